Source: an optimization exercise on an open RTL-to-GDS flow (aim: a short achievable clock period and few clock cycles). Production flows keep margins and buffers that such runs may drop. At most, simulation tests tie the RTL to the original design; equivalence was not proved. The runs stand in the order in which they began. Some may have run side by side, so a run need not build on the results above it, and the first need not be the original design. Some runs may be left out. An edit can pass the tests and still lose a function that they never use. For runs 1, 4 and 6, only the layout was checked, not whether the RTL still works. No driver is modelled on the clock port, so clocking that relies on it looks cheaper here than on a real chip. Power and IR drop assume default switching activity.

### design/flow/config.mk
export PLATFORM = sky130hd
export DESIGN_NAME = mips_mc
export DESIGN_NICKNAME = mips_mc
export VERILOG_FILES = /design/flow/design.v
export SDC_FILE = /design/flow/constraint.sdc
export NUM_CORES = 4
export LEC_CHECK = 0
export CAP_MARGIN = 20
export CORE_MARGIN = 2
export CORE_UTILIZATION = 40
export SLEW_MARGIN = 20
### design/flow/constraint.sdc
create_clock -name core_clock -period 9.0 [get_ports {clock}]
set_input_delay 1.8000 -clock core_clock [delete_from_list [all_inputs] [get_ports {clock}]]
set_output_delay 1.8000 -clock core_clock [all_outputs]
set_load 0.01 [all_outputs]
### design/flow/design.v
module adder
  #(parameter Width = 32)
  ( input [Width-1:0] in1,
    input [Width-1:0] in2,
    output [Width-1:0] out
  );
  assign out = in1 + in2;
endmodule
module alu
  #(parameter Width = 32)
  ( input [Width-1:0] in1, in2,
    input [5:0] aluop,
    output reg [Width-1:0] out,
    output reg zero
  );
  parameter OPR_ADD = 6'b100000;
  parameter OPR_SUB = 6'b100010;
  always @(in1, in2, aluop)
  begin
    case(aluop)
    OPR_ADD : out = in1 + in2;
    OPR_SUB : out = in1 - in2;
    default : out = 0;
    endcase
    zero = out == 0;
  end
endmodule
module bitdemux
  #(parameter LogNum = 3)
  ( input i,
    input [LogNum - 1:0] s,
    output reg [2**LogNum-1:0] o
  );
  parameter Num = 2**LogNum;
  always @(i, s)
  begin : switch_block
    integer k;
    for(k = 0; k < Num; k = k + 1)
      o[k] = (k == s) ? i : 0;
  end
endmodule
module left_shifter #(parameter LogWidth = 5) (
  input[2**LogWidth-1:0] in,
  input[LogWidth-1:0] shamt,
  output[2**LogWidth-1:0] out
);
  assign out = in << shamt;
endmodule
module mux2
  #(parameter Width = 32)
  ( input [Width-1:0] i0, i1,
    input s,
    output [Width-1:0] o
  );
  assign o = (s ? i1 : i0);
endmodule
module mux8
  #(parameter Width = 32)
  ( input [Width-1:0] i0, i1, i2, i3, i4, i5, i6, i7,
    input [2:0] s,
    output reg [Width-1:0] o
  );
  always @(s, i0, i1, i2, i3, i4, i5, i6, i7)
    case(s)
    3'd0: o = i0;
    3'd1: o = i1;
    3'd2: o = i2;
    3'd3: o = i3;
    3'd4: o = i4;
    3'd5: o = i5;
    3'd6: o = i6;
    3'd7: o = i7;
    default: o = 0;
    endcase
endmodule
module register
  #(parameter Width = 32)
  ( input [Width-1:0] in,
    output reg [Width-1:0] out,
    input load, clock, reset
  );
  always @(posedge clock, posedge reset)
    if(reset) out <= 0;
    else if(load) out <= in;
endmodule
module register_file
  ( input [4:0] raddr1, raddr2, waddr,
    input [31:0] wdata,
    input write, clock, reset,
    output [31:0] rdata1, rdata2
  );
  wire [7:0] l;
  wire [31:0] rout0, rout1, rout2, rout3, rout4, rout5, rout6, rout7;
  bitdemux bdm(.i(write), .s(waddr[2:0]), .o(l));
  register r0(.in(wdata), .out(rout0), .load(l[0]), .clock(clock), .reset(reset));
  register r1(.in(wdata), .out(rout1), .load(l[1]), .clock(clock), .reset(reset));
  register r2(.in(wdata), .out(rout2), .load(l[2]), .clock(clock), .reset(reset));
  register r3(.in(wdata), .out(rout3), .load(l[3]), .clock(clock), .reset(reset));
  register r4(.in(wdata), .out(rout4), .load(l[4]), .clock(clock), .reset(reset));
  register r5(.in(wdata), .out(rout5), .load(l[5]), .clock(clock), .reset(reset));
  register r6(.in(wdata), .out(rout6), .load(l[6]), .clock(clock), .reset(reset));
  register r7(.in(wdata), .out(rout7), .load(l[7]), .clock(clock), .reset(reset));
  mux8 m1(
    .i0(rout0),
    .i1(rout1),
    .i2(rout2),
    .i3(rout3),
    .i4(rout4),
    .i5(rout5),
    .i6(rout6),
    .i7(rout7),
    .s(raddr1[2:0]),
    .o(rdata1)
  );
  mux8 m2(
    .i0(rout0),
    .i1(rout1),
    .i2(rout2),
    .i3(rout3),
    .i4(rout4),
    .i5(rout5),
    .i6(rout6),
    .i7(rout7),
    .s(raddr2[2:0]),
    .o(rdata2)
  );
endmodule
module sign_ext #(parameter src = 16, dest = 32)
(
    input [src-1:0] in,
    output [dest-1:0] out
);
    assign out = { {(dest-src){in[src-1]}}, in};
endmodule
module zero_ext #(parameter src = 16, dest = 32)
(
    input [src-1:0] in,
    output [dest-1:0] out
);
    assign out = { {(dest-src){1'b0}}, in};
endmodule
module op_aut (
  input clock, reset,
  input pc_load,
  input rd_mux_s,
  input write,
  input op2_mux_s,
  input[5:0] alu_funct,
  input branch_mux_s,
  input j_mux_s,
  output[31:0] imem_addr,
  input[31:0] imem_data,
  output rf_we,
  output[2:0] rf_waddr,
  output[31:0] rf_wdata,
  output[5:0] opcode,
  output[5:0] funct,
  output zero
);
  wire[31:0] pc_out, pc_adder_out,
             instruction;
  wire[4:0] rs, rt, rd, rd_mux_out;
  wire[15:0] imm;
  wire[25:0] j_imm;
  wire[31:0] rdata1, rdata2, imm_data, imm_shifted, op2_data, alu_result;
  wire[31:0] branch_adder_out, branch_result;
  wire[31:0] j_imm_data, j_imm_shifted;
  wire[31:0] new_pc;
  register pc(.in(new_pc), .out(pc_out), .load(pc_load), .clock(clock), .reset(reset));
  adder pc_adder(.in1(pc_out), .in2(32'h04), .out(pc_adder_out));
  assign imem_addr = pc_out;
  assign instruction = imem_data;
  assign opcode = instruction[31:26];
  assign funct = instruction[5:0];
  assign rs = instruction[25:21];
  assign rt = instruction[20:16];
  assign rd = instruction[15:11];
  assign imm = instruction[15:0];
  assign j_imm = instruction[25:0];
  mux2 #(.Width(5)) rd_mux(.i0(rt), .i1(rd), .s(rd_mux_s), .o(rd_mux_out));
  assign rf_we = write;
  assign rf_waddr = rd_mux_out[2:0];
  assign rf_wdata = alu_result;
  register_file regs(.raddr1(rs), .raddr2(rt), .waddr(rd_mux_out), .wdata(alu_result),
                     .write(write), .clock(clock), .reset(reset),
                     .rdata1(rdata1), .rdata2(rdata2));
  sign_ext #(.src(16), .dest(32)) imm_ext(.in(imm), .out(imm_data));
  mux2 op2_mux(.i0(rdata2), .i1(imm_data), .s(op2_mux_s), .o(op2_data));
  alu alu_inst(.in1(rdata1), .in2(op2_data), .aluop(alu_funct), .out(alu_result), .zero(zero));
  left_shifter imm_shifter(.in(imm_data), .shamt(5'b00010), .out(imm_shifted));
  adder branch_adder(.in1(pc_adder_out), .in2(imm_shifted), .out(branch_adder_out));
  mux2 branch_mux(.i0(pc_adder_out), .i1(branch_adder_out), .s(branch_mux_s), .o(branch_result));
  zero_ext #(.src(26), .dest(32)) j_imm_ext(.in(j_imm), .out(j_imm_data));
  left_shifter j_imm_shifter(.in(j_imm_data), .shamt(5'b00010), .out(j_imm_shifted));
  mux2 j_mux(.i0(branch_result), .i1(j_imm_shifted), .s(j_mux_s), .o(new_pc));
endmodule
module fsm (
  input clock, reset,
  input [5:0] opcode,
  input [5:0] funct,
  input zero,
  output reg pc_load,
  output reg write,
  output reg [5:0] alu_funct,
  output reg rd_mux_s, op2_mux_s, branch_mux_s, j_mux_s
);
  reg[2:0] state;
  parameter IF = 3'd0;
  parameter ID = 3'd1;
  parameter EX = 3'd2;
  parameter MA = 3'd3;
  parameter WB = 3'd4;
  parameter OP_R = 6'b000000;
  parameter OP_ADDI = 6'b001000;
  parameter OP_BEQ = 6'b000100;
  parameter OP_J = 6'b000010;
  parameter OPR_ADD = 6'b100000;
  parameter OPR_SUB = 6'b100010;
  always @(posedge clock, posedge reset)
  begin
    if (reset)
    begin
      state <= IF;
      pc_load <= 0;
      write <= 0;
      alu_funct <= 0;
      rd_mux_s <= 1;
      op2_mux_s <= 0;
      branch_mux_s <= 0;
      j_mux_s <= 0;
    end
    else
    begin
      case (state)
      IF:
      begin
        pc_load <= 0;
        write <= 0;
        alu_funct <= 0;
        rd_mux_s <= 1;
        op2_mux_s <= 0;
        branch_mux_s <= 0;
        j_mux_s <= 0;
        state <= ID;
      end
      ID:
      begin
        case (opcode)
        OP_R:
        begin
          alu_funct <= funct;
          state <= EX;
        end
        OP_ADDI:
        begin
          alu_funct <= OPR_ADD;
          rd_mux_s <= 0;
          op2_mux_s <= 1;
          state <= EX;
        end
        OP_BEQ:
        begin
          alu_funct <= OPR_SUB;
          rd_mux_s <= 1;
          state <= EX;
        end
        OP_J:
        begin
          j_mux_s <= 1;
          pc_load <= 1;
          state <= IF;
        end
        endcase
      end
      EX:
      begin
        case (opcode)
        OP_R, OP_ADDI: state <= WB;
        OP_BEQ:
        begin
          branch_mux_s <= zero;
          pc_load <= 1;
          state <= IF;
        end
        endcase
      end
      MA:;
      WB:
      begin
        write <= 1;
        pc_load <= 1;
        state <= IF;
      end
      default: state <= IF;
      endcase
    end
  end
endmodule
module mips_mc (
  input clock,
  input reset,
  output [31:0] imem_addr,
  input [31:0] imem_data,
  output rf_we,
  output [2:0] rf_waddr,
  output [31:0] rf_wdata
);
  wire pc_load, write, rd_mux_s, op2_mux_s, branch_mux_s, j_mux_s, zero;
  wire [5:0] opcode, funct, alu_funct;
  op_aut op_aut_inst(.clock(clock), .reset(reset), .pc_load(pc_load),
                     .rd_mux_s(rd_mux_s), .write(write), .op2_mux_s(op2_mux_s),
                     .alu_funct(alu_funct), .branch_mux_s(branch_mux_s), .j_mux_s(j_mux_s),
                     .imem_addr(imem_addr), .imem_data(imem_data),
                     .rf_we(rf_we), .rf_waddr(rf_waddr), .rf_wdata(rf_wdata),
                     .opcode(opcode), .funct(funct), .zero(zero));
  fsm fsm_inst(.clock(clock), .reset(reset),
               .opcode(opcode), .funct(funct), .zero(zero),
               .pc_load(pc_load), .write(write), .alu_funct(alu_funct),
               .rd_mux_s(rd_mux_s), .op2_mux_s(op2_mux_s), .branch_mux_s(branch_mux_s), .j_mux_s(j_mux_s));
endmodule
### design/flow/run.sh
#!/bin/bash
# synth_recipe.tcl (not shown) runs the flow's synth.tcl, then flattens the netlist and writes it again
# the make line also repeats each setting of config.mk as NAME=value (left out here)
make -C /OpenROAD-flow-scripts/flow DESIGN_CONFIG=/design/flow/config.mk WORK_HOME=/design/flow/orfs CLKGATE_MAP_FILE= SYNTH_SCRIPT=/design/flow/synth_recipe.tcl finish
==> impl_metrics.env, run 1 <==
export IMPL_ir_worst_vdd_mv=0.125
export IMPL_critPathLaunchType="primary input"
export IMPL_via_count=19500
export IMPL_fp_dieW_um=231
export IMPL_yosysWarnings=5
export IMPL_arrival_ps=6980
export IMPL_p_sw_w=0.00235
export IMPL_swShare_pct=39.0
export IMPL_coreArea_mm2=0.0511
export IMPL_run_status="no timing/DRC/antenna violations"
export IMPL_drtIter0Drc=1674
export IMPL_viasPerCell=5.86
export IMPL_min_period_over_period_pct=97.5
export IMPL_synth_adder_area_share_pct=3.97
export IMPL_worst_pin_slew_ps=1260
export IMPL_hold_viol_final=0
export IMPL_gp_congestion=0.977
export IMPL_synth_top_family_by_area="compound AO/OA/AOI/OAI gates"
export IMPL_synth_flop_cell="dfrtp_1"
export IMPL_place_area_mm2=0.0233
export IMPL_grt_setup_unrepaired="yes"
export IMPL_start_util_pct=40.2
export IMPL_holdBufCountCts=0
export IMPL_slew_headroom_pct=15.3
export IMPL_final_cells=3329
export IMPL_cts_root_buffer="clkbuf_16"
export IMPL_critPathMaxFanout=20
export IMPL_drc_errors=0
export IMPL_netlist_area_leader_share_pct=36.5
export IMPL_multi_input_area_mm2=0.0121
export IMPL_cts_sinks=301
export IMPL_synth_edff_count=0
export IMPL_h_tree_depth=2
export IMPL_ant_nets=0
export IMPL_die_area_mm2=0.0532
export IMPL_nNetsFinal=2718
export IMPL_yosys_area_top_type="dfrtp_1"
export IMPL_grt_pass1_wl_um=117000
export IMPL_die_h_um=231
export IMPL_cts_tree="yes"
export IMPL_regArea_mm2=0.00753
export IMPL_setup_viol_count_final=0
export IMPL_grt_max_degree=157
export IMPL_ys_seq_elements=301
export IMPL_final_fill_count=4931
export IMPL_pwr_share_seq_pct=25.9
export IMPL_drive_gt1_share_pct=14.4
export IMPL_wl_per_cell_um=23.0
export IMPL_path_clk_slew_ps=50
export IMPL_p_int_w=0.00369
export IMPL_min_delay_path_class="register to register"
export IMPL_critical_path_required_ps=7200
export IMPL_syn_area_per_cell_um2=8.41
export IMPL_clock_path_buffers=3
export IMPL_antenna_found_initial=1
export IMPL_num_io_pins=102
export IMPL_first_global_vias=19100
export IMPL_yosys_top_cells_area="dfrtp_1 (37%), o21ai_0 (8.4%), nand2_1 (7.0%), mux2i_1 (3.9%), ha_1 (3.8%)"
export IMPL_leakagePower_nw=11.1
export IMPL_cts_made_buffers=37
export IMPL_first_pass_iters=5
export IMPL_clock_latency_ps=570
export IMPL_synthesis_instances=2443
export IMPL_period_needed_ps=8780
export IMPL_cp_end_kind="output port"
export IMPL_maxCapViolations=0
export IMPL_powerDensity_mw_per_mm2=244
export IMPL_fin_setup_tns_ps=0
export IMPL_wirelength_um=76500
export IMPL_io_buffer_count=99
export IMPL_criticalPathCategory="primary input to output port"
export IMPL_grt_usage_pct=28.5
export IMPL_overflow=0
export IMPL_finalClockSkew_ps=26.5
export IMPL_muxShareOfSynthArea_pct=8.91
export IMPL_rows=83
export IMPL_async_flop_share_pct=100
export IMPL_area_growth_pct=20.6
export IMPL_ys_types=92
export IMPL_synth_compound_area_share_pct=24.0
export IMPL_synth_xor_area_share_pct=4.30
export IMPL_seq_area_frac_synth_pct=36.6
export IMPL_holdWs_ps=481
export IMPL_synthSimpleGateAreaFrac_pct=17.0
export IMPL_slew_violations=0
export IMPL_clkPwrFrac_pct=27.0
export IMPL_timing_fmax_mhz=114
export IMPL_dp_cells=3257
export IMPL_pwr_share_comb_pct=47.1
export IMPL_design_area_mm2=0.0248
export IMPL_dp_hpwl_um=55100
export IMPL_synth_area_mm2=0.0206
==> routing by layer <==
metal  wire, µm  vias up  global-route usage (%)  share of wire [%]
met3       5210      163                    4.98                6.8
met2      35500      767                    46.6                 46
met4       3120        0                    11.7                4.1
li1           -     9115                       -                  -
met1      32700     9475                    37.5                 43
met5          0        -                       0                  0
==> state kept, by name, indices dropped and copies added (netlist names) <==
register                 flops
op_aut_inst.pc.out          30
fsm_inst.write               1
fsm_inst.pc_load             1
op_aut_inst.regs.r3.out     32
op_aut_inst.regs.r6.out     32
op_aut_inst.regs.r7.out     32
fsm_inst.state               3
op_aut_inst.regs.r2.out     32
op_aut_inst.regs.r4.out     32
fsm_inst.alu_funct           6
fsm_inst.branch_mux_s        1
op_aut_inst.regs.r0.out     32
fsm_inst.rd_mux_s            1
fsm_inst.op2_mux_s           1
fsm_inst.j_mux_s             1
op_aut_inst.regs.r1.out     32
op_aut_inst.regs.r5.out     32
==> timing repair <==
item                       4_1_cts  5_1_grt
setup buffers                    0        3
setup endpoints to repair        1       10
pin swaps                        0        6
gates cloned                     0        1
gates resized for setup          1       32
==> stage by stage <==
| stage | utilization, % | power [W] | setup WS (ps) |
|---|---|---|---|
| global route | 48.5 | 0.00639 | -92.0 |
| finish | 48.5 | 0.00604 | 224 |
| CTS | 48.1 | 0.00600 | 33.8 |
| detailed placement | 45.5 | 0.00435 | 33.9 |
| global placement | 45.5 | 0.00432 | 72.6 |
| floorplan | - | 0.00330 | 663 |
==> critical path: stages <==
cell and delay, ps:
clkbuf_4 220, buf_12 190, and2b_1 220, a221oi_1 290, o22ai_1 100, o21ai_0 230, inv_1 100, ha_1 300
a21oi_1 250, inv_1 100, fa_1 430, nor2b_1 160, o31ai_1 120, a211oi_1 490, a21o_1 270, nand3b_1 140
o311ai_2 280, buf_4 170, a31oi_1 90, xnor2_1 260, nand2_1 120, inv_1 100, clkdlybuf4s50_1 530
==> final timing paths <==
| path | start | end | slack [ps] | depth (start not counted) |
|---|---|---|---|---|
| worst max-delay path | imem_data[16] | rf_wdata[28] | 220 | 23 |
| worst min-delay path | op_aut_inst.regs.r1.out[18] | op_aut_inst.regs.r1.out[18] | 480 | 2 |
| worst max register to register | fsm_inst.alu_funct[0] | fsm_inst.branch_mux_s | 3070 | 22 |
| worst min register to register | op_aut_inst.regs.r1.out[18] | op_aut_inst.regs.r1.out[18] | 480 | 2 |
| min in group asynchronous | reset | fsm_inst.alu_funct[4] | 1760 | 2 |
| max in group asynchronous | reset | op_aut_inst.regs.r0.out[14] | 5810 | 3 |
==> cells in the final DEF, fill, tap and decap left out, types with 44 or more instances in the layout <==
master / Yosys / layout
nand2_1: 386 / 378
o21ai_0: 347 / 345
dfrtp_1: 300 / 300
buf_4: 7 / 186
nor2_1: 168 / 168
a21oi_1: 118 / 117
inv_1: 101 / 100
clkdlybuf4s50_1: 0 / 90
mux2i_1: 81 / 81
xnor2_1: 71 / 71
ha_1: 62 / 62
mux2_2: 44 / 44
==> synthesized netlist by cell type (35+ instances only) <==
cell type,count
o21ai_0,347
ha_1,62
mux2i_1,81
clkbuf_1,118
a221oi_1,35
dfrtp_1,300
a21oi_1,118
xnor2_1,71
nor2_1,168
inv_1,101
nand2_1,386
mux2_2,44
==> logic make-up (layout without fill, tap and decap cells) <==
group | after synthesis | in the layout
adders and majority gates | 64 | 64
AOI/OAI and AO/OA | 791 | 791
muxes | 149 | 149
and+or+nand+nor | 776 | 776
DFF | 301 | 301
xor gates and xnor gates | 100 | 100
other | 1 | 3
buffers and inverters | 261 | 465
==> layout make-up <==
class / count / area share (%)
diodes: 1 / 0.0101
clock buffers: 53 / 4.51
clock inverters: 14 / 0.848
inverters: 104 / 1.59
multi-input cells: 1882 / 48.8
flip-flops and latches: 301 / 30.4
well taps: 680 / 3.43
repair buffers: 294 / 10.4
==> power groups by stage <==
stage | Clock [W] | Combinational [W] | Sequential (W)
after floorplan | 0 | 0.00173 | 0.00157
after global placement | 0 | 0.00274 | 0.00158
after detailed placement | 0 | 0.00277 | 0.00158
after CTS | 0.00166 | 0.00279 | 0.00156
after global routing | 0.00171 | 0.00311 | 0.00157
final | 0.00163 | 0.00285 | 0.00156
==> run 2, diff against run 1 <==
--- a/design/flow/design.v
+++ b/design/flow/design.v
@@ -305,16 +305,91 @@
   output [2:0] rf_waddr,
   output [31:0] rf_wdata
 );
-  wire pc_load, write, rd_mux_s, op2_mux_s, branch_mux_s, j_mux_s, zero;
-  wire [5:0] opcode, funct, alu_funct;
-  op_aut op_aut_inst(.clock(clock), .reset(reset), .pc_load(pc_load),
-                     .rd_mux_s(rd_mux_s), .write(write), .op2_mux_s(op2_mux_s),
-                     .alu_funct(alu_funct), .branch_mux_s(branch_mux_s), .j_mux_s(j_mux_s),
-                     .imem_addr(imem_addr), .imem_data(imem_data),
-                     .rf_we(rf_we), .rf_waddr(rf_waddr), .rf_wdata(rf_wdata),
-                     .opcode(opcode), .funct(funct), .zero(zero));
-  fsm fsm_inst(.clock(clock), .reset(reset),
-               .opcode(opcode), .funct(funct), .zero(zero),
-               .pc_load(pc_load), .write(write), .alu_funct(alu_funct),
-               .rd_mux_s(rd_mux_s), .op2_mux_s(op2_mux_s), .branch_mux_s(branch_mux_s), .j_mux_s(j_mux_s));
+  reg [29:0] pc_q;                  
+  reg        v_d;                   
+  reg [31:0] ir_d;
+  reg [29:0] pcp1_d;                
+  reg [31:0] a_e, b_e;
+  reg        sub_e, we_e;
+  reg [2:0]  wa_e;
+  reg        we_w;
+  reg [2:0]  wa_w;
+  reg [31:0] wd_w;
+  reg [31:0] rf [0:7];
+  wire [31:0] bx_e  = b_e ^ {32{sub_e}};
+  wire [31:0] alu_e = a_e + bx_e + {31'd0, sub_e};
+  wire [5:0]  op_d  = ir_d[31:26];
+  wire        isr_d = (op_d == 6'b000000);
+  wire        isi_d = (op_d == 6'b001000);
+  wire        isb_d = (op_d == 6'b000100);
+  wire [5:0]  fn_d  = ir_d[5:0];
+  wire        fadd_d = (fn_d == 6'b100000);
+  wire        fsub_d = (fn_d == 6'b100010);
+  wire        zero_d = isr_d & ~fadd_d & ~fsub_d;    
+  wire [2:0]  rs_d = ir_d[23:21];
+  wire [2:0]  rt_d = ir_d[18:16];
+  wire [2:0]  rd_d = ir_d[13:11];
+  wire [31:0] sext_d = {{16{ir_d[15]}}, ir_d[15:0]};
+  wire [31:0] rfa_d = (we_w && wa_w == rs_d) ? wd_w : rf[rs_d];
+  wire [31:0] rfb_d = (we_w && wa_w == rt_d) ? wd_w : rf[rt_d];
+  wire        depa_d = we_e && (wa_e == rs_d);
+  wire        depb_d = we_e && (wa_e == rt_d);
+  wire [31:0] opa_d = depa_d ? alu_e : rfa_d;
+  wire [31:0] opb_d = depb_d ? alu_e : rfb_d;
+  function sum_eq(input [31:0] a, input [31:0] b, input cin, input [31:0] c);
+    reg [31:0] nc, x, y, z;
+    begin
+      nc = ~c;
+      x = a ^ b ^ nc;
+      y = (a & b) | (a & nc) | (b & nc);
+      z = {y[30:0], cin};
+      sum_eq = &(x ^ z);
+    end
+  endfunction
+  wire eq_d = (rs_d == rt_d) ? 1'b1 :
+              depa_d ? sum_eq(a_e, bx_e, sub_e, rfb_d) :
+              depb_d ? sum_eq(a_e, bx_e, sub_e, rfa_d) :
+              (rfa_d == rfb_d);
+  wire        taken_d  = v_d & isb_d & eq_d;
+  wire [29:0] target_d = pcp1_d + {{14{ir_d[15]}}, ir_d[15:0]};
+  wire        isj_f  = (imem_data[31:26] == 6'b000010);
+  wire [29:0] pcp1_f = pc_q + 30'd1;
+  wire [29:0] pc_n   = taken_d ? target_d :
+                       isj_f   ? {4'b0000, imem_data[25:0]} : pcp1_f;
+  assign imem_addr = {pc_q, 2'b00};
+  assign rf_we     = we_w;
+  assign rf_waddr  = wa_w;
+  assign rf_wdata  = wd_w;
+  integer k;
+  always @(posedge clock, posedge reset) begin
+    if (reset) begin
+      pc_q   <= 30'd0;
+      v_d    <= 1'b0;
+      ir_d   <= 32'd0;
+      pcp1_d <= 30'd0;
+      a_e    <= 32'd0;
+      b_e    <= 32'd0;
+      sub_e  <= 1'b0;
+      we_e   <= 1'b0;
+      wa_e   <= 3'd0;
+      we_w   <= 1'b0;
+      wa_w   <= 3'd0;
+      wd_w   <= 32'd0;
+      for (k = 0; k < 8; k = k + 1) rf[k] <= 32'd0;
+    end else begin
+      pc_q   <= pc_n;
+      v_d    <= ~taken_d & ~isj_f;
+      ir_d   <= imem_data;
+      pcp1_d <= pcp1_f;
+      a_e   <= zero_d ? 32'd0 : opa_d;
+      b_e   <= isi_d ? sext_d : zero_d ? 32'd0 : opb_d;
+      sub_e <= isr_d & fsub_d;
+      we_e  <= v_d & (isr_d | isi_d);
+      wa_e  <= isr_d ? rd_d : rt_d;
+      we_w <= we_e;
+      wa_w <= wa_e;
+      wd_w <= alu_e;
+      if (we_w) rf[wa_w] <= wd_w;
+    end
+  end
 endmodule
==> run 2 against run 1 <==
  * Routed wire length rose by 27%
  * Still clean on timing, DRC and antenna
  * Final area rose by 27%
  * Sequential share of layout area rose by 5.3 points
  * Core utilization fell by 3.3 points
  * Power rose by 5.2%
  * Clock skew fell by 12 ps
  * Synthesized cell count rose by 12%
  * Setup slack improved by 2300 ps
  * First-iteration DRC count rose by 49%
  * Global-route usage fell by 2.3 points
==> impl_metrics.env, run 2 <==
export IMPL_synthSimpleGateAreaFrac_pct=9.04
export IMPL_hold_viol_final=0
export IMPL_min_delay_path_class="register to register"
export IMPL_r2r_start="ir_d[18]"
export IMPL_nNetsFinal=2904
export IMPL_netlist_area_leader_share_pct=39.9
export IMPL_synth_area_mm2=0.0282
export IMPL_critical_path_required_ps=9490
export IMPL_leakagePower_nw=14.4
export IMPL_synth_compound_area_share_pct=14.9
export IMPL_pwr_share_seq_pct=40.5
export IMPL_muxShareOfSynthArea_pct=17.0
export IMPL_wirelength_um=97000
export IMPL_cts_root_buffer="clkbuf_16"
export IMPL_holdBufCountCts=0
export IMPL_die_h_um=270
export IMPL_ant_nets=0
export IMPL_yosys_area_top_type="dfrtp_1"
export IMPL_slew_headroom_pct=27.8
export IMPL_grt_max_degree=186
export IMPL_grt_pass1_wl_um=146000
export IMPL_ys_seq_elements=450
export IMPL_setup_ws_ps=2500
export IMPL_drtIter0Drc=2495
export IMPL_num_io_pins=102
export IMPL_die_area_mm2=0.0727
export IMPL_synth_xor_area_share_pct=6.95
export IMPL_cts_tree="yes"
export IMPL_period_needed_ps=6500
export IMPL_grt_setup_unrepaired="no"
export IMPL_critPathLaunchType="register"
export IMPL_clock_latency_ps=610
export IMPL_synth_adder_area_share_pct=7.25
export IMPL_fin_setup_tns_ps=0
export IMPL_timing_fmax_mhz=154
export IMPL_run_status="no timing/DRC/antenna violations"
export IMPL_setup_viol_count_final=0
export IMPL_min_period_over_period_pct=72.2
export IMPL_rr_endpoint="pc_q[21]"
export IMPL_drc_errors=0
export IMPL_regToRegSetupSlack_ps=2500
export IMPL_seq_area_frac_synth_pct=39.9
export IMPL_synth_top_family_by_area="multiplexers"
export IMPL_min_to="wa_w[0]"
export IMPL_cts_setup_buffers=0
export IMPL_final_common_cell="dfrtp_1"
export IMPL_yosys_top_cells_area="dfrtp_1 (40%), mux2_2 (9.5%), mux2i_1 (6.7%), fa_1 (4.5%), xnor2_1 (3.8%)"
export IMPL_viasPerCell=6.03
export IMPL_yosysWarnings=2
export IMPL_fp_dieW_um=270
export IMPL_start_util_pct=40.4
export IMPL_antenna_found_initial=1
export IMPL_top_register="rf"
export IMPL_hp_start="wa_e[0]"
export IMPL_worst_pin_slew_ps=1060
export IMPL_overflow=0
export IMPL_pwr_share_comb_pct=26.3
export IMPL_drive_gt1_share_pct=14.9
export IMPL_reg2regPathDepth=16
export IMPL_dp_hpwl_um=67800
export IMPL_wl_per_cell_um=26.1
export IMPL_synth_common_cells="dfrtp_1 (450), mux2_2 (237), nand2_1 (201)"
export IMPL_criticalPathCategory="register to register"
export IMPL_ir_worst_vdd_mv=0.146
export IMPL_cp_end_kind="register"
export IMPL_async_flop_share_pct=100
export IMPL_synth_edff_count=0
export IMPL_finalClockSkew_ps=14.9
export IMPL_cts_made_buffers=49
export IMPL_first_global_vias=22500
export IMPL_h_tree_depth=2
export IMPL_clock_path_buffers=3
export IMPL_path_clk_slew_ps=60
export IMPL_maxCapViolations=0
export IMPL_coreArea_mm2=0.0699
export IMPL_cts_sinks=450
export IMPL_hold_depth=0
export IMPL_gp_congestion=0.924
export IMPL_p_int_w=0.00423
export IMPL_layout_common_cells="dfrtp_1 (443), mux2_2 (237), nand2_1 (201)"
export IMPL_area_growth_pct=11.9
export IMPL_critPathMaxFanout=57
export IMPL_rows=97
export IMPL_io_buffer_count=99
export IMPL_yosysMostFrequentCell="dfrtp_1"
export IMPL_cts_resized=0
export IMPL_first_pass_iters=8
export IMPL_pre_cts_slack_ps=2570
export IMPL_syn_area_per_cell_um2=10.3
export IMPL_largest_reg_flops=256
export IMPL_powerDensity_mw_per_mm2=201
export IMPL_grt_usage_pct=26.2
export IMPL_slew_violations=0
export IMPL_synthesis_instances=2742
export IMPL_via_count=22500
export IMPL_p_sw_w=0.00213
export IMPL_synth_flop_cell="dfrtp_1"
export IMPL_arrival_ps=6990
export IMPL_swShare_pct=33.5
export IMPL_power_w=0.00636
export IMPL_ys_types=82
export IMPL_final_util_pct=45.2
export IMPL_clkPwrFrac_pct=33.2
-- run 2: cell types whose count changed after synthesis, sizes merged, moves of 74 or more --
cell / delta
o21ai: -198
mux2: +196
nand2: -185
dfrtp: +150
mux2i: +109
xor2: +74
-- run 2: final cells by class --
class | instances | area [µm²]
Clock inverter | 21 | 292
Timing Repair Buffer | 145 | 1380
Tap cell | 940 | 1180
Fill cell | 6606 | 38300
Clock buffer | 66 | 1350
Antenna cell | 1 | 2.50
Inverter | 132 | 499
Sequential cell | 450 | 11300
Multi-Input combinational cell | 1967 | 15600
-- run 2: power groups by stage --
stage	sequential, W	clock [W]	combinational, W
2_1_floorplan	0.00246	0	0.00115
3_3_place_gp	0.00259	0	0.00162
3_5_place_dp	0.00259	0	0.00165
4_1_cts	0.00256	0.00214	0.00166
5_1_grt	0.00260	0.00223	0.00181
6_report	0.00257	0.00211	0.00168
-- run 2: how the worst max path moves through the flow --
stage | startpoint | endpoint | slack, ps | cells past startpoint
3_3_place_gp | ir_d[18] | pc_q[21] | 2600 | 16
2_1_floorplan | reset | a_e[0] | 1110 | 1
5_1_grt | ir_d[18] | pc_q[0] | 2190 | 16
4_1_cts | ir_d[18] | pc_q[0] | 2540 | 16
3_5_place_dp | ir_d[18] | pc_q[21] | 2570 | 16
6_report | ir_d[18] | pc_q[21] | 2500 | 16
-- run 2: logic make-up (layout without fill, tap and decap cells) --
logic type      count (synthesis)  count (layout)
simple gates                  554             554
fa+ha+maj                     125             125
compound gates                623             623
other cells                     1               3
xor+xnor                      224             224
buf+inv                       326             364
mux                           439             439
flops                         450             450
-- run 2: metrics by stage --
stage,hold WS (ps),instance area [µm²],std cells
final,454,31600,3722
after global placement,444,29900,3632
after global routing,482,31600,3721
after CTS,460,31500,3719
after floorplan,386,28200,2743
after detailed placement,437,29900,3632
-- run 2: critical path, cell delays in order (launching register included) --
cell and delay [ps]:
dfrtp_4 960, inv_1 680, nand3_1 250, buf_4 440, nor2_1 60, or3_1 560, o21ai_0 490, fa_1 530
xnor2_1 150, nor4_1 420, nand4_1 150, nor4_1 350, a21oi_1 110, a31oi_1 370, o21ai_4 60, buf_4 290
mux2_4 370
-- run 2: per-layer routing --
metal,up-vias,part of all wire (%),GRT usage (%)
li1,9809,-,-
met1,11300,42,36.0
met2,1076,45,40.8
met3,248,8.7,5.33
met4,2,4.0,9.81
met5,-,0.019,0
Testbench counts for the RTL of run 2, summed over its fixed seeds: cycles 29,823.
==> run 3, diff against run 2 <==
==> design/flow/flow/run.sh (new file) <==
#!/bin/bash
# Standard ORFS layout, with repair_timing aiming past the 9 ns clock.
cp standard.sh standard.sh.txt 2>/dev/null
export SETUP_SLACK_MARGIN=6.3
bash standard.sh > standard.log 2>&1
==> design/flow/standard.sh (new file) <==
#!/bin/bash
# synth_recipe.tcl (not shown) runs the flow's synth.tcl, then flattens the netlist and writes it again
# the make line also repeats each setting of config.mk as NAME=value (left out here)
make -C /OpenROAD-flow-scripts/flow DESIGN_CONFIG=/design/flow/config.mk WORK_HOME=/design/flow/orfs CLKGATE_MAP_FILE= SYNTH_SCRIPT=/design/flow/synth_recipe.tcl "${@:-finish}"
--- a/design/flow/config.mk
+++ b/design/flow/config.mk
@@ -5,6 +5,7 @@
 export SDC_FILE = /design/flow/constraint.sdc
 export NUM_CORES = 4
 export LEC_CHECK = 0
+export ABC_CLOCK_PERIOD_IN_PS = 2700
 export CAP_MARGIN = 20
 export CORE_MARGIN = 2
 export CORE_UTILIZATION = 40
removed: design/flow/run.sh
==> run 3 against run 2 <==
  * Still clean on timing, DRC and antenna
  * Flip-flop and latch count is the same
  * Power rose by 8.6%
  * Routed wire length up 16%
  * Critical endpoint is now pc_q[0]
==> impl_metrics.env, run 3 <==
export IMPL_path_clk_slew_ps=60
export IMPL_synth_flop_cell="dfrtp_1"
export IMPL_io_buffer_count=99
export IMPL_grt_pass1_wl_um=166000
export IMPL_ant_nets=0
export IMPL_dp_cells=3632
export IMPL_run_status="no timing/DRC/antenna violations"
export IMPL_power_w=0.00690
export IMPL_powerDensity_mw_per_mm2=185
export IMPL_nNetsFinal=3222
export IMPL_top_register="rf"
export IMPL_hold_viol_final=0
export IMPL_min_period_over_period_pct=50.8
export IMPL_gp_congestion=0.960
export IMPL_area_growth_pct=32.2
export IMPL_via_count=25100
export IMPL_min_delay_path_class="register to register"
export IMPL_yosys_area_top_type="dfrtp_1"
export IMPL_period_needed_ps=4570
export IMPL_synth_edff_count=0
export IMPL_wl_per_cell_um=27.8
export IMPL_drc_errors=0
export IMPL_grt_usage_pct=30.2
export IMPL_slew_violations=0
export IMPL_synth_common_cells="dfrtp_1 (450), mux2_2 (237), nand2_1 (201)"
export IMPL_netlist_area_leader_share_pct=39.9
export IMPL_yosysWarnings=2
export IMPL_diodes=0
export IMPL_fp_dieW_um=270
export IMPL_first_pass_iters=6
export IMPL_ir_worst_vdd_mv=0.209
export IMPL_critPathLaunchType="register"
export IMPL_cts_root_buffer="clkbuf_16"
export IMPL_die_area_mm2=0.0727
export IMPL_clock_latency_ps=620
export IMPL_setup_ws_ps=4430
export IMPL_pre_cts_slack_ps=2860
export IMPL_synth_area_mm2=0.0282
export IMPL_die_h_um=270
export IMPL_cp_end_kind="register"
export IMPL_largest_reg_flops=256
export IMPL_dp_hpwl_um=67000
export IMPL_clock_path_buffers=3
export IMPL_slew_headroom_pct=35.4
export IMPL_cts_tree="yes"
export IMPL_ys_seq_elements=450
export IMPL_grt_setup_unrepaired="yes"
export IMPL_regArea_mm2=0.0113
export IMPL_multi_input_area_mm2=0.0178
export IMPL_setup_viol_count_final=0
export IMPL_seq_area_frac_synth_pct=39.9
export IMPL_syn_area_per_cell_um2=10.3
export IMPL_h_tree_depth=2
export IMPL_synthesis_instances=2742
export IMPL_grt_max_degree=81
export IMPL_start_util_pct=40.4
export IMPL_drive_gt1_share_pct=35.8
export IMPL_critical_path_required_ps=9500
export IMPL_cts_sinks=450
export IMPL_layout_common_cells="dfrtp_1 (402), mux2_2 (236), buf_4 (234)"
export IMPL_wirelength_um=112000
export IMPL_final_fill_count=6032
export IMPL_coreArea_mm2=0.0699
export IMPL_final_cells=4045
export IMPL_viasPerCell=6.19
export IMPL_holdBufCountCts=0
export IMPL_first_global_vias=25000
export IMPL_rows=97
export IMPL_critPathMaxFanout=11
export IMPL_timing_fmax_mhz=219
export IMPL_final_common_cell="dfrtp_1"
export IMPL_arrival_ps=5070
export IMPL_num_io_pins=102
export IMPL_criticalPathCategory="register to register"
export IMPL_cts_made_buffers=50
export IMPL_async_flop_share_pct=100
export IMPL_ys_types=82
export IMPL_finalClockSkew_ps=22.1
export IMPL_yosys_top_cells_area="dfrtp_1 (40%), mux2_2 (9.5%), mux2i_1 (6.7%), fa_1 (4.5%), xnor2_1 (3.8%)"
export IMPL_maxCapViolations=0
export IMPL_leakagePower_nw=17.1
export IMPL_yosysMostFrequentCell="dfrtp_1"
export IMPL_fin_setup_tns_ps=0
export IMPL_antenna_found_initial=3
export IMPL_worst_pin_slew_ps=966
export IMPL_drtIter0Drc=3236
export IMPL_final_util_pct=53.4
export IMPL_overflow=0
export IMPL_regToRegSetupSlack_ps=4430
run 3: cell types whose count changed in the layout (fill, tap and decap cells not counted), moves of 26 or more:
cell and change:
buf_4 +191, buf_6 +82, clkdlybuf4s50_1 -66, o21ai_0 -56, dfrtp_1 -41, a21oi_1 -40, buf_12 +37, dfrtp_2 +37
buf_2 +35, a21oi_2 +33, o21ai_2 +31, xnor2_1 -26
run 3: timing repair:
item	4_1_cts	5_1_grt
cloned	23	1
setup buffers	244	51
hold endpoints to repair	0	0
pin swaps	100	52
setup endpoints to repair	599	441
resized for setup	728	95
run 3: metal layers:
layer	track usage, %	vias up	part of all wire, %	routed length, µm
met5	0	-	0.012	13
li1	-	10500	-	-
met2	45.2	1513	43	48400
met4	13.9	2	5.5	6170
met1	41.1	12700	41	45900
met3	7.92	397	11	11900
run 3: through the flow:
| step | area [µm²] | hold WS (ps) |
|---|---|---|
| final | 37300 | 456 |
| after detailed placement | 30200 | 418 |
| after global placement | 30200 | 434 |
| after CTS | 36400 | 447 |
| after floorplan | 28600 | 386 |
| after global routing | 37300 | 467 |
run 3: path summary, 6_finish.rpt:
| kind | start | to | cells after the start |
|---|---|---|---|
| max | ir_d[21] | pc_q[0] | 16 |
| max in group asynchronous | reset | wd_w[3] | 4 |
| max reg2reg | ir_d[21] | pc_q[0] | 16 |
| min in group asynchronous | reset | v_d | 2 |
| min reg2reg | wa_e[1] | wa_w[1] | 0 |
| min | wa_e[1] | wa_w[1] | 0 |
run 3: where the power goes:
part           leakage, nW  internal [W]  total, W  switching (W)
registers             5.84       0.00226   0.00248       0.000215
logic                 10.4       0.00104   0.00229        0.00125
clock network        0.817       0.00122   0.00213       0.000912
run 3: worst max-delay path, stage by stage, from the launching register on:
cell      delay (ps)
dfrtp_4          530
inv_1            130
buf_12           190
o21ai_0          210
o221ai_1         170
o22ai_2          290
a21o_1           240
inv_1             70
fa_1             500
xnor2_2          200
nor4_1           280
nand4_1          140
or4_4            510
a31oi_4          300
o21ai_4          150
buf_12           210
mux2_1           310
run 3: area by class of cell:
class / instances / share of cell area (%)
Multi-Input combinational cell: 1971 / 47.7
Clock inverter: 24 / 0.637
Sequential cell: 450 / 30.4
Inverter: 132 / 1.35
Tap cell: 940 / 3.15
Clock buffer: 70 / 3.91
Timing Repair inverter: 2 / 0.0335
Timing Repair Buffer: 456 / 12.8
run 3: logic make-up after synthesis:
| kind of cell | share of synthesized area, % |
|---|---|
| compound gates | 14.9 |
| simple gates | 9.04 |
| flops | 39.9 |
| mux | 17.0 |
| buf+inv | 4.91 |
| xor+xnor | 6.95 |
| fa+ha+maj | 7.25 |
| other cells | 0.0133 |
==> run 4, diff against run 3 <==
--- a/design/flow/design.v
+++ b/design/flow/design.v
@@ -307,7 +307,14 @@
 );
   reg [29:0] pc_q;                  
   reg        v_d;                   
-  reg [31:0] ir_d;
+  reg        vb_d;                  
+  reg        same_d;                
+  reg        isi_d, sub_d, wr_d;
+  reg [2:0]  wa_d;
+  reg [7:0]  sa_d, sb_d;            
+  reg        swa_d, swb_d;          
+  reg        depa_d, depb_d;        
+  reg [15:0] imm_d;
   reg [29:0] pcp1_d;                
   reg [31:0] a_e, b_e;
   reg        sub_e, we_e;
@@ -318,22 +325,17 @@
   reg [31:0] rf [0:7];
   wire [31:0] bx_e  = b_e ^ {32{sub_e}};
   wire [31:0] alu_e = a_e + bx_e + {31'd0, sub_e};
-  wire [5:0]  op_d  = ir_d[31:26];
-  wire        isr_d = (op_d == 6'b000000);
-  wire        isi_d = (op_d == 6'b001000);
-  wire        isb_d = (op_d == 6'b000100);
-  wire [5:0]  fn_d  = ir_d[5:0];
-  wire        fadd_d = (fn_d == 6'b100000);
-  wire        fsub_d = (fn_d == 6'b100010);
-  wire        zero_d = isr_d & ~fadd_d & ~fsub_d;    
-  wire [2:0]  rs_d = ir_d[23:21];
-  wire [2:0]  rt_d = ir_d[18:16];
-  wire [2:0]  rd_d = ir_d[13:11];
-  wire [31:0] sext_d = {{16{ir_d[15]}}, ir_d[15:0]};
-  wire [31:0] rfa_d = (we_w && wa_w == rs_d) ? wd_w : rf[rs_d];
-  wire [31:0] rfb_d = (we_w && wa_w == rt_d) ? wd_w : rf[rt_d];
-  wire        depa_d = we_e && (wa_e == rs_d);
-  wire        depb_d = we_e && (wa_e == rt_d);
+  reg [31:0] rfa_d, rfb_d;
+  integer i;
+  always @* begin
+    rfa_d = {32{swa_d}} & wd_w;
+    rfb_d = {32{swb_d}} & wd_w;
+    for (i = 0; i < 8; i = i + 1) begin
+      rfa_d = rfa_d | ({32{sa_d[i]}} & rf[i]);
+      rfb_d = rfb_d | ({32{sb_d[i]}} & rf[i]);
+    end
+  end
+  wire [31:0] sext_d = {{16{imm_d[15]}}, imm_d};
   wire [31:0] opa_d = depa_d ? alu_e : rfa_d;
   wire [31:0] opb_d = depb_d ? alu_e : rfb_d;
   function sum_eq(input [31:0] a, input [31:0] b, input cin, input [31:0] c);
@@ -346,13 +348,31 @@
       sum_eq = &(x ^ z);
     end
   endfunction
-  wire eq_d = (rs_d == rt_d) ? 1'b1 :
-              depa_d ? sum_eq(a_e, bx_e, sub_e, rfb_d) :
-              depb_d ? sum_eq(a_e, bx_e, sub_e, rfa_d) :
-              (rfa_d == rfb_d);
-  wire        taken_d  = v_d & isb_d & eq_d;
-  wire [29:0] target_d = pcp1_d + {{14{ir_d[15]}}, ir_d[15:0]};
-  wire        isj_f  = (imem_data[31:26] == 6'b000010);
+  wire eq_d = same_d |
+              (depa_d & sum_eq(a_e, bx_e, sub_e, rfb_d)) |
+              (depb_d & sum_eq(a_e, bx_e, sub_e, rfa_d)) |
+              (~depa_d & ~depb_d & (rfa_d == rfb_d));
+  wire        taken_d  = vb_d & eq_d;
+  wire [29:0] target_d = pcp1_d + {{14{imm_d[15]}}, imm_d};
+  wire [5:0]  op_f  = imem_data[31:26];
+  wire        isr_f = (op_f == 6'b000000);
+  wire        isi_f = (op_f == 6'b001000);
+  wire        isb_f = (op_f == 6'b000100);
+  wire        isj_f = (op_f == 6'b000010);
+  wire [5:0]  fn_f  = imem_data[5:0];
+  wire        fadd_f = (fn_f == 6'b100000);
+  wire        fsub_f = (fn_f == 6'b100010);
+  wire        zero_f = isr_f & ~fadd_f & ~fsub_f;    
+  wire [2:0]  rs_f = imem_data[23:21];
+  wire [2:0]  rt_f = imem_data[18:16];
+  wire [2:0]  rd_f = imem_data[13:11];
+  wire        ua_f = ~zero_f;                        
+  wire        ub_f = ~zero_f & ~isi_f;               
+  wire        wa_hit_f = we_e & (wa_e == rs_f);
+  wire        wb_hit_f = we_e & (wa_e == rt_f);
+  wire        wr_now_d = v_d & wr_d;
+  wire        ea_hit_f = wr_now_d & (wa_d == rs_f);
+  wire        eb_hit_f = wr_now_d & (wa_d == rt_f);
   wire [29:0] pcp1_f = pc_q + 30'd1;
   wire [29:0] pc_n   = taken_d ? target_d :
                        isj_f   ? {4'b0000, imem_data[25:0]} : pcp1_f;
@@ -365,7 +385,19 @@
     if (reset) begin
       pc_q   <= 30'd0;
       v_d    <= 1'b0;
-      ir_d   <= 32'd0;
+      vb_d   <= 1'b0;
+      same_d <= 1'b0;
+      isi_d  <= 1'b0;
+      sub_d  <= 1'b0;
+      wr_d   <= 1'b0;
+      wa_d   <= 3'd0;
+      sa_d   <= 8'd0;
+      sb_d   <= 8'd0;
+      swa_d  <= 1'b0;
+      swb_d  <= 1'b0;
+      depa_d <= 1'b0;
+      depb_d <= 1'b0;
+      imm_d  <= 16'd0;
       pcp1_d <= 30'd0;
       a_e    <= 32'd0;
       b_e    <= 32'd0;
@@ -379,13 +411,27 @@
     end else begin
       pc_q   <= pc_n;
       v_d    <= ~taken_d & ~isj_f;
-      ir_d   <= imem_data;
+      vb_d   <= ~taken_d & isb_f;
+      same_d <= (rs_f == rt_f);
+      isi_d  <= isi_f;
+      sub_d  <= isr_f & fsub_f;
+      wr_d   <= isr_f | isi_f;
+      wa_d   <= isr_f ? rd_f : rt_f;
+      for (k = 0; k < 8; k = k + 1) begin
+        sa_d[k] <= ua_f & ~wa_hit_f & (rs_f == k);
+        sb_d[k] <= ub_f & ~wb_hit_f & (rt_f == k);
+      end
+      swa_d  <= ua_f & wa_hit_f;
+      swb_d  <= ub_f & wb_hit_f;
+      depa_d <= ua_f & ea_hit_f;
+      depb_d <= ub_f & eb_hit_f;
+      imm_d  <= imem_data[15:0];
       pcp1_d <= pcp1_f;
-      a_e   <= zero_d ? 32'd0 : opa_d;
-      b_e   <= isi_d ? sext_d : zero_d ? 32'd0 : opb_d;
-      sub_e <= isr_d & fsub_d;
-      we_e  <= v_d & (isr_d | isi_d);
-      wa_e  <= isr_d ? rd_d : rt_d;
+      a_e   <= opa_d;
+      b_e   <= opb_d | ({32{isi_d}} & sext_d);
+      sub_e <= sub_d;
+      we_e  <= v_d & wr_d;
+      wa_e  <= wa_d;
       we_w <= we_e;
       wa_w <= wa_e;
       wd_w <= alu_e;
==> run 4 against run 3 <==
  * Non-clock buffer count fell by 36
  * Final cell count shrank 13%
  * Clock-buffer cell count rose by 3
  * Sequential power down 5%
  * Critical path type unchanged
  * Synthesized cell count decreased by 16%
  * Combinational power fell by 39%
  * Flip-flop and latch count increased by 16
  * Synthesized area shrank 7.5%
  * Setup slack better by 560 ps
  * First-iteration DRC count fell by 18%
  * Routed wire length shrank 13%
  * Power fell by 11%
==> impl_metrics.env, run 4 <==
export IMPL_run_status="no timing/DRC/antenna violations"
export IMPL_first_pass_iters=10
export IMPL_grt_max_degree=127
export IMPL_worst_pin_slew_ps=993
export IMPL_cts_made_buffers=53
export IMPL_path_clk_slew_ps=60
export IMPL_ir_worst_vdd_mv=0.162
export IMPL_design_area_mm2=0.0348
export IMPL_criticalPathCategory="register to register"
export IMPL_timing_fmax_mhz=249
export IMPL_place_area_mm2=0.0283
export IMPL_ys_seq_elements=466
export IMPL_reg2regPathDepth=16
export IMPL_powerDensity_mw_per_mm2=176
export IMPL_layout_common_cells="dfrtp_1 (421), mux2_2 (266), buf_4 (196)"
export IMPL_wl_per_cell_um=27.7
export IMPL_top_register="rf"
export IMPL_hold_viol_final=0
export IMPL_coreArea_mm2=0.0645
export IMPL_viasPerCell=6.08
export IMPL_synth_area_mm2=0.0261
export IMPL_synthesis_instances=2296
export IMPL_endpoint="pc_q[20]"
export IMPL_final_fill_count=5469
export IMPL_syn_area_per_cell_um2=11.4
export IMPL_clock_path_buffers=3
export IMPL_yosysWarnings=2
export IMPL_arrival_ps=4560
export IMPL_first_global_vias=22100
export IMPL_fp_dieW_um=259
export IMPL_synth_flop_cell="dfrtp_1"
export IMPL_synth_common_cells="dfrtp_1 (466), mux2_2 (274), inv_1 (134)"
export IMPL_critPathMaxFanout=11
export IMPL_synth_edff_count=0
export IMPL_start_util_pct=40.5
export IMPL_fin_setup_tns_ps=0
export IMPL_area_growth_pct=33.5
export IMPL_via_count=21400
export IMPL_final_common_cell="dfrtp_1"
export IMPL_min_period_over_period_pct=44.6
export IMPL_cts_tree="yes"
export IMPL_yosys_top_cells_area="dfrtp_1 (45%), mux2_2 (12%), fa_1 (4.9%), xnor2_1 (3.8%), xor2_1 (3.7%)"
export IMPL_cts_sinks=466
export IMPL_gp_congestion=0.908
export IMPL_seq_area_frac_synth_pct=44.7
export IMPL_io_buffer_count=99
export IMPL_cts_root_buffer="clkbuf_16"
export IMPL_min_delay_path_class="register to register"
export IMPL_yosys_area_top_type="dfrtp_1"
export IMPL_ys_types=71
export IMPL_die_area_mm2=0.0673
export IMPL_critPathLaunchType="register"
export IMPL_cp_end_kind="register"
export IMPL_rr_endpoint="pc_q[20]"
export IMPL_r2r_start="sb_d[4]"
export IMPL_finalClockSkew_ps=29.3
export IMPL_num_io_pins=102
export IMPL_drc_errors=0
export IMPL_critical_path_required_ps=9550
export IMPL_yosysMostFrequentCell="dfrtp_1"
export IMPL_clock_latency_ps=630
export IMPL_grt_pass1_wl_um=142000
export IMPL_drtIter0Drc=2660
export IMPL_netlist_area_leader_share_pct=44.7
export IMPL_maxCapViolations=0
export IMPL_crit_start="sb_d[4]"
export IMPL_grt_setup_unrepaired="yes"
export IMPL_ant_nets=0
export IMPL_regToRegSetupSlack_ps=4980
export IMPL_nNetsFinal=2781
export IMPL_grt_usage_pct=28.0
export IMPL_async_flop_share_pct=100
export IMPL_rows=93
export IMPL_wirelength_um=97500
export IMPL_period_needed_ps=4020
export IMPL_dp_hpwl_um=57500
export IMPL_setup_viol_count_final=0
export IMPL_slew_headroom_pct=33.8
export IMPL_leakagePower_nw=16.5
export IMPL_die_h_um=259
export IMPL_drive_gt1_share_pct=39.3
export IMPL_largest_reg_flops=256
export IMPL_slew_violations=0
export IMPL_antenna_found_initial=0
export IMPL_h_tree_depth=2
export IMPL_holdBufCountCts=0
export IMPL_overflow=0
-- run 4: cell count changes after synthesis, moves of 30 or more --
cell	previous run	this run
clkbuf_1	109	79
nand2_1	201	69
mux2i_1	190	63
a222oi_1	0	64
nand3_1	35	98
mux2_2	237	274
a21oi_1	110	71
a22oi_1	8	110
o22ai_1	81	5
o21ai_0	149	36
nor2_1	142	81
-- run 4: where the power goes --
| part | total (W) | internal (W) | switching (W) |
|---|---|---|---|
| registers | 0.00235 | 0.00225 | 0.0000992 |
| clock network | 0.00236 | 0.00142 | 0.000939 |
| logic | 0.00140 | 0.000638 | 0.000765 |
| total | 0.00612 | 0.00431 | 0.00180 |
-- run 4: worst max-delay path: stages (launching register included) --
cell and delay (ps):
dfrtp_2 430, buf_12 160, buf_4 150, a222oi_1 310, nand3_1 180, a221oi_4 350
inv_1 130, fa_1 530, xnor2_2 240, nor4_1 100, nand4_1 110, nor3_2 60
or3_4 400, a32oi_4 220, buf_6 190, clkbuf_16 190, mux2i_1 180
-- run 4: layout make-up --
type	instances	area (µm²)	share of cell area [%]
clock inverters	22	372	1.07
inverters	135	518	1.49
well taps	855	1070	3.07
repair inverters	2	10.0	0.0287
repair buffers	420	4120	11.8
diodes	1	2.50	0.00718
flip-flops and latches	466	11700	33.6
clock buffers	73	1500	4.31
multi-input cells	1544	15500	44.5
-- run 4: how the worst min path moves through the flow --
stage / startpoint / to / slack (ps) / cells past startpoint
6_report: sub_d / sub_e / 360 / 0
5_1_grt: sub_d / sub_e / 370 / 0
4_1_cts: sub_d / sub_e / 360 / 0
3_5_place_dp: sub_d / sub_e / 350 / 0
3_3_place_gp: sub_d / sub_e / 330 / 0
2_1_floorplan: sub_d / sub_e / 330 / 0
-- run 4: routing by layer --
layer  vias to the layer above  GRT usage, %  part of all wire, %
met5                         -             0                    0
met4                         0          13.6                  5.3
met3                       287          4.66                  8.1
met2                      1159          44.9                   47
met1                     10900          36.9                   40
li1                       9028             -                    -
-- run 4: logic make-up (layout without fill, tap and decap cells) --
family | after synthesis | after routing | synth area share (%)
simple gates | 379 | 379 | 7.24
flops | 466 | 466 | 44.7
xor+xnor | 223 | 223 | 7.51
buf+inv | 287 | 652 | 4.41
fa+ha+maj | 125 | 125 | 7.84
other cells | 1 | 3 | 0.0144
compound gates | 477 | 477 | 14.0
mux | 338 | 338 | 14.3
-- run 4: repair_timing --
| action | CTS | global route |
|---|---|---|
| cloned | 9 | 5 |
| pin swaps | 72 | 75 |
| setup buffers | 200 | 65 |
| resized for setup | 636 | 124 |
| endpoints found under the setup margin | 635 | 196 |
-- run 4: through the flow --
step / power (W) / utilization, % / std cells / worst slack [ps] / hold WS (ps)
after floorplan: 0.00320 / - / 2297 / 891 / 331
after global placement: 0.00360 / 43.9 / 3143 / 4080 / 334
after detailed placement: 0.00362 / 43.9 / 3143 / 4000 / 350
after CTS: 0.00607 / 52.1 / 3447 / 5090 / 364
after global routing: 0.00637 / 54.0 / 3517 / 4900 / 369
final: 0.00612 / 54.0 / 3518 / 4980 / 361
==> run 5, diff against run 4 <==
--- a/design/flow/design.v
+++ b/design/flow/design.v
@@ -296,7 +296,7 @@
     end
   end
 endmodule
-module mips_mc (
+module mips_mc #(parameter NRC = 3) (
   input clock,
   input reset,
   output [31:0] imem_addr,
@@ -308,7 +308,7 @@
   reg [29:0] pc_q;                  
   reg        v_d;                   
   reg        vb_d;                  
-  reg        same_d;                
+  reg        btd_d;                 
   reg        isi_d, sub_d, wr_d;
   reg [2:0]  wa_d;
   reg [7:0]  sa_d, sb_d;            
@@ -316,15 +316,27 @@
   reg        depa_d, depb_d;        
   reg [15:0] imm_d;
   reg [29:0] pcp1_d;                
+  reg [29:0] pcm1_d;                
+  reg        jf_d;                  
+  reg [25:0] jt_d;                  
+  reg [NRC-1:0] rc_v;
+  reg [29:0] rc_key [0:NRC-1];
+  reg [29:0] rc_tgt [0:NRC-1];
+  reg [1:0]  rc_ptr;
+  reg        fill_e, fj_e;          
+  reg [29:0] fkey_e;
+  reg [25:0] jt_e;
   reg [31:0] a_e, b_e;
-  reg        sub_e, we_e;
+  reg        sub_e, we_e, vb_e;
   reg [2:0]  wa_e;
+  reg [29:0] tgt_e;                 
   reg        we_w;
+  reg [7:0]  wen_w;                 
   reg [2:0]  wa_w;
   reg [31:0] wd_w;
   reg [31:0] rf [0:7];
-  wire [31:0] bx_e  = b_e ^ {32{sub_e}};
-  wire [31:0] alu_e = a_e + bx_e + {31'd0, sub_e};
+  wire [31:0] alu_e   = a_e + b_e + {31'd0, sub_e};
+  wire        taken_e = vb_e & (a_e == b_e);
   reg [31:0] rfa_d, rfb_d;
   integer i;
   always @* begin
@@ -338,22 +350,6 @@
   wire [31:0] sext_d = {{16{imm_d[15]}}, imm_d};
   wire [31:0] opa_d = depa_d ? alu_e : rfa_d;
   wire [31:0] opb_d = depb_d ? alu_e : rfb_d;
-  function sum_eq(input [31:0] a, input [31:0] b, input cin, input [31:0] c);
-    reg [31:0] nc, x, y, z;
-    begin
-      nc = ~c;
-      x = a ^ b ^ nc;
-      y = (a & b) | (a & nc) | (b & nc);
-      z = {y[30:0], cin};
-      sum_eq = &(x ^ z);
-    end
-  endfunction
-  wire eq_d = same_d |
-              (depa_d & sum_eq(a_e, bx_e, sub_e, rfb_d)) |
-              (depb_d & sum_eq(a_e, bx_e, sub_e, rfa_d)) |
-              (~depa_d & ~depb_d & (rfa_d == rfb_d));
-  wire        taken_d  = vb_d & eq_d;
-  wire [29:0] target_d = pcp1_d + {{14{imm_d[15]}}, imm_d};
   wire [5:0]  op_f  = imem_data[31:26];
   wire        isr_f = (op_f == 6'b000000);
   wire        isi_f = (op_f == 6'b001000);
@@ -366,6 +362,8 @@
   wire [2:0]  rs_f = imem_data[23:21];
   wire [2:0]  rt_f = imem_data[18:16];
   wire [2:0]  rd_f = imem_data[13:11];
+  wire        same_f = (rs_f == rt_f);
+  wire        bt_f  = isb_f & same_f;                
   wire        ua_f = ~zero_f;                        
   wire        ub_f = ~zero_f & ~isi_f;               
   wire        wa_hit_f = we_e & (wa_e == rs_f);
@@ -374,8 +372,25 @@
   wire        ea_hit_f = wr_now_d & (wa_d == rs_f);
   wire        eb_hit_f = wr_now_d & (wa_d == rt_f);
   wire [29:0] pcp1_f = pc_q + 30'd1;
-  wire [29:0] pc_n   = taken_d ? target_d :
-                       isj_f   ? {4'b0000, imem_data[25:0]} : pcp1_f;
+  wire [NRC-1:0] rc_hit;
+  genvar g;
+  generate for (g = 0; g < NRC; g = g + 1) begin : rc_look
+    assign rc_hit[g] = rc_v[g] & (rc_key[g] == pc_q);
+  end endgenerate
+  reg [29:0] rc_t;
+  integer m;
+  always @* begin
+    rc_t = 30'd0;
+    for (m = 0; m < NRC; m = m + 1) rc_t = rc_t | ({30{rc_hit[m]}} & rc_tgt[m]);
+  end
+  wire [29:0] seq_n = (|rc_hit) ? rc_t : pcp1_f;
+  wire [29:0] tgt_d = pcp1_d + {{14{imm_d[15]}}, imm_d};
+  wire        btd_f = bt_f;
+  wire        redir_f = isj_f;
+  wire [29:0] pc_n = taken_e ? tgt_e :
+                     btd_d   ? tgt_d :
+                     isj_f   ? {4'b0000, imem_data[25:0]} : seq_n;
+  wire [29:0] rc_ft = fj_e ? {4'b0000, jt_e} : tgt_e;
   assign imem_addr = {pc_q, 2'b00};
   assign rf_we     = we_w;
   assign rf_waddr  = wa_w;
@@ -386,7 +401,7 @@
       pc_q   <= 30'd0;
       v_d    <= 1'b0;
       vb_d   <= 1'b0;
-      same_d <= 1'b0;
+      btd_d  <= 1'b0;
       isi_d  <= 1'b0;
       sub_d  <= 1'b0;
       wr_d   <= 1'b0;
@@ -399,20 +414,36 @@
       depb_d <= 1'b0;
       imm_d  <= 16'd0;
       pcp1_d <= 30'd0;
+      pcm1_d <= 30'd0;
+      jf_d   <= 1'b0;
+      jt_d   <= 26'd0;
+      rc_v   <= {NRC{1'b0}};
+      rc_ptr <= 2'd0;
+      fill_e <= 1'b0;
+      fj_e   <= 1'b0;
+      fkey_e <= 30'd0;
+      jt_e   <= 26'd0;
+      for (k = 0; k < NRC; k = k + 1) begin
+        rc_key[k] <= 30'd0;
+        rc_tgt[k] <= 30'd0;
+      end
       a_e    <= 32'd0;
       b_e    <= 32'd0;
       sub_e  <= 1'b0;
       we_e   <= 1'b0;
+      vb_e   <= 1'b0;
       wa_e   <= 3'd0;
+      tgt_e  <= 30'd0;
       we_w   <= 1'b0;
+      wen_w  <= 8'd0;
       wa_w   <= 3'd0;
       wd_w   <= 32'd0;
       for (k = 0; k < 8; k = k + 1) rf[k] <= 32'd0;
     end else begin
       pc_q   <= pc_n;
-      v_d    <= ~taken_d & ~isj_f;
-      vb_d   <= ~taken_d & isb_f;
-      same_d <= (rs_f == rt_f);
+      v_d    <= ~taken_e & ~btd_d & ~redir_f;
+      vb_d   <= ~taken_e & ~btd_d & isb_f & ~same_f;
+      btd_d  <= ~taken_e & ~btd_d & btd_f;
       isi_d  <= isi_f;
       sub_d  <= isr_f & fsub_f;
       wr_d   <= isr_f | isi_f;
@@ -427,15 +458,31 @@
       depb_d <= ub_f & eb_hit_f;
       imm_d  <= imem_data[15:0];
       pcp1_d <= pcp1_f;
+      pcm1_d <= pc_q - 30'd1;
+      jf_d   <= isj_f;
+      jt_d   <= imem_data[25:0];
+      fill_e <= jf_d | btd_d;
+      fj_e   <= jf_d;
+      fkey_e <= pcm1_d;
+      jt_e   <= jt_d;
+      if (fill_e) begin
+        rc_v[rc_ptr]   <= 1'b1;
+        rc_key[rc_ptr] <= fkey_e;
+        rc_tgt[rc_ptr] <= rc_ft;
+        rc_ptr <= (rc_ptr == NRC - 1) ? 2'd0 : rc_ptr + 2'd1;
+      end
       a_e   <= opa_d;
-      b_e   <= opb_d | ({32{isi_d}} & sext_d);
+      b_e   <= (opb_d ^ {32{sub_d}}) | ({32{isi_d}} & sext_d);
       sub_e <= sub_d;
-      we_e  <= v_d & wr_d;
+      we_e  <= ~taken_e & v_d & wr_d;
+      vb_e  <= ~taken_e & vb_d;
       wa_e  <= wa_d;
+      tgt_e <= tgt_d;
       we_w <= we_e;
+      for (k = 0; k < 8; k = k + 1) wen_w[k] <= we_e & (wa_e == k);
       wa_w <= wa_e;
       wd_w <= alu_e;
-      if (we_w) rf[wa_w] <= wd_w;
+      for (k = 0; k < 8; k = k + 1) if (wen_w[k]) rf[k] <= wd_w;
     end
   end
 endmodule
==> design/flow/flow/run.sh (replaced) <==
#!/bin/bash
# The standard ORFS layout (standard.sh), with these changes:
#  - repair_timing aims at a 2.5 ns period instead of stopping at 0 slack on
#    the 9 ns clock (SETUP_SLACK_MARGIN 6.5; the SDC is unchanged);
#  - synthesis leaves additions to ABC instead of mapping full/half-adder
#    cells (ADDER_MAP_FILE empty), and ABC and the resizer avoid the slow
#    4-high stacked gates and the delay cells (added to DONT_USE_CELLS);

# Each tool's output goes to the ORFS logs; make's output to standard.log.
here=$(pwd)
base="sky130_fd_sc_hd__probe_p_8 sky130_fd_sc_hd__probec_p_8 sky130_fd_sc_hd__lpflow_bleeder_1 sky130_fd_sc_hd__lpflow_clkbufkapwr_1 sky130_fd_sc_hd__lpflow_clkbufkapwr_16 sky130_fd_sc_hd__lpflow_clkbufkapwr_2 sky130_fd_sc_hd__lpflow_clkbufkapwr_4 sky130_fd_sc_hd__lpflow_clkbufkapwr_8 sky130_fd_sc_hd__lpflow_clkinvkapwr_1 sky130_fd_sc_hd__lpflow_clkinvkapwr_16 sky130_fd_sc_hd__lpflow_clkinvkapwr_2 sky130_fd_sc_hd__lpflow_clkinvkapwr_4 sky130_fd_sc_hd__lpflow_clkinvkapwr_8 sky130_fd_sc_hd__lpflow_decapkapwr_12 sky130_fd_sc_hd__lpflow_decapkapwr_3 sky130_fd_sc_hd__lpflow_decapkapwr_4 sky130_fd_sc_hd__lpflow_decapkapwr_6 sky130_fd_sc_hd__lpflow_decapkapwr_8 sky130_fd_sc_hd__lpflow_inputiso0n_1 sky130_fd_sc_hd__lpflow_inputiso0p_1 sky130_fd_sc_hd__lpflow_inputiso1n_1 sky130_fd_sc_hd__lpflow_inputiso1p_1 sky130_fd_sc_hd__lpflow_inputisolatch_1 sky130_fd_sc_hd__lpflow_isobufsrc_1 sky130_fd_sc_hd__lpflow_isobufsrc_16 sky130_fd_sc_hd__lpflow_isobufsrc_2 sky130_fd_sc_hd__lpflow_isobufsrc_4 sky130_fd_sc_hd__lpflow_isobufsrc_8 sky130_fd_sc_hd__lpflow_isobufsrckapwr_16 sky130_fd_sc_hd__lpflow_lsbuf_lh_hl_isowell_tap_1 sky130_fd_sc_hd__lpflow_lsbuf_lh_hl_isowell_tap_2 sky130_fd_sc_hd__lpflow_lsbuf_lh_hl_isowell_tap_4 sky130_fd_sc_hd__lpflow_lsbuf_lh_isowell_4 sky130_fd_sc_hd__lpflow_lsbuf_lh_isowell_tap_1 sky130_fd_sc_hd__lpflow_lsbuf_lh_isowell_tap_2 sky130_fd_sc_hd__lpflow_lsbuf_lh_isowell_tap_4"
extra=""
for c in or4_1 or4_2 or4_4 or4b_1 or4b_2 or4b_4 or4bb_1 or4bb_2 or4bb_4 \
         nor4_1 nor4_2 nor4_4 nor4b_1 nor4b_2 nor4b_4 nor4bb_1 nor4bb_2 nor4bb_4 \
         o41a_1 o41a_2 o41a_4 o41ai_1 o41ai_2 o41ai_4 a41o_1 a41o_2 a41o_4 a41oi_1 a41oi_2 a41oi_4 \
         clkdlybuf4s15_1 clkdlybuf4s15_2 clkdlybuf4s18_1 clkdlybuf4s18_2 clkdlybuf4s25_1 clkdlybuf4s25_2 \
         clkdlybuf4s50_1 clkdlybuf4s50_2 dlygate4sd1_1 dlygate4sd2_1 dlygate4sd3_1 \
         dlymetal6s2s_1 dlymetal6s4s_1 dlymetal6s6s_1; do
  extra="$extra sky130_fd_sc_hd__$c"
done
bash standard.sh \
  SETUP_SLACK_MARGIN=6.5 \
  ADDER_MAP_FILE= \
  "DONT_USE_CELLS=$base$extra" \
  finish > "$here/standard.log" 2>&1
--- a/design/flow/config.mk
+++ b/design/flow/config.mk
@@ -5,7 +5,7 @@
 export SDC_FILE = /design/flow/constraint.sdc
 export NUM_CORES = 4
 export LEC_CHECK = 0
-export ABC_CLOCK_PERIOD_IN_PS = 2700
+export ABC_CLOCK_PERIOD_IN_PS = 2500
 export CAP_MARGIN = 20
 export CORE_MARGIN = 2
 export CORE_UTILIZATION = 40
==> run 5 against run 4 <==
  * Register-to-register slack better by 1000 ps
  * Clock-buffer cell count increased by 54
  * Via count increased by 40%
  * Global-route usage down 2.3 points
  * Final cell count rose by 41%
  * Flip-flop and latch count is 322 higher
  * Highest routed layer is now met5
  * Synthesized cell count increased by 44%
  * Combinational power is 66% higher
  * Non-clock buffer count grew 151
==> impl_metrics.env, run 5 <==
export IMPL_run_status="no timing/DRC/antenna violations"
export IMPL_period_needed_ps=3120
export IMPL_fin_setup_tns_ps=0
export IMPL_syn_area_per_cell_um2=11.1
export IMPL_leakagePower_nw=20.4
export IMPL_holdWs_ps=333
export IMPL_power_w=0.0107
export IMPL_fp_dieW_um=307
export IMPL_slowest_delay_ps=520
export IMPL_critical_path_required_ps=7200
export IMPL_slowest_stage="dfrtp_4"
export IMPL_final_common_cell="dfrtp_1"
export IMPL_dp_cells=4368
export IMPL_crit_family="flip-flops"
export IMPL_cts_sinks=788
export IMPL_gp_congestion=0.927
export IMPL_r2r_start="pc_q[4]"
export IMPL_via_count=29900
export IMPL_seq_area_frac_synth_pct=53.6
export IMPL_yosysWarnings=4
export IMPL_ant_nets=0
export IMPL_hp_start="jt_d[17]"
export IMPL_reg_top3="rf x256, rc_key x90, rc_tgt x90"
export IMPL_synth_edff_count=0
export IMPL_grt_setup_unrepaired="yes"
export IMPL_setup_viol_count_final=0
export IMPL_rr_endpoint="pcm1_d[14]"
export IMPL_hold_depth=0
export IMPL_arrival_ps=1320
export IMPL_cts_root_buffer="clkbuf_16"
export IMPL_wl_per_cell_um=25.5
export IMPL_cp_num_buf_inv=1
export IMPL_async_flop_share_pct=100
export IMPL_final_cells=4958
export IMPL_die_h_um=307
export IMPL_powerDensity_mw_per_mm2=228
export IMPL_hold_viol_final=0
export IMPL_yosys_top_cells_area="dfrtp_1 (54%), mux2_2 (10%), xnor2_1 (5.3%), nand2_1 (3.4%), a22oi_1 (2.7%)"
export IMPL_dp_hpwl_um=70500
export IMPL_slew_headroom_pct=22.4
export IMPL_grt_pass1_wl_um=185000
export IMPL_critPathLaunchType="register"
export IMPL_num_io_pins=102
export IMPL_cts_tree="yes"
export IMPL_setup_ws_ps=5880
export IMPL_reg2regPathDepth=21
export IMPL_p_int_w=0.00739
export IMPL_swShare_pct=30.7
export IMPL_timing_fmax_mhz=321
export IMPL_h_tree_depth=3
export IMPL_regToRegSetupSlack_ps=5980
export IMPL_wirelength_um=126000
export IMPL_min_delay_path_class="register to register"
export IMPL_path_clk_slew_ps=60
export IMPL_finalClockSkew_ps=30.5
export IMPL_io_buffer_count=99
export IMPL_layout_common_cells="dfrtp_1 (675), mux2_2 (325), nand2_1 (322)"
export IMPL_synthesis_instances=3302
export IMPL_synth_area_mm2=0.0368
export IMPL_ys_seq_elements=788
export IMPL_pwr_share_seq_pct=41.9
export IMPL_cts_made_buffers=88
export IMPL_critPathMaxFanout=2
export IMPL_diodes=0
export IMPL_first_pass_iters=9
export IMPL_nNetsFinal=3739
export IMPL_cp_cell_sequence="buf_6"
export IMPL_pwr_share_comb_pct=21.9
export IMPL_antenna_found_initial=3
export IMPL_worst_pin_slew_ps=1160
export IMPL_clock_path_buffers=3
export IMPL_drtIter0Drc=3707
export IMPL_min_to="jt_e[17]"
export IMPL_die_area_mm2=0.0944
export IMPL_ir_worst_vdd_mv=0.178
export IMPL_grt_usage_pct=25.7
export IMPL_overflow=0
export IMPL_rows=111
export IMPL_min_period_over_period_pct=34.7
export IMPL_clock_latency_ps=660
export IMPL_area_growth_pct=27.0
export IMPL_first_global_vias=29200
export IMPL_cp_end_kind="output port"
export IMPL_drc_errors=0
export IMPL_largest_reg_flops=256
export IMPL_viasPerCell=6.03
export IMPL_pre_cts_slack_ps=4950
export IMPL_synth_common_cells="dfrtp_1 (788), nand2_1 (333), mux2_2 (328)"
export IMPL_yosys_area_top_type="dfrtp_1"
export IMPL_synth_flop_cell="dfrtp_1"
export IMPL_netlist_area_leader_share_pct=53.6
export IMPL_start_util_pct=40.3
export IMPL_drive_gt1_share_pct=32.9
export IMPL_criticalPathCategory="register to output port"
export IMPL_grt_max_degree=162
export IMPL_clkPwrFrac_pct=36.3
export IMPL_p_sw_w=0.00327
export IMPL_yosysMostFrequentCell="dfrtp_1"
export IMPL_coreArea_mm2=0.0914
export IMPL_maxCapViolations=0
export IMPL_ys_types=93
export IMPL_top_register="rf"
export IMPL_slew_violations=0
run 5: cell count changes in the layout (fill, tap and decap cells not counted), sizes merged, moves of 52 or more:
cell | previous run | this run
buf | 379 | 544
nor3 | 22 | 104
nand2 | 69 | 334
a21oi | 71 | 123
ha | 61 | 0
a221oi | 66 | 13
nor2 | 81 | 141
fa | 64 | 0
xnor2 | 114 | 225
dfrtp | 466 | 788
inv | 134 | 49
o21ai | 38 | 129
clkbuf | 84 | 153
mux2 | 275 | 328
run 5: area by class of cell:
cell class | instances | area, µm²
Multi-Input combinational cell | 2208 | 18000
Fill cell | 7818 | 44700
Inverter | 47 | 181
Sequential cell | 788 | 19900
Tap cell | 1186 | 1480
Clock buffer | 127 | 2580
Clock inverter | 30 | 513
Timing Repair Buffer | 571 | 4100
Timing Repair inverter | 1 | 5.00
run 5: worst max path at each step:
stage             start             to  slack (ps)  cells after the start
6_report       pc_q[18]  imem_addr[20]        5880                      1
5_1_grt        pc_q[18]  imem_addr[20]        5860                      1
4_1_cts        pc_q[18]  imem_addr[20]        5850                      1
3_5_place_dp      reset  rc_tgt[0][21]        4950                      4
3_3_place_gp      reset     pcp1_d[16]        4930                      4
2_1_floorplan     reset         a_e[0]       -3610                      1
run 5: power by group through the flow:
stage                     Clock, W  Sequential [W]  Combinational, W
final                      0.00386         0.00446           0.00233
after global routing       0.00407         0.00450           0.00249
after CTS                  0.00390         0.00443           0.00211
after global placement           0         0.00462           0.00144
after detailed placement         0         0.00462           0.00145
after floorplan                  0         0.00432           0.00124
run 5: metrics by stage:
step,util [%],area (µm²)
floorplan,-,37200
global placement,41.8,38200
detailed placement,41.8,38200
CTS,49.5,45300
global route,51.1,46700
finish,51.1,46700
run 5: logic make-up (layout without fill, tap and decap cells):
group	Yosys count	after routing	synth area share, %
AO/OA/AOI/OAI	686	686	13.5
XOR/XNOR	287	287	6.95
adder cells (fa/ha/maj)	28	28	0.799
buffers and inverters	313	776	3.47
flip-flops	788	788	53.6
multiplexers	362	362	11.0
other	1	2	0.0102
AND/OR/NAND/NOR	837	843	10.7
run 5: what timing repair did:
| action | CTS | global route |
|---|---|---|
| endpoints found under the setup margin | 897 | 529 |
| pin swaps | 151 | 151 |
| hold endpoints to repair | 0 | 0 |
| hold buffers | 0 | 0 |
| gates resized for setup | 608 | 254 |
| gates cloned | 13 | 6 |
| setup buffers | 331 | 83 |
run 5: routing by layer:
| metal | global-route usage (%) | part of all wire, % | vias to the layer above |
|---|---|---|---|
| li1 | - | - | 12800 |
| met1 | 34.9 | 41 | 15100 |
| met2 | 40.6 | 46 | 1603 |
| met3 | 4.97 | 8.5 | 371 |
| met4 | 10.2 | 4.5 | 6 |
| met5 | 0 | 0.021 | - |
Testbench counts for the RTL of run 5, summed over its fixed seeds: cycles 29,161.
==> run 6, diff against run 5 <==
--- a/design/flow/design.v
+++ b/design/flow/design.v
@@ -296,7 +296,7 @@
     end
   end
 endmodule
-module mips_mc #(parameter NRC = 3) (
+module mips_mc #(parameter NRC = 3, parameter PCW = 12) (
   input clock,
   input reset,
   output [31:0] imem_addr,
@@ -305,7 +305,9 @@
   output [2:0] rf_waddr,
   output [31:0] rf_wdata
 );
-  reg [29:0] pc_q;                  
+  reg [PCW-1:0] pc_q;               
+  reg [PCW-1:0] pcn_q;              
+  wire [PCW-1:0] pc_i = ~pcn_q;
   reg        v_d;                   
   reg        vb_d;                  
   reg        btd_d;                 
@@ -315,24 +317,25 @@
   reg        swa_d, swb_d;          
   reg        depa_d, depb_d;        
   reg [15:0] imm_d;
-  reg [29:0] pcp1_d;                
-  reg [29:0] pcm1_d;                
+  reg [PCW-1:0] pcp1_d;                
+  reg [PCW-1:0] pcm1_d;                
   reg        jf_d;                  
-  reg [25:0] jt_d;                  
+  reg [PCW-1:0] jt_d;                  
   reg [NRC-1:0] rc_v;
-  reg [29:0] rc_key [0:NRC-1];
-  reg [29:0] rc_tgt [0:NRC-1];
+  reg [PCW-1:0] rc_key [0:NRC-1];
+  reg [PCW-1:0] rc_tgt [0:NRC-1];
   reg [1:0]  rc_ptr;
   reg        fill_e, fj_e;          
-  reg [29:0] fkey_e;
-  reg [25:0] jt_e;
+  reg [PCW-1:0] fkey_e;
+  reg [PCW-1:0] jt_e;
   reg [31:0] a_e, b_e;
   reg        sub_e, we_e, vb_e;
   reg [2:0]  wa_e;
-  reg [29:0] tgt_e;                 
+  reg [PCW-1:0] tgt_e;                 
   reg        we_w;
+  reg [2:0]  wa_o;                  
+  reg [31:0] wd_o;
   reg [7:0]  wen_w;                 
-  reg [2:0]  wa_w;
   reg [31:0] wd_w;
   reg [31:0] rf [0:7];
   wire [31:0] alu_e   = a_e + b_e + {31'd0, sub_e};
@@ -350,11 +353,10 @@
   wire [31:0] sext_d = {{16{imm_d[15]}}, imm_d};
   wire [31:0] opa_d = depa_d ? alu_e : rfa_d;
   wire [31:0] opb_d = depb_d ? alu_e : rfb_d;
-  wire [5:0]  op_f  = imem_data[31:26];
-  wire        isr_f = (op_f == 6'b000000);
-  wire        isi_f = (op_f == 6'b001000);
-  wire        isb_f = (op_f == 6'b000100);
-  wire        isj_f = (op_f == 6'b000010);
+  wire        isi_f = imem_data[29];
+  wire        isb_f = imem_data[28];
+  wire        isj_f = imem_data[27];
+  wire        isr_f = ~imem_data[29] & ~imem_data[28] & ~imem_data[27];
   wire [5:0]  fn_f  = imem_data[5:0];
   wire        fadd_f = (fn_f == 6'b100000);
   wire        fsub_f = (fn_f == 6'b100010);
@@ -371,34 +373,35 @@
   wire        wr_now_d = v_d & wr_d;
   wire        ea_hit_f = wr_now_d & (wa_d == rs_f);
   wire        eb_hit_f = wr_now_d & (wa_d == rt_f);
-  wire [29:0] pcp1_f = pc_q + 30'd1;
+  wire [PCW-1:0] pcp1_f = pc_i + 1'b1;
   wire [NRC-1:0] rc_hit;
   genvar g;
   generate for (g = 0; g < NRC; g = g + 1) begin : rc_look
-    assign rc_hit[g] = rc_v[g] & (rc_key[g] == pc_q);
+    assign rc_hit[g] = rc_v[g] & (rc_key[g] == pc_i);
   end endgenerate
-  reg [29:0] rc_t;
+  reg [PCW-1:0] rc_t;
   integer m;
   always @* begin
-    rc_t = 30'd0;
-    for (m = 0; m < NRC; m = m + 1) rc_t = rc_t | ({30{rc_hit[m]}} & rc_tgt[m]);
+    rc_t = {PCW{1'b0}};
+    for (m = 0; m < NRC; m = m + 1) rc_t = rc_t | ({PCW{rc_hit[m]}} & rc_tgt[m]);
   end
-  wire [29:0] seq_n = (|rc_hit) ? rc_t : pcp1_f;
-  wire [29:0] tgt_d = pcp1_d + {{14{imm_d[15]}}, imm_d};
+  wire [PCW-1:0] seq_n = (|rc_hit) ? rc_t : pcp1_f;
+  wire [PCW-1:0] tgt_d = pcp1_d + imm_d[PCW-1:0];
   wire        btd_f = bt_f;
   wire        redir_f = isj_f;
-  wire [29:0] pc_n = taken_e ? tgt_e :
-                     btd_d   ? tgt_d :
-                     isj_f   ? {4'b0000, imem_data[25:0]} : seq_n;
-  wire [29:0] rc_ft = fj_e ? {4'b0000, jt_e} : tgt_e;
-  assign imem_addr = {pc_q, 2'b00};
+  wire [PCW-1:0] pc_e = taken_e ? tgt_e : btd_d ? tgt_d : seq_n;
+  wire           jsel = isj_f & ~taken_e & ~btd_d;
+  wire [PCW-1:0] pc_n = jsel ? imem_data[PCW-1:0] : pc_e;
+  wire [PCW-1:0] rc_ft = fj_e ? jt_e : tgt_e;
+  assign imem_addr = {{(30-PCW){1'b0}}, pc_q, 2'b00};
   assign rf_we     = we_w;
-  assign rf_waddr  = wa_w;
-  assign rf_wdata  = wd_w;
+  assign rf_waddr  = wa_o;
+  assign rf_wdata  = wd_o;
   integer k;
   always @(posedge clock, posedge reset) begin
     if (reset) begin
-      pc_q   <= 30'd0;
+      pc_q   <= {PCW{1'b0}};
+      pcn_q  <= {PCW{1'b1}};
       v_d    <= 1'b0;
       vb_d   <= 1'b0;
       btd_d  <= 1'b0;
@@ -412,35 +415,21 @@
       swb_d  <= 1'b0;
       depa_d <= 1'b0;
       depb_d <= 1'b0;
-      imm_d  <= 16'd0;
-      pcp1_d <= 30'd0;
-      pcm1_d <= 30'd0;
       jf_d   <= 1'b0;
-      jt_d   <= 26'd0;
       rc_v   <= {NRC{1'b0}};
       rc_ptr <= 2'd0;
       fill_e <= 1'b0;
       fj_e   <= 1'b0;
-      fkey_e <= 30'd0;
-      jt_e   <= 26'd0;
-      for (k = 0; k < NRC; k = k + 1) begin
-        rc_key[k] <= 30'd0;
-        rc_tgt[k] <= 30'd0;
-      end
-      a_e    <= 32'd0;
-      b_e    <= 32'd0;
       sub_e  <= 1'b0;
       we_e   <= 1'b0;
       vb_e   <= 1'b0;
       wa_e   <= 3'd0;
-      tgt_e  <= 30'd0;
       we_w   <= 1'b0;
       wen_w  <= 8'd0;
-      wa_w   <= 3'd0;
-      wd_w   <= 32'd0;
       for (k = 0; k < 8; k = k + 1) rf[k] <= 32'd0;
     end else begin
       pc_q   <= pc_n;
+      pcn_q  <= ~pc_n;
       v_d    <= ~taken_e & ~btd_d & ~redir_f;
       vb_d   <= ~taken_e & ~btd_d & isb_f & ~same_f;
       btd_d  <= ~taken_e & ~btd_d & btd_f;
@@ -456,33 +445,38 @@
       swb_d  <= ub_f & wb_hit_f;
       depa_d <= ua_f & ea_hit_f;
       depb_d <= ub_f & eb_hit_f;
-      imm_d  <= imem_data[15:0];
-      pcp1_d <= pcp1_f;
-      pcm1_d <= pc_q - 30'd1;
       jf_d   <= isj_f;
-      jt_d   <= imem_data[25:0];
       fill_e <= jf_d | btd_d;
       fj_e   <= jf_d;
-      fkey_e <= pcm1_d;
-      jt_e   <= jt_d;
       if (fill_e) begin
-        rc_v[rc_ptr]   <= 1'b1;
-        rc_key[rc_ptr] <= fkey_e;
-        rc_tgt[rc_ptr] <= rc_ft;
+        rc_v[rc_ptr] <= 1'b1;
         rc_ptr <= (rc_ptr == NRC - 1) ? 2'd0 : rc_ptr + 2'd1;
       end
-      a_e   <= opa_d;
-      b_e   <= (opb_d ^ {32{sub_d}}) | ({32{isi_d}} & sext_d);
       sub_e <= sub_d;
       we_e  <= ~taken_e & v_d & wr_d;
       vb_e  <= ~taken_e & vb_d;
       wa_e  <= wa_d;
-      tgt_e <= tgt_d;
       we_w <= we_e;
       for (k = 0; k < 8; k = k + 1) wen_w[k] <= we_e & (wa_e == k);
-      wa_w <= wa_e;
-      wd_w <= alu_e;
       for (k = 0; k < 8; k = k + 1) if (wen_w[k]) rf[k] <= wd_w;
     end
   end
+  always @(posedge clock) begin
+    imm_d  <= imem_data[15:0];
+    pcp1_d <= pcp1_f;
+    pcm1_d <= pc_i - 1'b1;
+    jt_d   <= imem_data[PCW-1:0];
+    fkey_e <= pcm1_d;
+    jt_e   <= jt_d;
+    if (fill_e) begin
+      rc_key[rc_ptr] <= fkey_e;
+      rc_tgt[rc_ptr] <= rc_ft;
+    end
+    a_e   <= opa_d;
+    b_e   <= (opb_d ^ {32{sub_d}}) | ({32{isi_d}} & sext_d);
+    tgt_e <= tgt_d;
+    wd_w  <= alu_e;
+    wa_o  <= wa_e;
+    wd_o  <= alu_e;
+  end
 endmodule
--- a/design/flow/flow/run.sh
+++ b/design/flow/flow/run.sh
@@ -5,8 +5,6 @@
 #  - synthesis leaves additions to ABC instead of mapping full/half-adder
 #    cells (ADDER_MAP_FILE empty), and ABC and the resizer avoid the slow
 #    4-high stacked gates and the delay cells (added to DONT_USE_CELLS);
-
-# Each tool's output goes to the ORFS logs; make's output to standard.log.
 here=$(pwd)
 base="sky130_fd_sc_hd__probe_p_8 sky130_fd_sc_hd__probec_p_8 sky130_fd_sc_hd__lpflow_bleeder_1 sky130_fd_sc_hd__lpflow_clkbufkapwr_1 sky130_fd_sc_hd__lpflow_clkbufkapwr_16 sky130_fd_sc_hd__lpflow_clkbufkapwr_2 sky130_fd_sc_hd__lpflow_clkbufkapwr_4 sky130_fd_sc_hd__lpflow_clkbufkapwr_8 sky130_fd_sc_hd__lpflow_clkinvkapwr_1 sky130_fd_sc_hd__lpflow_clkinvkapwr_16 sky130_fd_sc_hd__lpflow_clkinvkapwr_2 sky130_fd_sc_hd__lpflow_clkinvkapwr_4 sky130_fd_sc_hd__lpflow_clkinvkapwr_8 sky130_fd_sc_hd__lpflow_decapkapwr_12 sky130_fd_sc_hd__lpflow_decapkapwr_3 sky130_fd_sc_hd__lpflow_decapkapwr_4 sky130_fd_sc_hd__lpflow_decapkapwr_6 sky130_fd_sc_hd__lpflow_decapkapwr_8 sky130_fd_sc_hd__lpflow_inputiso0n_1 sky130_fd_sc_hd__lpflow_inputiso0p_1 sky130_fd_sc_hd__lpflow_inputiso1n_1 sky130_fd_sc_hd__lpflow_inputiso1p_1 sky130_fd_sc_hd__lpflow_inputisolatch_1 sky130_fd_sc_hd__lpflow_isobufsrc_1 sky130_fd_sc_hd__lpflow_isobufsrc_16 sky130_fd_sc_hd__lpflow_isobufsrc_2 sky130_fd_sc_hd__lpflow_isobufsrc_4 sky130_fd_sc_hd__lpflow_isobufsrc_8 sky130_fd_sc_hd__lpflow_isobufsrckapwr_16 sky130_fd_sc_hd__lpflow_lsbuf_lh_hl_isowell_tap_1 sky130_fd_sc_hd__lpflow_lsbuf_lh_hl_isowell_tap_2 sky130_fd_sc_hd__lpflow_lsbuf_lh_hl_isowell_tap_4 sky130_fd_sc_hd__lpflow_lsbuf_lh_isowell_4 sky130_fd_sc_hd__lpflow_lsbuf_lh_isowell_tap_1 sky130_fd_sc_hd__lpflow_lsbuf_lh_isowell_tap_2 sky130_fd_sc_hd__lpflow_lsbuf_lh_isowell_tap_4"
 extra=""
@@ -18,8 +16,8 @@
          dlymetal6s2s_1 dlymetal6s4s_1 dlymetal6s6s_1; do
   extra="$extra sky130_fd_sc_hd__$c"
 done
-bash standard.sh \
-  SETUP_SLACK_MARGIN=6.5 \
-  ADDER_MAP_FILE= \
-  "DONT_USE_CELLS=$base$extra" \
-  finish > "$here/standard.log" 2>&1
+args=(SETUP_SLACK_MARGIN=6.5 ADDER_MAP_FILE= "DONT_USE_CELLS=$base$extra")
+bash standard.sh "${args[@]}" cts > "$here/standard.log" 2>&1 || exit 1
+odb=$(ls -d "$here"/orfs/results/*/*/*/4_cts.odb)
+ODB="$odb" openroad -no_init -exit "$here/flow/clock_root.tcl" > "$here/clock_root.log" 2>&1 || exit 1
+bash standard.sh "${args[@]}" finish >> "$here/standard.log" 2>&1
==> design/flow/flow/clock_root.tcl (new file) <==
read_db $::env(ODB)
set block [ord::get_db_block]
set port_net [$block findNet clock]
set sinks [$port_net getITerms]
if {[llength $sinks] != 1} { puts "CLOCKROOT: port drives [llength $sinks] pins, left as is"; exit 0 }
set root [[lindex $sinks 0] getInst]
set out_net ""
foreach it [$root getITerms] {
  if {[$it isOutputSignal]} { set out_net [$it getNet] }
}
set loads {}
foreach it [$out_net getITerms] {
  if {[$it getInst] != $root} { lappend loads $it }
}
if {[llength $loads] > 4 || [llength $loads] == 0} { puts "CLOCKROOT: root drives [llength $loads] pins, left as is"; exit 0 }
foreach it $loads {
  if {![string match "*clkbuf*" [[[$it getInst] getMaster] getName]]} { puts "CLOCKROOT: root drives a non-buffer, left as is"; exit 0 }
}
foreach it $loads { $it disconnect; $it connect $port_net }
puts "CLOCKROOT: removed [$root getName] ([[$root getMaster] getName]); port now drives [llength $loads] buffers"
odb::dbInst_destroy $root
odb::dbNet_destroy $out_net
write_db $::env(ODB)
==> run 6 against run 5 <==
  * Register-to-register slack improved by 160 ps
  * Clock-buffer cell count down 40
  * Via count is 33% lower
  * Final cell count is 32% lower
  * Synthesized area is 29% lower
  * Flip-flop and latch count is 210 lower
  * Setup slack improved by 260 ps
  * Critical path depth up 10
  * Core utilization decreased by 1.6 points
  * Largest power group unchanged
==> impl_metrics.env, run 6 <==
export IMPL_cp_num_buf_inv=1
export IMPL_clock_latency_ps=470
export IMPL_final_cells=3364
export IMPL_first_global_vias=19900
export IMPL_via_count=20000
export IMPL_rows=93
export IMPL_criticalPathCategory="register to register"
export IMPL_slowest_delay_ps=380
export IMPL_io_buffer_count=74
export IMPL_drtIter0Drc=2377
export IMPL_grt_max_degree=113
export IMPL_leakagePower_nw=12.8
export IMPL_min_delay_path_class="register to register"
export IMPL_cp_cell_sequence="maj3_2 > maj3_2 > o211ai_4 > a211oi_4 > o21ba_4 > o311ai_4 > buf_6 > a21boi_4 > o211ai_1 > nand3_1 > mux2_4"
export IMPL_critPathMaxFanout=3
export IMPL_worst_pin_slew_ps=1200
export IMPL_dp_hpwl_um=46900
export IMPL_cp_end_kind="register"
export IMPL_multi_input_area_mm2=0.0124
export IMPL_nNetsFinal=2490
export IMPL_viasPerCell=5.94
export IMPL_slowest_stage="dfrtp_1"
export IMPL_fp_dieW_um=259
export IMPL_ys_types=80
export IMPL_arrival_ps=3190
export IMPL_maxCapViolations=0
export IMPL_critPathLaunchType="register"
export IMPL_run_status="no timing/DRC/antenna violations"
export IMPL_drc_errors=0
export IMPL_drive_gt1_share_pct=34.7
export IMPL_cts_tree="yes"
export IMPL_yosysWarnings=2
export IMPL_cts_root_buffer="clkbuf_16"
export IMPL_diodes=0
export IMPL_top_register="rf"
export IMPL_netlist_area_leader_share_pct=30.8
export IMPL_layout_common_cells="dfrtp_1 (308), mux2_2 (274), buf_1 (142)"
export IMPL_synth_common_cells="dfrtp_1 (320), mux2_2 (284), dfxtp_1 (174)"
export IMPL_cts_made_buffers=61
export IMPL_pre_cts_slack_ps=4970
export IMPL_synth_area_mm2=0.0260
export IMPL_min_period_over_period_pct=31.7
export IMPL_powerDensity_mw_per_mm2=323
export IMPL_yosys_top_cells_area="dfrtp_1 (31%), dfxtp_1 (13%), mux2_2 (12%), edfxtp_1 (8.3%), a22oi_1 (3.7%)"
export IMPL_first_pass_iters=7
export IMPL_fin_setup_tns_ps=0
export IMPL_final_common_cell="dfrtp_1"
export IMPL_hold_viol_final=0
export IMPL_dp_cells=3035
export IMPL_setup_viol_count_final=0
export IMPL_ys_seq_elements=578
export IMPL_die_h_um=259
export IMPL_synthesis_instances=2255
export IMPL_grt_pass1_wl_um=121000
export IMPL_grt_usage_pct=23.4
export IMPL_synth_flop_cell="dfrtp_1"
export IMPL_holdBufCountCts=0
export IMPL_antenna_found_initial=0
export IMPL_area_growth_pct=22.5
export IMPL_regArea_mm2=0.0142
export IMPL_cp_common_cell="maj3_2"
export IMPL_timing_fmax_mhz=350
export IMPL_grt_setup_unrepaired="yes"
export IMPL_path_clk_slew_ps=60
export IMPL_start_util_pct=40.4
export IMPL_holdWs_ps=326
export IMPL_cts_sinks=578
export IMPL_seq_area_frac_synth_pct=53.7
export IMPL_wirelength_um=80800
export IMPL_largest_reg_flops=256
export IMPL_wl_per_cell_um=24.0
export IMPL_yosys_area_top_type="dfrtp_1"
export IMPL_synth_edff_count=72
export IMPL_overflow=0
export IMPL_num_io_pins=102
export IMPL_gp_congestion=0.864
export IMPL_crit_family="compound AO/OA/AOI/OAI gates"
export IMPL_coreArea_mm2=0.0643
export IMPL_period_needed_ps=2860
export IMPL_critical_path_required_ps=9330
export IMPL_ant_nets=0
export IMPL_syn_area_per_cell_um2=11.5
export IMPL_die_area_mm2=0.0671
export IMPL_slew_headroom_pct=20.0
export IMPL_async_flop_share_pct=57.4
export IMPL_ir_worst_vdd_mv=0.217
export IMPL_reg_top3="rf x256, rc_key x36, rc_tgt x36"
export IMPL_final_util_pct=49.6
export IMPL_finalClockSkew_ps=36.5
export IMPL_final_fill_count=5597
export IMPL_slew_violations=0
export IMPL_yosysMostFrequentCell="dfrtp_1"
export IMPL_clock_path_buffers=3
export IMPL_setup_ws_ps=6140
export IMPL_h_tree_depth=2
-- run 6: cell types whose count changed after synthesis, sizes merged, moves of 22 or more --
cell,delta
mux2,-43
nor3,-22
nand4,-26
o21ai,-103
nand2,-241
buf,-26
a21oi,-31
nor2,-46
dfxtp,+174
xnor2,-116
edfxtp,+72
dfrtp,-468
clkbuf,-36
-- run 6: per-stage QoR --
stage	cell area [µm²]	total power [W]
after floorplan	26400	0.00614
after global placement	27000	0.00675
after detailed placement	27000	0.00685
after CTS	30900	0.0100
after global routing	31900	0.0108
final	31900	0.0103
-- run 6: layer usage --
metal	track usage, %	vias to the layer above	wire length, µm
met2	37.2	1029	37500
met1	32.2	10000	33500
met3	4.59	220	7310
li1	-	8689	-
met4	7.50	0	2500
met5	0	-	0
-- run 6: cells by family after synthesis --
| family | Yosys count | synth area share, % |
|---|---|---|
| other | 1 | 0.0144 |
| adder cells (fa/ha/maj) | 18 | 0.721 |
| AND/OR/NAND/NOR | 444 | 8.31 |
| AO/OA/AOI/OAI | 482 | 14.3 |
| flip-flops | 578 | 53.7 |
| multiplexers | 300 | 12.9 |
| XOR/XNOR | 178 | 5.99 |
| buffers and inverters | 254 | 4.03 |
-- run 6: final timing paths --
kind	start	to	slack [ps]	depth (start not counted)
max	sub_e	a_e[26]	6140	11
min	pcm1_d[5]	fkey_e[5]	330	0
max reg2reg	sub_e	a_e[26]	6140	11
min reg2reg	pcm1_d[5]	fkey_e[5]	330	0
max in group asynchronous	reset	rf[1][27]	6660	4
min in group asynchronous	reset	rf[5][1]	1720	2
-- run 6: where the power goes --
part / total (W) / switching (W) / leakage [nW] / internal, W
logic: 0.00322 / 0.00163 / 5.58 / 0.00160
registers: 0.00456 / 0.000889 / 6.28 / 0.00367
clock network: 0.00252 / 0.00106 / 0.979 / 0.00146
total: 0.0103 / 0.00357 / 12.8 / 0.00673
-- run 6: timing repair --
action / in CTS / in global routing
cloned: 2 / 1
resized for setup: 326 / 218
pin swaps: 70 / 107
setup endpoints to repair: 452 / 356
endpoints found under the hold margin: 0 / 0
buffers inserted: 146 / 64
-- run 6: layout make-up --
cell class | count | share of cell area [%]
Sequential cell | 578 | 44.5
Multi-Input combinational cell | 1443 | 38.8
Timing Repair Buffer | 322 | 6.34
Clock buffer | 87 | 5.31
Tap cell | 855 | 3.35
Clock inverter | 28 | 1.11
Inverter | 50 | 0.624
Timing Repair inverter | 1 | 0.0157
==> run 7, diff against run 6 <==
--- a/design/flow/design.v
+++ b/design/flow/design.v
@@ -315,7 +315,9 @@
   reg [2:0]  wa_d;
   reg [7:0]  sa_d, sb_d;            
   reg        swa_d, swb_d;          
-  reg        depa_d, depb_d;        
+  reg        depa_d;                
+  reg        depbp_d, depbn_d;      
+  reg        subr_d;                
   reg [15:0] imm_d;
   reg [PCW-1:0] pcp1_d;                
   reg [PCW-1:0] pcm1_d;                
@@ -351,8 +353,9 @@
     end
   end
   wire [31:0] sext_d = {{16{imm_d[15]}}, imm_d};
-  wire [31:0] opa_d = depa_d ? alu_e : rfa_d;
-  wire [31:0] opb_d = depb_d ? alu_e : rfb_d;
+  wire [31:0] opa_d = ({32{depa_d}} & alu_e) | rfa_d;
+  wire [31:0] opb_d = ({32{depbp_d}} & alu_e) | ({32{depbn_d}} & ~alu_e) |
+                      (rfb_d ^ {32{subr_d}}) | ({32{isi_d}} & sext_d);
   wire        isi_f = imem_data[29];
   wire        isb_f = imem_data[28];
   wire        isj_f = imem_data[27];
@@ -414,7 +417,9 @@
       swa_d  <= 1'b0;
       swb_d  <= 1'b0;
       depa_d <= 1'b0;
-      depb_d <= 1'b0;
+      depbp_d <= 1'b0;
+      depbn_d <= 1'b0;
+      subr_d <= 1'b0;
       jf_d   <= 1'b0;
       rc_v   <= {NRC{1'b0}};
       rc_ptr <= 2'd0;
@@ -438,13 +443,15 @@
       wr_d   <= isr_f | isi_f;
       wa_d   <= isr_f ? rd_f : rt_f;
       for (k = 0; k < 8; k = k + 1) begin
-        sa_d[k] <= ua_f & ~wa_hit_f & (rs_f == k);
-        sb_d[k] <= ub_f & ~wb_hit_f & (rt_f == k);
+        sa_d[k] <= ua_f & ~ea_hit_f & ~wa_hit_f & (rs_f == k);
+        sb_d[k] <= ub_f & ~eb_hit_f & ~wb_hit_f & (rt_f == k);
       end
-      swa_d  <= ua_f & wa_hit_f;
-      swb_d  <= ub_f & wb_hit_f;
+      swa_d  <= ua_f & ~ea_hit_f & wa_hit_f;
+      swb_d  <= ub_f & ~eb_hit_f & wb_hit_f;
       depa_d <= ua_f & ea_hit_f;
-      depb_d <= ub_f & eb_hit_f;
+      depbp_d <= ub_f & eb_hit_f & ~(isr_f & fsub_f);
+      depbn_d <= ub_f & eb_hit_f & (isr_f & fsub_f);
+      subr_d <= isr_f & fsub_f & ~eb_hit_f;
       jf_d   <= isj_f;
       fill_e <= jf_d | btd_d;
       fj_e   <= jf_d;
@@ -473,7 +480,7 @@
       rc_tgt[rc_ptr] <= rc_ft;
     end
     a_e   <= opa_d;
-    b_e   <= (opb_d ^ {32{sub_d}}) | ({32{isi_d}} & sext_d);
+    b_e   <= opb_d;
     tgt_e <= tgt_d;
     wd_w  <= alu_e;
     wa_o  <= wa_e;
==> design/flow/flow/clock_root.tcl (replaced) <==
read_db $::env(ODB)
set block [ord::get_db_block]
set port_net [$block findNet clock]
set sinks [$port_net getITerms]
if {[llength $sinks] != 1} { puts "CLOCKROOT: port drives [llength $sinks] pins, left as is"; exit 0 }
set root [[lindex $sinks 0] getInst]
set out_net ""
foreach it [$root getITerms] { if {[$it isOutputSignal]} { set out_net [$it getNet] } }
set loads {}
foreach it [$out_net getITerms] { if {[$it getInst] != $root} { lappend loads $it } }
if {[llength $loads] == 0} { puts "CLOCKROOT: root drives nothing, left as is"; exit 0 }
foreach it $loads {
  if {![string match "*clkbuf*" [[[$it getInst] getMaster] getName]]} { puts "CLOCKROOT: root drives a non-buffer, left as is"; exit 0 }
}
set moved 0
if {[llength $loads] > 4} {
  # centre of the buffers
  set sx 0; set sy 0
  foreach it $loads { lassign [[$it getInst] getLocation] x y; set sx [expr {$sx + $x}]; set sy [expr {$sy + $y}] }
  set cx [expr {double($sx) / [llength $loads]}]; set cy [expr {double($sy) / [llength $loads]}]
  # sort by angle around the centre, cut into 4 runs
  set byang {}
  foreach it $loads { lassign [[$it getInst] getLocation] x y; lappend byang [list [expr {atan2($y - $cy, $x - $cx)}] $it] }
  set byang [lsort -real -index 0 $byang]
  set n [llength $byang]
  set keep {}
  for {set g 0} {$g < 4} {incr g} {
    set lo [expr {($g * $n) / 4}]; set hi [expr {(($g + 1) * $n) / 4 - 1}]
    set grp {}
    for {set i $lo} {$i <= $hi} {incr i} { lappend grp [lindex [lindex $byang $i] 1] }
    set k [lindex $grp 0]
    set kinst [$k getInst]
    set knet ""
    foreach it [$kinst getITerms] { if {[$it isOutputSignal]} { set knet [$it getNet] } }
    set gx 0; set gy 0
    foreach it $grp { lassign [[$it getInst] getLocation] x y; set gx [expr {$gx + $x}]; set gy [expr {$gy + $y}] }
    foreach it [lrange $grp 1 end] {
      set inst [$it getInst]
      set onet ""
      foreach t [$inst getITerms] { if {[$t isOutputSignal]} { set onet [$t getNet] } }
      foreach t [$onet getITerms] { if {[$t getInst] != $inst} { $t disconnect; $t connect $knet } }
      foreach t [$onet getBTerms] { puts "CLOCKROOT: a buffer drives a port, left as is"; exit 0 }
      odb::dbInst_destroy $inst
      odb::dbNet_destroy $onet
    }
    $kinst setLocation [expr {int($gx / [llength $grp])}] [expr {int($gy / [llength $grp])}]
    lappend keep $k
    incr moved
  }
  set loads $keep
}
foreach it $loads { $it disconnect; $it connect $port_net }
puts "CLOCKROOT: removed [$root getName] ([[$root getMaster] getName]); port now drives [llength $loads] buffers (merged into $moved)"
odb::dbInst_destroy $root
odb::dbNet_destroy $out_net
if {$moved} {
  detailed_placement
  check_placement
}
write_db $::env(ODB)
==> run 7 against run 6 <==
  * Combinational power increased by 15%
  * Fmax increased by 0.51%
  * Routed wire length increased by 8.4%
  * Clock skew decreased by 7.1 ps
  * Flip-flop and latch count increased by 2
  * Die area increased by 0.94%
  * Via count increased by 3.4%
  * Critical path depth decreased by 10
  * Critical endpoint is now imem_addr[8]
  * Largest cell class unchanged
==> impl_metrics.env, run 7 <==
export IMPL_via_count=20600
export IMPL_io_buffer_count=74
export IMPL_yosysMostFrequentCell="dfrtp_1"
export IMPL_regToRegSetupSlack_ps=6200
export IMPL_hold_viol_final=0
export IMPL_die_area_mm2=0.0677
export IMPL_arrival_ps=1040
export IMPL_nNetsFinal=2515
export IMPL_cts_root_buffer="clkbuf_16"
export IMPL_maxCapViolations=0
export IMPL_critical_path_required_ps=7200
export IMPL_final_common_cell="dfrtp_1"
export IMPL_grt_usage_pct=24.9
export IMPL_pwr_share_comb_pct=33.7
export IMPL_start_util_pct=40.6
export IMPL_path_clk_slew_ps=60
export IMPL_largest_reg_flops=256
export IMPL_timing_fmax_mhz=352
export IMPL_cp_cell_sequence="buf_6"
export IMPL_p_int_w=0.00707
export IMPL_cts_made_buffers=67
export IMPL_yosys_top_cells_area="dfrtp_1 (31%), dfxtp_1 (13%), mux2_2 (12%), edfxtp_1 (8.2%), xnor2_1 (3.8%)"
export IMPL_leakagePower_nw=13.1
export IMPL_netlist_area_leader_share_pct=30.7
export IMPL_ant_nets=0
export IMPL_first_global_vias=20500
export IMPL_reg_top3="rf x256, rc_key x36, rc_tgt x36"
export IMPL_crit_family="flip-flops"
export IMPL_slowest_stage="dfrtp_1"
export IMPL_drive_gt1_share_pct=35.7
export IMPL_ys_seq_elements=580
export IMPL_layout_common_cells="dfrtp_1 (311), mux2_2 (267), buf_1 (149)"
export IMPL_overflow=0
export IMPL_synth_area_mm2=0.0263
export IMPL_design_area_mm2=0.0327
export IMPL_endpoint="imem_addr[8]"
export IMPL_top_register="rf"
export IMPL_ir_worst_vdd_mv=0.197
export IMPL_fp_dieW_um=260
export IMPL_run_status="no timing/DRC/antenna violations"
export IMPL_wirelength_um=87600
export IMPL_syn_area_per_cell_um2=11.7
export IMPL_period_needed_ps=2840
export IMPL_reg2regPathDepth=18
export IMPL_clock_latency_ps=490
export IMPL_seq_area_frac_synth_pct=53.4
export IMPL_slowest_delay_ps=420
export IMPL_synth_edff_count=72
export IMPL_synthesis_instances=2237
export IMPL_worst_pin_slew_ps=1270
export IMPL_powerDensity_mw_per_mm2=335
export IMPL_fin_setup_tns_ps=0
export IMPL_rows=93
export IMPL_yosys_area_top_type="dfrtp_1"
export IMPL_yosysWarnings=2
export IMPL_cp_num_buf_inv=1
export IMPL_min_delay_path_class="register to register"
export IMPL_cts_sinks=580
export IMPL_grt_pass1_wl_um=128000
export IMPL_viasPerCell=6.09
export IMPL_drtIter0Drc=2684
export IMPL_grt_setup_unrepaired="yes"
export IMPL_min_period_over_period_pct=31.6
export IMPL_h_tree_depth=3
export IMPL_wl_per_cell_um=25.8
export IMPL_p_sw_w=0.00391
export IMPL_critPathLaunchType="register"
export IMPL_slew_violations=0
export IMPL_rr_endpoint="pc_q[2]"
export IMPL_swShare_pct=35.6
export IMPL_cts_tree="yes"
export IMPL_antenna_found_initial=1
export IMPL_synth_flop_cell="dfrtp_1"
export IMPL_worst_path_stages=1
export IMPL_place_area_mm2=0.0273
export IMPL_clkPwrFrac_pct=24.2
export IMPL_cp_end_kind="output port"
export IMPL_drc_errors=0
export IMPL_synth_common_cells="dfrtp_1 (322), mux2_2 (274), dfxtp_1 (174)"
export IMPL_finalClockSkew_ps=29.4
export IMPL_pwr_share_seq_pct=42.1
export IMPL_final_util_pct=50.6
export IMPL_clock_path_buffers=3
export IMPL_hold_depth=0
export IMPL_r2r_start="jt_d[1]"
export IMPL_setup_viol_count_final=0
export IMPL_gp_congestion=0.928
export IMPL_critPathMaxFanout=1
export IMPL_crit_start="pc_q[6]"
export IMPL_slew_headroom_pct=15.1
export IMPL_die_h_um=260
export IMPL_num_io_pins=102
export IMPL_holdBufCountCts=0
export IMPL_criticalPathCategory="register to output port"
export IMPL_ys_types=79
export IMPL_async_flop_share_pct=57.6
export IMPL_coreArea_mm2=0.0647
export IMPL_area_growth_pct=24.7
export IMPL_grt_max_degree=118
export IMPL_dp_hpwl_um=50500
export IMPL_first_pass_iters=10
## run 7: cell count changes after synthesis, sizes merged, moves of 10 or more
cell,change
a21oi,-28
a22o,-22
nor3,-47
a21o,+14
mux2,-11
nand2,+12
o21ai,+12
mux2i,+21
nand3,-22
nand4,+28
or2,+10
inv,-27
a221oi,+51
a22oi,-24
## run 7: per-layer routing
| metal | track usage, % | vias up | wire length, µm |
|---|---|---|---|
| met4 | 10.6 | 0 | 3610 |
| met5 | 0 | - | 0 |
| li1 | - | 8821 | - |
| met2 | 39.9 | 1128 | 40800 |
| met1 | 33.1 | 10400 | 35200 |
| met3 | 4.82 | 258 | 8000 |
## run 7: kinds of logic (layout without fill, tap and decap cells)
logic type / count (synthesis) / after routing / share of synthesized area [%]
flops: 580 / 580 / 53.4
compound gates: 484 / 484 / 14.4
simple gates: 432 / 435 / 8.28
mux: 310 / 310 / 13.1
buf+inv: 216 / 493 / 3.47
xor+xnor: 188 / 188 / 6.35
fa+ha+maj: 26 / 26 / 1.04
other cells: 1 / 22 / 0.0143
## run 7: metrics by stage
stage	instances	hold WS (ps)	setup WS (ps)	power (W)
6_report	3393	326	6160	0.0110
5_1_grt	3392	336	6130	0.0115
4_1_cts	3323	323	5990	0.0107
3_5_place_dp	3031	315	5160	0.00716
3_3_place_gp	3031	311	5220	0.00706
2_1_floorplan	2256	310	2750	0.00633
## run 7: final cells by class
cell class	instances	area [µm²]
fill	5638	32000
sequential	580	14200
multi-input combinational	1463	13000
timing repair buffer	351	2200
clock buffer	100	1880
tap	855	1070
clock inverter	19	287
inverter	21	101
timing repair inverter	2	12.5
antenna	2	5.00
## run 7: how the worst min path moves through the flow
stage	slack, ps	endpoint	start
floorplan	310	fkey_e[10]	pcm1_d[10]
global placement	310	fkey_e[4]	pcm1_d[4]
detailed placement	310	fkey_e[2]	pcm1_d[2]
CTS	320	fkey_e[2]	pcm1_d[2]
global route	340	fkey_e[8]	pcm1_d[8]
finish	330	fkey_e[11]	pcm1_d[11]
## run 7: timing repair
action                     4_1_cts  5_1_grt
pin swaps                       88       97
setup endpoints to repair      451      457
resized for setup              363      228
cloned                           4        2
setup buffers                  164       71
## run 7: power by group through the flow
stage / logic, W / registers, W / clock network (W)
floorplan: 0.00213 / 0.00421 / 0
global placement: 0.00247 / 0.00458 / 0
detailed placement: 0.00252 / 0.00463 / 0
CTS: 0.00327 / 0.00456 / 0.00286
global route: 0.00396 / 0.00472 / 0.00280
finish: 0.00370 / 0.00462 / 0.00266
Testbench counts for the RTL of run 7, summed over its fixed seeds: cycles 29,161.
==> run 8, diff against run 7 <==
--- a/design/flow/flow/run.sh
+++ b/design/flow/flow/run.sh
@@ -4,7 +4,9 @@
 #    the 9 ns clock (SETUP_SLACK_MARGIN 6.5; the SDC is unchanged);
 #  - synthesis leaves additions to ABC instead of mapping full/half-adder
 #    cells (ADDER_MAP_FILE empty), and ABC and the resizer avoid the slow
-#    4-high stacked gates and the delay cells (added to DONT_USE_CELLS);
+#    3- and 4-high stacked OR/NOR gates, maj3 and the delay cells (added to
+#    DONT_USE_CELLS);
+#  - clock tree sinks are clustered in groups of at most 20 within 100 um;
 here=$(pwd)
 base="sky130_fd_sc_hd__probe_p_8 sky130_fd_sc_hd__probec_p_8 sky130_fd_sc_hd__lpflow_bleeder_1 sky130_fd_sc_hd__lpflow_clkbufkapwr_1 sky130_fd_sc_hd__lpflow_clkbufkapwr_16 sky130_fd_sc_hd__lpflow_clkbufkapwr_2 sky130_fd_sc_hd__lpflow_clkbufkapwr_4 sky130_fd_sc_hd__lpflow_clkbufkapwr_8 sky130_fd_sc_hd__lpflow_clkinvkapwr_1 sky130_fd_sc_hd__lpflow_clkinvkapwr_16 sky130_fd_sc_hd__lpflow_clkinvkapwr_2 sky130_fd_sc_hd__lpflow_clkinvkapwr_4 sky130_fd_sc_hd__lpflow_clkinvkapwr_8 sky130_fd_sc_hd__lpflow_decapkapwr_12 sky130_fd_sc_hd__lpflow_decapkapwr_3 sky130_fd_sc_hd__lpflow_decapkapwr_4 sky130_fd_sc_hd__lpflow_decapkapwr_6 sky130_fd_sc_hd__lpflow_decapkapwr_8 sky130_fd_sc_hd__lpflow_inputiso0n_1 sky130_fd_sc_hd__lpflow_inputiso0p_1 sky130_fd_sc_hd__lpflow_inputiso1n_1 sky130_fd_sc_hd__lpflow_inputiso1p_1 sky130_fd_sc_hd__lpflow_inputisolatch_1 sky130_fd_sc_hd__lpflow_isobufsrc_1 sky130_fd_sc_hd__lpflow_isobufsrc_16 sky130_fd_sc_hd__lpflow_isobufsrc_2 sky130_fd_sc_hd__lpflow_isobufsrc_4 sky130_fd_sc_hd__lpflow_isobufsrc_8 sky130_fd_sc_hd__lpflow_isobufsrckapwr_16 sky130_fd_sc_hd__lpflow_lsbuf_lh_hl_isowell_tap_1 sky130_fd_sc_hd__lpflow_lsbuf_lh_hl_isowell_tap_2 sky130_fd_sc_hd__lpflow_lsbuf_lh_hl_isowell_tap_4 sky130_fd_sc_hd__lpflow_lsbuf_lh_isowell_4 sky130_fd_sc_hd__lpflow_lsbuf_lh_isowell_tap_1 sky130_fd_sc_hd__lpflow_lsbuf_lh_isowell_tap_2 sky130_fd_sc_hd__lpflow_lsbuf_lh_isowell_tap_4"
 extra=""
@@ -13,10 +15,13 @@
          o41a_1 o41a_2 o41a_4 o41ai_1 o41ai_2 o41ai_4 a41o_1 a41o_2 a41o_4 a41oi_1 a41oi_2 a41oi_4 \
          clkdlybuf4s15_1 clkdlybuf4s15_2 clkdlybuf4s18_1 clkdlybuf4s18_2 clkdlybuf4s25_1 clkdlybuf4s25_2 \
          clkdlybuf4s50_1 clkdlybuf4s50_2 dlygate4sd1_1 dlygate4sd2_1 dlygate4sd3_1 \
-         dlymetal6s2s_1 dlymetal6s4s_1 dlymetal6s6s_1; do
+         dlymetal6s2s_1 dlymetal6s4s_1 dlymetal6s6s_1 \
+         or3_1 or3_2 or3_4 or3b_1 or3b_2 or3b_4 nor3_1 nor3_2 nor3_4 nor3b_1 nor3b_2 nor3b_4 \
+         maj3_1 maj3_2 maj3_4; do
   extra="$extra sky130_fd_sc_hd__$c"
 done
-args=(SETUP_SLACK_MARGIN=6.5 ADDER_MAP_FILE= "DONT_USE_CELLS=$base$extra")
+args=(SETUP_SLACK_MARGIN=6.5 ADDER_MAP_FILE= "DONT_USE_CELLS=$base$extra"
+      CTS_CLUSTER_SIZE=20 CTS_CLUSTER_DIAMETER=100)
 bash standard.sh "${args[@]}" cts > "$here/standard.log" 2>&1 || exit 1
 odb=$(ls -d "$here"/orfs/results/*/*/*/4_cts.odb)
 ODB="$odb" openroad -no_init -exit "$here/flow/clock_root.tcl" > "$here/clock_root.log" 2>&1 || exit 1
==> run 8 against run 7 <==
  * Sequential power about the same
  * Fmax is 3.1% higher
  * First-iteration DRC count fell by 25%
  * Via count decreased by 1.0%
  * Routed wire length decreased by 2.4%
  * Clock-buffer cell count shrank 41
  * Global-route usage down 0.47 points
  * Setup slack gained 86 ps
  * Power is 11% lower
  * Largest power group unchanged
  * Highest routed layer is now met5
==> impl_metrics.env, run 8 <==
export IMPL_synth_flop_cell="dfrtp_1"
export IMPL_slowest_stage="dfrtp_1"
export IMPL_clock_path_buffers=3
export IMPL_reg2regPathDepth=13
export IMPL_cts_root_buffer="clkbuf_16"
export IMPL_fin_setup_tns_ps=0
export IMPL_holdBufCountCts=0
export IMPL_regToRegSetupSlack_ps=6260
export IMPL_first_pass_iters=8
export IMPL_cts_made_buffers=37
export IMPL_nNetsFinal=2494
export IMPL_cts_tree="yes"
export IMPL_powerDensity_mw_per_mm2=314
export IMPL_final_fill_count=5865
export IMPL_syn_area_per_cell_um2=11.5
export IMPL_critPathMaxFanout=1
export IMPL_synthesis_instances=2303
export IMPL_wl_per_cell_um=25.5
export IMPL_grt_setup_unrepaired="yes"
export IMPL_h_tree_depth=2
export IMPL_worst_pin_slew_ps=1210
export IMPL_cp_end_kind="output port"
export IMPL_synth_common_cells="dfrtp_1 (322), mux2_2 (275), dfxtp_1 (174)"
export IMPL_synth_edff_count=72
export IMPL_regArea_mm2=0.0142
export IMPL_cts_sinks=580
export IMPL_area_growth_pct=17.8
export IMPL_overflow=0
export IMPL_io_buffer_count=74
export IMPL_dp_cells=3102
export IMPL_run_status="no timing/DRC/antenna violations"
export IMPL_antenna_found_initial=1
export IMPL_grt_pass1_wl_um=126000
export IMPL_cp_cell_sequence="clkbuf_2"
export IMPL_setup_viol_count_final=0
export IMPL_min_delay_path_class="register to register"
export IMPL_layout_common_cells="dfrtp_1 (303), mux2_2 (267), buf_1 (126)"
export IMPL_ir_worst_vdd_mv=0.163
export IMPL_cp_num_buf_inv=1
export IMPL_leakagePower_nw=12.3
export IMPL_rows=94
export IMPL_start_util_pct=40.3
export IMPL_viasPerCell=6.09
export IMPL_min_period_over_period_pct=30.6
export IMPL_finalClockSkew_ps=39.9
export IMPL_wirelength_um=85500
export IMPL_yosys_top_cells_area="dfrtp_1 (31%), dfxtp_1 (13%), mux2_2 (12%), edfxtp_1 (8.2%), xnor2_1 (3.5%)"
export IMPL_die_area_mm2=0.0680
export IMPL_slowest_delay_ps=410
export IMPL_drive_gt1_share_pct=31.2
export IMPL_drc_errors=0
export IMPL_clock_latency_ps=420
export IMPL_period_needed_ps=2760
export IMPL_coreArea_mm2=0.0655
export IMPL_critical_path_required_ps=7200
export IMPL_reg_top3="rf x256, rc_key x36, rc_tgt x36"
export IMPL_die_h_um=261
export IMPL_first_global_vias=20200
export IMPL_yosys_area_top_type="dfrtp_1"
export IMPL_hp_start="pcm1_d[9]"
export IMPL_pre_cts_slack_ps=4900
export IMPL_hold_depth=0
export IMPL_timing_fmax_mhz=363
export IMPL_arrival_ps=960
export IMPL_fp_dieW_um=261
export IMPL_hold_viol_final=0
export IMPL_multi_input_area_mm2=0.0126
export IMPL_synth_area_mm2=0.0264
export IMPL_final_common_cell="dfrtp_1"
export IMPL_async_flop_share_pct=57.6
export IMPL_yosysMostFrequentCell="dfrtp_1"
export IMPL_ys_types=71
export IMPL_slew_violations=0
export IMPL_largest_reg_flops=256
export IMPL_ant_nets=0
export IMPL_criticalPathCategory="register to output port"
export IMPL_seq_area_frac_synth_pct=53.2
export IMPL_num_io_pins=102
export IMPL_grt_usage_pct=24.5
export IMPL_r2r_start="sub_e"
export IMPL_gp_congestion=0.919
export IMPL_grt_max_degree=77
export IMPL_diodes=0
export IMPL_ys_seq_elements=580
export IMPL_drtIter0Drc=2006
export IMPL_min_to="fkey_e[9]"
export IMPL_path_clk_slew_ps=90
export IMPL_final_cells=3353
export IMPL_maxCapViolations=0
export IMPL_rr_endpoint="a_e[28]"
export IMPL_slew_headroom_pct=19.2
export IMPL_top_register="rf"
export IMPL_yosysWarnings=2
export IMPL_critPathLaunchType="register"
export IMPL_via_count=20400
export IMPL_setup_ws_ps=6240
export IMPL_dp_hpwl_um=52400
export IMPL_netlist_area_leader_share_pct=30.6
export IMPL_crit_family="flip-flops"
[run 8: cell count changes in the layout (fill, tap and decap cells not counted), moves of 15 or more]
cell / previous run / this run
inv_1: 18 / 40
nand2_1: 90 / 107
nor2_1: 77 / 107
nor3_1: 16 / 0
buf_2: 83 / 60
and3_1: 3 / 18
o211ai_1: 10 / 30
clkbuf_16: 65 / 36
maj3_2: 15 / 0
mux2i_1: 35 / 13
buf_6: 71 / 55
buf_1: 149 / 126
[run 8: kinds of logic after synthesis]
logic type	after synthesis	share of synthesized area (%)
compound gates	536	15.7
flops	580	53.2
other cells	1	0.0142
buf+inv	243	3.87
xor+xnor	190	6.37
simple gates	460	8.52
mux	293	12.4
[run 8: worst max-delay path by stage]
stage	from	to	slack [ps]	cells past startpoint
global route	sub_e	a_e[28]	6160	13
floorplan	reset	btd_d	2750	1
global placement	reset	rf[2][15]	4930	4
finish	pc_q[5]	imem_addr[7]	6240	1
detailed placement	reset	rf[5][15]	4900	4
CTS	pc_q[9]	imem_addr[11]	6020	1
[run 8: area by class of cell]
type                            instances  area share, %
Sequential cell                       580           45.8
Multi-Input combinational cell       1501           40.5
Timing Repair Buffer                  294           6.05
Tap cell                              864           3.48
Clock buffer                           59           3.21
Inverter                               47          0.644
Clock inverter                          8          0.350
[run 8: metal layers]
layer | global-route usage (%) | part of all wire [%] | up-vias
li1 | - | - | 8853
met1 | 34.4 | 43 | 10300
met2 | 37.4 | 45 | 1060
met3 | 5.23 | 9.2 | 217
met4 | 8.48 | 3.4 | 2
met5 | 0 | 0.015 | -
[run 8: power breakdown]
group | internal [W] | switching (W)
clock | 0.000791 | 0.000924
combinational | 0.00162 | 0.00181
sequential | 0.00367 | 0.000956
[run 8: timing repair]
action                                  CTS  global route
resized for setup                       309           217
gates cloned                              1             2
endpoints found under the setup margin  419           459
pin swaps                                35            54
buffers inserted                        101            80
[run 8: through the flow]
stage	utilization (%)	hold slack (ps)	power, W	cell area (µm²)
2_1_floorplan	-	310	0.00636	26700
3_3_place_gp	41.8	310	0.00715	27400
3_5_place_dp	41.8	312	0.00724	27400
4_1_cts	45.7	330	0.00951	29900
5_1_grt	47.4	334	0.0103	31100
6_report	47.4	327	0.00976	31100
==> run 9, diff against run 8 <==
--- a/design/flow/design.v
+++ b/design/flow/design.v
@@ -408,27 +408,14 @@
       v_d    <= 1'b0;
       vb_d   <= 1'b0;
       btd_d  <= 1'b0;
-      isi_d  <= 1'b0;
-      sub_d  <= 1'b0;
       wr_d   <= 1'b0;
-      wa_d   <= 3'd0;
-      sa_d   <= 8'd0;
-      sb_d   <= 8'd0;
-      swa_d  <= 1'b0;
-      swb_d  <= 1'b0;
-      depa_d <= 1'b0;
-      depbp_d <= 1'b0;
-      depbn_d <= 1'b0;
-      subr_d <= 1'b0;
       jf_d   <= 1'b0;
       rc_v   <= {NRC{1'b0}};
       rc_ptr <= 2'd0;
       fill_e <= 1'b0;
       fj_e   <= 1'b0;
-      sub_e  <= 1'b0;
       we_e   <= 1'b0;
       vb_e   <= 1'b0;
-      wa_e   <= 3'd0;
       we_w   <= 1'b0;
       wen_w  <= 8'd0;
       for (k = 0; k < 8; k = k + 1) rf[k] <= 32'd0;
@@ -438,20 +425,7 @@
       v_d    <= ~taken_e & ~btd_d & ~redir_f;
       vb_d   <= ~taken_e & ~btd_d & isb_f & ~same_f;
       btd_d  <= ~taken_e & ~btd_d & btd_f;
-      isi_d  <= isi_f;
-      sub_d  <= isr_f & fsub_f;
       wr_d   <= isr_f | isi_f;
-      wa_d   <= isr_f ? rd_f : rt_f;
-      for (k = 0; k < 8; k = k + 1) begin
-        sa_d[k] <= ua_f & ~ea_hit_f & ~wa_hit_f & (rs_f == k);
-        sb_d[k] <= ub_f & ~eb_hit_f & ~wb_hit_f & (rt_f == k);
-      end
-      swa_d  <= ua_f & ~ea_hit_f & wa_hit_f;
-      swb_d  <= ub_f & ~eb_hit_f & wb_hit_f;
-      depa_d <= ua_f & ea_hit_f;
-      depbp_d <= ub_f & eb_hit_f & ~(isr_f & fsub_f);
-      depbn_d <= ub_f & eb_hit_f & (isr_f & fsub_f);
-      subr_d <= isr_f & fsub_f & ~eb_hit_f;
       jf_d   <= isj_f;
       fill_e <= jf_d | btd_d;
       fj_e   <= jf_d;
@@ -459,16 +433,29 @@
         rc_v[rc_ptr] <= 1'b1;
         rc_ptr <= (rc_ptr == NRC - 1) ? 2'd0 : rc_ptr + 2'd1;
       end
-      sub_e <= sub_d;
       we_e  <= ~taken_e & v_d & wr_d;
       vb_e  <= ~taken_e & vb_d;
-      wa_e  <= wa_d;
       we_w <= we_e;
       for (k = 0; k < 8; k = k + 1) wen_w[k] <= we_e & (wa_e == k);
       for (k = 0; k < 8; k = k + 1) if (wen_w[k]) rf[k] <= wd_w;
     end
   end
   always @(posedge clock) begin
+    for (k = 0; k < 8; k = k + 1) begin
+      sa_d[k] <= ua_f & ~ea_hit_f & ~wa_hit_f & (rs_f == k);
+      sb_d[k] <= ub_f & ~eb_hit_f & ~wb_hit_f & (rt_f == k);
+    end
+    isi_d  <= isi_f;
+    sub_d  <= isr_f & fsub_f;
+    wa_d   <= isr_f ? rd_f : rt_f;
+    swa_d  <= ua_f & ~ea_hit_f & wa_hit_f;
+    swb_d  <= ub_f & ~eb_hit_f & wb_hit_f;
+    depa_d <= ua_f & ea_hit_f;
+    depbp_d <= ub_f & eb_hit_f & ~(isr_f & fsub_f);
+    depbn_d <= ub_f & eb_hit_f & (isr_f & fsub_f);
+    subr_d <= isr_f & fsub_f & ~eb_hit_f;
+    sub_e <= sub_d;
+    wa_e  <= wa_d;
     imm_d  <= imem_data[15:0];
     pcp1_d <= pcp1_f;
     pcm1_d <= pc_i - 1'b1;
--- a/design/flow/flow/run.sh
+++ b/design/flow/flow/run.sh
@@ -4,8 +4,8 @@
 #    the 9 ns clock (SETUP_SLACK_MARGIN 6.5; the SDC is unchanged);
 #  - synthesis leaves additions to ABC instead of mapping full/half-adder
 #    cells (ADDER_MAP_FILE empty), and ABC and the resizer avoid the slow
-#    3- and 4-high stacked OR/NOR gates, maj3 and the delay cells (added to
-#    DONT_USE_CELLS);
+#    3- and 4-high stacked OR/NOR gates, 4-input ANDs, maj3 and the delay
+#    cells (added to DONT_USE_CELLS);
 #  - clock tree sinks are clustered in groups of at most 20 within 100 um;
 here=$(pwd)
 base="sky130_fd_sc_hd__probe_p_8 sky130_fd_sc_hd__probec_p_8 sky130_fd_sc_hd__lpflow_bleeder_1 sky130_fd_sc_hd__lpflow_clkbufkapwr_1 sky130_fd_sc_hd__lpflow_clkbufkapwr_16 sky130_fd_sc_hd__lpflow_clkbufkapwr_2 sky130_fd_sc_hd__lpflow_clkbufkapwr_4 sky130_fd_sc_hd__lpflow_clkbufkapwr_8 sky130_fd_sc_hd__lpflow_clkinvkapwr_1 sky130_fd_sc_hd__lpflow_clkinvkapwr_16 sky130_fd_sc_hd__lpflow_clkinvkapwr_2 sky130_fd_sc_hd__lpflow_clkinvkapwr_4 sky130_fd_sc_hd__lpflow_clkinvkapwr_8 sky130_fd_sc_hd__lpflow_decapkapwr_12 sky130_fd_sc_hd__lpflow_decapkapwr_3 sky130_fd_sc_hd__lpflow_decapkapwr_4 sky130_fd_sc_hd__lpflow_decapkapwr_6 sky130_fd_sc_hd__lpflow_decapkapwr_8 sky130_fd_sc_hd__lpflow_inputiso0n_1 sky130_fd_sc_hd__lpflow_inputiso0p_1 sky130_fd_sc_hd__lpflow_inputiso1n_1 sky130_fd_sc_hd__lpflow_inputiso1p_1 sky130_fd_sc_hd__lpflow_inputisolatch_1 sky130_fd_sc_hd__lpflow_isobufsrc_1 sky130_fd_sc_hd__lpflow_isobufsrc_16 sky130_fd_sc_hd__lpflow_isobufsrc_2 sky130_fd_sc_hd__lpflow_isobufsrc_4 sky130_fd_sc_hd__lpflow_isobufsrc_8 sky130_fd_sc_hd__lpflow_isobufsrckapwr_16 sky130_fd_sc_hd__lpflow_lsbuf_lh_hl_isowell_tap_1 sky130_fd_sc_hd__lpflow_lsbuf_lh_hl_isowell_tap_2 sky130_fd_sc_hd__lpflow_lsbuf_lh_hl_isowell_tap_4 sky130_fd_sc_hd__lpflow_lsbuf_lh_isowell_4 sky130_fd_sc_hd__lpflow_lsbuf_lh_isowell_tap_1 sky130_fd_sc_hd__lpflow_lsbuf_lh_isowell_tap_2 sky130_fd_sc_hd__lpflow_lsbuf_lh_isowell_tap_4"
@@ -17,7 +17,8 @@
          clkdlybuf4s50_1 clkdlybuf4s50_2 dlygate4sd1_1 dlygate4sd2_1 dlygate4sd3_1 \
          dlymetal6s2s_1 dlymetal6s4s_1 dlymetal6s6s_1 \
          or3_1 or3_2 or3_4 or3b_1 or3b_2 or3b_4 nor3_1 nor3_2 nor3_4 nor3b_1 nor3b_2 nor3b_4 \
-         maj3_1 maj3_2 maj3_4; do
+         maj3_1 maj3_2 maj3_4 \
+         and4_1 and4_2 and4_4 and4b_1 and4b_2 and4b_4 and4bb_1 and4bb_2 and4bb_4; do
   extra="$extra sky130_fd_sc_hd__$c"
 done
 args=(SETUP_SLACK_MARGIN=6.5 ADDER_MAP_FILE= "DONT_USE_CELLS=$base$extra"
==> run 9 against run 8 <==
  * Non-clock buffer count decreased by 50
  * Final cell count shrank 0.86%
  * First-iteration DRC count grew 7.1%
  * Final area decreased by 2.0%
  * Global-route usage is 0.61 points lower
  * Flip-flop and latch count unchanged
  * Synthesized area about the same
  * Clock power fell by 4%
  * Die area hardly changed
  * Largest power group unchanged
  * Highest routed layer unchanged
==> impl_metrics.env, run 9 <==
export IMPL_run_status="no timing/DRC/antenna violations"
export IMPL_criticalPathCategory="primary input to register"
export IMPL_period_needed_ps=2750
export IMPL_yosysMostFrequentCell="dfrtp_1"
export IMPL_top_register="rf"
export IMPL_arrival_ps=3040
export IMPL_cp_end_kind="register"
export IMPL_async_flop_share_pct=52.2
export IMPL_h_tree_depth=2
export IMPL_cts_made_buffers=35
export IMPL_gp_congestion=0.876
export IMPL_overflow=0
export IMPL_hold_viol_final=0
export IMPL_ys_seq_elements=580
export IMPL_slowest_stage="a2111o_1"
export IMPL_drc_errors=0
export IMPL_synth_area_mm2=0.0264
export IMPL_slew_headroom_pct=19.6
export IMPL_slew_violations=0
export IMPL_grt_pass1_wl_um=124000
export IMPL_antenna_found_initial=3
export IMPL_synth_common_cells="dfrtp_1 (291), mux2_2 (269), dfxtp_1 (205)"
export IMPL_synth_edff_count=72
export IMPL_final_util_pct=46.5
export IMPL_crit_start="imem_data[27]"
export IMPL_slowest_delay_ps=340
export IMPL_drtIter0Drc=2148
export IMPL_wl_per_cell_um=25.0
export IMPL_io_buffer_count=74
export IMPL_dp_hpwl_um=50000
export IMPL_yosys_area_top_type="dfrtp_1"
export IMPL_reg2regPathDepth=13
export IMPL_drive_gt1_share_pct=28.8
export IMPL_rr_endpoint="pc_q[10]"
export IMPL_via_count=20200
export IMPL_setup_viol_count_final=0
export IMPL_holdBufCountCts=0
export IMPL_clock_latency_ps=410
export IMPL_cts_tree="yes"
export IMPL_viasPerCell=6.07
export IMPL_grt_setup_unrepaired="yes"
export IMPL_min_to="fkey_e[7]"
export IMPL_cts_sinks=580
export IMPL_synthesis_instances=2343
export IMPL_nNetsFinal=2467
export IMPL_first_pass_iters=10
export IMPL_cp_num_buf_inv=3
export IMPL_timing_fmax_mhz=364
export IMPL_coreArea_mm2=0.0655
export IMPL_holdWs_ps=332
export IMPL_powerDensity_mw_per_mm2=308
export IMPL_rows=94
export IMPL_netlist_area_leader_share_pct=27.6
export IMPL_grt_usage_pct=23.9
export IMPL_diodes=0
export IMPL_critPathLaunchType="primary input"
export IMPL_maxCapViolations=0
export IMPL_largest_reg_flops=256
export IMPL_seq_area_frac_synth_pct=52.5
export IMPL_r2r_start="pcn_q[10]"
export IMPL_hold_depth=0
export IMPL_first_global_vias=19900
export IMPL_yosys_top_cells_area="dfrtp_1 (28%), dfxtp_1 (16%), mux2_2 (11%), edfxtp_1 (8.2%), xnor2_1 (3.5%)"
export IMPL_worst_pin_slew_ps=1210
export IMPL_fin_setup_tns_ps=0
export IMPL_yosysWarnings=2
export IMPL_ir_worst_vdd_mv=0.149
export IMPL_synth_flop_cell="dfrtp_1"
export IMPL_critical_path_required_ps=9290
export IMPL_path_clk_slew_ps=80
export IMPL_min_delay_path_class="register to register"
export IMPL_clock_path_buffers=3
export IMPL_leakagePower_nw=12.1
export IMPL_die_h_um=261
export IMPL_area_growth_pct=15.3
export IMPL_crit_family="compound AO/OA/AOI/OAI gates"
export IMPL_num_io_pins=102
export IMPL_fp_dieW_um=261
export IMPL_layout_common_cells="dfrtp_1 (283), mux2_2 (265), dfxtp_1 (131)"
export IMPL_critPathMaxFanout=6
export IMPL_reg_top3="rf x256, rc_key x36, rc_tgt x36"
export IMPL_pre_cts_slack_ps=4930
export IMPL_syn_area_per_cell_um2=11.3
export IMPL_finalClockSkew_ps=48.5
export IMPL_regToRegSetupSlack_ps=6330
export IMPL_wirelength_um=83000
export IMPL_hp_start="pcm1_d[7]"
export IMPL_ys_types=77
export IMPL_grt_max_degree=122
export IMPL_die_area_mm2=0.0681
export IMPL_cp_cell_sequence="buf_6 > buf_12 > buf_12 > or2_4 > a21oi_2 > o21ai_1 > a2111o_1 > o221a_2"
export IMPL_cp_common_cell="buf_12"
export IMPL_min_period_over_period_pct=30.5
export IMPL_final_common_cell="dfrtp_1"
export IMPL_cts_root_buffer="clkbuf_16"
export IMPL_start_util_pct=40.3
export IMPL_setup_ws_ps=6250
export IMPL_ant_nets=0
run 9: cell types whose count changed after synthesis, sizes merged, moves of 7 or more:
cell   delta
inv      +15
dfxtp    +31
a31oi     -9
nand3     +9
buf      +19
a21oi     +7
dfrtp    -31
and4     -16
nand2     +8
mux2i     -8
run 9: per-stage QoR:
stage	area [µm²]	power (W)	std cells
global route	30400	0.00990	3324
detailed placement	27300	0.00711	3129
floorplan	26600	0.00633	2362
finish	30400	0.00939	3324
global placement	27300	0.00700	3129
CTS	29700	0.00919	3279
run 9: layout make-up:
cell class / instances / area (µm²)
clock buffers: 58 / 962
clock inverters: 5 / 75.1
fillers: 5953 / 35100
inverters: 62 / 240
multi-input cells: 1510 / 12400
flip-flops and latches: 580 / 14100
well taps: 864 / 1080
repair buffers: 244 / 1610
repair inverters: 1 / 5.00
run 9: report_power, final:
group / internal (W) / leakage (nW) / switching (W)
registers: 0.00369 / 6.16 / 0.000909
logic: 0.00149 / 5.41 / 0.00166
clock network: 0.000753 / 0.494 / 0.000894
total: 0.00593 / 12.1 / 0.00346
run 9: timing repair:
item / 4_1_cts / 5_1_grt
buffers inserted: 85 / 46
gates cloned: 1 / 0
pin swaps: 38 / 53
setup endpoints to repair: 415 / 315
gates resized for setup: 283 / 171
run 9: cell families (layout without fill, tap and decap cells):
logic type	after synthesis	count (layout)	synth area share, %
other cells	1	20	0.0142
xor+xnor	196	196	6.62
flops	580	580	52.5
buf+inv	272	370	4.41
simple gates	461	461	8.31
compound gates	553	553	16.2
mux	280	280	11.9
run 9: worst max path at each step:
stage / slack, ps / cells after the start / endpoint
final: 6250 / 8 / pc_q[8]
after CTS: 6050 / 1 / imem_addr[9]
after floorplan: 3180 / 1 / btd_d
after global routing: 6220 / 9 / sb_d[3]
after global placement: 4980 / 4 / rf[3][23]
after detailed placement: 4930 / 4 / rf[6][23]
run 9: metal layers:
metal	GRT usage [%]	vias up	routed length (µm)
li1	-	8797	-
met1	32.4	10100	34800
met2	38.1	980	38200
met3	4.30	264	6470
met4	8.94	4	3440
met5	0	-	21
Testbench counts for the RTL of run 9, summed over its fixed seeds: cycles 29,161.
==> run 10, diff against run 9 <==
--- a/design/flow/design.v
+++ b/design/flow/design.v
@@ -318,6 +318,7 @@
   reg        depa_d;                
   reg        depbp_d, depbn_d;      
   reg        subr_d;                
+  reg        zero_d, zero_e;        
   reg [15:0] imm_d;
   reg [PCW-1:0] pcp1_d;                
   reg [PCW-1:0] pcm1_d;                
@@ -341,6 +342,7 @@
   reg [31:0] wd_w;
   reg [31:0] rf [0:7];
   wire [31:0] alu_e   = a_e + b_e + {31'd0, sub_e};
+  wire [31:0] res_e   = zero_e ? 32'd0 : alu_e;
   wire        taken_e = vb_e & (a_e == b_e);
   reg [31:0] rfa_d, rfb_d;
   integer i;
@@ -353,8 +355,9 @@
     end
   end
   wire [31:0] sext_d = {{16{imm_d[15]}}, imm_d};
-  wire [31:0] opa_d = ({32{depa_d}} & alu_e) | rfa_d;
-  wire [31:0] opb_d = ({32{depbp_d}} & alu_e) | ({32{depbn_d}} & ~alu_e) |
+  wire [31:0] opa_d = ({32{depa_d & ~zero_e}} & alu_e) | rfa_d;
+  wire [31:0] opb_d = ({32{depbp_d & ~zero_e}} & alu_e) |
+                      ({32{depbn_d & ~zero_e}} & ~alu_e) | {32{depbn_d & zero_e}} |
                       (rfb_d ^ {32{subr_d}}) | ({32{isi_d}} & sext_d);
   wire        isi_f = imem_data[29];
   wire        isb_f = imem_data[28];
@@ -369,8 +372,8 @@
   wire [2:0]  rd_f = imem_data[13:11];
   wire        same_f = (rs_f == rt_f);
   wire        bt_f  = isb_f & same_f;                
-  wire        ua_f = ~zero_f;                        
-  wire        ub_f = ~zero_f & ~isi_f;               
+  wire        ua_f = 1'b1;                           
+  wire        ub_f = ~isi_f;                         
   wire        wa_hit_f = we_e & (wa_e == rs_f);
   wire        wb_hit_f = we_e & (wa_e == rt_f);
   wire        wr_now_d = v_d & wr_d;
@@ -447,6 +450,8 @@
     end
     isi_d  <= isi_f;
     sub_d  <= isr_f & fsub_f;
+    zero_d <= zero_f;
+    zero_e <= zero_d;
     wa_d   <= isr_f ? rd_f : rt_f;
     swa_d  <= ua_f & ~ea_hit_f & wa_hit_f;
     swb_d  <= ub_f & ~eb_hit_f & wb_hit_f;
@@ -469,8 +474,8 @@
     a_e   <= opa_d;
     b_e   <= opb_d;
     tgt_e <= tgt_d;
-    wd_w  <= alu_e;
+    wd_w  <= res_e;
     wa_o  <= wa_e;
-    wd_o  <= alu_e;
+    wd_o  <= res_e;
   end
 endmodule
==> run 10 against run 9 <==
  * Largest cell class unchanged
  * Fmax decreased by 0.45%
  * Power decreased by 0.77%
  * Synthesized area decreased by 1.1%
  * Critical path type is now register to output port
  * Setup slack got worse by 12 ps
  * Highest routed layer is now met4
==> impl_metrics.env, run 10 <==
export IMPL_run_status="no timing/DRC/antenna violations"
export IMPL_ys_seq_elements=582
export IMPL_antenna_found_initial=1
export IMPL_pwr_share_seq_pct=48.9
export IMPL_cts_root_buffer="clkbuf_16"
export IMPL_grt_usage_pct=23.0
export IMPL_ys_types=77
export IMPL_critPathMaxFanout=1
export IMPL_slowest_stage="dfrtp_1"
export IMPL_top_register="rf"
export IMPL_clkPwrFrac_pct=17.2
export IMPL_yosys_area_top_type="dfrtp_1"
export IMPL_async_flop_share_pct=52.1
export IMPL_first_pass_iters=9
export IMPL_ant_nets=0
export IMPL_setup_viol_count_final=0
export IMPL_nNetsFinal=2474
export IMPL_layout_common_cells="dfrtp_1 (283), mux2_2 (269), nor2_1 (131)"
export IMPL_yosysMostFrequentCell="dfrtp_1"
export IMPL_viasPerCell=6.06
export IMPL_min_to="fkey_e[5]"
export IMPL_grt_pass1_wl_um=120000
export IMPL_power_w=0.00932
export IMPL_critPathLaunchType="register"
export IMPL_drtIter0Drc=2497
export IMPL_gp_congestion=0.917
export IMPL_synth_common_cells="dfrtp_1 (291), mux2_2 (273), dfxtp_1 (207)"
export IMPL_netlist_area_leader_share_pct=27.9
export IMPL_pwr_share_comb_pct=33.9
export IMPL_period_needed_ps=2760
export IMPL_timing_fmax_mhz=362
export IMPL_grt_max_degree=125
export IMPL_reg_top3="rf x256, rc_key x36, rc_tgt x36"
export IMPL_overflow=0
export IMPL_r2r_start="a_e[5]"
export IMPL_cts_tree="yes"
export IMPL_worst_pin_slew_ps=1190
export IMPL_regToRegSetupSlack_ps=6310
export IMPL_drc_errors=0
export IMPL_fin_setup_tns_ps=0
export IMPL_io_buffer_count=74
export IMPL_wl_per_cell_um=24.3
export IMPL_yosysWarnings=2
export IMPL_cts_made_buffers=35
export IMPL_min_delay_path_class="register to register"
export IMPL_powerDensity_mw_per_mm2=306
export IMPL_synth_area_mm2=0.0261
export IMPL_hold_viol_final=0
export IMPL_synthesis_instances=2320
export IMPL_syn_area_per_cell_um2=11.3
export IMPL_die_area_mm2=0.0674
export IMPL_synth_edff_count=72
export IMPL_min_period_over_period_pct=30.7
export IMPL_slowest_delay_ps=430
export IMPL_hold_depth=0
export IMPL_via_count=20100
export IMPL_largest_reg_flops=256
export IMPL_p_sw_w=0.00342
export IMPL_clock_path_buffers=3
export IMPL_leakagePower_nw=11.9
export IMPL_crit_family="flip-flops"
export IMPL_hp_start="pcm1_d[5]"
export IMPL_maxCapViolations=0
export IMPL_slew_violations=0
export IMPL_final_fill_count=5825
export IMPL_cts_sinks=582
export IMPL_rr_endpoint="b_e[24]"
export IMPL_rows=93
export IMPL_area_growth_pct=16.6
export IMPL_cp_cell_sequence="buf_6"
export IMPL_slew_headroom_pct=20.8
export IMPL_fp_dieW_um=260
export IMPL_num_io_pins=102
export IMPL_grt_setup_unrepaired="yes"
export IMPL_cp_end_kind="output port"
export IMPL_h_tree_depth=2
export IMPL_p_int_w=0.00590
export IMPL_reg2regPathDepth=12
export IMPL_finalClockSkew_ps=29.8
export IMPL_yosys_top_cells_area="dfrtp_1 (28%), dfxtp_1 (16%), mux2_2 (12%), edfxtp_1 (8.3%), xnor2_1 (3.9%)"
export IMPL_final_common_cell="dfrtp_1"
export IMPL_drive_gt1_share_pct=30.2
export IMPL_coreArea_mm2=0.0645
export IMPL_criticalPathCategory="register to output port"
export IMPL_synth_flop_cell="dfrtp_1"
export IMPL_first_global_vias=19700
export IMPL_cp_num_buf_inv=1
export IMPL_start_util_pct=40.5
export IMPL_clock_latency_ps=390
export IMPL_wirelength_um=80700
export IMPL_die_h_um=260
export IMPL_swShare_pct=36.7
export IMPL_seq_area_frac_synth_pct=53.2
export IMPL_dp_hpwl_um=49100
export IMPL_arrival_ps=960
export IMPL_path_clk_slew_ps=90
export IMPL_ir_worst_vdd_mv=0.142
export IMPL_critical_path_required_ps=7200
-- run 10: cell types whose count changed after synthesis, sizes merged, moves of 21 or more --
| cell | before | now |
|---|---|---|
| nor2 | 134 | 155 |
| a22o | 35 | 3 |
| a22oi | 102 | 129 |
| buf | 91 | 70 |
| clkbuf | 119 | 142 |
| inv | 61 | 33 |
-- run 10: cell families (layout without fill, tap and decap cells) --
group,count (synthesis),after routing,synth area share (%)
flops,582,582,53.2
compound gates,543,543,15.7
simple gates,478,478,8.45
mux,281,281,12.1
buf+inv,245,372,4.06
xor+xnor,190,190,6.43
other cells,1,21,0.0144
-- run 10: stage by stage --
step,area [µm²],setup WS (ps),std cells,hold WS [ps],util (%)
after floorplan,26400,3180,2339,310,-
after global placement,26900,5180,3090,313,41.8
after detailed placement,26900,5070,3090,312,41.8
after CTS,29600,6020,3270,328,45.9
after global routing,30500,6200,3321,324,47.3
final,30500,6240,3322,325,47.3
-- run 10: how the worst max path moves through the flow --
stage	to	slack [ps]	cells past startpoint	start
floorplan	btd_d	3180	1	reset
global placement	rf[0][30]	5180	4	reset
detailed placement	rf[0][30]	5070	4	reset
CTS	imem_addr[4]	6020	1	pc_q[2]
global route	imem_addr[4]	6200	1	pc_q[2]
finish	imem_addr[4]	6240	1	pc_q[2]
-- run 10: power groups by stage --
stage	registers (W)	logic [W]	clock network, W
3_5_place_dp	0.00460	0.00234	0
5_1_grt	0.00466	0.00343	0.00172
6_report	0.00456	0.00316	0.00160
4_1_cts	0.00450	0.00289	0.00168
2_1_floorplan	0.00413	0.00204	0
3_3_place_gp	0.00454	0.00229	0
-- run 10: timing repair --
item	in CTS	in global routing
resized for setup	333	170
cloned	2	2
buffers inserted	115	50
pin swaps	43	66
endpoints found under the hold margin	0	0
hold buffers	0	0
endpoints found under the setup margin	434	227
-- run 10: routing by layer --
metal	GRT usage, %	vias up	wire length, µm
li1	-	8790	-
met1	32.3	10100	34700
met2	35.9	1009	36600
met3	4.43	204	6790
met4	7.28	0	2620
met5	0	-	0
-- run 10: final cells by class --
| cell class | instances | area, µm² | area share, % |
|---|---|---|---|
| flip-flops and latches | 582 | 14200 | 46.4 |
| multi-input cells | 1512 | 12300 | 40.4 |
| repair buffers | 276 | 1810 | 5.94 |
| well taps | 855 | 1070 | 3.51 |
| clock buffers | 55 | 950 | 3.12 |
| inverters | 33 | 135 | 0.444 |
| clock inverters | 7 | 47.5 | 0.156 |
| repair inverters | 1 | 5.00 | 0.0164 |
| diodes | 1 | 2.50 | 0.00821 |
Testbench counts for the RTL of run 10, summed over its fixed seeds: cycles 29,161.
==> run 11, diff against run 10 <==
--- a/design/flow/config.mk
+++ b/design/flow/config.mk
@@ -8,5 +8,5 @@
 export ABC_CLOCK_PERIOD_IN_PS = 2500
 export CAP_MARGIN = 20
 export CORE_MARGIN = 2
-export CORE_UTILIZATION = 40
+export CORE_UTILIZATION = 55
 export SLEW_MARGIN = 20
==> run 11 against run 10 <==
  * Still clean
  * Clock power barely moved
  * First-iteration DRC count rose by 9.6%
  * Sequential share of layout area rose by 0.37 points
  * Routed wire length rose by 1.9%
  * Combinational power rose by 2%
  * Fmax fell by 0.47%
  * Clock-buffer cell count rose by 4
  * Critical path type is now register to register
==> impl_metrics.env, run 11 <==
export IMPL_fp_dieW_um=222
export IMPL_largest_reg_flops=256
export IMPL_cts_sinks=582
export IMPL_critPathLaunchType="register"
export IMPL_start_util_pct=55.9
export IMPL_ys_seq_elements=582
export IMPL_holdWs_ps=329
export IMPL_regToRegSetupSlack_ps=6230
export IMPL_leakagePower_nw=11.9
export IMPL_min_delay_path_class="register to register"
export IMPL_arrival_ps=3060
export IMPL_setup_viol_count_final=0
export IMPL_cts_made_buffers=35
export IMPL_top_register="rf"
export IMPL_yosys_top_cells_area="dfrtp_1 (28%), dfxtp_1 (16%), mux2_2 (12%), edfxtp_1 (8.3%), xnor2_1 (3.9%)"
export IMPL_ant_nets=0
export IMPL_critical_path_required_ps=9280
export IMPL_critPathMaxFanout=21
export IMPL_ir_worst_vdd_mv=0.267
export IMPL_timing_fmax_mhz=361
export IMPL_antenna_found_initial=2
export IMPL_synth_area_mm2=0.0261
export IMPL_path_clk_slew_ps=90
export IMPL_async_flop_share_pct=52.1
export IMPL_grt_max_degree=167
export IMPL_place_area_mm2=0.0266
export IMPL_netlist_area_leader_share_pct=27.9
export IMPL_clock_path_buffers=3
export IMPL_wl_per_cell_um=26.8
export IMPL_coreArea_mm2=0.0468
export IMPL_viasPerCell=6.63
export IMPL_first_pass_iters=8
export IMPL_clock_latency_ps=390
export IMPL_reg_top3="rf x256, rc_key x36, rc_tgt x36"
export IMPL_ys_types=77
export IMPL_grt_usage_pct=32.3
export IMPL_yosys_area_top_type="dfrtp_1"
export IMPL_criticalPathCategory="register to register"
export IMPL_maxCapViolations=0
export IMPL_cts_root_buffer="clkbuf_16"
export IMPL_die_h_um=222
export IMPL_seq_area_frac_synth_pct=53.2
export IMPL_cts_tree="yes"
export IMPL_synth_flop_cell="dfrtp_1"
export IMPL_worst_pin_slew_ps=1230
export IMPL_powerDensity_mw_per_mm2=311
export IMPL_run_status="no timing/DRC/antenna violations"
export IMPL_yosysMostFrequentCell="dfrtp_1"
export IMPL_drive_gt1_share_pct=30.4
export IMPL_fin_setup_tns_ps=0
export IMPL_gp_congestion=0.929
export IMPL_h_tree_depth=2
export IMPL_min_period_over_period_pct=30.8
export IMPL_synthesis_instances=2320
export IMPL_grt_pass1_wl_um=122000
export IMPL_nNetsFinal=2464
export IMPL_yosysWarnings=2
export IMPL_slew_violations=0
export IMPL_num_io_pins=102
export IMPL_io_buffer_count=74
export IMPL_dp_hpwl_um=48700
export IMPL_grt_setup_unrepaired="yes"
export IMPL_design_area_mm2=0.0302
export IMPL_syn_area_per_cell_um2=11.3
export IMPL_via_count=20300
export IMPL_synth_edff_count=72
export IMPL_holdBufCountCts=0
export IMPL_finalClockSkew_ps=23.2
export IMPL_overflow=0
export IMPL_cp_end_kind="register"
export IMPL_area_growth_pct=15.5
export IMPL_layout_common_cells="dfrtp_1 (283), mux2_2 (269), dfxtp_1 (134)"
export IMPL_first_global_vias=19500
export IMPL_wirelength_um=82200
export IMPL_hold_viol_final=0
export IMPL_power_w=0.00938
export IMPL_die_area_mm2=0.0493
export IMPL_slew_headroom_pct=17.8
export IMPL_drtIter0Drc=2737
export IMPL_rows=79
export IMPL_final_common_cell="dfrtp_1"
export IMPL_period_needed_ps=2770
export IMPL_drc_errors=0
export IMPL_synth_common_cells="dfrtp_1 (291), mux2_2 (273), dfxtp_1 (207)"
==> run 11: cell counts after synthesis <==
No cell type changed its count.
==> run 11: area by class of cell <==
| type | instances | area [µm²] |
|---|---|---|
| Antenna cell | 1 | 2.50 |
| Clock buffer | 59 | 966 |
| Clock inverter | 4 | 45.0 |
| Fill cell | 3706 | 16600 |
| Inverter | 33 | 131 |
| Multi-Input combinational cell | 1513 | 12300 |
| Sequential cell | 582 | 14100 |
| Tap cell | 607 | 759 |
| Timing Repair Buffer | 265 | 1790 |
| Timing Repair inverter | 1 | 5.00 |
==> run 11: layer usage <==
| metal | routed length, µm | vias up | track usage [%] |
|---|---|---|---|
| li1 | - | 8773 | - |
| met1 | 36400 | 10200 | 47.9 |
| met2 | 35000 | 1163 | 47.1 |
| met3 | 8420 | 199 | 7.88 |
| met4 | 2390 | 0 | 9.26 |
| met5 | 0 | - | 0 |
==> run 11: cells by family after synthesis <==
logic type	Yosys count	synth area share, %
other	1	0.0144
DFF	582	53.2
xor gates and xnor gates	190	6.43
AOI/OAI and AO/OA	543	15.7
muxes	281	12.1
and+or+nand+nor	478	8.45
buffers and inverters	245	4.06
==> run 11: worst max-delay path, stage by stage, from the launching register on <==
cell	delay, ps
dfxtp_1	400
xnor2_1	520
nand4_1	160
nor2_1	130
nand4_1	130
nor2_2	140
buf_6	280
nor2_1	200
a22o_1	290
o22a_1	230
o22a_1	200
==> run 11: worst paths after layout <==
path | start | to | cells past startpoint
hold / removal | zero_d | zero_e | 0
max in group asynchronous | reset | wen_w[7] | 4
setup reg to reg | b_e[26] | pc_q[8] | 10
setup / recovery | b_e[26] | pc_q[8] | 10
hold reg to reg | zero_d | zero_e | 0
min in group asynchronous | reset | rf[1][8] | 2
==> run 11: metrics by stage <==
stage	instances	util (%)	worst slack (ps)
after floorplan	2339	-	3180
after global placement	2845	56.9	5240
after detailed placement	2845	56.9	5170
after CTS	3014	62.7	6040
after global routing	3064	64.5	6190
final	3065	64.5	6230
==> run 11: power by group <==
group | switching [W] | internal [W] | total (W)
clock network | 0.000868 | 0.000748 | 0.00162
registers | 0.000885 | 0.00365 | 0.00453
logic | 0.00172 | 0.00151 | 0.00323
==> run 11: repair_timing <==
action | 4_1_cts | 5_1_grt
cloned | 2 | 3
pin swaps | 52 | 74
gates resized for setup | 348 | 154
setup endpoints to repair | 241 | 366
setup buffers | 103 | 46

==> separate check: timing with driven ports <==
The flow's constraints put no driver on any port. The routed layouts listed below were extracted and timed again, unchanged, in two steps. Step 1: set_driving_cell puts a clkbuf_16 on clock and a buf_2 on each other input, an assumption about the parent block. Step 2 moves the port delays by t, midway between the first and last clock arrival at a register: inputs arrive t later, outputs are due t later. That takes back most of the time a late clock gives input paths. a / b / c = no drivers / after step 1 / after step 2; a / b = the first two.
run	shift t [ns]	setup WS [ns]	worst hold slack (ns)	slew at the worst register clock pin (ns)	worst data-port slew with drivers (ns)
run 1	0.615	0.224 / 0.154 / 0.154	0.481 / 0.481 / 0.481	0.06 / 0.06	0.11
run 2	0.663	2.498 / 2.498 / 2.498	0.454 / 0.454 / 0.454	0.07 / 0.07	0.06
run 3	0.676	4.427 / 4.427 / 4.427	0.456 / 0.456 / 0.456	0.07 / 0.07	0.06
run 4	0.682	4.985 / 4.985 / 4.985	0.361 / 0.361 / 0.361	0.07 / 0.07	0.04
run 5	0.713	5.881 / 5.811 / 5.563	0.333 / 0.333 / 0.333	0.07 / 0.07	0.11
run 6	0.572	6.143 / 6.084 / 5.930	0.326 / 0.326 / 0.326	0.07 / 0.07	0.06
run 7	0.601	6.157 / 6.030 / 5.953	0.326 / 0.326 / 0.326	0.07 / 0.07	0.09
run 8	0.520	6.243 / 6.118 / 5.831	0.327 / 0.327 / 0.327	0.09 / 0.09	0.07
run 9	0.514	6.252 / 6.146 / 5.830	0.332 / 0.332 / 0.332	0.09 / 0.09	0.07
run 10	0.498	6.240 / 6.120 / 5.953	0.325 / 0.325 / 0.325	0.09 / 0.09	0.08
run 11	0.506	6.227 / 6.135 / 5.981	0.329 / 0.329 / 0.329	0.09 / 0.09	0.06
After both steps every run listed still meets setup and hold. For run 9, which loses most, drivers alone change the setup slack by -0.106 ns; drivers and shift together by -0.422 ns.
